Background: an optimization exercise with open tools, aiming at small area, a short achievable clock period and few clock cycles. Do not read the settings as production practice. At most, simulation tests tie the RTL to the original design; equivalence was not proved. The runs stand in the order in which they began. Some may have run side by side, so a run need not build on the results above it, and the first need not be the original design. Not every run is shown, and edits may drop behaviour that the tests do not exercise. Function not checked in runs 2 to 6, 8 to 13, 16, 17, 20, 21 and 29: the RTL went through the layout flow alone.

==> flow/design.v <==
`timescale          1ns/1ps
`default_nettype    none
module NfiVe_MDU (
	input clk,
	input rst_n,
	input start,
	output done,
	input [2:0] op,
	input mul_div,
	input [31:0] op1, op2,
	output [31:0] result
);
	wire [31:0] result_m, result_d;
	wire done_m, done_d;
	wire start_m, start_d;
	assign result = mul_div ? result_m : result_d;
	assign done = mul_div ? done_m : done_d;
	assign start_m = mul_div & start;
	assign start_d = ~mul_div & start;
	div div_unit (
		.clk(clk),
		.rst(rst_n),
		.dividend_i(op1),      
		.divisor_i(op2),       
		.start_i(start_d),                 
		.op_i(op),                
		.reg_waddr_i(5'd0),
		.result_o(result_d),        
		.ready_o(done_d)             
	);
	mul mul_unit (
    	.clk(clk),
		.rst_n(rst_n),
    	.op1(op1), 
		.op2(op2),
    	.op(op),
    	.result(result_m),
    	.done(done_m),
    	.start(start_m)
	);
endmodule
module mul #(parameter size = 32) (
    input clk, 
    input rst_n,
    input [size-1:0] op1, op2,
    input [2:0] op,
    output wire [size-1:0] result,
    output done,
    input start
);
    reg[2*size-1:0] mul_temp;
    reg[2*size-1:0] mul_temp_invert;
    reg [size-1:0] mul_op1, mul_op2;
    wire [size-1:0] reg1_data_invert = ~op1 + 1;
    wire [size-1:0] reg2_data_invert = ~op2 + 1;
    reg [1:0] cntr;
    always @(posedge clk or negedge rst_n)
        if(~rst_n) cntr <= 2'b00;
        else 
            if(start) 
                cntr <= cntr + 1'b1; 
            else 
                cntr <= 2'b00;
    always @ (posedge clk) if(start) begin
        case (op)
                3'b000, 3'b011: begin
                    mul_op1 <= op1;
                    mul_op2 <= op2;
                end
                3'b010: begin
                    mul_op1 <= (op1[31] == 1'b1)? (reg1_data_invert): op1;
                    mul_op2 <= op2;
                end
                3'b001: begin
                    mul_op1 <= (op1[31] == 1'b1)? (reg1_data_invert): op1;
                    mul_op2 <= (op2[31] == 1'b1)? (reg2_data_invert): op2;
                end
                default: begin
                    mul_op1 <= op1;
                    mul_op2 <= op2;
                end
        endcase
    end
    always @(posedge clk) begin
        mul_temp <= mul_op1 * mul_op2;
        mul_temp_invert <= ~mul_temp + 1;
    end
    reg [31:0] reg_wdata;
    always @* begin
        case (op)
            3'b000: reg_wdata = mul_temp[31:0];
            3'b011: reg_wdata = mul_temp[63:32];
            3'b001: 
                case ({op1[31], op2[31]})
                    2'b00: reg_wdata = mul_temp[63:32];
                    2'b11: reg_wdata = mul_temp[63:32];
                    2'b10: reg_wdata = mul_temp_invert[63:32];
                    default: reg_wdata = mul_temp_invert[63:32];
                endcase
            3'b010: begin
                if (op1[31] == 1'b1) begin
                    reg_wdata = mul_temp_invert[63:32];
                end else begin
                    reg_wdata = mul_temp[63:32];
                end
            end
            default: reg_wdata = mul_temp[31:0];
        endcase
    end
    assign result = reg_wdata;
    assign done = (cntr == 2'b10);
endmodule
module div(
    input wire clk,
    input wire rst,
    input wire[31:0] dividend_i,       
    input wire[31:0] divisor_i,        
    input wire start_i,                   
    input wire[2:0] op_i,                 
    input wire[4:0] reg_waddr_i,  
    output reg[31:0] result_o,         
    output reg ready_o,                   
    output reg busy_o,                   
    output reg[4:0] reg_waddr_o   
    );
    localparam STATE_IDLE  = 4'b0001;
    localparam STATE_START = 4'b0010;
    localparam STATE_CALC  = 4'b0100;
    localparam STATE_END   = 4'b1000;
    reg[31:0] dividend_r;
    reg[31:0] divisor_r;
    reg[2:0] op_r;
    reg[3:0] state;
    reg[31:0] count;
    reg[31:0] div_result;
    reg[31:0] div_remain;
    reg[31:0] minuend;
    reg invert_result;
    wire op_div = (op_r == 3'b100);
    wire op_divu = (op_r == 3'b101);
    wire op_rem = (op_r == 3'b110);
    wire op_remu = (op_r == 3'b111);
    wire[31:0] dividend_invert = (-dividend_r);
    wire[31:0] divisor_invert = (-divisor_r);
    wire minuend_ge_divisor = minuend >= divisor_r;
    wire[31:0] minuend_sub_res = minuend - divisor_r;
    wire[31:0] div_result_tmp = minuend_ge_divisor? ({div_result[30:0], 1'b1}): ({div_result[30:0], 1'b0});
    wire[31:0] minuend_tmp = minuend_ge_divisor? minuend_sub_res[30:0]: minuend[30:0];
    always @ (posedge clk) begin
        if (rst == 1'b0) begin
            state <= STATE_IDLE;
            ready_o <= 1'b0;
            result_o <= 32'h0;
            div_result <= 32'h0;
            div_remain <= 32'h0;
            op_r <= 3'h0;
            reg_waddr_o <= 32'h0;
            dividend_r <= 32'h0;
            divisor_r <= 32'h0;
            minuend <= 32'h0;
            invert_result <= 1'b0;
            busy_o <= 1'b0;
            count <= 32'h0;
        end else begin
            case (state)
                STATE_IDLE: begin
                    if (start_i == 1'b1) begin
                        op_r <= op_i;
                        dividend_r <= dividend_i;
                        divisor_r <= divisor_i;
                        reg_waddr_o <= reg_waddr_i;
                        state <= STATE_START;
                        busy_o <= 1'b1;
                    end else begin
                        op_r <= 3'h0;
                        reg_waddr_o <= 32'h0;
                        dividend_r <= 32'h0;
                        divisor_r <= 32'h0;
                        ready_o <= 1'b0;
                        result_o <= 32'h0;
                        busy_o <= 1'b0;
                    end
                end
                STATE_START: begin
                    if (start_i == 1'b1) begin
                        if (divisor_r == 32'h0) begin
                            if (op_div | op_divu) begin
                                result_o <= 32'hffffffff;
                            end else begin
                                result_o <= dividend_r;
                            end
                            ready_o <= 1'b1;
                            state <= STATE_IDLE;
                            busy_o <= 1'b0;
                        end else begin
                            busy_o <= 1'b1;
                            count <= 32'h40000000;
                            state <= STATE_CALC;
                            div_result <= 32'h0;
                            div_remain <= 32'h0;
                            if (op_div | op_rem) begin
                                if (dividend_r[31] == 1'b1) begin
                                    dividend_r <= dividend_invert;
                                    minuend <= dividend_invert[31];
                                end else begin
                                    minuend <= dividend_r[31];
                                end
                                if (divisor_r[31] == 1'b1) begin
                                    divisor_r <= divisor_invert;
                                end
                            end else begin
                                minuend <= dividend_r[31];
                            end
                            if ((op_div && (dividend_r[31] ^ divisor_r[31] == 1'b1))
                                || (op_rem && (dividend_r[31] == 1'b1))) begin
                                invert_result <= 1'b1;
                            end else begin
                                invert_result <= 1'b0;
                            end
                        end
                    end else begin
                        state <= STATE_IDLE;
                        result_o <= 32'h0;
                        ready_o <= 1'b0;
                        busy_o <= 1'b0;
                    end
                end
                STATE_CALC: begin
                    if (start_i == 1'b1) begin
                        dividend_r <= {dividend_r[30:0], 1'b0};
                        div_result <= div_result_tmp;
                        count <= {1'b0, count[31:1]};
                        if (|count) begin
                            minuend <= {minuend_tmp[30:0], dividend_r[30]};
                        end else begin
                            state <= STATE_END;
                            if (minuend_ge_divisor) begin
                                div_remain <= minuend_sub_res;
                            end else begin
                                div_remain <= minuend;
                            end
                        end
                    end else begin
                        state <= STATE_IDLE;
                        result_o <= 32'h0;
                        ready_o <= 1'b0;
                        busy_o <= 1'b0;
                    end
                end
                STATE_END: begin
                    if (start_i == 1'b1) begin
                        ready_o <= 1'b1;
                        state <= STATE_IDLE;
                        busy_o <= 1'b0;
                        if (op_div | op_divu) begin
                            if (invert_result) begin
                                result_o <= (-div_result);
                            end else begin
                                result_o <= div_result;
                            end
                        end else begin
                            if (invert_result) begin
                                result_o <= (-div_remain);
                            end else begin
                                result_o <= div_remain;
                            end
                        end
                    end else begin
                        state <= STATE_IDLE;
                        result_o <= 32'h0;
                        ready_o <= 1'b0;
                        busy_o <= 1'b0;
                    end
                end
            endcase
        end
    end
endmodule
==> flow/run.sh <==
#!/bin/bash
# synth_recipe.tcl (not shown) runs the flow's synth.tcl, then flattens the netlist and writes it again
# the make line also repeats each setting of config.mk as NAME=value (left out here)
make -C /OpenROAD-flow-scripts/flow DESIGN_CONFIG=/design/flow/config.mk WORK_HOME=/design/flow/orfs CLKGATE_MAP_FILE= SYNTH_SCRIPT=/design/flow/synth_recipe.tcl finish
==> flow/config.mk <==
export PLATFORM = sky130hd
export DESIGN_NAME = NfiVe_MDU
export DESIGN_NICKNAME = NfiVe_MDU
export VERILOG_FILES = /design/flow/design.v
export SDC_FILE = /design/flow/constraint.sdc
export NUM_CORES = 4
export LEC_CHECK = 0
export CAP_MARGIN = 20
export CORE_MARGIN = 2
export CORE_UTILIZATION = 45
export SLEW_MARGIN = 20
==> flow/constraint.sdc <==
create_clock -name core_clock -period 10.0 [get_ports {clk}]
set_input_delay 2.0000 -clock core_clock [delete_from_list [all_inputs] [get_ports {clk}]]
set_output_delay 2.0000 -clock core_clock [all_outputs]
set_load 0.01 [all_outputs]
==> results of run 1 <==
[routing by layer]
layer,vias to the layer above,wire length (µm)
met5,-,13
met4,2,5050
met3,217,10400
met2,1225,78000
met1,21300,68500
li1,19100,-
[final cells by class]
type,instances,area [µm²]
multi-input combinational,4377,39900
fill,11300,60200
timing repair buffer,215,1950
antenna,2,5.00
tap,1536,1920
inverter,924,3470
clock inverter,24,335
sequential,394,8540
clock buffer,67,1410
[flip-flops by register name (all words and copies together) (netlist names)]
register and flops:
mul_unit.mul_temp 64, div_unit.invert_result 1, div_unit.divisor_r 32, mul_unit.mul_temp_invert 32, div_unit.result_o 32, div_unit.dividend_r 32, mul_unit.cntr 2, mul_unit.mul_op1 32
div_unit.ready_o 1, mul_unit.mul_op2 32, div_unit.count 31, div_unit.minuend 32, div_unit.div_remain 32, div_unit.div_result 32, div_unit.op_r 3, div_unit.state 4
[cells in the mapped netlist, drive strengths merged (64+ instances only)]
library cell / n
o21ai: 267
clkbuf: 344
a21oi: 246
xor2: 92
xnor2: 138
a22oi: 67
dfxtp: 328
and2: 633
fa: 897
nor2: 307
nor3: 78
ha: 302
nand3: 69
edfxtp: 64
inv: 924
nand2: 679
[per-stage QoR]
| stage | utilization [%] | hold slack, ns |
|---|---|---|
| 4_1_cts | 48.8 | 0.426 |
| 5_1_grt | 48.9 | 0.443 |
| 6_report | 48.9 | 0.422 |
| 3_3_place_gp | 47.2 | 0.416 |
| 3_5_place_dp | 47.3 | 0.418 |
| 2_1_floorplan | - | 0.403 |
[critical path, delay by kind of cell, from the launching register on]
| family | cells | cell delay [ns] |
|---|---|---|
| buffers and inverters | 6 | 0.83 |
| AOI/OAI and AO/OA | 7 | 1.61 |
| adders and majority gates | 9 | 4.25 |
| xor gates and xnor gates | 1 | 0.20 |
| and+or+nand+nor | 3 | 0.63 |
| DFF | 1 | 1.06 |
[placed cells by master (no fill, tap or decap), types with 11 or more instances in the layout]
cell             netlist  layout
fa_1                 897     897
edfxtp_1              64      64
and3_1                13      13
and2_1               632     632
nand2_1              678     677
a21oi_1              246     245
ha_1                 302     302
clkdlybuf4s50_1        0     102
nand3_1               68      68
xor2_1                92      92
nand2b_1              28      28
buf_4                  3     102
o21a_1                16      16
a222oi_1              42      42
o211ai_1              21      21
o31ai_1               25      25
a32oi_1               12      12
a211oi_1              30      30
nand4_1               32      32
o41ai_1               15      15
inv_1                923     922
o21ai_0              258     257
a31oi_1               39      39
or4_1                 15      15
nor2_1               307     299
nor2b_1               19      18
a22oi_1               67      67
o21bai_1              14      13
mux2i_1               19      19
dfxtp_1              328     328
nor3_1                74      73
clkbuf_16              0      51
or3_1                 36      36
a221oi_1              18      18
nor4_1                49      49
o22ai_1               11      11
a21o_1                46      46
xnor2_1              138     138
[worst paths after layout]
path | from | end
setup / recovery | mul_unit.mul_op1[14]$_DFFE_PP_ | mul_unit.mul_temp[60]$_DFF_P_
hold / removal | mul_unit.cntr[0]$_DFF_PN0_ | mul_unit.cntr[0]$_DFF_PN0_
min in group asynchronous | rst_n | mul_unit.cntr[1]$_DFF_PN0_
max in group asynchronous | rst_n | mul_unit.cntr[0]$_DFF_PN0_
setup reg to reg | mul_unit.mul_op1[14]$_DFFE_PP_ | mul_unit.mul_temp[60]$_DFF_P_
hold reg to reg | mul_unit.cntr[0]$_DFF_PN0_ | mul_unit.cntr[0]$_DFF_PN0_
[logic make-up (layout without fill, tap and decap cells)]
family                   after synthesis  count (layout)
other                                  0               2
flip-flops                           394             394
AO/OA/AOI/OAI                        926             926
XOR/XNOR                             230             230
AND/OR/NAND/NOR                     2000            2000
adder cells (fa/ha/maj)             1199            1199
buffers and inverters               1287            1230
multiplexers                          22              22
==> results.toml, run 1 <==
[status]
status = "timing/DRC/antenna clean"

[synthesis]
synth_top_cell_by_area = "fa_1"
ys.warnings.count = 2
synth_compound_area_share_pct = 11.0
async_flop_share_pct = 0.508
synth-simple-area-share_pct = 18.8
syn-num-nets = 7328
ys_ff_latch = 394
ys_seq_area_share_pct = 16.0
synth_area_per_cell_um2 = 8.79
synth_xor_area_share_pct = 3.78
synth.mux.area_fraction_pct = 0.442
synthAdderAreaFrac_pct = 40.8
synth_cell_types = 84
synth_top_family_by_area = "adder cells"
synth_ff_type = "dfxtp_1"
synth-edff-count = 64
yosys-top-cells-area = "fa_1 (34%), dfxtp_1 (12%), and2_1 (7.4%)"
yosysTopAreaCellShare_pct = 33.7
postSynthCellCount = 6058
synthesis.area_um2 = 53300

[setup_path]
cp.required_ns = 10.51
reg2regPathDepth = 26
cpPeakStageDelay_ns = 1.06
cp-start-kind = "flip-flop"
cp_max_fo = 22
cp_common_cell = "fa_1"
crit_type = "reg2reg"
cp.arrival_ns = 9.23
rrSetupSlack_ns = 1.28
end_kind = "flip-flop"
cpMaxStageDelayCell = "edfxtp_1"

[die]
coreArea_um2 = 118000
die_y_um = 348
rows = 126
die_area_um2 = 121000
dieWidth_um = 348
ios = 104
start_util_pct = 45.2

[drt]
drc = 0
first_iter_violations = 3036
routedWlPerCell_um = 21.5
drtAntennaViolNets = 0
vias = 41900
vias_per_cell = 5.56
firstDrtPassIters = 8
wirelength_um = 162000

[min_path]
whs_path_depth = 1
hold_path.class = "reg2reg"

[clocking]
cts.sinks = 394
cts_tree = "built"
insertion_delay_ns = 0.63
numCtsBuffers = 49
postCtsSetupBuffers = 0
cts-resized-gates = 0
clockRootBuffer = "clkbuf_16"
htreeDepth = 2
cts_buffer_depth = 3
ctsHoldBuffers = 0
clk_pin_slew_ns = 0.06

[placement]
io_buffer_count = 103
place_congestion = 0.955
place_hpwl_um = 131000
placed_area_um2 = 55700
dp_worst_setup_slack_ns = 1.38
dp_cells = 7441

[global_route]
overflow = 0
grt_busiest_layer = "met2"
grt_usage_pct = 27.3
grtUsageMet2_pct = 46.3
grt_first_pass_wirelength_um = 257000
gr-usage-met3_pct = 4.13
grt_use_met1_pct = 36.1
grt_max_degree = 75
grt_pass1_vias = 43700
antenna_found_initial = 4

[timing]
finalMaxSlewViolations = 0
worstMarginPinSlew_ns = 1.11
grt_setup_unrepaired = "false"
clock_skew_ns = 0.0252
finalCritPeriodShare_pct = 87.2
fin_ws_ns = 1.28
max_freq_mhz = 115
finalSetupViolCount = 0
period_minus_slack_ns = 8.72
tns_ns = 0
relSlewSlack_pct = 25.9
hold_violations = 0

[final_layout]
stdcell_count = 7539
area_growth_pct = 8.07
stdcell_area_um2 = 57600
drive_above_1_share_pct = 4.03
fin_nets = 7231

[run]
cap_violations = 0
Testbench counts, summed over its fixed seeds: cycles 51,114.
Power of run 1 is not shown: default switching activity piles up to over one toggle a cycle in this logic, so the estimate is an artifact.
==> inputs of run 2 (changes only) <==
==> flow/design.v (replaced) <==
`timescale          1ns/1ps
`default_nettype    none
module NfiVe_MDU (
	input clk,
	input rst_n,
	input start,
	output done,
	input [2:0] op,
	input mul_div,
	input [31:0] op1, op2,
	output [31:0] result
);
	localparam S_IDLE = 3'd0, S_MUL = 3'd1, S_PRE = 3'd2, S_DIV = 3'd3,
	           S_CORR = 3'd4, S_FIN = 3'd5;
	reg [2:0]  state;
	reg        done_r;
	reg [2:0]  op_r;
	reg [4:0]  cnt;
	reg [32:0] M;       
	reg [31:0] B;       
	reg [33:0] acc;     
	reg        bprev;   
	reg        corr;    
	reg        inv;     
	reg        sa;      
	assign done = done_r;
	assign result = B;
	wire        sgn_div = ~op[0];
	wire        a_neg = sgn_div & op1[31];
	wire        b_neg = sgn_div & op2[31];
	wire [31:0] a_abs = a_neg ? (~op1 + 32'd1) : op1;
	wire [31:0] b_abs = b_neg ? (~op2 + 32'd1) : op2;
	wire       is_mul = (state == S_MUL);
	wire       is_div = (state == S_DIV);
	wire [2:0] bw0 = {B[1:0], bprev};
	wire [2:0] bw1 = B[3:1];
	wire one0 = is_mul ? (bw0[1] ^ bw0[0]) : 1'b1;
	wire two0 = is_mul & ((bw0[2] & ~bw0[1] & ~bw0[0]) | (~bw0[2] & bw0[1] & bw0[0]));
	wire neg0 = is_mul ? bw0[2] : is_div;
	wire one1 = is_mul & (bw1[1] ^ bw1[0]);
	wire two1 = is_mul & ((bw1[2] & ~bw1[1] & ~bw1[0]) | (~bw1[2] & bw1[1] & bw1[0]));
	wire neg1 = is_mul & bw1[2];
	wire [34:0] m35 = {{2{M[32]}}, M};
	wire [34:0] m2  = {M[32], M, 1'b0};
	wire [34:0] pp0 = ({35{one0}} & m35 | {35{two0}} & m2) ^ {35{neg0}};
	wire [34:0] pp1 = ({35{one1}} & m35 | {35{two1}} & m2) ^ {35{neg1}};
	wire [36:0] r0 = {{3{acc[33]}}, acc};
	wire [36:0] r1 = {{2{pp0[34]}}, pp0};
	wire [36:0] r2 = {pp1, neg1, neg1};
	wire [36:0] cs_s = r0 ^ r1 ^ r2;
	wire [36:0] cs_c = (r0 & r1) | (r0 & r2) | (r1 & r2);
	wire [36:0] sum = cs_s + {cs_c[35:0], neg1} + {36'd0, neg0};
	wire [5:0] za, zb;
	lzc32 u_lza (.x(acc[31:0]), .z(za));
	lzc32 u_lzb (.x(M[31:0]), .z(zb));
	wire [6:0] sdiff = {1'b0, zb} - {1'b0, za};
	wire       b_zero = zb[5];
	wire       s_neg = sdiff[6];
	wire [31:0] m_al = M[31:0] << sdiff[4:0];
	wire ge = ~sum[36];
	wire [31:0] r_new = ge ? sum[31:0] : acc[31:0];
	wire        rem = op_r[1];
	always @(posedge clk or negedge rst_n) begin
		if (~rst_n) begin
			state <= S_IDLE;
			done_r <= 1'b0;
		end else begin
			case (state)
			S_IDLE: begin
				done_r <= 1'b0;
				if (start) state <= mul_div ? S_MUL : S_PRE;
			end
			S_MUL: begin
				if (cnt == 5'd0) begin
					state <= corr ? S_CORR : S_IDLE;
					done_r <= corr;
				end else
					done_r <= (cnt == 5'd1) & ~corr;
			end
			S_CORR: begin
				state <= S_IDLE;
				done_r <= 1'b0;
			end
			S_PRE: begin
				if (b_zero | s_neg) begin
					state <= S_FIN;
					done_r <= 1'b1;
				end else begin
					state <= S_DIV;
					done_r <= (sdiff[4:0] == 5'd0) & ~(rem ? sa : (sa ^ inv));
				end
			end
			S_DIV: begin
				if (cnt == 5'd0) begin
					state <= inv ? S_FIN : S_IDLE;
					done_r <= inv;
				end else
					done_r <= (cnt == 5'd1) & ~inv;
			end
			default: begin  
				state <= S_IDLE;
				done_r <= 1'b0;
			end
			endcase
		end
	end
	always @(posedge clk) begin
		case (state)
		S_IDLE: if (start) begin
			op_r <= op;
			bprev <= 1'b0;
			if (mul_div) begin
				M <= {op[1:0] != 2'b11 & op1[31], op1};
				B <= op2;
				acc <= 34'd0;
				cnt <= 5'd7;
				corr <= op[1] & op2[31];
			end else begin
				M <= {1'b0, b_abs};
				acc <= {2'b00, a_abs};
				sa <= a_neg;
				inv <= b_neg;    
			end
		end
		S_MUL: begin
			acc <= {sum[36], sum[36:4]};
			bprev <= B[3];
			if (cnt == 5'd0 && op_r[1:0] != 2'b00 && !corr)
				B <= sum[35:4];
			else
				B <= {sum[3:0], B[31:4]};
			cnt <= cnt - 5'd1;
		end
		S_CORR: B <= sum[31:0];
		S_PRE: begin
			if (b_zero) begin
				B <= rem ? acc[31:0] : 32'hffffffff;
				inv <= rem & sa;
			end else if (s_neg) begin
				B <= rem ? acc[31:0] : 32'd0;
				inv <= rem & sa;
			end else begin
				B <= 32'd0;
				M <= {1'b0, m_al};
				cnt <= sdiff[4:0];
				inv <= rem ? sa : (sa ^ inv);
			end
		end
		S_DIV: begin
			acc <= {2'b00, r_new};
			M <= {1'b0, M[32:1]};
			cnt <= cnt - 5'd1;
			if (cnt == 5'd0 && rem)
				B <= r_new;
			else
				B <= {B[30:0], ge};
		end
		S_FIN: if (inv) B <= ~B + 32'd1;
		default: ;
		endcase
	end
endmodule
module lzc32 (
	input  [31:0] x,
	output [5:0]  z
);
	wire [7:0] v;
	wire [15:0] g;   
	genvar i;
	generate
		for (i = 0; i < 8; i = i + 1) begin : grp
			wire [3:0] n = x[4*i+3:4*i];
			assign v[i] = |n;
			assign g[2*i+1:2*i] = n[3] ? 2'd0 : n[2] ? 2'd1 : n[1] ? 2'd2 : 2'd3;
		end
	endgenerate
	wire [3:0] v8;
	wire [11:0] g8;
	generate
		for (i = 0; i < 4; i = i + 1) begin : p8
			assign v8[i] = v[2*i+1] | v[2*i];
			assign g8[3*i+2:3*i] = v[2*i+1] ? {1'b0, g[4*i+3:4*i+2]} : {1'b1, g[4*i+1:4*i]};
		end
	endgenerate
	wire [1:0] v16;
	wire [7:0] g16;
	generate
		for (i = 0; i < 2; i = i + 1) begin : p16
			assign v16[i] = v8[2*i+1] | v8[2*i];
			assign g16[4*i+3:4*i] = v8[2*i+1] ? {1'b0, g8[6*i+5:6*i+3]} : {1'b1, g8[6*i+2:6*i]};
		end
	endgenerate
	assign z = v16[1] ? {2'b00, g16[7:4]} :
	           v16[0] ? {2'b01, g16[3:0]} : 6'd32;
endmodule
==> run 2 against run 1 <==
  * Register-to-register slack improved by 1.6 ns
  * Maximum frequency increased by 23%
  * Highest routed layer is now met4
  * Synthesized area shrank 70%
  * Hold slack gained 0.31 ns
  * Global-route usage increased by 10 points
  * Count of clock-buffer cells in the layout shrank 48
  * Wire length decreased by 57%
  * Sequential share of layout area is 3.9 points higher
  * Still clean
  * Final area shrank 69%
==> results.toml, run 2 <==
[drt]
drc = 0
vias_per_cell = 6.75
firstDrtPassIters = 6
wirelength_um = 70100
drtAntennaViolNets = 0
routedWlPerCell_um = 27.8
first_iter_violations = 1978
vias = 17000

[synthesis]
synthAdderAreaFrac_pct = 8.63
postSynthCellCount = 2060
yosys-top-cells-area = "edfxtp_1 (20%), xnor2_1 (6.9%), o21ai_0 (5.6%)"
synthTopCellsByCount = "nor2_1 (188), nand2_1 (182), o21ai_0 (181)"
synth_area_per_cell_um2 = 7.80
synth_compound_area_share_pct = 28.7
async_flop_share_pct = 3.54
synth_top_family_by_area = "compound AO/OA/AOI/OAI gates"
yosysTopAreaCellShare_pct = 20.4
ys.warnings.count = 1
synth_top_cell_by_area = "edfxtp_1"
synth_ff_type = "edfxtp_1"
synth.most_common_cell = "nor2_1"
synthesis.area_um2 = 16100
synth-edff-count = 109
synth_cell_types = 83
synth_xor_area_share_pct = 10.5
ys_ff_latch = 113
ys_seq_area_share_pct = 21.0
synth.mux.area_fraction_pct = 6.88
syn-num-nets = 2219
synth-simple-area-share_pct = 18.6

[clocking]
ctsHoldBuffers = 0
numCtsBuffers = 17
cts_buffer_depth = 2
postCtsSetupBuffers = 0
clk_pin_slew_ns = 0.06
cts.sinks = 113
clockRootBuffer = "clkbuf_16"
cts_tree = "built"
htreeDepth = 4
cts-resized-gates = 0
insertion_delay_ns = 0.46

[run]
cap_violations = 0

[final_layout]
fin_nets = 2205
final_common_cell = "nor2_1"
final_cell_mix = "nor2_1 (183), nand2_1 (182), o21ai_0 (181)"
stdcell_count = 2520
reg_top3 = "M: 33 flops, acc: 33 flops, B: 32 flops"
drive_above_1_share_pct = 6.31
diodes = 0
area_growth_pct = 12.0
utilization_pct = 50.9
fillers = 3511

[die]
die_y_um = 193
start_util_pct = 45.4
dieWidth_um = 193
die_area_um2 = 37200
coreArea_um2 = 35400
ios = 104
rows = 69

[placement]
place_hpwl_um = 54400
place_congestion = 0.966
dp_cells = 2486
dp_worst_setup_slack_ns = 2.70
io_buffer_count = 102

[timing]
max_freq_mhz = 141
worstMarginPinSlew_ns = 0.998
grt_setup_unrepaired = "false"
tns_ns = 0
finalCritPeriodShare_pct = 71.1
finalMaxSlewViolations = 0
clock_skew_ns = 0.00935
finalSetupViolCount = 0
period_minus_slack_ns = 7.11
fin_ws_ns = 2.89
relSlewSlack_pct = 33.5
hold_violations = 0

[global_route]
grt_usage_pct = 37.5
antenna_found_initial = 0
grt_max_degree = 64
grt_first_pass_wirelength_um = 102000
overflow = 0
grt_pass1_vias = 15700

[status]
status = "timing/DRC/antenna clean"

[setup_path]
cpPeakStageDelay_ns = 0.86
cp-start-kind = "flip-flop"
end_kind = "flip-flop"
r2r-start = "state[1]$_DFFE_PN0P_"
cp_max_fo = 33
crit_type = "reg2reg"
cp.arrival_ns = 7.32
rrSetupSlack_ns = 2.89
cpMaxStageDelayCell = "and2_2"
timing.rr.end = "B[8]$_DFFE_PP_"
reg2regPathDepth = 20
cp_common_cell = "buf_4"
cp.required_ns = 10.21
crit_chain = "buf_4, nor2_2, buf_4, and2_2, inv_1, xnor2_1, fa_1, inv_1, ha_1, a21o_1, a21oi_1, nand2_1, a21oi_1, o31ai_4, mux2i_4, buf_16, buf_4, mux2i_1, a211oi_1, o22a_1"

[min_path]
min_from = "sa$_DFFE_PP_"
hold_path.class = "reg2reg"
whs_path_depth = 3
holdPathEnd = "done_r$_DFF_PN0_"
-- run 2: cell type report --
class | count | area (µm²) | area share [%]
tap | 461 | 577 | 3.20
multi-input combinational | 1712 | 11900 | 66.2
sequential | 113 | 3370 | 18.7
clock buffer | 19 | 433 | 2.41
inverter | 61 | 229 | 1.27
clock inverter | 13 | 120 | 0.667
timing repair buffer | 141 | 1350 | 7.51
-- run 2: critical path: cells and delay by family (launching register included) --
| family | cells | cell delay [ns] |
|---|---|---|
| simple gates | 3 | 1.13 |
| buf+inv | 6 | 1.60 |
| xor+xnor | 1 | 0.24 |
| mux | 2 | 0.84 |
| fa+ha+maj | 2 | 0.84 |
| flops | 1 | 0.66 |
| compound gates | 6 | 1.50 |
-- run 2: kinds of logic (layout without fill, tap and decap cells) --
kind of cell,count (synthesis),after routing
AO/OA/AOI/OAI,712,712
flip-flops,113,113
AND/OR/NAND/NOR,618,618
multiplexers,102,102
XOR/XNOR,192,192
buffers and inverters,235,234
adder cells (fa/ha/maj),88,88
-- run 2: how the worst max path moves through the flow --
stage | start | endpoint | slack [ns] | cells after the start
3_3_place_gp | state[1]$_DFFE_PN0P_ | B[8]$_DFFE_PP_ | 2.75 | 18
5_1_grt | state[1]$_DFFE_PN0P_ | B[10]$_DFFE_PP_ | 2.61 | 20
6_report | state[1]$_DFFE_PN0P_ | B[8]$_DFFE_PP_ | 2.89 | 20
2_1_floorplan | state[2]$_DFFE_PN0P_ | B[19]$_DFFE_PP_ | 4.72 | 20
4_1_cts | state[1]$_DFFE_PN0P_ | B[8]$_DFFE_PP_ | 2.67 | 18
3_5_place_dp | state[1]$_DFFE_PN0P_ | B[8]$_DFFE_PP_ | 2.70 | 18
-- run 2: per-layer routing --
layer | routed length (µm) | up-vias | GRT usage, %
met3 | 5520 | 168 | 5.67
met4 | 4190 | 0 | 20.7
li1 | - | 7648 | -
met1 | 29700 | 8284 | 51.1
met5 | 0 | - | 0
met2 | 30700 | 898 | 57.1
-- run 2: per-stage QoR --
stage | hold slack, ns | instance area [µm²]
5_1_grt | 0.765 | 18000
3_3_place_gp | 0.707 | 17400
4_1_cts | 0.735 | 17900
3_5_place_dp | 0.724 | 17400
6_report | 0.732 | 18000
2_1_floorplan | 0.614 | 16100
Power of run 2 is left out for the same reason.
==> inputs of run 3 (changes only) <==
--- a/flow/config.mk
+++ b/flow/config.mk
@@ -6,6 +6,8 @@
 export NUM_CORES = 4
 export LEC_CHECK = 0
+export ABC_CLOCK_PERIOD_IN_PS = 3000
 export CAP_MARGIN = 20
 export CORE_MARGIN = 2
 export CORE_UTILIZATION = 45
+export SETUP_SLACK_MARGIN = 5
 export SLEW_MARGIN = 20
==> run 3 against run 2 <==
  * Synthesized area unchanged
  * Worst setup slack improved by 2.1 ns
  * Count of clock-buffer cells in the layout is 1 lower
  * Synthesized cell count unchanged
  * Critical path depth is 2 higher
  * Critical path type unchanged
  * Highest routed layer unchanged
==> results.toml, run 3 <==
[clocking]
cts_buffer_depth = 2
insertion_delay_ns = 0.45
ctsHoldBuffers = 0
cts_tree = "built"
htreeDepth = 4
clockRootBuffer = "clkbuf_16"
cts.sinks = 113
clk_pin_slew_ns = 0.06
numCtsBuffers = 17

[final_layout]
multi_input_area_um2 = 13400
final_cell_mix = "nand2_1 (178), nor2_1 (178), o21ai_0 (169)"
fin_nets = 2362
reg_top3 = "M: 33 flops, acc: 33 flops, B: 32 flops"
fillers = 3262
register_area_um2 = 3370
drive_above_1_share_pct = 21.0
area_growth_pct = 30.9

[timing]
worstMarginPinSlew_ns = 1.06
grt_setup_unrepaired = "true"
hold_violations = 0
clock_skew_ns = 0.0119
finalMaxSlewViolations = 0
finalSetupViolCount = 0
relSlewSlack_pct = 29.2
period_minus_slack_ns = 5.04
tns_ns = 0
finalCritPeriodShare_pct = 50.4
max_freq_mhz = 199

[setup_path]
cp-start-kind = "flip-flop"
cp.required_ns = 10.20
crit_chain = "buf_4, xnor2_2, nand2_8, buf_12, nand2_1, xnor2_2, ha_1, nor3b_2, or2_4, nand2_1, fa_2, nor2b_4, o2111ai_4, nand2_2, a21oi_4, o31ai_4, mux2i_4, buf_12, buf_8, mux2i_4, nor2_1, o32a_1"
cpPeakStageDelay_ns = 0.45
r2r-start = "B[0]$_DFFE_PP_"
rrSetupSlack_ns = 4.96
timing.rr.end = "B[21]$_DFFE_PP_"
crit_type = "reg2reg"
cp_max_fo = 9
cpMaxStageDelayCell = "edfxtp_1"
reg2regPathDepth = 22
end_kind = "flip-flop"
cp.arrival_ns = 5.23

[synthesis]
synth_ff_type = "edfxtp_1"
yosys-top-cells-area = "edfxtp_1 (20%), xnor2_1 (6.9%), o21ai_0 (5.6%)"
synth.most_common_cell = "nor2_1"
ys_ff_latch = 113
synthTopCellsByCount = "nor2_1 (188), nand2_1 (182), o21ai_0 (181)"
ys.warnings.count = 1
synth-edff-count = 109
ys_seq_area_share_pct = 21.0
synth_top_cell_by_area = "edfxtp_1"
async_flop_share_pct = 3.54
syn-num-nets = 2219
postSynthCellCount = 2060
yosysTopAreaCellShare_pct = 20.4
synth_area_per_cell_um2 = 7.80
synthesis.area_um2 = 16100
synth_cell_types = 83

[placement]
io_buffer_count = 102
place_hpwl_um = 55800
place_congestion = 0.993

[min_path]
holdPathEnd = "inv$_DFFE_PP_"
hold_path.class = "reg2reg"
whs_path_depth = 2
min_from = "sa$_DFFE_PP_"

[drt]
firstDrtPassIters = 6
first_iter_violations = 2612
wirelength_um = 79200
vias = 18400
drtAntennaViolNets = 0
drc = 0
routedWlPerCell_um = 29.6
vias_per_cell = 6.88

[global_route]
grt_use_met1_pct = 57.0
grt_busiest_layer = "met2"
grt_usage_pct = 41.0
overflow = 0
grt_max_degree = 77
grt_pass1_vias = 16200
grt_first_pass_wirelength_um = 110000
gr-usage-met3_pct = 7.75
grtUsageMet2_pct = 59.8
antenna_found_initial = 2

[run]
cap_violations = 0

[die]
die_y_um = 193
start_util_pct = 45.4
ios = 104
dieWidth_um = 193
coreArea_um2 = 35400
rows = 69
die_area_um2 = 37200

[status]
status = "timing/DRC/antenna clean"
-- run 3: changes by cell type in the layout (fill, tap and decap cells not counted), sizes merged, moves of 2 or more --
cell,before,now
clkinvlp,4,0
buf,40,182
a21oi,175,177
dlymetal6s2s,0,3
bufbuf,0,6
clkinv,9,13
clkdlybuf4s50,101,98
-- run 3: how the worst max path moves through the flow --
stage,start,endpoint,depth (start not counted)
final,B[0]$_DFFE_PP_,B[21]$_DFFE_PP_,22
after global routing,B[0]$_DFFE_PP_,B[13]$_DFFE_PP_,22
after CTS,state[2]$_DFFE_PN0P_,B[24]$_DFFE_PP_,19
after detailed placement,state[2]$_DFFE_PN0P_,B[15]$_DFFE_PP_,18
after global placement,state[2]$_DFFE_PN0P_,B[15]$_DFFE_PP_,18
after floorplan,state[2]$_DFFE_PN0P_,B[19]$_DFFE_PP_,21
-- run 3: timing repair --
item,in CTS,in global routing
setup buffers,49,91
cloned,13,3
endpoints found under the setup margin,130,129
resized for setup,170,142
pin swaps,32,61
-- run 3: critical path, delay by kind of cell (launching register included) --
kind / cells / cell delay (ns)
buffers and inverters: 4 / 0.67
AO/OA/AOI/OAI: 4 / 0.95
multiplexers: 2 / 0.53
adder cells (fa/ha/maj): 2 / 0.67
XOR/XNOR: 2 / 0.44
AND/OR/NAND/NOR: 8 / 1.05
flip-flops: 1 / 0.45
-- run 3: layout make-up --
class                           count  area share [%]
Antenna cell                        1          0.0119
Clock buffer                       18            2.04
Clock inverter                     14           0.696
Inverter                           61            1.12
Multi-Input combinational cell   1719            63.5
Sequential cell                   113            16.0
Tap cell                          461            2.74
Timing Repair Buffer              291            13.8
-- run 3: stage by stage --
step                      area, µm²  worst slack, ns  hold WS (ns)  instances  utilization (%)
after CTS                     19500             4.93         0.724       2583             55.2
after global placement        17400             2.76         0.706       2489             49.1
final                         21000             4.96         0.734       2678             59.4
after detailed placement      17400             2.78         0.716       2489             49.1
after global routing          21000             4.79         0.770       2678             59.4
after floorplan               16100             5.03         0.614       2060                -
-- run 3: cells by family (layout without fill, tap and decap cells) --
logic type,Yosys count,in the layout,share of synthesized area [%]
XOR/XNOR,192,193,10.5
AND/OR/NAND/NOR,618,620,18.6
buffers and inverters,235,384,5.65
flip-flops,113,113,21.0
AO/OA/AOI/OAI,712,715,28.7
other,0,1,0
adder cells (fa/ha/maj),88,88,8.63
multiplexers,102,103,6.88
-- run 3: metal layers --
metal  part of all wire [%]  vias to the layer above
met5                      0                        -
met4                    6.5                        0
met3                     11                      218
met2                     42                     1256
met1                     41                     8973
li1                       -                     7976
Power of run 3 is left out for the same reason.
==> inputs of run 4 (changes only) <==
--- a/flow/config.mk
+++ b/flow/config.mk
@@ -6,5 +6,4 @@
 export NUM_CORES = 4
 export LEC_CHECK = 0
-export ABC_CLOCK_PERIOD_IN_PS = 3000
 export CAP_MARGIN = 20
 export CORE_MARGIN = 2
==> run 4 against run 3 <==
  * Via count is the same
  * Final cell count unchanged
  * Hold slack did not move
  * Critical path depth is the same
  * Final area unchanged
  * Register-to-register slack is essentially flat
  * Wire length is the same
==> results.toml, run 4 <==
[status]
status = "timing/DRC/antenna clean"

[timing]
clock_skew_ns = 0.0119
finalSetupViolCount = 0
max_freq_mhz = 199
holdWs_ns = 0.734
worstMarginPinSlew_ns = 1.06
relSlewSlack_pct = 29.2
finalCritPeriodShare_pct = 50.4
finalMaxSlewViolations = 0
period_minus_slack_ns = 5.04
fin_ws_ns = 4.96
tns_ns = 0
hold_violations = 0
grt_setup_unrepaired = "true"

[placement]
place_congestion = 0.993
place_hpwl_um = 55800
io_buffer_count = 102
placed_area_um2 = 17400
dp_worst_setup_slack_ns = 2.78

[global_route]
overflow = 0
grt_pass1_vias = 16200
antenna_found_initial = 2
grt_max_degree = 77
grt_usage_pct = 41.0
grt_first_pass_wirelength_um = 110000

[setup_path]
cpPeakStageDelay_ns = 0.45
crit_chain = "buf_4, xnor2_2, nand2_8, buf_12, nand2_1, xnor2_2, ha_1, nor3b_2, or2_4, nand2_1, fa_2, nor2b_4, o2111ai_4, nand2_2, a21oi_4, o31ai_4, mux2i_4, buf_12, buf_8, mux2i_4, nor2_1, o32a_1"
cp.required_ns = 10.20
cp-start-kind = "flip-flop"
reg2regPathDepth = 22
crit_family = "simple AND/OR/NAND/NOR gates"
end_kind = "flip-flop"
crit_type = "reg2reg"
cp.arrival_ns = 5.23
critPathBufInv = 4
cpMaxStageDelayCell = "edfxtp_1"
cp_max_fo = 9
worst-path-stages = 22

[synthesis]
ys.warnings.count = 1
synthTopCellsByCount = "nor2_1 (188), nand2_1 (182), o21ai_0 (181)"
synth_ff_type = "edfxtp_1"
synth_cell_types = 83
ys_seq_area_share_pct = 21.0
syn-num-nets = 2219
synth.most_common_cell = "nor2_1"
yosysTopAreaCellShare_pct = 20.4
synth-edff-count = 109
synth_area_per_cell_um2 = 7.80
postSynthCellCount = 2060
synthesis.area_um2 = 16100
yosys-top-cells-area = "edfxtp_1 (20%), xnor2_1 (6.9%), o21ai_0 (5.6%)"
ys_ff_latch = 113
synth_top_cell_by_area = "edfxtp_1"
async_flop_share_pct = 3.54

[final_layout]
stdcell_area_um2 = 21000
fin_nets = 2362
final_cell_mix = "nand2_1 (178), nor2_1 (178), o21ai_0 (169)"
drive_above_1_share_pct = 21.0
area_growth_pct = 30.9
reg_top3 = "M: 33 flops, acc: 33 flops, B: 32 flops"

[min_path]
whs_path_depth = 2
hold_path.class = "reg2reg"

[clocking]
numCtsBuffers = 17
clk_pin_slew_ns = 0.06
cts_tree = "built"
cts.sinks = 113
insertion_delay_ns = 0.45
htreeDepth = 4
ctsHoldBuffers = 0
clockRootBuffer = "clkbuf_16"
cts_buffer_depth = 2

[drt]
vias_per_cell = 6.88
routedWlPerCell_um = 29.6
drc = 0
first_iter_violations = 2612
wirelength_um = 79200
vias = 18400
drtAntennaViolNets = 0
firstDrtPassIters = 6

[run]
cap_violations = 0

[die]
rows = 69
die_y_um = 193
start_util_pct = 45.4
dieWidth_um = 193
die_area_um2 = 37200
coreArea_um2 = 35400
ios = 104
[run 4: cell counts in the layout (fill, tap and decap cells not counted)]
No cell type changed its count.
[run 4: area by class of cell]
type                            instances  area (µm²)
Fill cell                            3262       14400
Multi-Input combinational cell       1719       13400
Sequential cell                       113        3370
Timing Repair Buffer                  291        2910
Tap cell                              461         577
Clock buffer                           18         429
Inverter                               61         236
Clock inverter                         14         146
Antenna cell                            1        2.50
[run 4: routing by layer]
metal | vias to the layer above | track usage (%) | wire length, µm | part of all wire (%)
li1 | 7976 | - | - | -
met1 | 8973 | 57.0 | 32100 | 41
met2 | 1256 | 59.8 | 33400 | 42
met3 | 218 | 7.75 | 8530 | 11
met4 | 0 | 22.9 | 5140 | 6.5
met5 | - | 0 | 0 | 0
[run 4: logic make-up (layout without fill, tap and decap cells)]
group | count (synthesis) | after routing | share of synthesized area, %
AOI/OAI and AO/OA | 712 | 715 | 28.7
DFF | 113 | 113 | 21.0
other | 0 | 1 | 0
buffers and inverters | 235 | 384 | 5.65
muxes | 102 | 103 | 6.88
and+or+nand+nor | 618 | 620 | 18.6
xor gates and xnor gates | 192 | 193 | 10.5
adders and majority gates | 88 | 88 | 8.63
[run 4: worst register-to-register path, stage by stage, from the launching register on]
cell       delay, ns
edfxtp_1        0.45
buf_4           0.18
xnor2_2         0.30
nand2_8         0.12
buf_12          0.17
nand2_1         0.10
xnor2_2         0.14
ha_1            0.28
nor3b_2         0.23
or2_4           0.16
nand2_1         0.06
fa_2            0.39
nor2b_4         0.17
o2111ai_4       0.15
nand2_2         0.14
a21oi_4         0.10
o31ai_4         0.37
mux2i_4         0.31
buf_12          0.19
buf_8           0.15
mux2i_4         0.23
nor2_1          0.07
o32a_1          0.34
[run 4: through the flow]
step | utilization (%) | std cells
finish | 59.4 | 2678
CTS | 55.2 | 2583
floorplan | - | 2060
global route | 59.4 | 2678
global placement | 49.1 | 2489
detailed placement | 49.1 | 2489
[run 4: path summary, 6_finish.rpt]
kind / from / to / slack [ns]
min in group asynchronous: rst_n / done_r$_DFF_PN0_ / 1.75
setup reg to reg: B[0]$_DFFE_PP_ / B[21]$_DFFE_PP_ / 4.96
hold / removal: sa$_DFFE_PP_ / inv$_DFFE_PP_ / 0.73
max in group asynchronous: rst_n / state[0]$_DFFE_PN0P_ / 8.08
setup / recovery: B[0]$_DFFE_PP_ / B[21]$_DFFE_PP_ / 4.96
hold reg to reg: sa$_DFFE_PP_ / inv$_DFFE_PP_ / 0.73
[run 4: repair_timing]
item / 4_1_cts / 5_1_grt
setup buffers: 49 / 91
pin swaps: 32 / 61
endpoints found under the setup margin: 130 / 129
gates cloned: 13 / 3
hold endpoints to repair: 0 / 0
gates resized for setup: 170 / 142
Power of run 4 is left out for the same reason.
==> inputs of run 5 (changes only) <==
==> flow/design.v (replaced) <==
`timescale          1ns/1ps
`default_nettype    none
module NfiVe_MDU (
	input clk,
	input rst_n,
	input start,
	output done,
	input [2:0] op,
	input mul_div,
	input [31:0] op1, op2,
	output [31:0] result
);
	reg st_mul, st_pre, st_div, st_corr, st_fin;
	wire st_idle = ~(st_mul | st_pre | st_div | st_corr | st_fin);
	reg        done_r;
	reg        rem;     
	reg        mulhi;   
	reg [4:0]  cnt;
	reg [32:0] M;       
	reg [31:0] B;       
	reg [33:0] acc;     
	reg        corr;    
	reg        inv;     
	reg        sa;      
	reg        dv;      
	reg        one0, two0, neg0, one1, two1, neg1;
	assign done = done_r;
	assign result = B;
	wire        sgn_div = ~op[0];
	wire        a_neg = sgn_div & op1[31];
	wire        b_neg = sgn_div & op2[31];
	wire [31:0] a_abs = (op1 ^ {32{a_neg}}) + {31'd0, a_neg};
	wire [31:0] b_abs = (op2 ^ {32{b_neg}}) + {31'd0, b_neg};
	wire [5:0] za_in, zb_raw;
	lzc32 u_lza (.x(a_abs), .z(za_in));
	lzc32 u_lzb (.x(op2 ^ {32{b_neg}}), .z(zb_raw));
	wire [5:0] zb_in = (zb_raw[5] & b_neg) ? 6'd31 : zb_raw;
	wire        msx = M[32] & ~dv;
	wire [34:0] m35 = {msx, msx, M};
	wire [34:0] m2  = {M[32], M, 1'b0};
	wire [34:0] pp0 = ({35{one0}} & m35 | {35{two0}} & m2) ^ {35{neg0}};
	wire [34:0] pp1 = ({35{one1}} & m35 | {35{two1}} & m2) ^ {35{neg1}};
	wire [36:0] r0 = {{3{acc[33]}}, acc};
	wire [36:0] r1 = {{2{pp0[34]}}, pp0};
	wire [36:0] r2 = {pp1, neg1, neg1};
	wire [36:0] cs_s = r0 ^ r1 ^ r2;
	wire [36:0] cs_c = (r0 & r1) | (r0 & r2) | (r1 & r2);
	wire [37:0] sum_x = {cs_s, 1'b1} + {cs_c[35:0], neg1, neg0};
	wire [36:0] sum = sum_x[37:1];
	wire [2:0] nb0 = st_idle ? {op2[1:0], 1'b0} : B[5:3];
	wire [2:0] nb1 = st_idle ? op2[3:1] : B[7:5];
	reg  [5:0] za, zb;
	wire [6:0] sdiff = {1'b0, zb} - {1'b0, za};
	wire       b_zero = zb[5];
	wire       s_neg = sdiff[6];
	wire [32:0] m_al = {1'b0, M[31:0]} << sdiff[4:0];
	wire ge = ~sum[36];
	wire [31:0] r_new = ge ? sum[31:0] : acc[31:0];
	wire mul_last = st_mul & (cnt == 5'd0);
	wire div_last = st_div & (cnt == 5'd0);
	always @(posedge clk or negedge rst_n) begin
		if (~rst_n) begin
			st_mul <= 1'b0; st_pre <= 1'b0; st_div <= 1'b0; st_corr <= 1'b0; st_fin <= 1'b0;
			done_r <= 1'b0;
		end else begin
			st_mul <= st_idle & start & mul_div | st_mul & (cnt != 5'd0);
			st_corr <= mul_last & corr;
			st_pre <= st_idle & start & ~mul_div;
			st_div <= st_pre & ~(b_zero | s_neg) | st_div & (cnt != 5'd0);
			st_fin <= st_pre & (b_zero | s_neg) | div_last & inv;
			done_r <= st_mul & (cnt == 5'd1) & ~corr
			        | mul_last & corr
			        | st_pre & (b_zero | s_neg)
			        | st_pre & ~(b_zero | s_neg) & (sdiff[4:0] == 5'd0) & ~(rem ? sa : (sa ^ inv))
			        | st_div & (cnt == 5'd1) & ~inv
			        | div_last & inv;
		end
	end
	always @(posedge clk) begin
		if (st_idle | st_mul) begin
			one0 <= nb0[1] ^ nb0[0];
			two0 <= (nb0[2] & ~nb0[1] & ~nb0[0]) | (~nb0[2] & nb0[1] & nb0[0]);
			neg0 <= nb0[2];
			one1 <= nb1[1] ^ nb1[0];
			two1 <= (nb1[2] & ~nb1[1] & ~nb1[0]) | (~nb1[2] & nb1[1] & nb1[0]);
			neg1 <= nb1[2];
		end
		if (st_idle & start & ~mul_div) begin
			one0 <= 1'b1; two0 <= 1'b0; neg0 <= 1'b1;
			one1 <= 1'b0; two1 <= 1'b0; neg1 <= 1'b0;
		end
		if (mul_last) begin
			one0 <= 1'b1; two0 <= 1'b0; neg0 <= 1'b0;
			one1 <= 1'b0; two1 <= 1'b0; neg1 <= 1'b0;
		end
		if (st_idle & start) begin
			rem <= op[1];
			dv <= ~mul_div;
			za <= za_in;
			zb <= zb_in;
			mulhi <= op[1:0] != 2'b00;
			if (mul_div) begin
				M <= {op[1:0] != 2'b11 & op1[31], op1};
				B <= op2;
				acc <= 34'd0;
				cnt <= 5'd7;
				corr <= op[1] & op2[31];
			end else begin
				M <= {1'b0, b_abs};
				acc <= {2'b00, a_abs};
				sa <= a_neg;
				inv <= b_neg;    
			end
		end
		if (st_mul) begin
			acc <= {sum[36], sum[36:4]};
			if (cnt == 5'd0 && mulhi && !corr)
				B <= sum[35:4];
			else
				B <= {sum[3:0], B[31:4]};
			cnt <= cnt - 5'd1;
		end
		if (st_corr) B <= sum[31:0];
		if (st_pre) begin
			if (b_zero) begin
				B <= rem ? acc[31:0] : 32'hffffffff;
				inv <= rem & sa;
			end else if (s_neg) begin
				B <= rem ? acc[31:0] : 32'd0;
				inv <= rem & sa;
			end else begin
				B <= 32'd0;
				M <= m_al;
				cnt <= sdiff[4:0];
				inv <= rem ? sa : (sa ^ inv);
			end
		end
		if (st_div) begin
			acc <= {2'b00, r_new};
			M <= {1'b0, M[32:1]};
			cnt <= cnt - 5'd1;
			if (cnt == 5'd0 && rem)
				B <= r_new;
			else
				B <= {B[30:0], ge};
		end
		if (st_fin & inv) B <= ~B + 32'd1;
	end
endmodule
module lzc32 (
	input  [31:0] x,
	output [5:0]  z
);
	wire [7:0] v;
	wire [15:0] g;   
	genvar i;
	generate
		for (i = 0; i < 8; i = i + 1) begin : grp
			wire [3:0] n = x[4*i+3:4*i];
			assign v[i] = |n;
			assign g[2*i+1:2*i] = n[3] ? 2'd0 : n[2] ? 2'd1 : n[1] ? 2'd2 : 2'd3;
		end
	endgenerate
	wire [3:0] v8;
	wire [11:0] g8;
	generate
		for (i = 0; i < 4; i = i + 1) begin : p8
			assign v8[i] = v[2*i+1] | v[2*i];
			assign g8[3*i+2:3*i] = v[2*i+1] ? {1'b0, g[4*i+3:4*i+2]} : {1'b1, g[4*i+1:4*i]};
		end
	endgenerate
	wire [1:0] v16;
	wire [7:0] g16;
	generate
		for (i = 0; i < 2; i = i + 1) begin : p16
			assign v16[i] = v8[2*i+1] | v8[2*i];
			assign g16[4*i+3:4*i] = v8[2*i+1] ? {1'b0, g8[6*i+5:6*i+3]} : {1'b1, g8[6*i+2:6*i]};
		end
	endgenerate
	assign z = v16[1] ? {2'b00, g16[7:4]} :
	           v16[0] ? {2'b01, g16[3:0]} : 6'd32;
endmodule
==> flow/flow/run.sh (new file) <==
#!/bin/bash
set -euo pipefail
cd "$(dirname "$0")/.."
MARGIN=$(cat flow/margin.txt)
bash standard.sh SETUP_SLACK_MARGIN=$MARGIN finish > flow_standard.log 2>&1
==> flow/flow/margin.txt (new file) <==
7
==> flow/standard.sh (new file) <==
#!/bin/bash
# synth_recipe.tcl (not shown) runs the flow's synth.tcl, then flattens the netlist and writes it again
# the make line also repeats each setting of config.mk as NAME=value (left out here)
make -C /OpenROAD-flow-scripts/flow DESIGN_CONFIG=/design/flow/config.mk WORK_HOME=/design/flow/orfs CLKGATE_MAP_FILE= SYNTH_SCRIPT=/design/flow/synth_recipe.tcl "${@:-finish}"
--- a/flow/config.mk
+++ b/flow/config.mk
@@ -9,4 +9,3 @@
 export CORE_MARGIN = 2
 export CORE_UTILIZATION = 45
-export SETUP_SLACK_MARGIN = 5
 export SLEW_MARGIN = 20
removed: flow/run.sh
==> run 5 against run 4 <==
  * Still clean
  * Count of clock-buffer cells in the layout increased by 7
  * Synthesized area up 18%
  * Die area grew 18%
==> results.toml, run 5 <==
[status]
status = "timing/DRC/antenna clean"

[placement]
dp_worst_setup_slack_ns = 3.17
io_buffer_count = 102
place_congestion = 0.998
place_hpwl_um = 66500
dp_cells = 3015
placed_area_um2 = 20700

[min_path]
holdPathEnd = "M[5]$_DFF_P_"
whs_path_depth = 2
min_from = "M[6]$_DFF_P_"
hold_path.class = "reg2reg"

[setup_path]
cp.arrival_ns = 5.04
cp-start-kind = "input port"
rrSetupSlack_ns = 5.50
end_kind = "flip-flop"
crit_type = "in2reg"
timing.rr.end = "B[31]$_DFFE_PP_"
cp_max_fo = 4
setup.worst_path.start = "op1[6]"
r2r-start = "one0$_SDFFE_PP1P_"
reg2regPathDepth = 20
cp.required_ns = 10.23

[synthesis]
synth.most_common_cell = "nand2_1"
synth_top_cell_by_area = "edfxtp_1"
ys_ff_latch = 133
yosys-top-cells-area = "edfxtp_1 (13%), xnor2_1 (8.1%), a21oi_1 (5.7%)"
synth_ff_type = "edfxtp_1"
syn-num-nets = 2733
synthesis.area_um2 = 19000
synth_area_per_cell_um2 = 7.38
ys.warnings.count = 1
ys_seq_area_share_pct = 18.5
synth_cell_types = 96
synth-edff-count = 83
synthTopCellsByCount = "nand2_1 (240), a21oi_1 (217), clkbuf_1 (211)"
yosysTopAreaCellShare_pct = 13.1
async_flop_share_pct = 4.51
postSynthCellCount = 2576

[timing]
finalMaxSlewViolations = 0
fin_ws_ns = 5.19
finalSetupViolCount = 0
period_minus_slack_ns = 4.81
tns_ns = 0
clock_skew_ns = 0.0157
hold_violations = 0
grt_setup_unrepaired = "true"
max_freq_mhz = 208
finalCritPeriodShare_pct = 48.1
worstMarginPinSlew_ns = 1.25
relSlewSlack_pct = 16.7

[final_layout]
reg_top3 = "M: 33 flops, acc: 33 flops, B: 32 flops"
fin_nets = 3030
drive_above_1_share_pct = 38.0
area_growth_pct = 48.2
final_common_cell = "buf_4"
stdcell_count = 3429
stdcell_area_um2 = 28200
final_cell_mix = "buf_4 (272), nand2_1 (219), a21oi_1 (139)"

[die]
die_area_um2 = 43900
coreArea_um2 = 41900
ios = 104
die_y_um = 210
dieWidth_um = 210
rows = 75
start_util_pct = 45.4

[drt]
drtAntennaViolNets = 0
dr_wl_met2_um = 44600
routedWlPerCell_um = 30.1
first_iter_violations = 3389
highest_layer = "met4"
drc = 0
vias_per_cell = 7.02
wirelength_um = 103000
firstDrtPassIters = 8
vias = 24100
met1_length_um = 37500
dr_wl_met3_um = 12200

[clocking]
ctsHoldBuffers = 0
htreeDepth = 4
cts_tree = "built"
clockRootBuffer = "clkbuf_16"
numCtsBuffers = 17
cts_buffer_depth = 2
insertion_delay_ns = 0.49
clk_pin_slew_ns = 0.06
cts.sinks = 133

[run]
cap_violations = 0

[global_route]
grt_pass1_vias = 22200
grt_first_pass_wirelength_um = 146000
overflow = 0
antenna_found_initial = 2
grt_max_degree = 70
grt_usage_pct = 44.8
run 5: cell types whose count changed in the layout (fill, tap and decap cells not counted), moves of 26 or more:
| cell | change |
|---|---|
| o21ai_1 | +43 |
| inv_1 | +77 |
| nand2_1 | +41 |
| o21ai_0 | -68 |
| o211ai_1 | +32 |
| nand3_1 | +38 |
| buf_4 | +121 |
| xnor2_1 | +33 |
| buf_6 | +91 |
| buf_2 | +35 |
| edfxtp_1 | -26 |
| nor2_1 | -40 |
| clkdlybuf4s50_1 | -91 |
| a21oi_2 | +31 |
run 5: final cells by class:
| class | instances | area [µm²] |
|---|---|---|
| Inverter | 154 | 646 |
| Fill cell | 3422 | 13700 |
| Clock buffer | 25 | 528 |
| Timing Repair Buffer | 511 | 5010 |
| Antenna cell | 4 | 10.0 |
| Tap cell | 539 | 674 |
| Multi-Input combinational cell | 2051 | 17600 |
| Clock inverter | 7 | 88.8 |
| Sequential cell | 133 | 3590 |
| Timing Repair inverter | 5 | 51.3 |
run 5: cell families after synthesis:
logic type / count (synthesis) / synth area share [%]
mux: 77 / 5.08
fa+ha+maj: 86 / 7.12
simple gates: 758 / 19.6
flops: 133 / 18.5
buf+inv: 398 / 7.96
compound gates: 910 / 31.8
xor+xnor: 214 / 9.93
run 5: through the flow:
| stage | util, % | hold WS (ns) |
|---|---|---|
| floorplan | - | 0.524 |
| global placement | 49.5 | 0.556 |
| detailed placement | 49.6 | 0.571 |
| CTS | 62.6 | 0.572 |
| global route | 67.3 | 0.605 |
| finish | 67.3 | 0.573 |
run 5: what timing repair did:
action,in CTS,in global routing
gates cloned,21,4
pin swaps,208,204
gates resized for setup,918,245
buffers inserted,245,108
setup endpoints to repair,240,169
run 5: layer usage:
metal	vias up	track usage [%]
met5	-	0
met4	0	30.5
met3	485	12.1
met2	1790	68.0
met1	11600	55.6
li1	10200	-
run 5: worst max path at each step:
stage / to / slack (ns) / depth (start not counted)
floorplan: za[0]$_DFFE_PP_ / 4.98 / 10
global placement: za[0]$_DFFE_PP_ / 3.20 / 11
detailed placement: za[0]$_DFFE_PP_ / 3.17 / 11
CTS: za[0]$_DFFE_PP_ / 5.17 / 11
global route: za[0]$_DFFE_PP_ / 5.15 / 11
finish: za[0]$_DFFE_PP_ / 5.19 / 11
run 5: worst max-delay path, cell delays in order:
cell and delay [ns]:
buf_8 0.09, or4b_4 0.56, nor4b_4 0.32, buf_4 0.17, o211ai_4 0.10, or3_4 0.43, a211oi_4 0.30, xnor2_4 0.11
or4_4 0.59, nor4bb_4 0.30, nor3_1 0.08
Power of run 5 is left out for the same reason.
==> inputs of run 6 (changes only) <==
--- a/flow/design.v
+++ b/flow/design.v
@@ -23,5 +23,4 @@
 	reg        inv;     
 	reg        sa;      
-	reg        dv;      
 	reg        one0, two0, neg0, one1, two1, neg1;
 	assign done = done_r;
@@ -30,12 +29,7 @@
 	wire        a_neg = sgn_div & op1[31];
 	wire        b_neg = sgn_div & op2[31];
-	wire [31:0] a_abs = (op1 ^ {32{a_neg}}) + {31'd0, a_neg};
-	wire [31:0] b_abs = (op2 ^ {32{b_neg}}) + {31'd0, b_neg};
-	wire [5:0] za_in, zb_raw;
-	lzc32 u_lza (.x(a_abs), .z(za_in));
-	lzc32 u_lzb (.x(op2 ^ {32{b_neg}}), .z(zb_raw));
-	wire [5:0] zb_in = (zb_raw[5] & b_neg) ? 6'd31 : zb_raw;
-	wire        msx = M[32] & ~dv;
-	wire [34:0] m35 = {msx, msx, M};
+	wire [31:0] a_abs = a_neg ? (~op1 + 32'd1) : op1;
+	wire [31:0] b_abs = b_neg ? (~op2 + 32'd1) : op2;
+	wire [34:0] m35 = {{2{M[32]}}, M};
 	wire [34:0] m2  = {M[32], M, 1'b0};
 	wire [34:0] pp0 = ({35{one0}} & m35 | {35{two0}} & m2) ^ {35{neg0}};
@@ -50,9 +44,11 @@
 	wire [2:0] nb0 = st_idle ? {op2[1:0], 1'b0} : B[5:3];
 	wire [2:0] nb1 = st_idle ? op2[3:1] : B[7:5];
-	reg  [5:0] za, zb;
+	wire [5:0] za, zb;
+	lzc32 u_lza (.x(acc[31:0]), .z(za));
+	lzc32 u_lzb (.x(M[31:0]), .z(zb));
 	wire [6:0] sdiff = {1'b0, zb} - {1'b0, za};
 	wire       b_zero = zb[5];
 	wire       s_neg = sdiff[6];
-	wire [32:0] m_al = {1'b0, M[31:0]} << sdiff[4:0];
+	wire [31:0] m_al = M[31:0] << sdiff[4:0];
 	wire ge = ~sum[36];
 	wire [31:0] r_new = ge ? sum[31:0] : acc[31:0];
@@ -96,7 +92,4 @@
 		if (st_idle & start) begin
 			rem <= op[1];
-			dv <= ~mul_div;
-			za <= za_in;
-			zb <= zb_in;
 			mulhi <= op[1:0] != 2'b00;
 			if (mul_div) begin
@@ -131,5 +124,5 @@
 			end else begin
 				B <= 32'd0;
-				M <= m_al;
+				M <= {1'b0, m_al};
 				cnt <= sdiff[4:0];
 				inv <= rem ? sa : (sa ^ inv);
==> run 6 against run 5 <==
  * Via count fell by 9.1%
  * Final cell count fell by 11%
  * Die area fell by 11%
  * Critical endpoint is now M[29]$_DFF_P_
  * Final area fell by 10%
  * Count of clock-buffer cells in the layout fell by 8
  * Still clean
  * Global-route usage rose by 0.26 points
  * Synthesized cell count fell by 10%
  * Register-to-register slack got worse by 0.11 ns
  * Sequential share of layout area fell by 0.080 points
  * Non-clock buffer count fell by 70
  * Clock skew rose by 0.0045 ns
==> results.toml, run 6 <==
[die]
coreArea_um2 = 36800
ios = 104
start_util_pct = 45.9
die_y_um = 198
dieWidth_um = 198
die_area_um2 = 39100
rows = 70

[clocking]
clockRootBuffer = "clkbuf_16"
clk_pin_slew_ns = 0.07
insertion_delay_ns = 0.46
numCtsBuffers = 17
cts_tree = "built"
cts.sinks = 120
htreeDepth = 4
cts_buffer_depth = 2

[global_route]
grt_max_degree = 77
antenna_found_initial = 0
grtUsageMet2_pct = 68.6
gr-usage-met3_pct = 12.2
grt_busiest_layer = "met2"
grt_use_met1_pct = 55.3
grt_first_pass_wirelength_um = 130000
grt_usage_pct = 45.1
grt_pass1_vias = 20000
overflow = 0

[synthesis]
synth_ff_type = "edfxtp_1"
yosysTopAreaCellShare_pct = 12.6
synthTopCellsByCount = "a21oi_1 (228), nor2_1 (211), nand2_1 (199)"
synth_top_cell_by_area = "edfxtp_1"
ys_seq_area_share_pct = 18.6
ys.warnings.count = 1
syn-num-nets = 2469
synth-edff-count = 71
synth.most_common_cell = "a21oi_1"
synth_cell_types = 83
postSynthCellCount = 2313
synth_area_per_cell_um2 = 7.30
ys_ff_latch = 120
synthesis.area_um2 = 16900
async_flop_share_pct = 5.00
yosys-top-cells-area = "edfxtp_1 (13%), xnor2_1 (8.1%), a21oi_1 (6.8%)"

[final_layout]
final_common_cell = "buf_4"
drive_above_1_share_pct = 38.2
final_cell_mix = "buf_4 (222), nand2_1 (181), nor2_1 (170)"
diodes = 0
multi_input_area_um2 = 15900
fin_nets = 2744
stdcell_count = 3068
fillers = 2964
area_growth_pct = 50.0
reg_top3 = "M: 33 flops, acc: 33 flops, B: 32 flops"
stdcell_area_um2 = 25300
register_area_um2 = 3210

[placement]
dp_cells = 2719
place_congestion = 0.998
place_hpwl_um = 59100
io_buffer_count = 102
placed_area_um2 = 18400

[timing]
finalCritPeriodShare_pct = 46.1
period_minus_slack_ns = 4.61
finalSetupViolCount = 0
grt_setup_unrepaired = "true"
hold_violations = 0
finalMaxSlewViolations = 0
tns_ns = 0
worstMarginPinSlew_ns = 1.02
max_freq_mhz = 217
relSlewSlack_pct = 31.7
clock_skew_ns = 0.0203

[setup_path]
cp.required_ns = 10.30
setup.worst_path.start = "acc[25]$_DFFE_PP_"
cp-start-kind = "flip-flop"
crit_type = "reg2reg"
cp_max_fo = 4
r2r-start = "acc[25]$_DFFE_PP_"
cp.arrival_ns = 4.90
end_kind = "flip-flop"

[drt]
vias = 21900
firstDrtPassIters = 7
drtAntennaViolNets = 0
routedWlPerCell_um = 30.4
drc = 0
first_iter_violations = 3536
vias_per_cell = 7.13
wirelength_um = 93300

[status]
status = "timing/DRC/antenna clean"

[min_path]
min_from = "cnt[0]$_DFF_P_"
hold_path.class = "reg2reg"

[run]
cap_violations = 0
## run 6: cell count changes in the layout (fill, tap and decap cells not counted), sizes merged, moves of 19 or more
| cell | before | now |
|---|---|---|
| nand3 | 72 | 39 |
| xnor2 | 177 | 158 |
| nand2 | 242 | 201 |
| nor2 | 154 | 211 |
| clkdlybuf4s50 | 7 | 46 |
| o211ai | 56 | 14 |
| buf | 465 | 375 |
## run 6: kinds of logic (layout without fill, tap and decap cells)
kind of cell,Yosys count,in the layout,share of synthesized area [%]
compound gates,804,804,31.1
simple gates,691,699,19.5
buf+inv,343,622,7.78
xor+xnor,197,197,10.3
flops,120,120,18.6
fa+ha+maj,85,85,7.94
mux,73,73,4.75
## run 6: critical path: stages, from the launching register on
cell,delay (ns)
edfxtp_1,0.43
inv_2,0.17
nand4_1,0.22
nor2_2,0.22
and3_2,0.26
o31ai_4,0.13
o31ai_4,0.37
ha_2,0.24
inv_2,0.05
fa_2,0.57
buf_12,0.12
buf_12,0.10
clkinvlp_4,0.14
buf_6,0.16
buf_6,0.12
a211oi_4,0.16
a21oi_2,0.08
mux2i_2,0.24
mux2i_2,0.16
a2111oi_4,0.38
a221oi_1,0.11
## run 6: layout make-up
cell class | count | area share, %
clock buffer | 17 | 1.68
clock inverter | 14 | 0.617
inverter | 148 | 2.38
multi-input combinational | 1858 | 62.7
sequential | 120 | 12.7
tap | 468 | 2.31
timing repair buffer | 441 | 17.6
timing repair inverter | 2 | 0.0593
## run 6: final timing paths
| kind | to | slack, ns | cells past startpoint |
|---|---|---|---|
| max | M[29]$_DFF_P_ | 5.39 | 20 |
| min | cnt[0]$_DFF_P_ | 0.55 | 1 |
| max reg2reg | M[29]$_DFF_P_ | 5.39 | 20 |
| min reg2reg | cnt[0]$_DFF_P_ | 0.55 | 1 |
| max in group asynchronous | st_div$_DFF_PN0_ | 7.72 | 1 |
| min in group asynchronous | done_r$_DFF_PN0_ | 1.88 | 1 |
## run 6: what timing repair did
item | CTS | global route
endpoints found under the setup margin | 219 | 172
pin swaps | 167 | 115
hold buffers | 0 | 0
resized for setup | 754 | 255
buffers inserted | 205 | 80
cloned | 27 | 6
endpoints found under the hold margin | 0 | 0
## run 6: stage by stage
stage	hold WS (ns)	setup WS (ns)	utilization, %
2_1_floorplan	0.471	5.76	-
3_3_place_gp	0.496	3.93	50.0
3_5_place_dp	0.523	3.98	50.0
4_1_cts	0.535	5.61	63.4
5_1_grt	0.579	5.31	68.9
6_report	0.552	5.39	68.9
## run 6: per-layer routing
metal	share of wire, %	up-vias
met4	9.1	0
met1	35	10400
li1	-	9110
met5	0	-
met2	43	1847
met3	13	521
Power of run 6 is left out for the same reason.
==> inputs of run 7 (changes only) <==
--- a/flow/design.v
+++ b/flow/design.v
@@ -16,4 +16,5 @@
 	reg        rem;     
 	reg        mulhi;   
+	reg        dv;      
 	reg [4:0]  cnt;
 	reg [32:0] M;       
@@ -23,5 +24,7 @@
 	reg        inv;     
 	reg        sa;      
-	reg        one0, two0, neg0, one1, two1, neg1;
+	reg        finw;    
+	reg        one0, two0, neg0, one1, two1, neg1;   
+	reg        r0z, r0i;                             
 	assign done = done_r;
 	assign result = B;
@@ -31,15 +34,17 @@
 	wire [31:0] a_abs = a_neg ? (~op1 + 32'd1) : op1;
 	wire [31:0] b_abs = b_neg ? (~op2 + 32'd1) : op2;
-	wire [34:0] m35 = {{2{M[32]}}, M};
-	wire [34:0] m2  = {M[32], M, 1'b0};
+	wire        msx = M[32] & ~dv;
+	wire [34:0] m35 = {msx, msx, M};
+	wire [34:0] m2  = {msx, M, 1'b0};
 	wire [34:0] pp0 = ({35{one0}} & m35 | {35{two0}} & m2) ^ {35{neg0}};
 	wire [34:0] pp1 = ({35{one1}} & m35 | {35{two1}} & m2) ^ {35{neg1}};
-	wire [36:0] r0 = {{3{acc[33]}}, acc};
+	wire [36:0] r0 = ({{3{acc[33]}}, acc} & {37{~r0z}}) ^ {37{r0i}};
 	wire [36:0] r1 = {{2{pp0[34]}}, pp0};
-	wire [36:0] r2 = {pp1, neg1, neg1};
+	wire [36:0] r2 = {pp1, neg1, neg1 | r0i};
 	wire [36:0] cs_s = r0 ^ r1 ^ r2;
 	wire [36:0] cs_c = (r0 & r1) | (r0 & r2) | (r1 & r2);
 	wire [37:0] sum_x = {cs_s, 1'b1} + {cs_c[35:0], neg1, neg0};
 	wire [36:0] sum = sum_x[37:1];
+	wire        sneg = sum[36];
 	wire [2:0] nb0 = st_idle ? {op2[1:0], 1'b0} : B[5:3];
 	wire [2:0] nb1 = st_idle ? op2[3:1] : B[7:5];
@@ -50,9 +55,10 @@
 	wire       b_zero = zb[5];
 	wire       s_neg = sdiff[6];
+	wire       quick = b_zero | s_neg;
 	wire [31:0] m_al = M[31:0] << sdiff[4:0];
-	wire ge = ~sum[36];
-	wire [31:0] r_new = ge ? sum[31:0] : acc[31:0];
+	wire       inv_n = rem ? sa : (sa ^ inv);
 	wire mul_last = st_mul & (cnt == 5'd0);
 	wire div_last = st_div & (cnt == 5'd0);
+	wire [31:0] q_new = {B[30:0], ~sneg};
 	always @(posedge clk or negedge rst_n) begin
 		if (~rst_n) begin
@@ -63,12 +69,12 @@
 			st_corr <= mul_last & corr;
 			st_pre <= st_idle & start & ~mul_div;
-			st_div <= st_pre & ~(b_zero | s_neg) | st_div & (cnt != 5'd0);
-			st_fin <= st_pre & (b_zero | s_neg) | div_last & inv;
+			st_div <= st_pre & ~quick | st_div & (cnt != 5'd0);
+			st_fin <= st_pre & quick | div_last & (rem | inv);
 			done_r <= st_mul & (cnt == 5'd1) & ~corr
 			        | mul_last & corr
-			        | st_pre & (b_zero | s_neg)
-			        | st_pre & ~(b_zero | s_neg) & (sdiff[4:0] == 5'd0) & ~(rem ? sa : (sa ^ inv))
-			        | st_div & (cnt == 5'd1) & ~inv
-			        | div_last & inv;
+			        | st_pre & quick
+			        | st_pre & ~quick & (sdiff[4:0] == 5'd0) & ~rem & ~inv_n
+			        | st_div & (cnt == 5'd1) & ~rem & ~inv
+			        | div_last & (rem | inv);
 		end
 	end
@@ -81,4 +87,6 @@
 			two1 <= (nb1[2] & ~nb1[1] & ~nb1[0]) | (~nb1[2] & nb1[1] & nb1[0]);
 			neg1 <= nb1[2];
+			r0z <= 1'b0;
+			r0i <= 1'b0;
 		end
 		if (st_idle & start & ~mul_div) begin
@@ -90,7 +98,24 @@
 			one1 <= 1'b0; two1 <= 1'b0; neg1 <= 1'b0;
 		end
+		if (st_pre & quick) begin
+			one0 <= 1'b0; neg0 <= 1'b0;
+			r0i <= rem & sa;
+		end
+		if (st_div) begin
+			if (cnt != 5'd0)
+				neg0 <= ~sneg;
+			else if (rem) begin
+				one0 <= sneg;
+				neg0 <= sneg & inv;
+				r0i <= inv;
+			end else begin
+				neg0 <= 1'b1;
+				r0z <= 1'b1;
+			end
+		end
 		if (st_idle & start) begin
 			rem <= op[1];
 			mulhi <= op[1:0] != 2'b00;
+			dv <= ~mul_div;
 			if (mul_div) begin
 				M <= {op[1:0] != 2'b11 & op1[31], op1};
@@ -116,27 +141,29 @@
 		if (st_corr) B <= sum[31:0];
 		if (st_pre) begin
-			if (b_zero) begin
-				B <= rem ? acc[31:0] : 32'hffffffff;
-				inv <= rem & sa;
-			end else if (s_neg) begin
-				B <= rem ? acc[31:0] : 32'd0;
-				inv <= rem & sa;
+			finw <= rem;
+			if (quick) begin
+				B <= b_zero ? 32'hffffffff : 32'd0;
 			end else begin
 				B <= 32'd0;
 				M <= {1'b0, m_al};
 				cnt <= sdiff[4:0];
-				inv <= rem ? sa : (sa ^ inv);
+				inv <= inv_n;
 			end
 		end
 		if (st_div) begin
-			acc <= {2'b00, r_new};
-			M <= {1'b0, M[32:1]};
+			acc <= sum[33:0];
 			cnt <= cnt - 5'd1;
-			if (cnt == 5'd0 && rem)
-				B <= r_new;
-			else
-				B <= {B[30:0], ge};
-		end
-		if (st_fin & inv) B <= ~B + 32'd1;
+			if (cnt != 5'd0) begin
+				M <= {1'b0, M[32:1]};
+				B <= q_new;
+			end else if (!rem) begin
+				if (inv) begin
+					M <= {1'b0, q_new};
+					finw <= 1'b1;
+				end else
+					B <= q_new;
+			end
+		end
+		if (st_fin & finw) B <= sum[31:0];
 	end
 endmodule
==> run 7 against run 6 <==
  * Final cell count down 4.5%
  * Highest routed layer is now met5
  * Largest cell class unchanged
  * Critical endpoint is now M[26]$_DFF_P_
  * Synthesized area decreased by 4.2%
  * Core utilization is 0.099 points lower
==> results.toml, run 7 <==
[status]
status = "timing/DRC/antenna clean"

[die]
rows = 69
die_area_um2 = 37500
ios = 104
coreArea_um2 = 35500
dieWidth_um = 194
die_y_um = 194
start_util_pct = 45.6

[synthesis]
ys_seq_area_share_pct = 18.1
postSynthCellCount = 2213
synthAdderAreaFrac_pct = 8.33
synthesis.area_um2 = 16200
synth_top_cell_by_area = "dfxtp_1"
synth_xor_area_share_pct = 11.2
async_flop_share_pct = 4.80
synthTopCellsByCount = "nand2_1 (242), nor2_1 (195), a21oi_1 (180)"
synth_compound_area_share_pct = 28.7
synth-simple-area-share_pct = 19.8
ys_ff_latch = 125
synth_ff_type = "dfxtp_1"
syn-num-nets = 2369
synth_cell_types = 77
synth.mux.area_fraction_pct = 6.96
synth.most_common_cell = "nand2_1"
yosys-top-cells-area = "dfxtp_1 (9.8%), xnor2_1 (9.3%), edfxtp_1 (7.4%)"
synth_top_family_by_area = "compound AO/OA/AOI/OAI gates"
synth-edff-count = 40
synth_area_per_cell_um2 = 7.31
ys.warnings.count = 1
yosysTopAreaCellShare_pct = 9.77

[global_route]
overflow = 0
grt_usage_pct = 47.5
grt_pass1_vias = 18900
grt_max_degree = 92
antenna_found_initial = 3
grt_first_pass_wirelength_um = 132000

[final_layout]
drive_above_1_share_pct = 38.4
largest_register = "acc"
reg_top3 = "acc: 34 flops, M: 33 flops, B: 32 flops"
largest_register_ffs = 34
multi_input_area_um2 = 15600
fillers = 2832
final_common_cell = "nand2_1"
register_area_um2 = 3150
fin_nets = 2612
area_growth_pct = 50.8
final_cell_mix = "nand2_1 (218), buf_4 (189), nor2_1 (179)"

[setup_path]
cp.arrival_ns = 5.15
cp.required_ns = 10.36
end_kind = "flip-flop"
crit_type = "reg2reg"
cp_max_fo = 10
r2r-start = "acc[28]$_DFFE_PP_"
setup.worst_path.start = "acc[28]$_DFFE_PP_"
cp-start-kind = "flip-flop"
reg2regPathDepth = 17

[clocking]
cts_buffer_depth = 2
numCtsBuffers = 17
clk_pin_slew_ns = 0.06
clockRootBuffer = "clkbuf_16"
insertion_delay_ns = 0.46
cts.sinks = 125
htreeDepth = 4
cts_tree = "built"
ctsHoldBuffers = 0

[drt]
vias = 20600
drtAntennaViolNets = 0
first_iter_violations = 3469
vias_per_cell = 7.02
firstDrtPassIters = 8
wirelength_um = 93600
routedWlPerCell_um = 31.9
drc = 0

[timing]
relSlewSlack_pct = 22.7
grt_setup_unrepaired = "true"
tns_ns = 0
hold_violations = 0
finalMaxSlewViolations = 0
finalCritPeriodShare_pct = 47.9
clock_skew_ns = 0.0282
finalSetupViolCount = 0
max_freq_mhz = 209
period_minus_slack_ns = 4.79
worstMarginPinSlew_ns = 1.16

[min_path]
min_from = "finw$_DFF_P_"
whs_path_depth = 2
hold_path.class = "reg2reg"

[placement]
place_congestion = 1.03
io_buffer_count = 102
place_hpwl_um = 58900

[run]
cap_violations = 0
-- run 7: worst paths after layout --
kind | slack (ns) | end
worst min register to register | 0.50 | finw$_DFF_P_
max in group asynchronous | 7.86 | st_div$_DFF_PN0_
min in group asynchronous | 1.84 | done_r$_DFF_PN0_
worst max register to register | 5.21 | M[26]$_DFF_P_
worst min-delay path | 0.50 | finw$_DFF_P_
worst max-delay path | 5.21 | M[26]$_DFF_P_
-- run 7: logic make-up (layout without fill, tap and decap cells) --
kind of cell / count (synthesis) / count (layout)
AO/OA/AOI/OAI: 711 / 711
AND/OR/NAND/NOR: 699 / 705
buffers and inverters: 293 / 542
XOR/XNOR: 207 / 208
flip-flops: 125 / 125
multiplexers: 93 / 93
adder cells (fa/ha/maj): 85 / 85
other: 0 / 1
-- run 7: critical path: stages, from the launching register on --
cell and delay (ns):
edfxtp_1 0.41, nor4_2 0.35, and3_1 0.27, nand4_1 0.26, a311oi_4 0.42, nor3_4 0.11, ha_2 0.22, inv_2 0.09
fa_4 0.68, buf_8 0.21, mux2i_2 0.17, mux2i_1 0.43, mux2i_2 0.17, mux2i_2 0.38, nor2_1 0.08, a21oi_1 0.17
o21ai_0 0.11, a31oi_1 0.16
-- run 7: layout make-up --
cell class,count,share of cell area (%)
timing repair buffer,408,16.1
multi-input combinational,1802,64.1
inverter,98,1.93
clock inverter,14,0.554
sequential,125,12.9
clock buffer,18,1.80
timing repair inverter,4,0.251
tap,461,2.36
antenna,1,0.0103
-- run 7: layer usage --
metal	vias to the layer above	routed length (µm)	part of all wire [%]	GRT usage, %
met5	-	13	0.014	0
met4	2	7570	8.1	28.0
met3	417	13200	14	12.2
met2	1726	38100	41	68.0
met1	9918	34800	37	64.4
li1	8501	-	-	-
-- run 7: stage by stage --
| step | instances | worst slack [ns] | hold WS [ns] | util, % | area (µm²) |
|---|---|---|---|---|---|
| floorplan | 2213 | 5.29 | 0.457 | - | 17800 |
| global placement | 2610 | 4.31 | 0.449 | 51.5 | 18300 |
| detailed placement | 2610 | 4.32 | 0.459 | 51.5 | 18300 |
| CTS | 2872 | 5.47 | 0.488 | 65.3 | 23200 |
| global route | 2930 | 5.14 | 0.521 | 68.8 | 24400 |
| finish | 2931 | 5.21 | 0.503 | 68.8 | 24400 |
-- run 7: repair_timing --
action                     in CTS  in global routing
gates cloned                   16                  2
setup endpoints to repair     191                117
pin swaps                     165                113
setup buffers                 214                 56
resized for setup             737                170
Testbench counts for the RTL of run 7, summed over its fixed seeds: cycles 22,552.
Power of run 7 is left out for the same reason.
==> inputs of run 8 (changes only) <==
--- a/flow/design.v
+++ b/flow/design.v
@@ -34,4 +34,8 @@
 	wire [31:0] a_abs = a_neg ? (~op1 + 32'd1) : op1;
 	wire [31:0] b_abs = b_neg ? (~op2 + 32'd1) : op2;
+	wire [5:0] za_in, zb_raw;
+	lzc32 u_lza (.x(op1 ^ {32{a_neg}}), .z(za_in));
+	lzc32 u_lzb (.x(op2 ^ {32{b_neg}}), .z(zb_raw));
+	wire [5:0] zb_in = (zb_raw[5] & b_neg) ? 6'd31 : zb_raw;
 	wire        msx = M[32] & ~dv;
 	wire [34:0] m35 = {msx, msx, M};
@@ -49,12 +53,37 @@
 	wire [2:0] nb0 = st_idle ? {op2[1:0], 1'b0} : B[5:3];
 	wire [2:0] nb1 = st_idle ? op2[3:1] : B[7:5];
-	wire [5:0] za, zb;
-	lzc32 u_lza (.x(acc[31:0]), .z(za));
-	lzc32 u_lzb (.x(M[31:0]), .z(zb));
+	reg  [5:0] za, zb;
+	reg        afix;    
+	wire [31:0] pa = acc[31:0];
+	wire [15:0] any1, mul1;
+	wire [7:0]  any2, mul2;
+	wire [3:0]  any3, mul3;
+	wire [1:0]  any4, mul4;
+	genvar k;
+	generate
+		for (k = 0; k < 16; k = k + 1) begin : pw1
+			assign any1[k] = pa[2*k] | pa[2*k+1];
+			assign mul1[k] = pa[2*k] & pa[2*k+1];
+		end
+		for (k = 0; k < 8; k = k + 1) begin : pw2
+			assign any2[k] = any1[2*k] | any1[2*k+1];
+			assign mul2[k] = mul1[2*k] | mul1[2*k+1] | (any1[2*k] & any1[2*k+1]);
+		end
+		for (k = 0; k < 4; k = k + 1) begin : pw3
+			assign any3[k] = any2[2*k] | any2[2*k+1];
+			assign mul3[k] = mul2[2*k] | mul2[2*k+1] | (any2[2*k] & any2[2*k+1]);
+		end
+		for (k = 0; k < 2; k = k + 1) begin : pw4
+			assign any4[k] = any3[2*k] | any3[2*k+1];
+			assign mul4[k] = mul3[2*k] | mul3[2*k+1] | (any3[2*k] & any3[2*k+1]);
+		end
+	endgenerate
+	wire a_pow2 = ~(mul4[0] | mul4[1] | (any4[0] & any4[1]));
+	wire fix_a = sa & a_pow2 & ~afix;
 	wire [6:0] sdiff = {1'b0, zb} - {1'b0, za};
 	wire       b_zero = zb[5];
 	wire       s_neg = sdiff[6];
 	wire       quick = b_zero | s_neg;
-	wire [31:0] m_al = M[31:0] << sdiff[4:0];
+	wire [32:0] m_al = {1'b0, M[31:0]} << sdiff[4:0];
 	wire       inv_n = rem ? sa : (sa ^ inv);
 	wire mul_last = st_mul & (cnt == 5'd0);
@@ -68,11 +97,11 @@
 			st_mul <= st_idle & start & mul_div | st_mul & (cnt != 5'd0);
 			st_corr <= mul_last & corr;
-			st_pre <= st_idle & start & ~mul_div;
-			st_div <= st_pre & ~quick | st_div & (cnt != 5'd0);
-			st_fin <= st_pre & quick | div_last & (rem | inv);
+			st_pre <= st_idle & start & ~mul_div | st_pre & fix_a;
+			st_div <= st_pre & ~fix_a & ~quick | st_div & (cnt != 5'd0);
+			st_fin <= st_pre & ~fix_a & quick | div_last & (rem | inv);
 			done_r <= st_mul & (cnt == 5'd1) & ~corr
 			        | mul_last & corr
-			        | st_pre & quick
-			        | st_pre & ~quick & (sdiff[4:0] == 5'd0) & ~rem & ~inv_n
+			        | st_pre & ~fix_a & quick
+			        | st_pre & ~fix_a & ~quick & (sdiff[4:0] == 5'd0) & ~rem & ~inv_n
 			        | st_div & (cnt == 5'd1) & ~rem & ~inv
 			        | div_last & (rem | inv);
@@ -98,5 +127,5 @@
 			one1 <= 1'b0; two1 <= 1'b0; neg1 <= 1'b0;
 		end
-		if (st_pre & quick) begin
+		if (st_pre & ~fix_a & quick) begin
 			one0 <= 1'b0; neg0 <= 1'b0;
 			r0i <= rem & sa;
@@ -118,4 +147,7 @@
 			mulhi <= op[1:0] != 2'b00;
 			dv <= ~mul_div;
+			za <= za_in;
+			zb <= zb_in;
+			afix <= 1'b0;
 			if (mul_div) begin
 				M <= {op[1:0] != 2'b11 & op1[31], op1};
@@ -140,5 +172,9 @@
 		end
 		if (st_corr) B <= sum[31:0];
-		if (st_pre) begin
+		if (st_pre & fix_a) begin
+			za <= za - 6'd1;
+			afix <= 1'b1;
+		end
+		if (st_pre & ~fix_a) begin
 			finw <= rem;
 			if (quick) begin
@@ -146,5 +182,5 @@
 			end else begin
 				B <= 32'd0;
-				M <= {1'b0, m_al};
+				M <= m_al;
 				cnt <= sdiff[4:0];
 				inv <= inv_n;
==> flow/flow/run.sh (replaced) <==
#!/bin/bash
set -euo pipefail
cd "$(dirname "$0")/.."
bash standard.sh $(cat flow/knobs.txt) finish > flow_standard.log 2>&1
==> flow/flow/knobs.txt (new file) <==
SETUP_SLACK_MARGIN=6.5 TNS_END_PERCENT=0
removed: flow/flow/margin.txt
==> run 8 against run 7 <==
  * First-iteration DRC count decreased by 7.5%
  * Highest routed layer unchanged
  * Clock skew decreased by 0.0095 ns
  * Wire length decreased by 0.61%
  * Core utilization decreased by 14 points
  * Worst setup slack improved by 0.47 ns
  * Still clean on timing, DRC and antenna
  * Global-route usage decreased by 6.2 points
  * Final area decreased by 8.8%
  * Critical path type is now in2reg
  * Via count increased by 3.6%
==> results.toml, run 8 <==
[status]
status = "timing/DRC/antenna clean"

[final_layout]
reg_top3 = "acc: 34 flops, M: 33 flops, B: 32 flops"
fillers = 3879
drive_above_1_share_pct = 16.2
final_common_cell = "nand2_1"
area_growth_pct = 19.5
largest_register_ffs = 34
final_cell_mix = "nand2_1 (286), o21ai_0 (181), a21oi_1 (176)"
largest_register = "acc"
diodes = 0
fin_nets = 2703

[timing]
grt_setup_unrepaired = "true"
holdWs_ns = 0.497
tns_ns = 0
finalCritPeriodShare_pct = 43.2
clock_skew_ns = 0.0187
finalMaxSlewViolations = 0
hold_violations = 0
max_freq_mhz = 231
worstMarginPinSlew_ns = 1.14
relSlewSlack_pct = 24.0
period_minus_slack_ns = 4.32
finalSetupViolCount = 0

[synthesis]
yosys-top-cells-area = "dfxtp_1 (8.6%), xnor2_1 (8.6%), edfxtp_1 (8.4%)"
synth.most_common_cell = "nand2_1"
synth_ff_type = "dfxtp_1"
postSynthCellCount = 2564
synth_area_per_cell_um2 = 7.26
ys.warnings.count = 1
synthesis.area_um2 = 18600
synth_top_cell_by_area = "dfxtp_1"
synth_cell_types = 105
ys_ff_latch = 138
synthTopCellsByCount = "nand2_1 (289), o21ai_0 (194), clkbuf_1 (193)"
syn-num-nets = 2721
yosysTopAreaCellShare_pct = 8.61
ys_seq_area_share_pct = 17.8
async_flop_share_pct = 4.35
synth-edff-count = 52

[clocking]
clk_pin_slew_ns = 0.07
cts_buffer_depth = 2
clockRootBuffer = "clkbuf_16"
cts.sinks = 138
numCtsBuffers = 17
insertion_delay_ns = 0.49
cts_tree = "built"
htreeDepth = 4

[setup_path]
cp.arrival_ns = 4.73
cp-start-kind = "input port"
crit_family = "compound AO/OA/AOI/OAI gates"
cpPeakStageDelay_ns = 0.66
end_kind = "flip-flop"
cpMaxStageDelayCell = "clkdlybuf4s50_1"
critPathBufInv = 1
crit_type = "in2reg"
cp_max_fo = 7
crit_chain = "clkdlybuf4s50_1, or3_1, o41ai_1, xnor2_1, nand2_1, o211ai_1, a311oi_1, a221o_1"
cp.required_ns = 10.41
r2r-start = "neg0$_DFFE_PP_"
setup.worst_path.start = "op2[19]"

[global_route]
grt_first_pass_wirelength_um = 131000
antenna_found_initial = 2
grt_usage_pct = 41.3
overflow = 0
grt_max_degree = 83
grt_pass1_vias = 19200

[drt]
drtAntennaViolNets = 0
drc = 0
first_iter_violations = 3210
vias = 21300
routedWlPerCell_um = 30.1
vias_per_cell = 6.90
firstDrtPassIters = 8
wirelength_um = 93000

[min_path]
hold_path.class = "reg2reg"
min_from = "afix$_SDFFE_PP1P_"

[die]
rows = 74
die_area_um2 = 43000
ios = 104
dieWidth_um = 207
coreArea_um2 = 40800
start_util_pct = 45.6
die_y_um = 207

[placement]
place_congestion = 1.06
io_buffer_count = 102
place_hpwl_um = 66200

[run]
cap_violations = 0
-- run 8: changes by cell type after synthesis, moves of 12 or more --
cell      delta
a222oi_1    -13
a22oi_1     +15
a31oi_1     +18
buf_2       +25
clkbuf_1    +16
edfxtp_1    +12
inv_1       +18
nand2_1     +47
nand3_1     +18
nand4_1     +18
nor2_1      -17
o21ai_0     +46
o22ai_1     +14
-- run 8: final timing paths --
kind | end | slack, ns | cells past startpoint
setup / recovery | M[21]$_DFF_P_ | 5.68 | 8
hold / removal | afix$_SDFFE_PP1P_ | 0.50 | 2
setup reg to reg | acc[19]$_DFFE_PP_ | 5.75 | 17
hold reg to reg | afix$_SDFFE_PP1P_ | 0.50 | 2
max in group asynchronous | st_div$_DFF_PN0_ | 7.75 | 1
min in group asynchronous | done_r$_DFF_PN0_ | 1.87 | 1
-- run 8: repair_timing --
action,in CTS,in global routing
cloned,4,3
gates resized for setup,241,112
endpoints found under the hold margin,0,0
endpoints found under the setup margin,152,153
pin swaps,43,32
hold buffers,0,0
setup buffers,46,14
-- run 8: logic make-up (layout without fill, tap and decap cells) --
group           count (synthesis)  after routing  share of synthesized area, %
compound gates                875            875                          31.2
xor+xnor                      221            221                          10.5
fa+ha+maj                      86             86                          7.31
buf+inv                       374            369                          8.16
flops                         138            138                          17.8
mux                            74             74                          4.65
simple gates                  796            796                          20.4
-- run 8: layout make-up --
type	instances	area, µm²	share of cell area (%)
multi-input cells	2052	15000	67.4
flip-flops and latches	138	3360	15.1
repair buffers	220	2180	9.78
well taps	532	666	2.99
inverters	116	452	2.03
clock buffers	18	439	1.97
clock inverters	14	149	0.669
repair inverters	1	7.51	0.0337
-- run 8: routing by layer --
| layer | GRT usage (%) | up-vias | routed length (µm) |
|---|---|---|---|
| met5 | 0 | - | 9 |
| met4 | 24.3 | 2 | 6460 |
| met3 | 8.80 | 290 | 11400 |
| met2 | 60.4 | 1534 | 38800 |
| met1 | 55.8 | 10200 | 36300 |
| li1 | - | 9295 | - |
-- run 8: worst register-to-register path, stage by stage (launching register included) --
cell	delay (ns)
edfxtp_1	0.49
clkinv_4	0.17
buf_12	0.16
buf_16	0.16
xnor2_1	0.16
fa_1	0.50
inv_1	0.04
ha_2	0.35
o21ai_1	0.10
a21oi_2	0.18
o21ai_4	0.10
o31a_1	0.34
o21bai_2	0.27
a31oi_1	0.14
xnor2_1	0.14
buf_4	0.21
a221oi_2	0.39
a21oi_1	0.07
-- run 8: metrics by stage --
| step | std cells | util, % | instance area, µm² | setup slack [ns] |
|---|---|---|---|---|
| floorplan | 2564 | - | 18700 | 5.89 |
| global placement | 2992 | 48.2 | 19700 | 4.46 |
| detailed placement | 2992 | 48.2 | 19700 | 4.41 |
| CTS | 3074 | 53.1 | 21700 | 5.76 |
| global route | 3091 | 54.5 | 22200 | 5.63 |
| finish | 3091 | 54.5 | 22200 | 5.68 |
Power of run 8 is left out for the same reason.
==> inputs of run 9 (changes only) <==
==> flow/run.sh (new file) <==
#!/bin/bash
# synth_recipe.tcl (not shown) runs the flow's synth.tcl, then flattens the netlist and writes it again
# the make line also repeats each setting of config.mk as NAME=value (left out here)
make -C /OpenROAD-flow-scripts/flow DESIGN_CONFIG=/design/flow/config.mk WORK_HOME=/design/flow/orfs CLKGATE_MAP_FILE= SYNTH_SCRIPT=/design/flow/synth_recipe.tcl finish
--- a/flow/config.mk
+++ b/flow/config.mk
@@ -9,3 +9,4 @@
 export CORE_MARGIN = 2
 export CORE_UTILIZATION = 45
+export SETUP_SLACK_MARGIN = 5
 export SLEW_MARGIN = 20
removed: flow/flow/run.sh
removed: flow/flow/knobs.txt
removed: flow/standard.sh
==> run 9 against run 8 <==
  * Register-to-register slack worse by 0.71 ns
  * Maximum frequency decreased by 13%
  * Via count down 1.4%
  * Wire length decreased by 4.0%
  * Die area is the same
  * Worst setup slack worse by 0.66 ns
  * Clock skew fell by 0.0018 ns
  * Critical path depth increased by 3
  * Hold slack lost 0.015 ns
  * Final cell count is 1.9% lower
  * Synthesized cell count stayed put
  * First-iteration DRC count grew 1.4%
  * Critical endpoint is now M[22]$_DFF_P_
==> results.toml, run 9 <==
[synthesis]
synth_area_per_cell_um2 = 7.26
ys_ff_latch = 138
synthAdderAreaFrac_pct = 7.31
ys.warnings.count = 1
synth.most_common_cell = "nand2_1"
yosysTopAreaCellShare_pct = 8.61
synth_xor_area_share_pct = 10.5
async_flop_share_pct = 4.35
synth_top_family_by_area = "compound AO/OA/AOI/OAI gates"
syn-num-nets = 2721
synthTopCellsByCount = "nand2_1 (289), o21ai_0 (194), clkbuf_1 (193)"
synth_ff_type = "dfxtp_1"
synth_cell_types = 105
synthesis.area_um2 = 18600
synth-simple-area-share_pct = 20.4
synth_top_cell_by_area = "dfxtp_1"
synth.mux.area_fraction_pct = 4.65
yosys-top-cells-area = "dfxtp_1 (8.6%), xnor2_1 (8.6%), edfxtp_1 (8.4%)"
postSynthCellCount = 2564
synth_compound_area_share_pct = 31.2
ys_seq_area_share_pct = 17.8
synth-edff-count = 52

[drt]
first_iter_violations = 3256
drc = 0
vias = 21000
drtAntennaViolNets = 0
vias_per_cell = 6.93
firstDrtPassIters = 9
routedWlPerCell_um = 29.4
wirelength_um = 89300

[die]
rows = 74
start_util_pct = 45.6
dieWidth_um = 207
coreArea_um2 = 40800
die_area_um2 = 43000
die_y_um = 207
ios = 104

[setup_path]
cp_max_fo = 9
rrSetupSlack_ns = 5.04
cp.arrival_ns = 5.33
end_kind = "flip-flop"
cp.required_ns = 10.35
crit_family = "buffers and inverters"
setup.worst_path.start = "op2[0]"
crit_type = "in2reg"
cpMaxStageDelayCell = "clkdlybuf4s50_1"
worst-path-stages = 11
reg2regPathDepth = 14
crit_chain = "clkdlybuf4s50_1, inv_1, ha_1, nor3b_2, and4_2, nand3_1, o31ai_1, xnor2_1, o21ai_0, a311oi_1, a221o_1"
critPathBufInv = 2
r2r-start = "M[14]$_DFF_P_"
cpPeakStageDelay_ns = 0.72
timing.rr.end = "B[29]$_DFF_P_"
crit_end = "M[22]$_DFF_P_"
cp-start-kind = "input port"

[min_path]
hold_path.class = "reg2reg"

[timing]
hold_violations = 0
worstMarginPinSlew_ns = 1.20
finalMaxSlewViolations = 0
max_freq_mhz = 201
clock_skew_ns = 0.0169
grt_setup_unrepaired = "true"
finalSetupViolCount = 0
finalCritPeriodShare_pct = 49.8
relSlewSlack_pct = 19.8
tns_ns = 0
period_minus_slack_ns = 4.98

[final_layout]
largest_register = "acc"
drive_above_1_share_pct = 7.65
reg_top3 = "acc: 34 flops, M: 33 flops, B: 32 flops"
area_growth_pct = 9.94
utilization_pct = 50.1
largest_register_ffs = 34
final_cell_mix = "nand2_1 (288), o21ai_0 (194), a21oi_1 (186)"
fin_nets = 2641
final_common_cell = "nand2_1"

[global_route]
grt_usage_pct = 40.0
grt_pass1_vias = 19200
antenna_found_initial = 6
overflow = 0
grt_first_pass_wirelength_um = 129000
grt_max_degree = 88

[placement]
place_congestion = 1.03
place_hpwl_um = 67000
io_buffer_count = 102

[clocking]
clockRootBuffer = "clkbuf_16"
cts_buffer_depth = 2
ctsHoldBuffers = 0
cts_tree = "built"
insertion_delay_ns = 0.46
cts.sinks = 138
clk_pin_slew_ns = 0.07
numCtsBuffers = 17
htreeDepth = 4

[run]
cap_violations = 0

[status]
status = "timing/DRC/antenna clean"
==> run 9: cell families (layout without fill, tap and decap cells) <==
kind of cell | count (synthesis) | count (layout)
AND/OR/NAND/NOR | 796 | 796
flip-flops | 138 | 138
buffers and inverters | 374 | 307
other | 0 | 3
multiplexers | 74 | 74
XOR/XNOR | 221 | 221
adder cells (fa/ha/maj) | 86 | 86
AO/OA/AOI/OAI | 875 | 875
==> run 9: worst min-delay path by stage <==
| stage | cells past startpoint | endpoint | startpoint | slack (ns) |
|---|---|---|---|---|
| finish | 2 | afix$_SDFFE_PP1P_ | afix$_SDFFE_PP1P_ | 0.48 |
| CTS | 2 | afix$_SDFFE_PP1P_ | afix$_SDFFE_PP1P_ | 0.48 |
| floorplan | 2 | afix$_SDFFE_PP1P_ | afix$_SDFFE_PP1P_ | 0.43 |
| global placement | 2 | afix$_SDFFE_PP1P_ | afix$_SDFFE_PP1P_ | 0.46 |
| detailed placement | 2 | afix$_SDFFE_PP1P_ | afix$_SDFFE_PP1P_ | 0.48 |
| global route | 2 | afix$_SDFFE_PP1P_ | afix$_SDFFE_PP1P_ | 0.50 |
==> run 9: worst register-to-register path, delay by kind of cell (launching register included) <==
family	cells	cell delay (ns)
AO/OA/AOI/OAI	5	1.34
AND/OR/NAND/NOR	4	1.20
adder cells (fa/ha/maj)	2	0.97
flip-flops	1	0.81
XOR/XNOR	2	0.48
buffers and inverters	1	0.04
==> run 9: per-stage QoR <==
stage                     area, µm²  hold WS (ns)  setup WS [ns]  std cells
after floorplan               18600         0.425           5.42       2564
after global placement        19700         0.460           4.48       2991
after detailed placement      19700         0.477           4.46       2991
after CTS                     20300         0.485           4.97       3024
after global routing          20500         0.496           4.88       3029
final                         20500         0.483           5.02       3032
==> run 9: metal layers <==
layer  vias up  global-route usage [%]  part of all wire [%]
met2      1563                    59.3                    42
met5         -                       0                 0.058
met1      9968                    52.6                    39
li1       9178                       -                     -
met4         6                    20.5                   5.7
met3       300                    11.7                    13
==> run 9: final cells by class <==
class | count | area [µm²]
Timing Repair inverter | 1 | 5.00
Sequential cell | 138 | 3320
Tap cell | 532 | 666
Clock inverter | 13 | 134
Timing Repair Buffer | 158 | 1460
Fill cell | 4064 | 20400
Clock buffer | 19 | 447
Multi-Input combinational cell | 2052 | 14000
Inverter | 116 | 439
Antenna cell | 3 | 7.51
==> run 9: timing repair <==
item                                   in CTS  in global routing
endpoints found under the hold margin       0                  0
gates resized for setup                    10                 25
setup buffers                               0                  5
setup endpoints to repair                  15                 39
cloned                                      1                  0
pin swaps                                   0                  2
Power of run 9 is left out for the same reason.
==> inputs of run 10 (changes only) <==
--- a/flow/design.v
+++ b/flow/design.v
@@ -34,8 +34,7 @@
 	wire [31:0] a_abs = a_neg ? (~op1 + 32'd1) : op1;
 	wire [31:0] b_abs = b_neg ? (~op2 + 32'd1) : op2;
-	wire [5:0] za_in, zb_raw;
-	lzc32 u_lza (.x(op1 ^ {32{a_neg}}), .z(za_in));
-	lzc32 u_lzb (.x(op2 ^ {32{b_neg}}), .z(zb_raw));
-	wire [5:0] zb_in = (zb_raw[5] & b_neg) ? 6'd31 : zb_raw;
+	wire [5:0]  za_in, zb_in;
+	lzc32 u_lza (.x(a_abs), .z(za_in));
+	lzc32 u_lzb (.x(b_abs), .z(zb_in));
 	wire        msx = M[32] & ~dv;
 	wire [34:0] m35 = {msx, msx, M};
@@ -54,36 +53,9 @@
 	wire [2:0] nb1 = st_idle ? op2[3:1] : B[7:5];
 	reg  [5:0] za, zb;
-	reg        afix;    
-	wire [31:0] pa = acc[31:0];
-	wire [15:0] any1, mul1;
-	wire [7:0]  any2, mul2;
-	wire [3:0]  any3, mul3;
-	wire [1:0]  any4, mul4;
-	genvar k;
-	generate
-		for (k = 0; k < 16; k = k + 1) begin : pw1
-			assign any1[k] = pa[2*k] | pa[2*k+1];
-			assign mul1[k] = pa[2*k] & pa[2*k+1];
-		end
-		for (k = 0; k < 8; k = k + 1) begin : pw2
-			assign any2[k] = any1[2*k] | any1[2*k+1];
-			assign mul2[k] = mul1[2*k] | mul1[2*k+1] | (any1[2*k] & any1[2*k+1]);
-		end
-		for (k = 0; k < 4; k = k + 1) begin : pw3
-			assign any3[k] = any2[2*k] | any2[2*k+1];
-			assign mul3[k] = mul2[2*k] | mul2[2*k+1] | (any2[2*k] & any2[2*k+1]);
-		end
-		for (k = 0; k < 2; k = k + 1) begin : pw4
-			assign any4[k] = any3[2*k] | any3[2*k+1];
-			assign mul4[k] = mul3[2*k] | mul3[2*k+1] | (any3[2*k] & any3[2*k+1]);
-		end
-	endgenerate
-	wire a_pow2 = ~(mul4[0] | mul4[1] | (any4[0] & any4[1]));
-	wire fix_a = sa & a_pow2 & ~afix;
 	wire [6:0] sdiff = {1'b0, zb} - {1'b0, za};
 	wire       b_zero = zb[5];
 	wire       s_neg = sdiff[6];
 	wire       quick = b_zero | s_neg;
-	wire [32:0] m_al = {1'b0, M[31:0]} << sdiff[4:0];
+	wire [31:0] m_al = M[31:0] << sdiff[4:0];
 	wire       inv_n = rem ? sa : (sa ^ inv);
 	wire mul_last = st_mul & (cnt == 5'd0);
@@ -97,11 +69,11 @@
 			st_mul <= st_idle & start & mul_div | st_mul & (cnt != 5'd0);
 			st_corr <= mul_last & corr;
-			st_pre <= st_idle & start & ~mul_div | st_pre & fix_a;
-			st_div <= st_pre & ~fix_a & ~quick | st_div & (cnt != 5'd0);
-			st_fin <= st_pre & ~fix_a & quick | div_last & (rem | inv);
+			st_pre <= st_idle & start & ~mul_div;
+			st_div <= st_pre & ~quick | st_div & (cnt != 5'd0);
+			st_fin <= st_pre & quick | div_last & (rem | inv);
 			done_r <= st_mul & (cnt == 5'd1) & ~corr
 			        | mul_last & corr
-			        | st_pre & ~fix_a & quick
-			        | st_pre & ~fix_a & ~quick & (sdiff[4:0] == 5'd0) & ~rem & ~inv_n
+			        | st_pre & quick
+			        | st_pre & ~quick & (sdiff[4:0] == 5'd0) & ~rem & ~inv_n
 			        | st_div & (cnt == 5'd1) & ~rem & ~inv
 			        | div_last & (rem | inv);
@@ -127,5 +99,5 @@
 			one1 <= 1'b0; two1 <= 1'b0; neg1 <= 1'b0;
 		end
-		if (st_pre & ~fix_a & quick) begin
+		if (st_pre & quick) begin
 			one0 <= 1'b0; neg0 <= 1'b0;
 			r0i <= rem & sa;
@@ -149,5 +121,4 @@
 			za <= za_in;
 			zb <= zb_in;
-			afix <= 1'b0;
 			if (mul_div) begin
 				M <= {op[1:0] != 2'b11 & op1[31], op1};
@@ -172,9 +143,5 @@
 		end
 		if (st_corr) B <= sum[31:0];
-		if (st_pre & fix_a) begin
-			za <= za - 6'd1;
-			afix <= 1'b1;
-		end
-		if (st_pre & ~fix_a) begin
+		if (st_pre) begin
 			finw <= rem;
 			if (quick) begin
@@ -182,5 +149,5 @@
 			end else begin
 				B <= 32'd0;
-				M <= m_al;
+				M <= {1'b0, m_al};
 				cnt <= sdiff[4:0];
 				inv <= inv_n;
==> flow/flow/run.sh (new file) <==
#!/bin/bash
set -euo pipefail
cd "$(dirname "$0")/.."
bash standard.sh $(cat flow/knobs.txt) finish > flow_standard.log 2>&1
==> flow/flow/knobs.txt (new file) <==
SETUP_SLACK_MARGIN=6.5 TNS_END_PERCENT=0
==> flow/standard.sh (new file) <==
#!/bin/bash
# synth_recipe.tcl (not shown) runs the flow's synth.tcl, then flattens the netlist and writes it again
# the make line also repeats each setting of config.mk as NAME=value (left out here)
make -C /OpenROAD-flow-scripts/flow DESIGN_CONFIG=/design/flow/config.mk WORK_HOME=/design/flow/orfs CLKGATE_MAP_FILE= SYNTH_SCRIPT=/design/flow/synth_recipe.tcl "${@:-finish}"
--- a/flow/config.mk
+++ b/flow/config.mk
@@ -9,4 +9,3 @@
 export CORE_MARGIN = 2
 export CORE_UTILIZATION = 45
-export SETUP_SLACK_MARGIN = 5
 export SLEW_MARGIN = 20
removed: flow/run.sh
==> run 10 against run 9 <==
  * Sequential cell count shrank 1
  * Global-route usage grew 1.4 points
  * Clock skew shrank 0.0075 ns
  * Non-clock buffer count grew 86
  * Maximum frequency grew 14%
  * Still clean
  * Final area grew 5.9%
  * Register-to-register slack gained 0.61 ns
  * Synthesized area shrank 3.9%
  * Worst setup slack gained 0.61 ns
  * Wire length shrank 2.7%
  * Synthesized cell count shrank 5.3%
  * Die area shrank 3.9%
==> results.toml, run 10 <==
[setup_path]
r2r-start = "neg0$_DFFE_PP_"
crit_type = "in2reg"
cp.arrival_ns = 4.58
cp.required_ns = 10.21
rrSetupSlack_ns = 5.65
cp_max_fo = 5
end_kind = "flip-flop"
cp-start-kind = "input port"
reg2regPathDepth = 16
timing.rr.end = "acc[22]$_DFFE_PP_"

[placement]
place_hpwl_um = 63800
place_congestion = 1.03
io_buffer_count = 102

[final_layout]
final_cell_mix = "nand2_1 (247), nor2_1 (197), o21ai_0 (173)"
drive_above_1_share_pct = 17.6
largest_register = "acc"
area_growth_pct = 21.1
fillers = 3797
fin_nets = 2624
reg_top3 = "acc: 34 flops, M: 33 flops, B: 32 flops"
largest_register_ffs = 34
diodes = 0
final_common_cell = "nand2_1"

[clocking]
cts_tree = "built"
htreeDepth = 4
clk_pin_slew_ns = 0.07
ctsHoldBuffers = 0
numCtsBuffers = 17
clockRootBuffer = "clkbuf_16"
cts_buffer_depth = 2
insertion_delay_ns = 0.46
cts.sinks = 137

[global_route]
grt_first_pass_wirelength_um = 126000
grt_usage_pct = 41.4
antenna_found_initial = 5
overflow = 0
grt_max_degree = 63
grt_pass1_vias = 19200

[drt]
drtAntennaViolNets = 0
routedWlPerCell_um = 28.9
drc = 0
vias_per_cell = 6.76
firstDrtPassIters = 6
vias = 20300
wirelength_um = 86900
first_iter_violations = 2695

[status]
status = "timing/DRC/antenna clean"

[timing]
finalCritPeriodShare_pct = 43.7
hold_violations = 0
relSlewSlack_pct = 18.0
max_freq_mhz = 229
clock_skew_ns = 0.00933
grt_setup_unrepaired = "true"
finalMaxSlewViolations = 0
finalSetupViolCount = 0
worstMarginPinSlew_ns = 1.22
tns_ns = 0
period_minus_slack_ns = 4.37

[min_path]
hold_path.class = "reg2reg"
holdPathEnd = "finw$_DFF_P_"
whs_path_depth = 2
min_from = "finw$_DFF_P_"

[synthesis]
synth_ff_type = "dfxtp_1"
synth_top_cell_by_area = "dfxtp_1"
yosys-top-cells-area = "dfxtp_1 (8.8%), edfxtp_1 (8.7%), xnor2_1 (7.9%)"
synthTopCellsByCount = "nand2_1 (253), nor2_1 (204), o21ai_0 (183)"
postSynthCellCount = 2429
async_flop_share_pct = 4.38
ys_seq_area_share_pct = 18.4
ys_ff_latch = 137
synth_area_per_cell_um2 = 7.36
synth-edff-count = 52
ys.warnings.count = 1
yosysTopAreaCellShare_pct = 8.85
syn-num-nets = 2587
synth.most_common_cell = "nand2_1"
synth_cell_types = 91
synthesis.area_um2 = 17900

[die]
dieWidth_um = 203
die_y_um = 203
ios = 104
start_util_pct = 45.3
die_area_um2 = 41300
coreArea_um2 = 39500
rows = 73

[run]
cap_violations = 0
-- run 10: layout make-up --
| class | count | area [µm²] | area share, % |
|---|---|---|---|
| inverters | 98 | 419 | 1.94 |
| clock buffers | 17 | 425 | 1.96 |
| repair inverters | 1 | 7.51 | 0.0347 |
| repair buffers | 244 | 2300 | 10.6 |
| clock inverters | 15 | 168 | 0.774 |
| multi-input cells | 1967 | 14400 | 66.3 |
| well taps | 525 | 657 | 3.03 |
| flip-flops and latches | 137 | 3330 | 15.4 |
-- run 10: worst max-delay path, stage by stage --
cell             delay, ns
clkdlybuf4s15_2       0.25
or4_4                 0.58
nor4_4                0.29
buf_4                 0.18
a21oi_1               0.09
xnor2_2               0.38
o21ai_0               0.15
o21ai_1               0.17
a31o_1                0.15
a21oi_1               0.06
mux2_4                0.29
-- run 10: logic make-up (layout without fill, tap and decap cells) --
| kind of cell | count (synthesis) | count (layout) | synth area share [%] |
|---|---|---|---|
| flip-flops | 137 | 137 | 18.4 |
| AO/OA/AOI/OAI | 814 | 814 | 30.2 |
| multiplexers | 95 | 95 | 5.86 |
| XOR/XNOR | 210 | 210 | 10.4 |
| adder cells (fa/ha/maj) | 87 | 87 | 7.68 |
| AND/OR/NAND/NOR | 761 | 761 | 20.3 |
| buffers and inverters | 325 | 375 | 7.09 |
-- run 10: worst max-delay path by stage --
stage / from / to
finish: op1[11] / za[0]$_DFFE_PP_
global route: op1[11] / za[0]$_DFFE_PP_
CTS: op1[0] / za[0]$_DFFE_PP_
detailed placement: op1[31] / za[1]$_DFFE_PP_
global placement: op1[31] / za[0]$_DFFE_PP_
floorplan: op1[6] / za[0]$_DFFE_PP_
-- run 10: what timing repair did --
item | CTS | global route
setup endpoints to repair | 185 | 183
gates resized for setup | 387 | 42
pin swaps | 58 | 12
cloned | 4 | 1
buffers inserted | 83 | 7
endpoints found under the hold margin | 0 | 0
-- run 10: through the flow --
| stage | instance area (µm²) | util (%) | instances | worst slack (ns) | hold WS, ns |
|---|---|---|---|---|---|
| 6_report | 21700 | 54.9 | 3004 | 5.63 | 0.514 |
| 5_1_grt | 21700 | 54.9 | 3004 | 5.55 | 0.559 |
| 4_1_cts | 21400 | 54.2 | 2996 | 5.75 | 0.508 |
| 3_5_place_dp | 19100 | 48.5 | 2877 | 3.88 | 0.479 |
| 3_3_place_gp | 19100 | 48.5 | 2877 | 3.92 | 0.473 |
| 2_1_floorplan | 18000 | - | 2429 | 5.52 | 0.457 |
-- run 10: layer usage --
metal / routed length (µm) / up-vias / share of wire, % / global-route usage [%]
met5: 62 / - / 0.071 / 0
met4: 6090 / 10 / 7.0 / 25.5
met3: 8930 / 272 / 10 / 8.02
met2: 37600 / 1303 / 43 / 63.3
met1: 34200 / 9801 / 39 / 53.9
li1: - / 8927 / - / -
Power of run 10 is left out for the same reason.
==> inputs of run 11 (changes only) <==
==> flow/design.v (replaced) <==
`timescale          1ns/1ps
`default_nettype    none
module NfiVe_MDU (
	input clk,
	input rst_n,
	input start,
	output done,
	input [2:0] op,
	input mul_div,
	input [31:0] op1, op2,
	output [31:0] result
);
	reg st_mul, st_corr, st_mfin, st_pre, st_div, st_radd, st_fin;
	wire st_idle = ~(st_mul | st_corr | st_mfin | st_pre | st_div | st_radd | st_fin);
	reg        done_r;
	reg        rem;     
	reg        mulhi;   
	reg        dv;      
	reg [4:0]  cnt;
	reg [32:0] M;       
	reg [31:0] B;       
	reg [35:0] acc_s;   
	reg [35:0] acc_c;   
	reg        cb;      
	reg        corr;    
	reg        inv;     
	reg        sa;      
	reg        one0, two0, neg0, one1, two1, neg1;   
	reg        r0z, r0i;                             
	assign done = done_r;
	assign result = B;
	wire        sgn_div = ~op[0];
	wire        a_neg = sgn_div & op1[31];
	wire        b_neg = sgn_div & op2[31];
	wire [31:0] a_abs = a_neg ? (~op1 + 32'd1) : op1;
	wire [31:0] b_abs = b_neg ? (~op2 + 32'd1) : op2;
	wire [5:0] za_in, zb_raw;
	lzc32 u_lza (.x(op1 ^ {32{a_neg}}), .z(za_in));
	lzc32 u_lzb (.x(op2 ^ {32{b_neg}}), .z(zb_raw));
	wire [5:0] zb_in = (zb_raw[5] & b_neg) ? 6'd31 : zb_raw;
	wire        msx = M[32] & ~dv;
	wire [34:0] m35 = {msx, msx, M};
	wire [34:0] m2  = {msx, M, 1'b0};
	wire [34:0] pp0 = ({35{one0}} & m35 | {35{two0}} & m2) ^ {35{neg0}};
	wire [34:0] pp1 = ({35{one1}} & m35 | {35{two1}} & m2) ^ {35{neg1}};
	wire [39:0] r0 = {{4{acc_s[35]}}, acc_s};
	wire [39:0] r3 = {{4{acc_c[35]}}, acc_c};
	wire [39:0] r1 = {{5{pp0[34]}}, pp0};
	wire [39:0] r2 = {{3{pp1[34]}}, pp1, neg1, neg1};
	wire [39:0] s1 = r0 ^ r1 ^ r2;
	wire [39:0] c1 = {(r0[38:0] & r1[38:0]) | (r0[38:0] & r2[38:0]) | (r1[38:0] & r2[38:0]), neg1};
	wire [39:0] s2 = s1 ^ c1 ^ r3;
	wire [39:0] c2 = {(s1[38:0] & c1[38:0]) | (s1[38:0] & r3[38:0]) | (c1[38:0] & r3[38:0]), neg0};
	wire [4:0]  lo = {1'b0, s2[3:0]} + {1'b0, c2[3:0]} + {4'd0, cb};
	wire [35:0] ax = (acc_s & {36{~r0z}}) ^ {36{r0i}};
	wire [35:0] ay = acc_c | {pp0[34], pp0};
	wire        cin = neg0 | cb | r0i;
	wire [36:0] sum_x = {ax, 1'b1} + {ay, cin};
	wire [35:0] sum = sum_x[36:1];
	wire        sneg = sum[35];
	wire [2:0] nb0 = st_idle ? {op2[1:0], 1'b0} : B[5:3];
	wire [2:0] nb1 = st_idle ? op2[3:1] : B[7:5];
	reg  [5:0] za, zb;
	reg        afix;    
	wire [31:0] pa = acc_s[31:0];
	wire [15:0] any1, mul1;
	wire [7:0]  any2, mul2;
	wire [3:0]  any3, mul3;
	wire [1:0]  any4, mul4;
	genvar k;
	generate
		for (k = 0; k < 16; k = k + 1) begin : pw1
			assign any1[k] = pa[2*k] | pa[2*k+1];
			assign mul1[k] = pa[2*k] & pa[2*k+1];
		end
		for (k = 0; k < 8; k = k + 1) begin : pw2
			assign any2[k] = any1[2*k] | any1[2*k+1];
			assign mul2[k] = mul1[2*k] | mul1[2*k+1] | (any1[2*k] & any1[2*k+1]);
		end
		for (k = 0; k < 4; k = k + 1) begin : pw3
			assign any3[k] = any2[2*k] | any2[2*k+1];
			assign mul3[k] = mul2[2*k] | mul2[2*k+1] | (any2[2*k] & any2[2*k+1]);
		end
		for (k = 0; k < 2; k = k + 1) begin : pw4
			assign any4[k] = any3[2*k] | any3[2*k+1];
			assign mul4[k] = mul3[2*k] | mul3[2*k+1] | (any3[2*k] & any3[2*k+1]);
		end
	endgenerate
	wire a_pow2 = ~(mul4[0] | mul4[1] | (any4[0] & any4[1]));
	wire fix_a = sa & a_pow2 & ~afix;
	wire [6:0] sdiff = {1'b0, zb} - {1'b0, za};
	wire       b_zero = zb[5];
	wire       s_neg = sdiff[6];
	wire       quick = b_zero | s_neg;
	wire [32:0] m_al = {1'b0, M[31:0]} << sdiff[4:0];
	wire       inv_n = rem ? sa : (sa ^ inv);
	wire       pre_go = st_pre & ~fix_a;
	wire mul_last = st_mul & (cnt == 5'd0);
	wire div_last = st_div & (cnt == 5'd0);
	wire [31:0] q_new = {B[30:0], ~sneg};
	always @(posedge clk or negedge rst_n) begin
		if (~rst_n) begin
			st_mul <= 1'b0; st_corr <= 1'b0; st_mfin <= 1'b0;
			st_pre <= 1'b0; st_div <= 1'b0; st_radd <= 1'b0; st_fin <= 1'b0;
			done_r <= 1'b0;
		end else begin
			st_mul  <= st_idle & start & mul_div | st_mul & (cnt != 5'd0);
			st_corr <= mul_last & corr;
			st_mfin <= mul_last & mulhi & ~corr | st_corr;
			st_pre  <= st_idle & start & ~mul_div | st_pre & fix_a;
			st_div  <= pre_go & ~quick | st_div & (cnt != 5'd0);
			st_radd <= div_last & rem & sneg;
			st_fin  <= pre_go & quick | div_last & (rem ? ~sneg : inv) | st_radd & inv;
			done_r  <= st_mul & (cnt == 5'd1) & ~mulhi
			         | mul_last & mulhi & ~corr
			         | st_corr
			         | pre_go & quick
			         | pre_go & ~quick & (sdiff[4:0] == 5'd0) & ~rem & ~inv_n
			         | st_div & (cnt == 5'd1) & ~rem & ~inv
			         | div_last & (rem ? ~(sneg & inv) : inv)
			         | st_radd & inv;
		end
	end
	always @(posedge clk) begin
		if (st_idle | st_mul) begin
			one0 <= nb0[1] ^ nb0[0];
			two0 <= (nb0[2] & ~nb0[1] & ~nb0[0]) | (~nb0[2] & nb0[1] & nb0[0]);
			neg0 <= nb0[2];
			one1 <= nb1[1] ^ nb1[0];
			two1 <= (nb1[2] & ~nb1[1] & ~nb1[0]) | (~nb1[2] & nb1[1] & nb1[0]);
			neg1 <= nb1[2];
			r0z <= 1'b0;
			r0i <= 1'b0;
		end
		if (st_idle & start & ~mul_div) begin
			one0 <= 1'b1; two0 <= 1'b0; neg0 <= 1'b1;
			one1 <= 1'b0; two1 <= 1'b0; neg1 <= 1'b0;
		end
		if (mul_last) begin
			one0 <= corr; two0 <= 1'b0; neg0 <= 1'b0;
			one1 <= 1'b0; two1 <= 1'b0; neg1 <= 1'b0;
		end
		if (st_corr) one0 <= 1'b0;
		if (pre_go & quick) begin
			one0 <= 1'b0; neg0 <= 1'b0;
			r0i <= rem & sa;
		end
		if (st_div) begin
			if (cnt != 5'd0)
				neg0 <= ~sneg;
			else if (rem) begin
				one0 <= sneg;
				neg0 <= 1'b0;
				r0i <= ~sneg & inv;
			end else begin
				neg0 <= 1'b1;
				r0z <= 1'b1;
			end
		end
		if (st_radd) begin
			one0 <= 1'b0;
			r0i <= 1'b1;
		end
		if (st_idle & start) begin
			rem <= op[1];
			mulhi <= op[1:0] != 2'b00;
			dv <= ~mul_div;
			za <= za_in;
			zb <= zb_in;
			afix <= 1'b0;
			cb <= 1'b0;
			acc_c <= 36'd0;
			if (mul_div) begin
				M <= {op[1:0] != 2'b11 & op1[31], op1};
				B <= op2;
				acc_s <= 36'd0;
				cnt <= 5'd7;
				corr <= op[1] & op2[31];
			end else begin
				M <= {1'b0, b_abs};
				acc_s <= {4'd0, a_abs};
				sa <= a_neg;
				inv <= b_neg;    
			end
		end
		if (st_mul) begin
			acc_s <= s2[39:4];
			acc_c <= c2[39:4];
			cb <= lo[4];
			B <= {lo[3:0], B[31:4]};
			cnt <= cnt - 5'd1;
		end
		if (st_corr) begin
			acc_s <= s2[35:0];
			acc_c <= c2[35:0];
		end
		if (st_mfin) B <= sum[31:0];
		if (st_pre & fix_a) begin
			za <= za - 6'd1;
			afix <= 1'b1;
		end
		if (pre_go) begin
			if (quick) begin
				B <= b_zero ? 32'hffffffff : 32'd0;
				inv <= rem & sa;
			end else begin
				B <= 32'd0;
				M <= m_al;
				cnt <= sdiff[4:0];
				inv <= inv_n;
			end
		end
		if (st_div) begin
			acc_s <= sum;
			cnt <= cnt - 5'd1;
			if (cnt != 5'd0) begin
				M <= {1'b0, M[32:1]};
				B <= q_new;
			end else if (!rem) begin
				if (inv)
					M <= {1'b0, q_new};
				else
					B <= q_new;
			end
		end
		if (st_radd) begin
			acc_s <= sum;
			B <= sum[31:0];
		end
		if (st_fin & (rem | inv)) B <= sum[31:0];
	end
endmodule
module lzc32 (
	input  [31:0] x,
	output [5:0]  z
);
	wire [7:0] v;
	wire [15:0] g;   
	genvar i;
	generate
		for (i = 0; i < 8; i = i + 1) begin : grp
			wire [3:0] n = x[4*i+3:4*i];
			assign v[i] = |n;
			assign g[2*i+1:2*i] = n[3] ? 2'd0 : n[2] ? 2'd1 : n[1] ? 2'd2 : 2'd3;
		end
	endgenerate
	wire [3:0] v8;
	wire [11:0] g8;
	generate
		for (i = 0; i < 4; i = i + 1) begin : p8
			assign v8[i] = v[2*i+1] | v[2*i];
			assign g8[3*i+2:3*i] = v[2*i+1] ? {1'b0, g[4*i+3:4*i+2]} : {1'b1, g[4*i+1:4*i]};
		end
	endgenerate
	wire [1:0] v16;
	wire [7:0] g16;
	generate
		for (i = 0; i < 2; i = i + 1) begin : p16
			assign v16[i] = v8[2*i+1] | v8[2*i];
			assign g16[4*i+3:4*i] = v8[2*i+1] ? {1'b0, g8[6*i+5:6*i+3]} : {1'b1, g8[6*i+2:6*i]};
		end
	endgenerate
	assign z = v16[1] ? {2'b00, g16[7:4]} :
	           v16[0] ? {2'b01, g16[3:0]} : 6'd32;
endmodule
==> flow/flow/knobs.txt (replaced) <==
SETUP_SLACK_MARGIN=6.8 TNS_END_PERCENT=0
==> run 11 against run 10 <==
  * Critical endpoint is now acc_s[27]$_DFFE_PP_
  * Highest routed layer is now met4
  * Still clean on timing, DRC and antenna
  * Wire length grew 5.0%
  * Register-to-register slack gained 0.46 ns
  * Maximum frequency grew 9.9%
  * Largest cell class unchanged
  * Synthesized cell count grew 7.2%
  * Count of clock-buffer cells in the layout grew 5
  * Final cell count grew 5.7%
  * Die area grew 14%
  * Critical path type unchanged
==> results.toml, run 11 <==
[timing]
period_minus_slack_ns = 3.98
worstMarginPinSlew_ns = 1.11
clock_skew_ns = 0.0151
finalCritPeriodShare_pct = 39.8
relSlewSlack_pct = 26.1
max_freq_mhz = 251
fin_ws_ns = 6.02
finalMaxSlewViolations = 0
hold_violations = 0
finalSetupViolCount = 0
grt_setup_unrepaired = "true"
tns_ns = 0

[clocking]
ctsHoldBuffers = 0
clk_pin_slew_ns = 0.08
cts.sinks = 178
cts_tree = "built"
numCtsBuffers = 17
htreeDepth = 4
cts_buffer_depth = 2
clockRootBuffer = "clkbuf_16"
insertion_delay_ns = 0.51

[drt]
drc = 0
first_iter_violations = 2450
routedWlPerCell_um = 28.7
vias = 21200
firstDrtPassIters = 6
wirelength_um = 91200
vias_per_cell = 6.69
drtAntennaViolNets = 0

[die]
die_y_um = 217
rows = 78
start_util_pct = 45.4
coreArea_um2 = 45200
dieWidth_um = 217
die_area_um2 = 47300
ios = 104

[setup_path]
cp-start-kind = "input port"
cp.required_ns = 10.26
cp_max_fo = 8
cp.arrival_ns = 4.24
rrSetupSlack_ns = 6.11
end_kind = "flip-flop"
crit_type = "in2reg"

[synthesis]
async_flop_share_pct = 4.49
ys_seq_area_share_pct = 22.1
ys.warnings.count = 1
postSynthCellCount = 2603
synth_cell_types = 101
synth_top_cell_by_area = "edfxtp_1"
yosys-top-cells-area = "edfxtp_1 (13%), xnor2_1 (7.6%), dfxtp_1 (7.6%)"
yosysTopAreaCellShare_pct = 13.5
synth-edff-count = 92
synthTopCellsByCount = "nand2_1 (290), a21oi_1 (197), xnor2_1 (179)"
synth.most_common_cell = "nand2_1"
syn-num-nets = 2802
synth_area_per_cell_um2 = 7.87
synthesis.area_um2 = 20500
ys_ff_latch = 178
synth_ff_type = "edfxtp_1"

[final_layout]
fillers = 4354
reg_top3 = "acc_c: 36 flops, acc_s: 36 flops, M: 33 flops"
fin_nets = 2760
drive_above_1_share_pct = 13.1
final_cell_mix = "nand2_1 (287), a21oi_1 (187), xnor2_1 (170)"
final_common_cell = "nand2_1"
area_growth_pct = 13.1

[min_path]
hold_path.class = "reg2reg"

[global_route]
grt_usage_pct = 38.5
overflow = 0
grt_max_degree = 66
grt_first_pass_wirelength_um = 133000
grt_pass1_vias = 20000
antenna_found_initial = 1

[run]
cap_violations = 0

[placement]
io_buffer_count = 102
place_congestion = 1.02
place_hpwl_um = 68500
dp_worst_setup_slack_ns = 4.33

[status]
status = "timing/DRC/antenna clean"
==> run 11: cell types whose count changed after synthesis, moves of 12 or more <==
cell / previous run / this run
buf_4: 0 / 15
edfxtp_1: 52 / 92
nor2_1: 204 / 170
nand2b_1: 26 / 57
inv_1: 92 / 131
nand3_1: 45 / 33
a21oi_1: 175 / 197
nand2_1: 253 / 290
or3_1: 5 / 21
xnor2_1: 162 / 179
buf_2: 10 / 26
nor2b_1: 48 / 21
fa_1: 38 / 78
o22ai_1: 22 / 82
==> run 11: layout make-up <==
cell class	count	area [µm²]	area share, %
multi-input cells	2037	15000	64.6
flip-flops and latches	178	4560	19.7
repair buffers	188	1700	7.35
well taps	600	751	3.24
inverters	137	567	2.45
clock buffers	22	497	2.14
clock inverters	10	95.1	0.410
repair inverters	2	17.5	0.0756
diodes	1	2.50	0.0108
==> run 11: worst max-delay path, cell delays in order <==
cell and delay [ns]:
buf_4 0.17, or4_4 0.56, nor2_4 0.14, nand4_1 0.16, or3_4 0.43, o31ai_4 0.20, xor2_1 0.20, nor2_2 0.10
o31a_1 0.26
==> run 11: metrics by stage <==
stage	std cells	hold slack [ns]	util (%)	instance area, µm²
final	3175	0.466	51.3	23200
after global routing	3174	0.492	51.3	23200
after CTS	3155	0.463	50.7	22900
after detailed placement	3091	0.447	47.7	21600
after global placement	3090	0.448	47.7	21500
after floorplan	2603	0.415	-	20500
==> run 11: cells by family after synthesis <==
kind of cell               count (synthesis)  share of synthesized area (%)
xor gates and xnor gates                 218                           9.32
muxes                                    105                           6.23
adders and majority gates                128                           10.7
and+or+nand+nor                          746                           17.4
buffers and inverters                    389                           7.64
AOI/OAI and AO/OA                        839                           26.7
DFF                                      178                           22.1
==> run 11: layer usage <==
layer,vias to the layer above,global-route usage [%],share of wire [%]
met4,0,22.8,7.4
li1,9325,-,-
met1,10400,49.1,39
met3,254,8.77,9.4
met5,-,0,0
met2,1253,59.8,44
==> run 11: what timing repair did <==
action,4_1_cts,5_1_grt
resized for setup,246,97
endpoints found under the hold margin,0,0
buffers inserted,26,18
pin swaps,20,34
setup endpoints to repair,199,224
gates cloned,6,0
==> run 11: final timing paths <==
kind	from	endpoint	depth (start not counted)
worst max-delay path	op1[2]	acc_s[27]$_DFFE_PP_	9
worst min-delay path	r0z$_DFF_P_	r0z$_DFF_P_	2
worst max register to register	neg0$_DFFE_PP_	acc_s[28]$_DFFE_PP_	14
worst min register to register	r0z$_DFF_P_	r0z$_DFF_P_	2
max in group asynchronous	rst_n	st_pre$_DFF_PN0_	1
min in group asynchronous	rst_n	st_mul$_DFF_PN0_	1
Power of run 11 is left out for the same reason.
==> inputs of run 12 (changes only) <==
--- a/flow/design.v
+++ b/flow/design.v
@@ -16,7 +16,6 @@
 	reg        rem;     
 	reg        mulhi;   
-	reg        dv;      
 	reg [4:0]  cnt;
-	reg [32:0] M;       
+	reg [33:0] M;       
 	reg [31:0] B;       
 	reg [35:0] acc_s;   
@@ -26,4 +25,6 @@
 	reg        inv;     
 	reg        sa;      
+	reg        bn;      
+	reg        apow2;   
 	reg        one0, two0, neg0, one1, two1, neg1;   
 	reg        r0z, r0i;                             
@@ -33,13 +34,11 @@
 	wire        a_neg = sgn_div & op1[31];
 	wire        b_neg = sgn_div & op2[31];
-	wire [31:0] a_abs = a_neg ? (~op1 + 32'd1) : op1;
-	wire [31:0] b_abs = b_neg ? (~op2 + 32'd1) : op2;
+	wire        a_p2 = a_neg & ~|(~op1[31:1] & op1[30:0]);
 	wire [5:0] za_in, zb_raw;
 	lzc32 u_lza (.x(op1 ^ {32{a_neg}}), .z(za_in));
 	lzc32 u_lzb (.x(op2 ^ {32{b_neg}}), .z(zb_raw));
 	wire [5:0] zb_in = (zb_raw[5] & b_neg) ? 6'd31 : zb_raw;
-	wire        msx = M[32] & ~dv;
-	wire [34:0] m35 = {msx, msx, M};
-	wire [34:0] m2  = {msx, M, 1'b0};
+	wire [34:0] m35 = {M[33], M};
+	wire [34:0] m2  = {M, 1'b0};
 	wire [34:0] pp0 = ({35{one0}} & m35 | {35{two0}} & m2) ^ {35{neg0}};
 	wire [34:0] pp1 = ({35{one1}} & m35 | {35{two1}} & m2) ^ {35{neg1}};
@@ -63,36 +62,11 @@
 	reg  [5:0] za, zb;
 	reg        afix;    
-	wire [31:0] pa = acc_s[31:0];
-	wire [15:0] any1, mul1;
-	wire [7:0]  any2, mul2;
-	wire [3:0]  any3, mul3;
-	wire [1:0]  any4, mul4;
-	genvar k;
-	generate
-		for (k = 0; k < 16; k = k + 1) begin : pw1
-			assign any1[k] = pa[2*k] | pa[2*k+1];
-			assign mul1[k] = pa[2*k] & pa[2*k+1];
-		end
-		for (k = 0; k < 8; k = k + 1) begin : pw2
-			assign any2[k] = any1[2*k] | any1[2*k+1];
-			assign mul2[k] = mul1[2*k] | mul1[2*k+1] | (any1[2*k] & any1[2*k+1]);
-		end
-		for (k = 0; k < 4; k = k + 1) begin : pw3
-			assign any3[k] = any2[2*k] | any2[2*k+1];
-			assign mul3[k] = mul2[2*k] | mul2[2*k+1] | (any2[2*k] & any2[2*k+1]);
-		end
-		for (k = 0; k < 2; k = k + 1) begin : pw4
-			assign any4[k] = any3[2*k] | any3[2*k+1];
-			assign mul4[k] = mul3[2*k] | mul3[2*k+1] | (any3[2*k] & any3[2*k+1]);
-		end
-	endgenerate
-	wire a_pow2 = ~(mul4[0] | mul4[1] | (any4[0] & any4[1]));
-	wire fix_a = sa & a_pow2 & ~afix;
+	wire fix_a = apow2 & ~afix;
 	wire [6:0] sdiff = {1'b0, zb} - {1'b0, za};
 	wire       b_zero = zb[5];
 	wire       s_neg = sdiff[6];
 	wire       quick = b_zero | s_neg;
-	wire [32:0] m_al = {1'b0, M[31:0]} << sdiff[4:0];
-	wire       inv_n = rem ? sa : (sa ^ inv);
+	wire [33:0] m_al = M << sdiff[4:0];
+	wire       inv_n = rem ? sa : (sa ^ bn);
 	wire       pre_go = st_pre & ~fix_a;
 	wire mul_last = st_mul & (cnt == 5'd0);
@@ -134,6 +108,12 @@
 		end
 		if (st_idle & start & ~mul_div) begin
-			one0 <= 1'b1; two0 <= 1'b0; neg0 <= 1'b1;
+			one0 <= 1'b0; two0 <= 1'b0; neg0 <= 1'b0;
 			one1 <= 1'b0; two1 <= 1'b0; neg1 <= 1'b0;
+			r0i <= a_neg;
+		end
+		if (st_pre) begin
+			r0i <= 1'b0;
+			one0 <= 1'b1;
+			neg0 <= ~bn;
 		end
 		if (mul_last) begin
@@ -148,8 +128,8 @@
 		if (st_div) begin
 			if (cnt != 5'd0)
-				neg0 <= ~sneg;
+				neg0 <= ~sneg ^ bn;
 			else if (rem) begin
 				one0 <= sneg;
-				neg0 <= 1'b0;
+				neg0 <= sneg & bn;
 				r0i <= ~sneg & inv;
 			end else begin
@@ -160,4 +140,5 @@
 		if (st_radd) begin
 			one0 <= 1'b0;
+			neg0 <= 1'b0;
 			r0i <= 1'b1;
 		end
@@ -165,5 +146,4 @@
 			rem <= op[1];
 			mulhi <= op[1:0] != 2'b00;
-			dv <= ~mul_div;
 			za <= za_in;
 			zb <= zb_in;
@@ -172,5 +152,5 @@
 			acc_c <= 36'd0;
 			if (mul_div) begin
-				M <= {op[1:0] != 2'b11 & op1[31], op1};
+				M <= {{2{op[1:0] != 2'b11 & op1[31]}}, op1};
 				B <= op2;
 				acc_s <= 36'd0;
@@ -178,8 +158,9 @@
 				corr <= op[1] & op2[31];
 			end else begin
-				M <= {1'b0, b_abs};
-				acc_s <= {4'd0, a_abs};
+				M <= {{2{b_neg}}, op2};
+				acc_s <= {{4{a_neg}}, op1};
 				sa <= a_neg;
-				inv <= b_neg;    
+				bn <= b_neg;
+				apow2 <= a_p2;
 			end
 		end
@@ -196,4 +177,5 @@
 		end
 		if (st_mfin) B <= sum[31:0];
+		if (st_pre & ~afix) acc_s <= sum;    
 		if (st_pre & fix_a) begin
 			za <= za - 6'd1;
@@ -215,9 +197,9 @@
 			cnt <= cnt - 5'd1;
 			if (cnt != 5'd0) begin
-				M <= {1'b0, M[32:1]};
+				M <= {M[33], M[33:1]};
 				B <= q_new;
 			end else if (!rem) begin
 				if (inv)
-					M <= {1'b0, q_new};
+					M <= {2'b00, q_new};
 				else
 					B <= q_new;
==> run 12 against run 11 <==
  * Still clean
  * Final area fell by 5.2%
  * Maximum frequency shrank 2.6%
  * Hold slack better by 0.028 ns
  * Register-to-register slack got worse by 0.17 ns
  * Synthesized cell count down 6.6%
  * Die area is 5.8% lower
  * First-iteration DRC count is 0.57% higher
  * Critical path depth is 1 higher
  * Final cell count shrank 7.1%
  * Via count decreased by 7.1%
  * Count of clock-buffer cells in the layout down 4
  * Global-route usage is 2.1 points lower
==> results.toml, run 12 <==
[drt]
wirelength_um = 81000
drtAntennaViolNets = 0
firstDrtPassIters = 8
vias = 19700
first_iter_violations = 2464
routedWlPerCell_um = 27.5
vias_per_cell = 6.69
drc = 0

[setup_path]
crit_type = "in2reg"
timing.rr.end = "neg0$_SDFFE_PP0P_"
critPathBufInv = 2
r2r-start = "one0$_SDFF_PP0_"
cpPeakStageDelay_ns = 0.73
cp.required_ns = 10.35
worst-path-stages = 10
cp_max_fo = 8
crit_chain = "clkdlybuf4s50_1, inv_1, a211oi_2, o22ai_1, a221oi_2, nand2_1, a21bo_2, nand3_1, a31oi_1, a2bb2oi_2"
rrSetupSlack_ns = 5.94
cp-start-kind = "input port"
setup.worst_path.start = "op2[3]"
crit_family = "compound AO/OA/AOI/OAI gates"
end_kind = "flip-flop"
cp.arrival_ns = 4.44
crit_end = "zb[0]$_SDFFCE_PP1P_"
cpMaxStageDelayCell = "clkdlybuf4s50_1"
reg2regPathDepth = 20

[synthesis]
async_flop_share_pct = 4.44
ys_seq_area_share_pct = 23.7
synth-edff-count = 93
synthesis.area_um2 = 19300
yosys-top-cells-area = "edfxtp_1 (14%), dfxtp_1 (8.2%), fa_1 (8.1%)"
synthTopCellsByCount = "nand2_1 (250), nor2_1 (202), a21oi_1 (182)"
synth_ff_type = "edfxtp_1"
synth_area_per_cell_um2 = 7.93
synth.most_common_cell = "nand2_1"
ys_ff_latch = 180
synth_top_cell_by_area = "edfxtp_1"
postSynthCellCount = 2431
synth_cell_types = 80
ys.warnings.count = 1
syn-num-nets = 2629
yosysTopAreaCellShare_pct = 14.5

[final_layout]
area_growth_pct = 13.9
fin_nets = 2593
register_area_um2 = 4620
final_common_cell = "nand2_1"
multi_input_area_um2 = 13700
fillers = 4016
final_cell_mix = "nand2_1 (249), nor2_1 (198), a21oi_1 (179)"
drive_above_1_share_pct = 10.6
reg_top3 = "acc_c: 36 flops, acc_s: 36 flops, M: 34 flops"

[placement]
io_buffer_count = 102
place_congestion = 0.988
place_hpwl_um = 57600

[global_route]
grt_first_pass_wirelength_um = 120000
antenna_found_initial = 2
overflow = 0
grt_pass1_vias = 18600
grt_usage_pct = 36.4
grt_max_degree = 74

[clocking]
cts_buffer_depth = 2
cts_tree = "built"
ctsHoldBuffers = 0
htreeDepth = 4
insertion_delay_ns = 0.51
numCtsBuffers = 17
clockRootBuffer = "clkbuf_16"
cts.sinks = 180
clk_pin_slew_ns = 0.07

[min_path]
hold_path.class = "reg2reg"

[timing]
relSlewSlack_pct = 26.9
period_minus_slack_ns = 4.09
hold_violations = 0
tns_ns = 0
worstMarginPinSlew_ns = 1.10
finalSetupViolCount = 0
max_freq_mhz = 245
finalCritPeriodShare_pct = 40.9
finalMaxSlewViolations = 0
grt_setup_unrepaired = "true"
clock_skew_ns = 0.0118

[die]
die_y_um = 211
ios = 104
start_util_pct = 45.8
rows = 75
dieWidth_um = 211
die_area_um2 = 44500
coreArea_um2 = 42100

[run]
cap_violations = 0

[status]
status = "timing/DRC/antenna clean"
## run 12: metal layers
layer,track usage (%),part of all wire (%)
met5,0,0
met4,20.4,6.2
met3,8.30,11
met2,53.8,42
met1,49.2,40
## run 12: how the worst min path moves through the flow
| stage | startpoint | endpoint | slack, ns | cells after the start |
|---|---|---|---|---|
| 5_1_grt | afix$_SDFFE_PP1P_ | afix$_SDFFE_PP1P_ | 0.51 | 2 |
| 2_1_floorplan | afix$_SDFFE_PP1P_ | afix$_SDFFE_PP1P_ | 0.46 | 2 |
| 3_3_place_gp | afix$_SDFFE_PP1P_ | afix$_SDFFE_PP1P_ | 0.47 | 2 |
| 6_report | afix$_SDFFE_PP1P_ | afix$_SDFFE_PP1P_ | 0.49 | 2 |
| 4_1_cts | afix$_SDFFE_PP1P_ | afix$_SDFFE_PP1P_ | 0.50 | 2 |
| 3_5_place_dp | afix$_SDFFE_PP1P_ | afix$_SDFFE_PP1P_ | 0.48 | 2 |
## run 12: logic make-up after synthesis
kind of cell | synth area share [%]
mux | 7.36
buf+inv | 7.88
fa+ha+maj | 11.3
simple gates | 16.0
flops | 23.7
xor+xnor | 7.40
compound gates | 26.4
## run 12: area by class of cell
class,instances,share of cell area [%]
clock inverters,14,0.849
repair buffers,173,7.61
multi-input cells,1861,62.4
repair inverters,1,0.0399
flip-flops and latches,180,21.1
inverters,161,3.00
well taps,539,3.07
clock buffers,18,1.95
diodes,2,0.0228
## run 12: worst register-to-register path, stage by stage, from the launching register on
cell and delay, ns:
dfxtp_4 0.39, buf_6 0.13, a22oi_2 0.21, xnor2_2 0.11, or2_4 0.25, ha_4 0.26, o21a_1 0.15, o311a_4 0.22
o2111ai_4 0.18, a21o_4 0.29, o311ai_4 0.34, a31oi_4 0.18, o21ai_4 0.21, xor2_2 0.16, buf_6 0.18, inv_6 0.06
ha_4 0.27, nand2_4 0.05, o31ai_4 0.08, a21oi_2 0.09, o21a_1 0.14
## run 12: timing repair
item / CTS / global route
cloned: 3 / 1
buffers inserted: 28 / 9
resized for setup: 97 / 52
endpoints found under the setup margin: 241 / 243
pin swaps: 18 / 22
## run 12: through the flow
step | util (%) | std cells | instance area [µm²] | hold WS, ns | setup WS, ns
after global routing | 52.1 | 2947 | 22000 | 0.511 | 5.87
after global placement | 48.5 | 2874 | 20400 | 0.472 | 4.37
after detailed placement | 48.6 | 2874 | 20500 | 0.482 | 4.38
final | 52.1 | 2949 | 22000 | 0.494 | 5.91
after CTS | 51.4 | 2937 | 21700 | 0.499 | 6.00
after floorplan | - | 2431 | 19400 | 0.456 | 6.39
Power of run 12 is left out for the same reason.
==> inputs of run 13 (changes only) <==
==> flow/flow/knobs.txt (replaced) <==
SETUP_SLACK_MARGIN=7.3 TNS_END_PERCENT=0
==> run 13 against run 12 <==
  * Worst setup slack is the same
  * Maximum frequency stayed put
  * Final cell count is the same
  * Register-to-register slack hardly changed
  * First-iteration DRC count is the same
  * Core utilization did not move
  * Count of clock-buffer cells in the layout stayed put
  * Global-route usage stayed put
  * Sequential cell count unchanged
  * Highest routed layer unchanged
==> results.toml, run 13 <==
[status]
status = "timing/DRC/antenna clean"

[drt]
vias = 19700
first_iter_violations = 2464
wirelength_um = 81000
vias_per_cell = 6.69
drc = 0
firstDrtPassIters = 8
routedWlPerCell_um = 27.5
drtAntennaViolNets = 0

[setup_path]
crit_type = "in2reg"
critPathBufInv = 2
crit_chain = "clkdlybuf4s50_1, inv_1, a211oi_2, o22ai_1, a221oi_2, nand2_1, a21bo_2, nand3_1, a31oi_1, a2bb2oi_2"
timing.rr.end = "neg0$_SDFFE_PP0P_"
r2r-start = "one0$_SDFF_PP0_"
cpMaxStageDelayCell = "clkdlybuf4s50_1"
crit_family = "compound AO/OA/AOI/OAI gates"
cpPeakStageDelay_ns = 0.73
cp_max_fo = 8
reg2regPathDepth = 20
rrSetupSlack_ns = 5.94
cp.required_ns = 10.35
cp.arrival_ns = 4.44
cp-start-kind = "input port"
end_kind = "flip-flop"

[timing]
max_freq_mhz = 245
finalCritPeriodShare_pct = 40.9
relSlewSlack_pct = 26.9
finalSetupViolCount = 0
clock_skew_ns = 0.0118
grt_setup_unrepaired = "true"
hold_violations = 0
worstMarginPinSlew_ns = 1.10
period_minus_slack_ns = 4.09
finalMaxSlewViolations = 0
tns_ns = 0

[clocking]
clockRootBuffer = "clkbuf_16"
cts_tree = "built"
numCtsBuffers = 17
cts_buffer_depth = 2
clk_pin_slew_ns = 0.07
insertion_delay_ns = 0.51
htreeDepth = 4
cts.sinks = 180

[final_layout]
area_growth_pct = 13.9
reg_top3 = "acc_c: 36 flops, acc_s: 36 flops, M: 34 flops"
drive_above_1_share_pct = 10.6
final_common_cell = "nand2_1"
final_cell_mix = "nand2_1 (249), nor2_1 (198), a21oi_1 (179)"
fin_nets = 2593

[synthesis]
synth_top_family_by_area = "compound AO/OA/AOI/OAI gates"
postSynthCellCount = 2431
ys_ff_latch = 180
synth_compound_area_share_pct = 26.4
synth.mux.area_fraction_pct = 7.36
ys.warnings.count = 1
synth-simple-area-share_pct = 16.0
ys_seq_area_share_pct = 23.7
synth_area_per_cell_um2 = 7.93
async_flop_share_pct = 4.44
synthesis.area_um2 = 19300
synth_cell_types = 80
synth-edff-count = 93
yosys-top-cells-area = "edfxtp_1 (14%), dfxtp_1 (8.2%), fa_1 (8.1%)"
synth_top_cell_by_area = "edfxtp_1"
yosysTopAreaCellShare_pct = 14.5
synthAdderAreaFrac_pct = 11.3
synthTopCellsByCount = "nand2_1 (250), nor2_1 (202), a21oi_1 (182)"
synth_ff_type = "edfxtp_1"
synth_xor_area_share_pct = 7.40
syn-num-nets = 2629
synth.most_common_cell = "nand2_1"

[placement]
place_congestion = 0.988
place_hpwl_um = 57600
io_buffer_count = 102

[die]
rows = 75
ios = 104
coreArea_um2 = 42100
die_y_um = 211
start_util_pct = 45.8
dieWidth_um = 211
die_area_um2 = 44500

[global_route]
antenna_found_initial = 2
grt_max_degree = 74
overflow = 0
grt_usage_pct = 36.4
grt_pass1_vias = 18600
grt_first_pass_wirelength_um = 120000

[min_path]
whs_path_depth = 2
holdPathEnd = "afix$_SDFFE_PP1P_"
min_from = "afix$_SDFFE_PP1P_"
hold_path.class = "reg2reg"

[run]
cap_violations = 0
## run 13: worst max path at each step
stage	from	end	slack (ns)	depth (start not counted)
4_1_cts	one0$_SDFF_PP0_	neg0$_SDFFE_PP0P_	6.00	19
2_1_floorplan	op1[23]	za[0]$_DFFE_PP_	6.39	9
3_5_place_dp	op2[31]	zb[0]$_SDFFCE_PP1P_	4.38	12
5_1_grt	one0$_SDFF_PP0_	neg0$_SDFFE_PP0P_	5.87	20
6_report	op2[3]	zb[0]$_SDFFCE_PP1P_	5.91	10
3_3_place_gp	op2[31]	zb[0]$_SDFFCE_PP1P_	4.37	12
## run 13: repair_timing
| item | in CTS | in global routing |
|---|---|---|
| endpoints found under the setup margin | 299 | 291 |
| resized for setup | 97 | 52 |
| hold buffers | 0 | 0 |
| pin swaps | 18 | 22 |
| cloned | 3 | 1 |
| buffers inserted | 28 | 9 |
## run 13: per-stage QoR
step | area [µm²] | utilization, % | hold WS (ns) | setup WS [ns] | std cells
floorplan | 19400 | - | 0.456 | 6.39 | 2431
global route | 22000 | 52.1 | 0.511 | 5.87 | 2947
finish | 22000 | 52.1 | 0.494 | 5.91 | 2949
detailed placement | 20500 | 48.6 | 0.482 | 4.38 | 2874
CTS | 21700 | 51.4 | 0.499 | 6.00 | 2937
global placement | 20400 | 48.5 | 0.472 | 4.37 | 2874
## run 13: logic make-up (layout without fill, tap and decap cells)
| family | Yosys count | in the layout |
|---|---|---|
| and+or+nand+nor | 681 | 684 |
| other | 0 | 2 |
| adders and majority gates | 127 | 127 |
| DFF | 180 | 180 |
| buffers and inverters | 393 | 367 |
| xor gates and xnor gates | 162 | 162 |
| AOI/OAI and AO/OA | 773 | 773 |
| muxes | 115 | 115 |
## run 13: layer usage
layer / vias to the layer above / global-route usage [%] / wire length, µm
li1: 8669 / - / -
met1: 9603 / 49.2 / 32700
met2: 1250 / 53.8 / 34300
met3: 195 / 8.30 / 9020
met4: 0 / 20.4 / 5000
met5: - / 0 / 0
## run 13: final cells by class
type	count	area (µm²)
repair inverters	1	8.76
clock inverters	14	186
multi-input cells	1861	13700
fillers	4016	20200
repair buffers	173	1670
diodes	2	5.00
inverters	161	658
well taps	539	674
flip-flops and latches	180	4620
clock buffers	18	429
## run 13: worst register-to-register path, cell delays in order (launching register included)
cell,delay (ns)
dfxtp_4,0.39
buf_6,0.13
a22oi_2,0.21
xnor2_2,0.11
or2_4,0.25
ha_4,0.26
o21a_1,0.15
o311a_4,0.22
o2111ai_4,0.18
a21o_4,0.29
o311ai_4,0.34
a31oi_4,0.18
o21ai_4,0.21
xor2_2,0.16
buf_6,0.18
inv_6,0.06
ha_4,0.27
nand2_4,0.05
o31ai_4,0.08
a21oi_2,0.09
o21a_1,0.14
Power of run 13 is left out for the same reason.
==> inputs of run 14 (changes only) <==
==> flow/design.v: back to that of run 7 <==
==> flow/flow/knobs.txt (replaced) <==
SETUP_SLACK_MARGIN=6.5 TNS_END_PERCENT=0
==> run 14 against run 13 <==
  * Still clean on timing, DRC and antenna
  * Via count is 5.9% lower
  * Clock skew is 0.0014 ns higher
  * Global-route usage is 3.1 points higher
  * Critical path depth is 6 higher
  * Count of clock-buffer cells in the layout is 4 higher
  * Synthesized cell count is 9.0% lower
  * Die area is 16% lower
  * Largest cell class unchanged
==> results.toml, run 14 <==
[status]
status = "timing/DRC/antenna clean"

[timing]
grt_setup_unrepaired = "true"
finalSetupViolCount = 0
clock_skew_ns = 0.0132
worstMarginPinSlew_ns = 1.20
finalCritPeriodShare_pct = 45.8
max_freq_mhz = 218
relSlewSlack_pct = 19.7
tns_ns = 0
finalMaxSlewViolations = 0
hold_violations = 0
period_minus_slack_ns = 4.58

[die]
coreArea_um2 = 35500
ios = 104
die_y_um = 194
die_area_um2 = 37500
rows = 69
dieWidth_um = 194
start_util_pct = 45.6

[setup_path]
cp-start-kind = "flip-flop"
cp.required_ns = 10.31
crit_type = "reg2reg"
cp_max_fo = 5
cp.arrival_ns = 4.89
end_kind = "flip-flop"

[synthesis]
ys_ff_latch = 125
synth_xor_area_share_pct = 11.2
postSynthCellCount = 2213
synth-edff-count = 40
synthAdderAreaFrac_pct = 8.33
yosys-top-cells-area = "dfxtp_1 (9.8%), xnor2_1 (9.3%), edfxtp_1 (7.4%)"
ys_seq_area_share_pct = 18.1
async_flop_share_pct = 4.80
synth_area_per_cell_um2 = 7.31
yosysTopAreaCellShare_pct = 9.77
synth_top_family_by_area = "compound AO/OA/AOI/OAI gates"
synth.mux.area_fraction_pct = 6.96
synth_compound_area_share_pct = 28.7
synth_cell_types = 77
synthesis.area_um2 = 16200
ys.warnings.count = 1
synth_top_cell_by_area = "dfxtp_1"
synth.most_common_cell = "nand2_1"
synth_ff_type = "dfxtp_1"
syn-num-nets = 2369
synth-simple-area-share_pct = 19.8
synthTopCellsByCount = "nand2_1 (242), nor2_1 (195), a21oi_1 (180)"

[placement]
io_buffer_count = 102
place_congestion = 1.09
place_hpwl_um = 56700

[global_route]
antenna_found_initial = 1
overflow = 0
grt_max_degree = 73
grt_first_pass_wirelength_um = 112000
grt_usage_pct = 39.5
grt_pass1_vias = 17000

[clocking]
cts.sinks = 125
insertion_delay_ns = 0.44
cts_buffer_depth = 2
clockRootBuffer = "clkbuf_16"
numCtsBuffers = 17
clk_pin_slew_ns = 0.06
cts_tree = "built"
htreeDepth = 4

[final_layout]
reg_top3 = "acc: 34 flops, M: 33 flops, B: 32 flops"
register_area_um2 = 2960
largest_register_ffs = 34
diodes = 0
final_cell_mix = "nand2_1 (241), nor2_1 (189), a21oi_1 (174)"
drive_above_1_share_pct = 14.2
fillers = 3415
largest_register = "acc"
final_common_cell = "nand2_1"
area_growth_pct = 19.0
multi_input_area_um2 = 12900
fin_nets = 2391

[drt]
first_iter_violations = 3116
vias_per_cell = 6.85
drtAntennaViolNets = 0
drc = 0
highest_layer = "met4"
routedWlPerCell_um = 28.5
dr_wl_met3_um = 10500
met1_length_um = 30200
wirelength_um = 77300
dr_wl_met2_um = 31400
vias = 18500
firstDrtPassIters = 10

[min_path]
hold_path.class = "reg2reg"

[run]
cap_violations = 0
run 14: changes by cell type after synthesis, moves of 15 or more:
cell      delta
inv_1       -63
edfxtp_1    -53
o22ai_1     -49
a221oi_1    -43
fa_1        -40
xnor2_1     +34
nand2b_1    -32
mux2i_1     -27
buf_1       -24
nor3_1      +24
nor2b_1     +20
a21o_1      -15
run 14: per-stage QoR:
stage | cells | area (µm²) | setup WS [ns] | hold WS (ns) | util, %
2_1_floorplan | 2213 | 16200 | 5.29 | 0.457 | -
3_3_place_gp | 2628 | 17400 | 4.18 | 0.492 | 49.1
3_5_place_dp | 2628 | 17400 | 4.06 | 0.510 | 49.1
4_1_cts | 2698 | 18900 | 5.54 | 0.530 | 53.3
5_1_grt | 2709 | 19300 | 5.32 | 0.559 | 54.3
6_report | 2709 | 19300 | 5.42 | 0.528 | 54.3
run 14: area by class of cell:
cell class	count	share of cell area, %
Clock buffer	22	2.47
Clock inverter	10	0.409
Inverter	98	1.94
Multi-Input combinational cell	1796	67.2
Sequential cell	125	15.4
Tap cell	461	3.00
Timing Repair Buffer	197	9.59
run 14: routing by layer:
| metal | up-vias | GRT usage, % |
|---|---|---|
| li1 | 8044 | - |
| met3 | 326 | 9.69 |
| met4 | 0 | 20.8 |
| met5 | - | 0 |
| met1 | 8721 | 54.0 |
| met2 | 1458 | 57.5 |
run 14: logic make-up (layout without fill, tap and decap cells):
group | after synthesis | in the layout
AO/OA/AOI/OAI | 711 | 711
AND/OR/NAND/NOR | 699 | 700
XOR/XNOR | 207 | 207
flip-flops | 125 | 125
buffers and inverters | 293 | 327
adder cells (fa/ha/maj) | 85 | 85
multiplexers | 93 | 93
run 14: critical path: stages (launching register included):
cell and delay (ns):
edfxtp_1 0.40, nor4_2 0.37, inv_1 0.14, nor3_4 0.19
a311oi_4 0.16, nor3_4 0.29, ha_2 0.25, inv_2 0.05
fa_2 0.71, buf_12 0.17, mux4_2 0.54, and2_1 0.20
a211oi_2 0.18, a211oi_2 0.09, a211oi_2 0.25, a211oi_2 0.10
a221o_1 0.36
run 14: worst paths after layout:
check	slack [ns]	end	cells after the start	start
setup / recovery	5.42	M[25]$_DFF_P_	16	acc[9]$_DFFE_PP_
max in group asynchronous	7.97	st_div$_DFF_PN0_	1	rst_n
hold / removal	0.53	cnt[0]$_DFF_P_	1	cnt[0]$_DFF_P_
hold reg to reg	0.53	cnt[0]$_DFF_P_	1	cnt[0]$_DFF_P_
setup reg to reg	5.42	M[25]$_DFF_P_	16	acc[9]$_DFFE_PP_
min in group asynchronous	1.80	st_corr$_DFF_PN0_	1	rst_n
run 14: timing repair:
action / in CTS / in global routing
cloned: 3 / 1
hold buffers: 0 / 0
gates resized for setup: 169 / 62
setup endpoints to repair: 150 / 151
pin swaps: 38 / 21
setup buffers: 35 / 10
Testbench counts for the RTL of run 14, summed over its fixed seeds: cycles 22,552.
Power of run 14 is left out for the same reason.
==> inputs of run 15 (changes only) <==
==> flow/flow/knobs.txt (replaced) <==
SETUP_SLACK_MARGIN=7 TNS_END_PERCENT=0
--- a/flow/config.mk
+++ b/flow/config.mk
@@ -8,4 +8,4 @@
 export CAP_MARGIN = 20
 export CORE_MARGIN = 2
-export CORE_UTILIZATION = 45
+export CORE_UTILIZATION = 52
 export SLEW_MARGIN = 20
==> run 15 against run 14 <==
  * Non-clock buffer count is 7 higher
  * Synthesized cell count stayed put
  * Register-to-register slack gained 0.13 ns
  * Sequential share of layout area is essentially flat
  * Final area rose by 0.99%
  * Worst setup slack improved by 0.13 ns
  * Hold slack lost 0.034 ns
  * Still clean
  * Via count is 1.4% higher
  * Critical endpoint is now M[27]$_DFF_P_
  * Global-route usage is 6.1 points higher
==> results.toml, run 15 <==
[synthesis]
synth_xor_area_share_pct = 11.2
synth-simple-area-share_pct = 19.8
synth_top_family_by_area = "compound AO/OA/AOI/OAI gates"
ys.warnings.count = 1
synth.most_common_cell = "nand2_1"
synth_compound_area_share_pct = 28.7
synth_top_cell_by_area = "dfxtp_1"
ys_seq_area_share_pct = 18.1
yosysTopAreaCellShare_pct = 9.77
synth-edff-count = 40
synthesis.area_um2 = 16200
postSynthCellCount = 2213
yosys-top-cells-area = "dfxtp_1 (9.8%), xnor2_1 (9.3%), edfxtp_1 (7.4%)"
synth_area_per_cell_um2 = 7.31
synth.mux.area_fraction_pct = 6.96
async_flop_share_pct = 4.80
synthTopCellsByCount = "nand2_1 (242), nor2_1 (195), a21oi_1 (180)"
synth_cell_types = 77
ys_ff_latch = 125
syn-num-nets = 2369
synth_ff_type = "dfxtp_1"
synthAdderAreaFrac_pct = 8.33

[timing]
fin_ws_ns = 5.55
tns_ns = 0
finalSetupViolCount = 0
clock_skew_ns = 0.0197
grt_setup_unrepaired = "true"
hold_violations = 0
finalCritPeriodShare_pct = 44.5
finalMaxSlewViolations = 0
worstMarginPinSlew_ns = 1.06
relSlewSlack_pct = 29.5
max_freq_mhz = 225
period_minus_slack_ns = 4.45

[final_layout]
fin_nets = 2399
largest_register = "acc"
drive_above_1_share_pct = 15.6
final_cell_mix = "nand2_1 (239), nor2_1 (189), a21oi_1 (170)"
final_common_cell = "nand2_1"
reg_top3 = "acc: 34 flops, M: 33 flops, B: 32 flops"
area_growth_pct = 20.1
largest_register_ffs = 34

[status]
status = "timing/DRC/antenna clean"

[placement]
io_buffer_count = 102
place_hpwl_um = 55500
dp_worst_setup_slack_ns = 3.84
place_congestion = 1.09

[die]
ios = 104
start_util_pct = 52.9
coreArea_um2 = 30600
dieWidth_um = 180
die_y_um = 180
die_area_um2 = 32600
rows = 64

[drt]
first_iter_violations = 3191
vias_per_cell = 7.09
firstDrtPassIters = 7
drc = 0
drtAntennaViolNets = 0
wirelength_um = 77600
vias = 18800
routedWlPerCell_um = 29.3

[min_path]
whs_path_depth = 2
min_from = "r0i$_DFF_P_"
holdPathEnd = "r0i$_DFF_P_"
hold_path.class = "reg2reg"

[setup_path]
rrSetupSlack_ns = 5.55
cp.arrival_ns = 4.83
r2r-start = "M[13]$_DFF_P_"
reg2regPathDepth = 19
crit_type = "reg2reg"
end_kind = "flip-flop"
timing.rr.end = "M[27]$_DFF_P_"
cp-start-kind = "flip-flop"
cp_max_fo = 18
cpMaxStageDelayCell = "or4_4"
cp.required_ns = 10.38
cp_common_cell = "mux2i_1"
crit_chain = "or4_4, nor2_1, nand2_1, nor2_2, nand3_1, a31oi_1, o21ai_1, ha_2, inv_2, fa_2, bufbuf_16, mux2i_1, mux2i_1, mux2i_1, mux2i_2, nor2_1, o21ai_1, nand3_1, nand2_1"
cpPeakStageDelay_ns = 0.51

[global_route]
grt_max_degree = 92
overflow = 0
antenna_found_initial = 2
grt_pass1_vias = 17000
grt_usage_pct = 45.6
grt_first_pass_wirelength_um = 112000

[clocking]
cts_tree = "built"
numCtsBuffers = 17
cts.sinks = 125
htreeDepth = 4
clockRootBuffer = "clkbuf_16"
clk_pin_slew_ns = 0.07
cts_buffer_depth = 2
insertion_delay_ns = 0.45

[run]
cap_violations = 0
-- run 15: cell counts after synthesis --
No cell type changed its count.
-- run 15: area by class of cell --
cell class,instances,area (µm²)
multi-input cells,1797,13000
fillers,2737,11100
flip-flops and latches,125,2980
repair buffers,204,1980
clock buffers,21,504
well taps,396,495
inverters,98,379
clock inverters,11,113
diodes,2,5.00
-- run 15: worst max-delay path by stage --
stage                           start                end  slack [ns]  depth (start not counted)
finish                  M[13]$_DFF_P_      M[27]$_DFF_P_        5.55                         19
global route        acc[17]$_DFFE_PP_      M[24]$_DFF_P_        5.50                         19
CTS                 acc[30]$_DFFE_PP_      M[25]$_DFF_P_        5.58                         17
detailed placement     neg0$_DFFE_PP_     neg0$_DFFE_PP_        3.84                         15
global placement       neg0$_DFFE_PP_     neg0$_DFFE_PP_        3.88                         15
floorplan                      op1[7]  acc[30]$_DFFE_PP_        5.29                         10
-- run 15: cells by family after synthesis --
kind of cell	count (synthesis)
fa+ha+maj	85
simple gates	699
mux	93
compound gates	711
flops	125
xor+xnor	207
buf+inv	293
-- run 15: metal layers --
layer | part of all wire, % | track usage [%] | vias up
met5 | 0.019 | 0 | -
met3 | 14 | 13.0 | 300
li1 | - | - | 8061
met1 | 38 | 62.0 | 8911
met2 | 41 | 67.1 | 1533
met4 | 5.9 | 20.4 | 2
-- run 15: through the flow --
| step | std cells | hold WS (ns) | utilization [%] | cell area [µm²] |
|---|---|---|---|---|
| final | 2654 | 0.495 | 63.6 | 19400 |
| after global routing | 2652 | 0.503 | 63.6 | 19400 |
| after CTS | 2619 | 0.472 | 60.9 | 18600 |
| after detailed placement | 2553 | 0.454 | 56.5 | 17300 |
| after global placement | 2553 | 0.446 | 56.5 | 17300 |
| after floorplan | 2213 | 0.457 | - | 16200 |
-- run 15: timing repair --
| item | 4_1_cts | 5_1_grt |
|---|---|---|
| resized for setup | 137 | 148 |
| buffers inserted | 30 | 31 |
| setup endpoints to repair | 191 | 191 |
| pin swaps | 25 | 34 |
| cloned | 4 | 2 |
| hold buffers | 0 | 0 |
-- run 15: worst max-delay path: cells and delay by family, from the launching register on --
kind / cells / cell delay [ns]
AOI/OAI and AO/OA: 3 / 0.60
adders and majority gates: 2 / 0.69
buffers and inverters: 2 / 0.42
DFF: 1 / 0.41
muxes: 4 / 0.96
and+or+nand+nor: 8 / 1.30
Power of run 15 is left out for the same reason.
==> inputs of run 16 (changes only) <==
==> flow/design.v (replaced) <==
`timescale          1ns/1ps
`default_nettype    none
module NfiVe_MDU (
	input clk,
	input rst_n,
	input start,
	output done,
	input [2:0] op,
	input mul_div,
	input [31:0] op1, op2,
	output [31:0] result
);
	reg st_mul, st_corr, st_mfin, st_pre, st_div, st_radd, st_fin;
	wire st_idle = ~(st_mul | st_corr | st_mfin | st_pre | st_div | st_radd | st_fin);
	reg        done_r;
	reg        rem;     
	reg        mulhi;   
	reg [4:0]  cnt;
	reg [33:0] M;       
	reg [31:0] B;       
	reg [35:0] acc_s;   
	reg [35:0] acc_c;   
	reg        cb;      
	reg        corr;    
	reg        inv;     
	reg        sa;      
	reg        bn;      
	reg        apow2;   
	reg        one0, two0, neg0, one1, two1, neg1;   
	reg        r0i;                                  
	reg        yz;                                   
	assign done = done_r;
	assign result = B;
	wire        sgn_div = ~op[0];
	wire        a_neg = sgn_div & op1[31];
	wire        b_neg = sgn_div & op2[31];
	wire        a_p2 = a_neg & ~|(~op1[31:1] & op1[30:0]);
	wire [5:0] za_in, zb_raw;
	lzc32 u_lza (.x(op1 ^ {32{a_neg}}), .z(za_in));
	lzc32 u_lzb (.x(op2 ^ {32{b_neg}}), .z(zb_raw));
	wire [5:0] zb_in = (zb_raw[5] & b_neg) ? 6'd31 : zb_raw;
	wire [34:0] m35 = {M[33], M};
	wire [34:0] m2  = {M, 1'b0};
	wire [34:0] pp0 = ({35{one0}} & m35 | {35{two0}} & m2) ^ {35{neg0}};
	wire [34:0] pp1 = ({35{one1}} & m35 | {35{two1}} & m2) ^ {35{neg1}};
	wire [39:0] r0 = {{4{acc_s[35]}}, acc_s};
	wire [39:0] r3 = {{4{acc_c[35]}}, acc_c};
	wire [39:0] r1 = {{5{pp0[34]}}, pp0};
	wire [39:0] r2 = {{3{pp1[34]}}, pp1, neg1, neg1};
	wire [39:0] s1 = r0 ^ r1 ^ r2;
	wire [39:0] c1 = {(r0[38:0] & r1[38:0]) | (r0[38:0] & r2[38:0]) | (r1[38:0] & r2[38:0]), neg1};
	wire [39:0] s2 = s1 ^ c1 ^ r3;
	wire [39:0] c2 = {(s1[38:0] & c1[38:0]) | (s1[38:0] & r3[38:0]) | (c1[38:0] & r3[38:0]), neg0};
	wire [4:0]  lo = {1'b0, s2[3:0]} + {1'b0, c2[3:0]} + {4'd0, cb};
	wire [35:0] ax = acc_s ^ {36{r0i}};
	wire        cin = cb | r0i;
	wire [36:0] sum_x = {ax, 1'b1} + {acc_c & {36{~yz}}, cin};
	wire [35:0] sum = sum_x[36:1];
	wire [36:0] dif_x = {acc_s, 1'b1} + {~acc_c, 1'b1};
	wire [35:0] dif = dif_x[36:1];
	wire        dsub = ~acc_s[35] ^ bn;
	wire [35:0] rnew = dsub ? dif : sum;
	wire        sneg = rnew[35];
	wire [2:0] nb0 = st_idle ? {op2[1:0], 1'b0} : B[5:3];
	wire [2:0] nb1 = st_idle ? op2[3:1] : B[7:5];
	reg  [5:0] za, zb;
	reg        afix;    
	wire fix_a = apow2 & ~afix;
	wire [6:0] sdiff = {1'b0, zb} - {1'b0, za};
	wire       b_zero = zb[5];
	wire       s_neg = sdiff[6];
	wire       quick = b_zero | s_neg;
	wire [33:0] m_al = M << sdiff[4:0];
	wire       inv_n = rem ? sa : (sa ^ bn);
	wire       pre_go = st_pre & ~fix_a;
	wire mul_last = st_mul & (cnt == 5'd0);
	wire div_last = st_div & (cnt == 5'd0);
	wire [31:0] q_new = {B[30:0], ~sneg};
	always @(posedge clk or negedge rst_n) begin
		if (~rst_n) begin
			st_mul <= 1'b0; st_corr <= 1'b0; st_mfin <= 1'b0;
			st_pre <= 1'b0; st_div <= 1'b0; st_radd <= 1'b0; st_fin <= 1'b0;
			done_r <= 1'b0;
		end else begin
			st_mul  <= st_idle & start & mul_div | st_mul & (cnt != 5'd0);
			st_corr <= mul_last & corr;
			st_mfin <= mul_last & mulhi & ~corr | st_corr;
			st_pre  <= st_idle & start & ~mul_div | st_pre & fix_a;
			st_div  <= pre_go & ~quick | st_div & (cnt != 5'd0);
			st_radd <= div_last & rem & sneg;
			st_fin  <= pre_go & quick | div_last & (rem ? ~sneg : inv) | st_radd & inv;
			done_r  <= st_mul & (cnt == 5'd1) & ~mulhi
			         | mul_last & mulhi & ~corr
			         | st_corr
			         | pre_go & quick
			         | pre_go & ~quick & (sdiff[4:0] == 5'd0) & ~rem & ~inv_n
			         | st_div & (cnt == 5'd1) & ~rem & ~inv
			         | div_last & (rem ? ~(sneg & inv) : inv)
			         | st_radd & inv;
		end
	end
	always @(posedge clk) begin
		if (st_idle | st_mul) begin
			one0 <= nb0[1] ^ nb0[0];
			two0 <= (nb0[2] & ~nb0[1] & ~nb0[0]) | (~nb0[2] & nb0[1] & nb0[0]);
			neg0 <= nb0[2];
			one1 <= nb1[1] ^ nb1[0];
			two1 <= (nb1[2] & ~nb1[1] & ~nb1[0]) | (~nb1[2] & nb1[1] & nb1[0]);
			neg1 <= nb1[2];
			r0i <= 1'b0;
			yz <= 1'b0;
		end
		if (st_idle & start & ~mul_div) begin
			r0i <= a_neg;
		end
		if (st_pre) r0i <= 1'b0;
		if (mul_last) begin
			one0 <= corr; two0 <= 1'b0; neg0 <= 1'b0;
			one1 <= 1'b0; two1 <= 1'b0; neg1 <= 1'b0;
		end
		if (st_corr) one0 <= 1'b0;
		if (pre_go & quick) begin
			r0i <= rem & sa;
		end
		if (div_last) begin
			r0i <= rem ? ~sneg & inv : 1'b1;
			yz <= ~sneg;
		end
		if (st_radd) begin
			r0i <= 1'b1;
			yz <= 1'b1;
		end
		if (st_idle & start) begin
			rem <= op[1];
			mulhi <= op[1:0] != 2'b00;
			za <= za_in;
			zb <= zb_in;
			afix <= 1'b0;
			cb <= 1'b0;
			acc_c <= 36'd0;
			if (mul_div) begin
				M <= {{2{op[1:0] != 2'b11 & op1[31]}}, op1};
				B <= op2;
				acc_s <= 36'd0;
				cnt <= 5'd7;
				corr <= op[1] & op2[31];
			end else begin
				M <= {{2{b_neg}}, op2};
				acc_s <= {{4{a_neg}}, op1};
				sa <= a_neg;
				bn <= b_neg;
				apow2 <= a_p2;
			end
		end
		if (st_mul) begin
			acc_s <= s2[39:4];
			acc_c <= c2[39:4];
			cb <= lo[4];
			B <= {lo[3:0], B[31:4]};
			cnt <= cnt - 5'd1;
		end
		if (st_corr) begin
			acc_s <= s2[35:0];
			acc_c <= c2[35:0];
		end
		if (st_mfin) B <= sum[31:0];
		if (st_pre & ~afix) acc_s <= sum;    
		if (st_pre & fix_a) begin
			za <= za - 6'd1;
			afix <= 1'b1;
		end
		if (pre_go) begin
			if (quick) begin
				B <= b_zero ? 32'hffffffff : 32'd0;
				inv <= rem & sa;
			end else begin
				B <= 32'd0;
				acc_c <= {{2{m_al[33]}}, m_al};
				cnt <= sdiff[4:0];
				inv <= inv_n;
			end
		end
		if (st_div) begin
			acc_s <= rnew;
			cnt <= cnt - 5'd1;
			if (cnt != 5'd0) begin
				acc_c <= {acc_c[35], acc_c[35:1]};
				B <= q_new;
			end else if (!rem) begin
				acc_s <= {4'd0, q_new};
				acc_c <= 36'd0;
				B <= q_new;
			end
		end
		if (st_radd) begin
			acc_s <= rnew;
			B <= rnew[31:0];
		end
		if (st_fin & (rem | inv)) B <= sum[31:0];
	end
endmodule
module lzc32 (
	input  [31:0] x,
	output [5:0]  z
);
	wire [7:0] v;
	wire [15:0] g;   
	genvar i;
	generate
		for (i = 0; i < 8; i = i + 1) begin : grp
			wire [3:0] n = x[4*i+3:4*i];
			assign v[i] = |n;
			assign g[2*i+1:2*i] = n[3] ? 2'd0 : n[2] ? 2'd1 : n[1] ? 2'd2 : 2'd3;
		end
	endgenerate
	wire [3:0] v8;
	wire [11:0] g8;
	generate
		for (i = 0; i < 4; i = i + 1) begin : p8
			assign v8[i] = v[2*i+1] | v[2*i];
			assign g8[3*i+2:3*i] = v[2*i+1] ? {1'b0, g[4*i+3:4*i+2]} : {1'b1, g[4*i+1:4*i]};
		end
	endgenerate
	wire [1:0] v16;
	wire [7:0] g16;
	generate
		for (i = 0; i < 2; i = i + 1) begin : p16
			assign v16[i] = v8[2*i+1] | v8[2*i];
			assign g16[4*i+3:4*i] = v8[2*i+1] ? {1'b0, g8[6*i+5:6*i+3]} : {1'b1, g8[6*i+2:6*i]};
		end
	endgenerate
	assign z = v16[1] ? {2'b00, g16[7:4]} :
	           v16[0] ? {2'b01, g16[3:0]} : 6'd32;
endmodule
--- a/flow/config.mk
+++ b/flow/config.mk
@@ -8,4 +8,4 @@
 export CAP_MARGIN = 20
 export CORE_MARGIN = 2
-export CORE_UTILIZATION = 52
+export CORE_UTILIZATION = 45
 export SLEW_MARGIN = 20
==> run 16 against run 15 <==
  * Critical endpoint is now zb[0]$_SDFFCE_PP1P_
  * First-iteration DRC count up 20%
  * Die area up 56%
  * Final area increased by 29%
  * Final cell count grew 34%
  * Global-route usage fell by 4.6 points
  * Critical path depth is 11 lower
  * Critical path type is now in2reg
  * Largest cell class unchanged
  * Core utilization decreased by 12 points
  * Worst setup slack improved by 0.61 ns
  * Count of clock-buffer cells in the layout is 3 lower
  * Sequential cell count grew 54
  * Clock skew up 0.014 ns
  * Maximum frequency grew 16%
==> results.toml, run 16 <==
[placement]
place_hpwl_um = 78200
io_buffer_count = 102
place_congestion = 1.04

[drt]
met1_length_um = 41900
highest_layer = "met5"
drc = 0
firstDrtPassIters = 8
wirelength_um = 106000
vias = 24300
drtAntennaViolNets = 0
routedWlPerCell_um = 29.8
dr_wl_met2_um = 43500
dr_wl_met3_um = 12900
vias_per_cell = 6.86
first_iter_violations = 3835

[timing]
period_minus_slack_ns = 3.84
finalMaxSlewViolations = 0
max_freq_mhz = 261
worstMarginPinSlew_ns = 1.09
relSlewSlack_pct = 27.1
hold_violations = 0
tns_ns = 0
finalCritPeriodShare_pct = 38.4
grt_setup_unrepaired = "true"
finalSetupViolCount = 0
clock_skew_ns = 0.0341

[final_layout]
area_growth_pct = 13.3
fin_nets = 3143
reg_top3 = "acc_c: 36 flops, acc_s: 36 flops, M: 33 flops"
final_cell_mix = "nand2_1 (316), a21oi_1 (289), nor2_1 (279)"
final_common_cell = "nand2_1"
drive_above_1_share_pct = 11.1

[die]
die_area_um2 = 50800
ios = 104
dieWidth_um = 225
start_util_pct = 45.3
rows = 81
die_y_um = 225
coreArea_um2 = 48600

[setup_path]
end_kind = "flip-flop"
crit_type = "in2reg"
timing.rr.end = "acc_s[34]$_DFFE_PP_"
cpMaxStageDelayCell = "clkdlybuf4s50_1"
r2r-start = "r0i$_SDFFE_PP1P_"
crit_chain = "clkdlybuf4s50_1, o21ai_0, o22ai_2, a21oi_1, o21bai_1, a21oi_1, o32ai_1, a22o_1"
cp.required_ns = 10.27
cp.arrival_ns = 4.10
rrSetupSlack_ns = 6.20
cp-start-kind = "input port"
reg2regPathDepth = 14
cp_max_fo = 6
cp_common_cell = "a21oi_1"
cpPeakStageDelay_ns = 0.74

[synthesis]
yosysTopAreaCellShare_pct = 12.3
async_flop_share_pct = 4.47
postSynthCellCount = 2931
synth.mux.area_fraction_pct = 6.32
yosys-top-cells-area = "edfxtp_1 (12%), dfxtp_1 (7.4%), fa_1 (7.0%)"
ys_ff_latch = 179
synth_cell_types = 91
synth-edff-count = 90
synthTopCellsByCount = "nand2_1 (318), a21oi_1 (297), nor2_1 (286)"
synthesis.area_um2 = 22100
synth_top_family_by_area = "compound AO/OA/AOI/OAI gates"
ys.warnings.count = 1
synth_compound_area_share_pct = 30.8
ys_seq_area_share_pct = 20.5
synthAdderAreaFrac_pct = 11.7
syn-num-nets = 3162
synth.most_common_cell = "nand2_1"
synth_top_cell_by_area = "edfxtp_1"
synth_area_per_cell_um2 = 7.52
synth_xor_area_share_pct = 7.38
synth_ff_type = "edfxtp_1"
synth-simple-area-share_pct = 16.5

[min_path]
whs_path_depth = 1
holdPathEnd = "acc_c[25]$_DFF_P_"
min_from = "acc_c[26]$_DFF_P_"
hold_path.class = "reg2reg"

[global_route]
grt_first_pass_wirelength_um = 151000
grt_usage_pct = 41.0
antenna_found_initial = 2
grt_max_degree = 88
overflow = 0
grt_pass1_vias = 22300

[clocking]
clk_pin_slew_ns = 0.08
cts_buffer_depth = 2
htreeDepth = 4
cts.sinks = 179
insertion_delay_ns = 0.52
cts_tree = "built"
numCtsBuffers = 17
clockRootBuffer = "clkbuf_16"

[run]
cap_violations = 0

[status]
status = "timing/DRC/antenna clean"
[run 16: cell count changes after synthesis, moves of 29 or more]
| cell | change |
|---|---|
| a21oi_1 | +117 |
| nor2_1 | +91 |
| inv_1 | +83 |
| o22ai_1 | +38 |
| fa_1 | +39 |
| xor2_1 | +29 |
| ha_1 | +36 |
| nand2_1 | +76 |
| a211oi_1 | +33 |
| o21ai_0 | +90 |
| xnor2_1 | -52 |
| edfxtp_1 | +50 |
[run 16: final cells by class]
| type | count | area, µm² |
|---|---|---|
| clock buffers | 18 | 450 |
| multi-input cells | 2358 | 16700 |
| fillers | 4733 | 23700 |
| repair buffers | 175 | 1650 |
| clock inverters | 14 | 150 |
| inverters | 179 | 704 |
| well taps | 622 | 778 |
| flip-flops and latches | 179 | 4540 |
| repair inverters | 2 | 17.5 |
| diodes | 2 | 5.00 |
[run 16: worst max path at each step]
stage	startpoint	end	slack, ns
2_1_floorplan	op1[18]	za[0]$_DFFE_PP_	6.17
3_3_place_gp	op[0]	zb[1]$_SDFFCE_PP1P_	4.62
3_5_place_dp	op[0]	zb[1]$_SDFFCE_PP1P_	4.61
4_1_cts	op[0]	za[0]$_DFFE_PP_	6.27
5_1_grt	op[0]	za[0]$_DFFE_PP_	6.16
6_report	op2[17]	zb[0]$_SDFFCE_PP1P_	6.16
[run 16: per-stage QoR]
stage          instance area [µm²]  hold WS [ns]  instances  worst slack [ns]  util (%)
3_3_place_gp                 23500         0.488       3484              4.62      48.3
4_1_cts                      24600         0.513       3533              6.27      50.6
6_report                     25000         0.516       3549              6.16      51.4
3_5_place_dp                 23500         0.497       3484              4.61      48.3
2_1_floorplan                22100         0.461       2931              6.17         -
5_1_grt                      25000         0.545       3547              6.16      51.4
[run 16: kinds of logic (layout without fill, tap and decap cells)]
logic type | count (synthesis) | after routing
AO/OA/AOI/OAI | 1063 | 1063
AND/OR/NAND/NOR | 834 | 835
buffers and inverters | 395 | 388
XOR/XNOR | 185 | 185
flip-flops | 179 | 179
adder cells (fa/ha/maj) | 160 | 160
multiplexers | 115 | 115
other | 0 | 2
[run 16: critical path, delay by kind of cell]
family | cells | cell delay (ns)
compound gates | 7 | 1.35
buf+inv | 1 | 0.74
[run 16: layer usage]
layer / vias to the layer above / global-route usage, %
met4: 2 / 25.2
met3: 345 / 9.17
met1: 11600 / 55.5
li1: 10600 / -
met2: 1754 / 59.1
met5: - / 0
[run 16: timing repair]
action | 4_1_cts | 5_1_grt
hold buffers | 0 | 0
buffers inserted | 14 | 11
endpoints found under the setup margin | 275 | 202
pin swaps | 16 | 17
resized for setup | 216 | 109
gates cloned | 3 | 3
Power of run 16 is left out for the same reason.
==> inputs of run 17 (changes only) <==
--- a/flow/config.mk
+++ b/flow/config.mk
@@ -6,4 +6,5 @@
 export NUM_CORES = 4
 export LEC_CHECK = 0
+export ABC_AREA = 1
 export CAP_MARGIN = 20
 export CORE_MARGIN = 2
==> run 17 against run 16 <==
  * Still clean
  * Count of clock-buffer cells in the layout up 3
  * Non-clock buffer count up 20
  * Critical path depth up 5
  * Synthesized area increased by 8.6%
==> results.toml, run 17 <==
[setup_path]
critPathBufInv = 4
crit_family = "adder cells"
timing.rr.end = "acc_s[21]$_DFFE_PP_"
end_kind = "flip-flop"
crit_type = "reg2reg"
r2r-start = "two0$_SDFFE_PP0P_"
cp.arrival_ns = 3.78
cp_max_fo = 13
cpPeakStageDelay_ns = 0.64
cpMaxStageDelayCell = "fa_1"
crit_chain = "clkinvlp_4, buf_12, buf_12, o22ai_1, xor2_1, fa_1, inv_1, fa_1, o22ai_1, nand2_1, o211ai_1, nand3_1, nand3_1"
cp-start-kind = "flip-flop"
rrSetupSlack_ns = 6.48
reg2regPathDepth = 13
cp.required_ns = 10.26

[global_route]
grt_max_degree = 111
overflow = 0
grt_pass1_vias = 25000
antenna_found_initial = 4
grt_first_pass_wirelength_um = 169000
grt_usage_pct = 41.6

[clocking]
cts_tree = "built"
htreeDepth = 4
clk_pin_slew_ns = 0.08
cts.sinks = 179
ctsHoldBuffers = 0
numCtsBuffers = 17
insertion_delay_ns = 0.52
cts_buffer_depth = 2
clockRootBuffer = "clkbuf_16"

[timing]
period_minus_slack_ns = 3.52
tns_ns = 0
worstMarginPinSlew_ns = 1.19
hold_violations = 0
finalSetupViolCount = 0
relSlewSlack_pct = 19.8
max_freq_mhz = 284
finalCritPeriodShare_pct = 35.2
grt_setup_unrepaired = "true"
finalMaxSlewViolations = 0
clock_skew_ns = 0.0167

[synthesis]
synth.most_common_cell = "nand2_1"
synth_cell_types = 62
synthTopCellsByCount = "nand2_1 (1027), inv_1 (562), o21ai_0 (325)"
syn-num-nets = 4092
synth_top_cell_by_area = "nand2_1"
postSynthCellCount = 3861
yosysTopAreaCellShare_pct = 16.1
ys_ff_latch = 179
synth-edff-count = 90
synth_ff_type = "edfxtp_1"
synthesis.area_um2 = 23900
synth_area_per_cell_um2 = 6.20
ys.warnings.count = 1
ys_seq_area_share_pct = 18.9
yosys-top-cells-area = "nand2_1 (16%), edfxtp_1 (11%), inv_1 (8.8%)"
async_flop_share_pct = 4.47

[die]
ios = 104
coreArea_um2 = 52600
die_y_um = 235
start_util_pct = 45.6
rows = 84
die_area_um2 = 55100
dieWidth_um = 235

[min_path]
hold_path.class = "reg2reg"
holdPathEnd = "acc_c[6]$_DFF_P_"
min_from = "acc_c[7]$_DFF_P_"
whs_path_depth = 2

[placement]
io_buffer_count = 102
place_hpwl_um = 90500
place_congestion = 1.03

[run]
cap_violations = 0

[drt]
vias = 27900
wirelength_um = 119000
drc = 0
first_iter_violations = 4061
routedWlPerCell_um = 25.8
drtAntennaViolNets = 0
firstDrtPassIters = 7
vias_per_cell = 6.06

[final_layout]
reg_top3 = "acc_c: 36 flops, acc_s: 36 flops, M: 33 flops"
drive_above_1_share_pct = 8.31
area_growth_pct = 12.7
fillers = 5645
final_cell_mix = "nand2_1 (1020), inv_1 (535), o21ai_0 (316)"
final_common_cell = "nand2_1"
utilization_pct = 51.4
multi_input_area_um2 = 16800
register_area_um2 = 4600
fin_nets = 4131

[status]
status = "timing/DRC/antenna clean"
-- run 17: final cells by class --
cell class                      count  share of cell area (%)
Sequential cell                   179                    17.1
Clock inverter                     11                   0.297
Timing Repair Buffer              195                    7.16
Inverter                          581                    8.36
Multi-Input combinational cell   2923                    62.1
Tap cell                          688                    3.19
Timing Repair inverter              3                  0.0880
Antenna cell                        5                  0.0463
Clock buffer                       21                    1.67
-- run 17: how the worst max path moves through the flow --
| stage | end | from | slack [ns] | cells past startpoint |
|---|---|---|---|---|
| floorplan | acc_s[0]$_DFFE_PP_ | start | 6.23 | 2 |
| global placement | za[2]$_DFFE_PP_ | op[0] | 4.76 | 12 |
| detailed placement | za[2]$_DFFE_PP_ | op[0] | 4.78 | 13 |
| CTS | B[30]$_DFF_P_ | M[0]$_DFFE_PP_ | 6.66 | 19 |
| global route | B[30]$_DFF_P_ | M[0]$_DFFE_PP_ | 6.43 | 19 |
| finish | acc_s[21]$_DFFE_PP_ | two0$_SDFFE_PP0P_ | 6.48 | 13 |
-- run 17: stage by stage --
| stage | instance area (µm²) | hold WS [ns] | worst slack (ns) | instances |
|---|---|---|---|---|
| finish | 27000 | 0.483 | 6.48 | 4606 |
| CTS | 26700 | 0.480 | 6.66 | 4590 |
| global route | 27000 | 0.511 | 6.43 | 4601 |
| detailed placement | 25200 | 0.468 | 4.78 | 4499 |
| global placement | 25200 | 0.471 | 4.76 | 4499 |
| floorplan | 24000 | 0.448 | 6.23 | 3861 |
-- run 17: worst reg2reg max path, cell delays in order, from the launching register on --
cell and delay, ns:
dfxtp_4 0.39, clkinvlp_4 0.12, buf_12 0.15, buf_12 0.15, o22ai_1 0.20, xor2_1 0.10, fa_1 0.49, inv_1 0.05
fa_1 0.64, o22ai_1 0.14, nand2_1 0.09, o211ai_1 0.43, nand3_1 0.23, nand3_1 0.09
-- run 17: cell families (layout without fill, tap and decap cells) --
| group | count (synthesis) | count (layout) | share of synthesized area [%] |
|---|---|---|---|
| mux | 20 | 20 | 0.836 |
| other cells | 0 | 5 | 0 |
| compound gates | 906 | 906 | 21.7 |
| fa+ha+maj | 160 | 160 | 10.8 |
| flops | 179 | 179 | 18.9 |
| simple gates | 1659 | 1665 | 28.7 |
| buf+inv | 765 | 811 | 12.7 |
| xor+xnor | 172 | 172 | 6.42 |
-- run 17: per-layer routing --
layer	track usage (%)	share of wire, %
met5	0	0
met4	27.0	7.5
met3	12.0	13
met2	57.0	39
met1	56.6	40
-- run 17: timing repair --
item                       4_1_cts  5_1_grt
setup buffers                   48        8
setup endpoints to repair      249      203
pin swaps                       42       27
gates cloned                    11        3
resized for setup              251       26
Power of run 17 is left out for the same reason.
==> inputs of run 18 (changes only) <==
==> flow/design.v: back to that of run 7 <==
==> flow/flow/knobs.txt (replaced) <==
SETUP_SLACK_MARGIN=7.5 TNS_END_PERCENT=0
==> run 18 against run 17 <==
  * Sequential share of layout area decreased by 2.9 points
  * Highest routed layer unchanged
  * Synthesized cell count decreased by 28%
  * Via count decreased by 25%
  * Still clean on timing, DRC and antenna
==> results.toml, run 18 <==
[status]
status = "timing/DRC/antenna clean"

[drt]
vias = 21100
wirelength_um = 87600
vias_per_cell = 6.16
drc = 0
first_iter_violations = 2943
drtAntennaViolNets = 0
routedWlPerCell_um = 25.6
firstDrtPassIters = 9

[timing]
max_freq_mhz = 249
worstMarginPinSlew_ns = 1.13
hold_violations = 0
tns_ns = 0
finalSetupViolCount = 0
period_minus_slack_ns = 4.02
clock_skew_ns = 0.0191
finalMaxSlewViolations = 0
grt_setup_unrepaired = "true"
finalCritPeriodShare_pct = 40.2
relSlewSlack_pct = 24.4

[synthesis]
yosysTopAreaCellShare_pct = 15.7
synthTopCellsByCount = "nand2_1 (711), inv_1 (360), a21oi_1 (202)"
ys_ff_latch = 125
ys.warnings.count = 1
postSynthCellCount = 2789
synth_ff_type = "dfxtp_1"
yosys-top-cells-area = "nand2_1 (16%), dfxtp_1 (9.3%), inv_1 (8.0%)"
synth_top_cell_by_area = "nand2_1"
synthesis.area_um2 = 16900
ys_seq_area_share_pct = 17.3
async_flop_share_pct = 4.80
syn-num-nets = 2945
synth_cell_types = 63
synth-edff-count = 40
synth.most_common_cell = "nand2_1"
synth_area_per_cell_um2 = 6.08

[global_route]
grt_pass1_vias = 19100
overflow = 0
grt_first_pass_wirelength_um = 125000
grt_usage_pct = 43.9
grt_max_degree = 74
antenna_found_initial = 1

[final_layout]
reg_top3 = "acc: 34 flops, M: 33 flops, B: 32 flops"
final_common_cell = "nand2_1"
fillers = 3792
final_cell_mix = "nand2_1 (676), inv_1 (331), nor2_1 (180)"
drive_above_1_share_pct = 15.3
fin_nets = 3052
diodes = 0
area_growth_pct = 23.5
largest_register = "acc"
largest_register_ffs = 34

[setup_path]
cp_max_fo = 13
crit_type = "in2reg"
r2r-start = "neg1$_SDFFE_PP0N_"
cp.arrival_ns = 4.18
cp.required_ns = 10.15
cp-start-kind = "input port"
end_kind = "flip-flop"
setup.worst_path.start = "op1[31]"

[clocking]
insertion_delay_ns = 0.46
numCtsBuffers = 17
cts_buffer_depth = 2
clockRootBuffer = "clkbuf_16"
htreeDepth = 4
cts_tree = "built"
cts.sinks = 125
clk_pin_slew_ns = 0.06

[die]
die_y_um = 198
die_area_um2 = 39200
coreArea_um2 = 37400
dieWidth_um = 198
start_util_pct = 45.3
ios = 104
rows = 71

[placement]
io_buffer_count = 102
place_hpwl_um = 66100
place_congestion = 1.06

[run]
cap_violations = 0

[min_path]
min_from = "cnt[0]$_DFF_P_"
hold_path.class = "reg2reg"
==> run 18: cell types whose count changed after synthesis, sizes merged, moves of 36 or more <==
cell	previous run	this run
inv	573	379
ha	83	47
nand2	1041	720
edfxtp	90	40
nor2	295	211
a21oi	247	202
fa	77	38
nand3	245	160
clkbuf	106	68
o21ai	368	234
==> run 18: layout make-up <==
type                       count  area, µm²  share of cell area, %
sequential                   125       2960                   14.1
multi-input combinational   2138      12900                   61.6
timing repair inverter         4       38.8                  0.185
timing repair buffer         223       2210                   10.6
inverter                     387       1570                   7.52
clock buffer                  17        425                   2.03
tap                          511        639                   3.06
clock inverter                15        184                  0.879
==> run 18: kinds of logic after synthesis <==
kind of cell | Yosys count | share of synthesized area [%]
AOI/OAI and AO/OA | 718 | 24.7
xor gates and xnor gates | 150 | 7.91
adders and majority gates | 85 | 7.96
buffers and inverters | 528 | 12.3
DFF | 125 | 17.3
muxes | 12 | 0.709
and+or+nand+nor | 1171 | 29.1
==> run 18: final timing paths <==
check                                    end  slack, ns  depth (start not counted)
hold / removal                cnt[0]$_DFF_P_       0.50                          1
hold reg to reg               cnt[0]$_DFF_P_       0.50                          1
setup reg to reg              neg0$_DFFE_PP_       5.98                         20
min in group asynchronous   done_r$_DFF_PN0_       1.84                          1
setup / recovery           acc[29]$_DFFE_PP_       5.98                         13
max in group asynchronous   st_mul$_DFF_PN0_       7.84                          1
==> run 18: worst max-delay path: stages <==
cell,delay (ns)
clkdlybuf4s50_1,0.55
inv_1,0.18
nor2_4,0.19
buf_6,0.22
clkinvlp_4,0.16
a21oi_2,0.17
nor2_2,0.08
o21ai_0,0.11
a21oi_1,0.09
o21ai_0,0.09
o21ai_0,0.10
nand2_1,0.09
o21ai_0,0.12
==> run 18: what timing repair did <==
action / in CTS / in global routing
setup endpoints to repair: 194 / 195
gates resized for setup: 219 / 129
gates cloned: 9 / 1
pin swaps: 29 / 28
hold buffers: 0 / 0
setup buffers: 59 / 26
==> run 18: per-layer routing <==
metal	vias to the layer above	track usage [%]	part of all wire, %
li1	9510	-	-
met1	9794	55.3	37
met2	1413	65.0	42
met3	342	9.85	12
met4	0	34.0	9.3
met5	-	0	0
==> run 18: stage by stage <==
| stage | worst slack (ns) | cells | hold slack [ns] | instance area (µm²) | utilization, % |
|---|---|---|---|---|---|
| 2_1_floorplan | 6.48 | 2789 | 0.454 | 17000 | - |
| 3_3_place_gp | 4.72 | 3293 | 0.474 | 18300 | 48.9 |
| 3_5_place_dp | 4.68 | 3293 | 0.482 | 18300 | 48.9 |
| 4_1_cts | 6.05 | 3393 | 0.502 | 20200 | 54.1 |
| 5_1_grt | 5.87 | 3420 | 0.506 | 20900 | 55.9 |
| 6_report | 5.98 | 3420 | 0.498 | 20900 | 55.9 |
Testbench counts for the RTL of run 18, summed over its fixed seeds: cycles 22,552.
Power of run 18 is left out for the same reason.
==> inputs of run 19 (changes only) <==
==> flow/flow/run.sh (replaced) <==
#!/bin/bash
set -euo pipefail
cd "$(dirname "$0")/.."
knobs=()
while IFS= read -r line; do
  [[ -n "$line" ]] && knobs+=("$line")
done < flow/knobs.txt
bash standard.sh "${knobs[@]}" finish > flow_standard.log 2>&1
==> flow/flow/knobs.txt (replaced) <==
SETUP_SLACK_MARGIN=6.5
TNS_END_PERCENT=0
BUFFER_PORTS_ARGS=-buffer_cell sky130_fd_sc_hd__buf_4
==> run 19 against run 18 <==
  * Count of clock-buffer cells in the layout is 3 higher
  * Core utilization barely moved
  * Non-clock buffer count decreased by 9
  * Still clean on timing, DRC and antenna
  * Synthesized area unchanged
  * Final area barely moved
  * Die area unchanged
  * Maximum frequency increased by 0.30%
  * Hold slack worse by 0.0059 ns
  * Critical path type is now reg2reg
  * Highest routed layer is now met5
  * First-iteration DRC count fell by 12%
==> results.toml, run 19 <==
[setup_path]
worst-path-stages = 19
crit_family = "simple AND/OR/NAND/NOR gates"
setup.worst_path.start = "acc[2]$_DFFE_PP_"
cp.required_ns = 10.34
cp-start-kind = "flip-flop"
reg2regPathDepth = 19
cp.arrival_ns = 4.35
cp_max_fo = 6
crit_chain = "nor4_2, nand3_1, nand3_2, o211ai_1, o2111ai_1, inv_2, ha_4, inv_4, fa_2, buf_12, buf_12, o21ai_4, nor2_1, a31oi_2, nor2_2, o211ai_1, nand2_1, o21ai_1, nand2_1"
cpPeakStageDelay_ns = 0.50
critPathBufInv = 4
end_kind = "flip-flop"
cpMaxStageDelayCell = "nor4_2"
crit_type = "reg2reg"
r2r-start = "acc[2]$_DFFE_PP_"

[synthesis]
async_flop_share_pct = 4.80
synth_cell_types = 63
yosysTopAreaCellShare_pct = 15.7
synth.mux.area_fraction_pct = 0.709
ys_seq_area_share_pct = 17.3
synth_xor_area_share_pct = 7.91
synthAdderAreaFrac_pct = 7.96
synth_ff_type = "dfxtp_1"
synthTopCellsByCount = "nand2_1 (711), inv_1 (360), a21oi_1 (202)"
synth_compound_area_share_pct = 24.7
synth-simple-area-share_pct = 29.1
synth_area_per_cell_um2 = 6.08
syn-num-nets = 2945
postSynthCellCount = 2789
ys.warnings.count = 1
synth-edff-count = 40
yosys-top-cells-area = "nand2_1 (16%), dfxtp_1 (9.3%), inv_1 (8.0%)"
synth_top_family_by_area = "simple AND/OR/NAND/NOR gates"
synthesis.area_um2 = 16900
synth.most_common_cell = "nand2_1"
synth_top_cell_by_area = "nand2_1"
ys_ff_latch = 125

[drt]
highest_layer = "met5"
drc = 0
firstDrtPassIters = 7
dr_wl_met3_um = 10300
drtAntennaViolNets = 0
vias = 21100
dr_wl_met2_um = 36500
routedWlPerCell_um = 26.0
vias_per_cell = 6.17
met1_length_um = 32900
first_iter_violations = 2589
wirelength_um = 88700

[global_route]
grt_usage_pct = 44.1
overflow = 0
grt_first_pass_wirelength_um = 125000
grt_pass1_vias = 19200
grt_max_degree = 74
antenna_found_initial = 1

[timing]
relSlewSlack_pct = 31.3
finalMaxSlewViolations = 0
worstMarginPinSlew_ns = 1.03
clock_skew_ns = 0.0159
period_minus_slack_ns = 4.01
tns_ns = 0
hold_violations = 0
finalCritPeriodShare_pct = 40.1
grt_setup_unrepaired = "true"
max_freq_mhz = 249
finalSetupViolCount = 0

[clocking]
htreeDepth = 4
ctsHoldBuffers = 0
numCtsBuffers = 17
cts_buffer_depth = 2
cts.sinks = 125
clk_pin_slew_ns = 0.07
clockRootBuffer = "clkbuf_16"
insertion_delay_ns = 0.46
cts_tree = "built"

[die]
coreArea_um2 = 37400
ios = 104
die_area_um2 = 39200
dieWidth_um = 198
start_util_pct = 45.3
die_y_um = 198
rows = 71

[placement]
place_congestion = 1.06
place_hpwl_um = 66900
io_buffer_count = 102

[min_path]
whs_path_depth = 2
hold_path.class = "reg2reg"
min_from = "two1$_SDFFE_PP0N_"

[final_layout]
largest_register_ffs = 34
fillers = 3778
area_growth_pct = 23.4
register_area_um2 = 2960
largest_register = "acc"
diodes = 0
reg_top3 = "acc: 34 flops, M: 33 flops, B: 32 flops"
final_cell_mix = "nand2_1 (664), inv_1 (332), buf_4 (185)"
final_common_cell = "nand2_1"
multi_input_area_um2 = 13100
fin_nets = 3043
drive_above_1_share_pct = 19.8

[run]
cap_violations = 0

[status]
status = "timing/DRC/antenna clean"
==> run 19: cell counts after synthesis <==
Identical to the previous run, type by type.
==> run 19: worst paths after layout <==
check	slack, ns	endpoint
min in group asynchronous	1.34	done_r$_DFF_PN0_
setup / recovery	5.99	M[21]$_DFF_P_
max in group asynchronous	8.53	st_mul$_DFF_PN0_
hold / removal	0.49	two1$_SDFFE_PP0N_
setup reg to reg	5.99	M[21]$_DFF_P_
hold reg to reg	0.49	two1$_SDFFE_PP0N_
==> run 19: per-stage QoR <==
| step | cells | worst slack, ns | cell area (µm²) | utilization, % | hold WS, ns |
|---|---|---|---|---|---|
| floorplan | 2789 | 6.40 | 17000 | - | 0.454 |
| global placement | 3289 | 4.98 | 17900 | 48.0 | 0.474 |
| detailed placement | 3289 | 4.95 | 17900 | 48.0 | 0.474 |
| CTS | 3361 | 6.00 | 19400 | 51.8 | 0.492 |
| global route | 3411 | 5.96 | 20900 | 55.9 | 0.525 |
| finish | 3411 | 5.99 | 20900 | 55.9 | 0.492 |
==> run 19: what timing repair did <==
item,CTS,global route
resized for setup,122,277
setup buffers,32,49
pin swaps,17,52
cloned,8,1
setup endpoints to repair,153,151
==> run 19: cell families after synthesis <==
group	after synthesis
and+or+nand+nor	1171
DFF	125
AOI/OAI and AO/OA	718
muxes	12
adders and majority gates	85
buffers and inverters	528
xor gates and xnor gates	150
==> run 19: per-layer routing <==
layer | GRT usage [%] | vias up
met3 | 11.1 | 378
met5 | 0 | -
met4 | 37.8 | 2
met2 | 64.2 | 1469
li1 | - | 9494
met1 | 54.3 | 9718
==> run 19: worst register-to-register path: stages (launching register included) <==
cell and delay, ns:
edfxtp_1 0.47, nor4_2 0.50, nand3_1 0.26, nand3_2 0.15, o211ai_1 0.15, o2111ai_1 0.12
inv_2 0.10, ha_4 0.17, inv_4 0.05, fa_2 0.47, buf_12 0.19, buf_12 0.14
o21ai_4 0.14, nor2_1 0.06, a31oi_2 0.22, nor2_2 0.10, o211ai_1 0.29, nand2_1 0.14
o21ai_1 0.10, nand2_1 0.06
==> run 19: area by class of cell <==
cell class | instances | share of cell area (%)
clock buffers | 20 | 2.24
clock inverters | 12 | 0.646
inverters | 387 | 7.64
multi-input cells | 2138 | 62.9
flip-flops and latches | 125 | 14.2
well taps | 511 | 3.06
repair buffers | 214 | 9.24
repair inverters | 4 | 0.156
Power of run 19 is left out for the same reason.
==> inputs of run 20 (changes only) <==
--- a/flow/design.v
+++ b/flow/design.v
@@ -34,4 +34,7 @@
 	wire [31:0] a_abs = a_neg ? (~op1 + 32'd1) : op1;
 	wire [31:0] b_abs = b_neg ? (~op2 + 32'd1) : op2;
+	wire [5:0]  za_in, zb_in;
+	lzc32 u_lza (.x(a_abs), .z(za_in));
+	lzc32 u_lzb (.x(b_abs), .z(zb_in));
 	wire        msx = M[32] & ~dv;
 	wire [34:0] m35 = {msx, msx, M};
@@ -49,7 +52,5 @@
 	wire [2:0] nb0 = st_idle ? {op2[1:0], 1'b0} : B[5:3];
 	wire [2:0] nb1 = st_idle ? op2[3:1] : B[7:5];
-	wire [5:0] za, zb;
-	lzc32 u_lza (.x(acc[31:0]), .z(za));
-	lzc32 u_lzb (.x(M[31:0]), .z(zb));
+	reg  [5:0] za, zb;
 	wire [6:0] sdiff = {1'b0, zb} - {1'b0, za};
 	wire       b_zero = zb[5];
@@ -118,4 +119,6 @@
 			mulhi <= op[1:0] != 2'b00;
 			dv <= ~mul_div;
+			za <= za_in;
+			zb <= zb_in;
 			if (mul_div) begin
 				M <= {op[1:0] != 2'b11 & op1[31], op1};
==> flow/flow/knobs.txt (replaced) <==
SETUP_SLACK_MARGIN=6.5
TNS_END_PERCENT=0
==> run 20 against run 19 <==
  * Count of clock-buffer cells in the layout increased by 2
  * Maximum frequency increased by 6.5%
  * Critical path depth increased by 1
  * Largest cell class unchanged
  * Still clean on timing, DRC and antenna
  * Final cell count increased by 13%
  * Highest routed layer unchanged
==> results.toml, run 20 <==
[status]
status = "timing/DRC/antenna clean"

[timing]
tns_ns = 0
max_freq_mhz = 266
grt_setup_unrepaired = "true"
relSlewSlack_pct = 26.6
worstMarginPinSlew_ns = 1.09
finalMaxSlewViolations = 0
finalCritPeriodShare_pct = 37.6
clock_skew_ns = 0.0119
period_minus_slack_ns = 3.76
hold_violations = 0
finalSetupViolCount = 0

[global_route]
grtUsageMet2_pct = 64.7
grt_usage_pct = 44.0
grt_pass1_vias = 21000
grt_busiest_layer = "met2"
gr-usage-met3_pct = 12.3
grt_max_degree = 64
overflow = 0
antenna_found_initial = 8
grt_first_pass_wirelength_um = 136000
grt_use_met1_pct = 57.9

[setup_path]
r2r-start = "two0$_SDFFE_PP0N_"
cp-start-kind = "flip-flop"
cp_max_fo = 15
cp.required_ns = 10.35
crit_type = "reg2reg"
end_kind = "flip-flop"
cp.arrival_ns = 4.11
setup.worst_path.start = "two0$_SDFFE_PP0N_"

[clocking]
cts_tree = "built"
cts.sinks = 137
htreeDepth = 4
clk_pin_slew_ns = 0.07
cts_buffer_depth = 2
clockRootBuffer = "clkbuf_16"
numCtsBuffers = 17
insertion_delay_ns = 0.45

[drt]
wirelength_um = 97900
drc = 0
vias_per_cell = 6.09
drtAntennaViolNets = 0
routedWlPerCell_um = 25.4
vias = 23500
first_iter_violations = 3138
firstDrtPassIters = 7

[die]
coreArea_um2 = 40700
start_util_pct = 45.5
dieWidth_um = 207
ios = 104
die_y_um = 207
die_area_um2 = 42800
rows = 74

[synthesis]
yosys-top-cells-area = "nand2_1 (20%), inv_1 (8.9%), dfxtp_1 (8.5%)"
synth_area_per_cell_um2 = 5.83
synth_cell_types = 58
synth_top_cell_by_area = "nand2_1"
ys_seq_area_share_pct = 17.8
syn-num-nets = 3338
synthTopCellsByCount = "nand2_1 (979), inv_1 (438), nor2_1 (261)"
ys_ff_latch = 137
synth_ff_type = "dfxtp_1"
synth-edff-count = 52
ys.warnings.count = 1
postSynthCellCount = 3180
yosysTopAreaCellShare_pct = 19.8
async_flop_share_pct = 4.38
synthesis.area_um2 = 18500
synth.most_common_cell = "nand2_1"

[placement]
io_buffer_count = 102
place_congestion = 1.03
place_hpwl_um = 71500

[final_layout]
final_cell_mix = "nand2_1 (870), inv_1 (394), a21oi_1 (208)"
fin_nets = 3467
largest_register_ffs = 34
area_growth_pct = 28.9
final_common_cell = "nand2_1"
reg_top3 = "acc: 34 flops, M: 33 flops, B: 32 flops"
utilization_pct = 58.6
largest_register = "acc"
register_area_um2 = 3320
multi_input_area_um2 = 15200
fillers = 4036
drive_above_1_share_pct = 21.9

[min_path]
hold_path.class = "reg2reg"
min_from = "M[29]$_DFF_P_"

[run]
cap_violations = 0
-- run 20: changes by cell type after synthesis, sizes merged, moves of 24 or more --
cell | previous run | this run
a21oi | 202 | 239
a31oi | 48 | 23
clkbuf | 68 | 92
inv | 379 | 451
nand2 | 720 | 997
nor2 | 211 | 295
o211ai | 60 | 36
-- run 20: kinds of logic (layout without fill, tap and decap cells) --
kind of cell / count (synthesis) / count (layout) / synth area share, %
AND/OR/NAND/NOR: 1528 / 1530 / 34.2
AO/OA/AOI/OAI: 650 / 650 / 19.7
buffers and inverters: 605 / 745 / 12.6
XOR/XNOR: 161 / 161 / 7.65
flip-flops: 137 / 137 / 17.8
adder cells (fa/ha/maj): 87 / 87 / 7.41
multiplexers: 12 / 12 / 0.655
other: 0 / 3 / 0
-- run 20: final cells by class --
class | count | area share (%)
Sequential cell | 137 | 13.9
Timing Repair Buffer | 244 | 9.25
Multi-Input combinational cell | 2440 | 63.6
Antenna cell | 3 | 0.0314
Timing Repair inverter | 7 | 0.298
Inverter | 462 | 7.71
Clock buffer | 22 | 2.03
Clock inverter | 10 | 0.377
Tap cell | 532 | 2.79
-- run 20: timing repair --
action                                  CTS  global route
endpoints found under the setup margin  177           148
gates resized for setup                 380           411
hold buffers                              0             0
gates cloned                             10             5
pin swaps                                59           144
setup buffers                            64            45
-- run 20: critical path: stages, from the launching register on --
cell and delay [ns]:
dfxtp_4 0.40, clkinvlp_4 0.15, buf_12 0.18, o22ai_2 0.20, xor2_1 0.12, fa_1 0.52, inv_1 0.07, ha_4 0.32
nand2_2 0.11, nor2_4 0.16, nand4_1 0.22, nor2_2 0.23, nand4_1 0.23, nand4_1 0.21, nand3_2 0.15, nand2_1 0.12
nand2_1 0.05, nand2_1 0.05, nand2_1 0.04, nand2_1 0.06, nand2_1 0.05
-- run 20: path summary, 6_finish.rpt --
check	slack, ns	end	cells past startpoint
max in group asynchronous	7.90	st_mul$_DFF_PN0_	1
setup / recovery	6.24	B[31]$_DFF_P_	20
hold reg to reg	0.48	M[28]$_DFF_P_	2
min in group asynchronous	1.82	st_div$_DFF_PN0_	1
hold / removal	0.48	M[28]$_DFF_P_	2
setup reg to reg	6.24	B[31]$_DFF_P_	20
-- run 20: per-layer routing --
metal | part of all wire (%) | up-vias | wire length (µm)
met5 | 0.068 | - | 67
met4 | 7.3 | 10 | 7130
met3 | 13 | 384 | 12800
met2 | 42 | 1636 | 40700
met1 | 38 | 10900 | 37100
li1 | - | 10500 | -
-- run 20: per-stage QoR --
step           area [µm²]  setup slack (ns)  instances  hold slack (ns)
5_1_grt             23900              6.18       3854            0.509
4_1_cts             22100              6.26       3804            0.484
3_5_place_dp        19900              4.59       3698            0.467
2_1_floorplan       18600              6.29       3180            0.442
3_3_place_gp        19900              4.61       3698            0.452
6_report            23900              6.24       3857            0.483
Power of run 20 is left out for the same reason.
==> inputs of run 21 (changes only) <==
--- a/flow/design.v
+++ b/flow/design.v
@@ -21,4 +21,5 @@
 	reg [31:0] B;       
 	reg [33:0] acc;     
+	reg        short;   
 	reg        corr;    
 	reg        inv;     
@@ -34,7 +35,13 @@
 	wire [31:0] a_abs = a_neg ? (~op1 + 32'd1) : op1;
 	wire [31:0] b_abs = b_neg ? (~op2 + 32'd1) : op2;
-	wire [5:0]  za_in, zb_in;
-	lzc32 u_lza (.x(a_abs), .z(za_in));
-	lzc32 u_lzb (.x(b_abs), .z(zb_in));
+	wire        sh1 = &op1[31:7] | ~|op1[31:7];
+	wire        sh2 = &op2[31:7] | ~|op2[31:7];
+	wire        swap = sh1 & ~sh2;
+	wire [31:0] mc = swap ? op2 : op1;
+	wire [31:0] mp = swap ? op1 : op2;
+	wire        s1 = op[1:0] != 2'b11;    
+	wire        s2 = ~op[1];              
+	wire        mc_s = swap ? s2 : s1;
+	wire        mp_u = swap ? ~s1 : ~s2;
 	wire        msx = M[32] & ~dv;
 	wire [34:0] m35 = {msx, msx, M};
@@ -50,7 +57,9 @@
 	wire [36:0] sum = sum_x[37:1];
 	wire        sneg = sum[36];
-	wire [2:0] nb0 = st_idle ? {op2[1:0], 1'b0} : B[5:3];
-	wire [2:0] nb1 = st_idle ? op2[3:1] : B[7:5];
-	reg  [5:0] za, zb;
+	wire [2:0] nb0 = st_idle ? {mp[1:0], 1'b0} : B[5:3];
+	wire [2:0] nb1 = st_idle ? mp[3:1] : B[7:5];
+	wire [5:0] za, zb;
+	lzc32 u_lza (.x(acc[31:0]), .z(za));
+	lzc32 u_lzb (.x(M[31:0]), .z(zb));
 	wire [6:0] sdiff = {1'b0, zb} - {1'b0, za};
 	wire       b_zero = zb[5];
@@ -59,5 +68,7 @@
 	wire [31:0] m_al = M[31:0] << sdiff[4:0];
 	wire       inv_n = rem ? sa : (sa ^ inv);
-	wire mul_last = st_mul & (cnt == 5'd0);
+	wire early = st_mul & short & (cnt == 5'd6);
+	wire mul_last = st_mul & (cnt == 5'd0) | early;
+	wire [33:0] hi8 = {{25{sum[36]}}, sum[36:28]};
 	wire div_last = st_div & (cnt == 5'd0);
 	wire [31:0] q_new = {B[30:0], ~sneg};
@@ -67,10 +78,10 @@
 			done_r <= 1'b0;
 		end else begin
-			st_mul <= st_idle & start & mul_div | st_mul & (cnt != 5'd0);
+			st_mul <= st_idle & start & mul_div | st_mul & ~mul_last;
 			st_corr <= mul_last & corr;
 			st_pre <= st_idle & start & ~mul_div;
 			st_div <= st_pre & ~quick | st_div & (cnt != 5'd0);
 			st_fin <= st_pre & quick | div_last & (rem | inv);
-			done_r <= st_mul & (cnt == 5'd1) & ~corr
+			done_r <= st_mul & ((cnt == 5'd1) | short & (cnt == 5'd7)) & ~corr
 			        | mul_last & corr
 			        | st_pre & quick
@@ -119,12 +130,11 @@
 			mulhi <= op[1:0] != 2'b00;
 			dv <= ~mul_div;
-			za <= za_in;
-			zb <= zb_in;
 			if (mul_div) begin
-				M <= {op[1:0] != 2'b11 & op1[31], op1};
-				B <= op2;
+				M <= {mc_s & mc[31], mc};
+				B <= mp;
 				acc <= 34'd0;
 				cnt <= 5'd7;
-				corr <= op[1] & op2[31];
+				corr <= mp_u & mp[31];
+				short <= sh1 | sh2;
 			end else begin
 				M <= {1'b0, b_abs};
@@ -135,9 +145,17 @@
 		end
 		if (st_mul) begin
-			acc <= {sum[36], sum[36:4]};
-			if (cnt == 5'd0 && mulhi && !corr)
-				B <= sum[35:4];
-			else
-				B <= {sum[3:0], B[31:4]};
+			if (early) begin
+				acc <= hi8;
+				if (mulhi && !corr)
+					B <= hi8[31:0];
+				else
+					B <= {sum[27:0], B[31:28]};
+			end else begin
+				acc <= {sum[36], sum[36:4]};
+				if (cnt == 5'd0 && mulhi && !corr)
+					B <= sum[35:4];
+				else
+					B <= {sum[3:0], B[31:4]};
+			end
 			cnt <= cnt - 5'd1;
 		end
==> run 21 against run 20 <==
  * Highest routed layer is now met4
  * Critical path type unchanged
  * Final area grew 9.7%
  * Via count is 7.7% higher
  * Critical path depth up 1
  * Die area increased by 0.66%
  * Final cell count increased by 3.2%
  * Largest cell class unchanged
  * First-iteration DRC count is 24% higher
  * Core utilization up 5.4 points
==> results.toml, run 21 <==
[setup_path]
timing.rr.end = "acc[0]$_DFFE_PP_"
r2r-start = "M[16]$_DFF_P_"
cp-start-kind = "flip-flop"
cp.required_ns = 10.24
reg2regPathDepth = 21
crit_type = "reg2reg"
end_kind = "flip-flop"
cp.arrival_ns = 4.28
rrSetupSlack_ns = 5.96
cp_max_fo = 5

[timing]
relSlewSlack_pct = 25.5
finalSetupViolCount = 0
grt_setup_unrepaired = "true"
finalCritPeriodShare_pct = 40.4
tns_ns = 0
hold_violations = 0
finalMaxSlewViolations = 0
max_freq_mhz = 247
worstMarginPinSlew_ns = 1.11
clock_skew_ns = 0.0134
fin_ws_ns = 5.96
period_minus_slack_ns = 4.04

[status]
status = "timing/DRC/antenna clean"

[synthesis]
ys.warnings.count = 1
postSynthCellCount = 3208
ys_ff_latch = 126
synth_area_per_cell_um2 = 5.82
synth-edff-count = 41
async_flop_share_pct = 4.76
syn-num-nets = 3366
synth_top_cell_by_area = "nand2_1"
ys_seq_area_share_pct = 15.9
yosys-top-cells-area = "nand2_1 (17%), inv_1 (9.3%), o21ai_0 (8.5%)"
synthTopCellsByCount = "nand2_1 (848), inv_1 (464), o21ai_0 (318)"
yosysTopAreaCellShare_pct = 17.1
synth.most_common_cell = "nand2_1"
synthesis.area_um2 = 18700
synth_ff_type = "dfxtp_1"
synth_cell_types = 63

[final_layout]
drive_above_1_share_pct = 28.1
stdcell_count = 3981
fin_nets = 3592
reg_top3 = "acc: 34 flops, M: 33 flops, B: 32 flops"
final_cell_mix = "nand2_1 (750), inv_1 (392), o21ai_0 (223)"
utilization_pct = 64.1
area_growth_pct = 40.4
largest_register = "acc"
final_common_cell = "nand2_1"
largest_register_ffs = 34

[die]
start_util_pct = 45.6
die_y_um = 208
rows = 74
ios = 104
coreArea_um2 = 40900
die_area_um2 = 43100
dieWidth_um = 208

[placement]
dp_cells = 3713
io_buffer_count = 102
dp_worst_setup_slack_ns = 3.66
place_hpwl_um = 73000
place_congestion = 1.08

[drt]
first_iter_violations = 3887
routedWlPerCell_um = 26.3
vias = 25300
drc = 0
wirelength_um = 105000
drtAntennaViolNets = 0
vias_per_cell = 6.36
firstDrtPassIters = 7

[global_route]
grt_usage_pct = 44.5
grt_max_degree = 66
grt_pass1_vias = 22400
grt_first_pass_wirelength_um = 144000
overflow = 0
antenna_found_initial = 1

[clocking]
clockRootBuffer = "clkbuf_16"
cts_buffer_depth = 2
insertion_delay_ns = 0.45
cts.sinks = 126
clk_pin_slew_ns = 0.06
numCtsBuffers = 17
htreeDepth = 4
cts_tree = "built"
ctsHoldBuffers = 0

[min_path]
hold_path.class = "reg2reg"
holdPathEnd = "M[32]$_DFF_P_"
whs_path_depth = 2
min_from = "M[32]$_DFF_P_"

[run]
cap_violations = 0
## run 21: cell types whose count changed after synthesis, moves of 23 or more
cell,previous run,this run
nand3_1,173,128
o21ai_1,7,39
o21ai_0,202,318
nand2_1,979,848
xor2_1,151,128
inv_1,438,464
## run 21: cells by family after synthesis
kind of cell | Yosys count | share of synthesized area, %
AND/OR/NAND/NOR | 1318 | 28.6
AO/OA/AOI/OAI | 863 | 26.6
buffers and inverters | 650 | 13.6
XOR/XNOR | 140 | 6.61
flip-flops | 126 | 15.9
adder cells (fa/ha/maj) | 87 | 7.36
multiplexers | 24 | 1.29
## run 21: through the flow
stage	cell area, µm²	hold WS (ns)
finish	26200	0.522
CTS	23500	0.496
detailed placement	20000	0.481
floorplan	18700	0.454
global placement	20000	0.472
global route	26200	0.545
## run 21: worst max-delay path: stages, from the launching register on
cell and delay [ns]:
dfxtp_4 0.40, clkinvlp_4 0.25, buf_6 0.21, o22ai_2 0.13, xor2_1 0.24, fa_1 0.43, inv_1 0.11, ha_4 0.23
nand2_4 0.08, inv_1 0.05, nand2_1 0.09, nand2_2 0.09, a21oi_4 0.15, nand3_4 0.12, buf_4 0.15, nand2_1 0.08
nand3_1 0.07, nand2_1 0.14, nand2_1 0.10, inv_1 0.19, nand2_1 0.17, a32oi_1 0.35
## run 21: worst max-delay path by stage
| stage | startpoint | endpoint |
|---|---|---|
| after detailed placement | acc[30]$_DFFE_PP_ | M[23]$_DFF_P_ |
| after global placement | acc[30]$_DFFE_PP_ | M[23]$_DFF_P_ |
| after floorplan | op1[1] | acc[30]$_DFFE_PP_ |
| after CTS | acc[3]$_DFFE_PP_ | M[10]$_DFF_P_ |
| final | M[16]$_DFF_P_ | acc[0]$_DFFE_PP_ |
| after global routing | two1$_SDFFE_PP0N_ | B[11]$_DFF_P_ |
## run 21: area by class of cell
type	count	area, µm²
antenna	2	5.00
clock buffer	17	425
clock inverter	15	185
fill	3793	14700
inverter	490	2090
multi-input combinational	2433	16400
sequential	126	3040
tap	532	666
timing repair buffer	352	3260
timing repair inverter	14	155
## run 21: what timing repair did
item / in CTS / in global routing
pin swaps: 68 / 141
gates resized for setup: 642 / 537
setup endpoints to repair: 147 / 140
gates cloned: 15 / 13
buffers inserted: 132 / 74
## run 21: per-layer routing
metal / part of all wire [%] / GRT usage [%] / vias up / wire, µm
li1: - / - / 11000 / -
met3: 13 / 10.9 / 403 / 14100
met5: 0 / 0 / - / 0
met1: 37 / 57.8 / 11900 / 38400
met4: 8.4 / 26.2 / 0 / 8800
met2: 42 / 66.9 / 2006 / 43500
Power of run 21 is left out for the same reason.
==> inputs of run 22 (changes only) <==
==> flow/design.v: back to that of run 7 <==
==> flow/flow/run.sh (replaced) <==
#!/bin/bash
set -euo pipefail
cd "$(dirname "$0")/.."
bash standard.sh $(cat flow/knobs.txt) finish > flow_standard.log 2>&1
==> flow/flow/knobs.txt (replaced) <==
SETUP_SLACK_MARGIN=6.5 TNS_END_PERCENT=0
==> run 22 against run 21 <==
  * Via count shrank 17%
  * Largest cell class unchanged
  * Die area shrank 9.0%
  * Global-route usage grew 0.12 points
  * First-iteration DRC count shrank 33%
  * Core utilization shrank 8.1 points
  * Sequential cell count shrank 1
  * Highest routed layer is now met5
  * Synthesized cell count shrank 13%
  * Worst setup slack gained 0.071 ns
  * Count of clock-buffer cells in the layout grew 1
  * Critical path depth shrank 7
  * Wire length shrank 15%
  * Critical path type is now in2reg
==> results.toml, run 22 <==
[status]
status = "timing/DRC/antenna clean"

[placement]
place_congestion = 1.05
place_hpwl_um = 66800
placed_area_um2 = 18300
io_buffer_count = 102

[clocking]
insertion_delay_ns = 0.47
cts_tree = "built"
cts.sinks = 125
htreeDepth = 4
numCtsBuffers = 17
clk_pin_slew_ns = 0.06
cts_buffer_depth = 2
ctsHoldBuffers = 0
clockRootBuffer = "clkbuf_16"

[synthesis]
yosys-top-cells-area = "nand2_1 (16%), dfxtp_1 (9.3%), inv_1 (8.0%)"
synth_ff_type = "dfxtp_1"
synth_cell_types = 63
ys_ff_latch = 125
synth_area_per_cell_um2 = 6.08
synth-edff-count = 40
ys.warnings.count = 1
synth.most_common_cell = "nand2_1"
async_flop_share_pct = 4.80
postSynthCellCount = 2789
syn-num-nets = 2945
yosysTopAreaCellShare_pct = 15.7
synthTopCellsByCount = "nand2_1 (711), inv_1 (360), a21oi_1 (202)"
synth_top_cell_by_area = "nand2_1"
ys_seq_area_share_pct = 17.3
synthesis.area_um2 = 16900

[die]
start_util_pct = 45.3
die_area_um2 = 39200
dieWidth_um = 198
ios = 104
rows = 71
coreArea_um2 = 37400
die_y_um = 198

[drt]
vias = 21000
wirelength_um = 88700
firstDrtPassIters = 6
first_iter_violations = 2589
vias_per_cell = 6.14
drtAntennaViolNets = 0
drc = 0
routedWlPerCell_um = 25.9

[timing]
worstMarginPinSlew_ns = 1.05
grt_setup_unrepaired = "true"
finalCritPeriodShare_pct = 39.7
hold_violations = 0
clock_skew_ns = 0.0157
max_freq_mhz = 252
holdWs_ns = 0.490
period_minus_slack_ns = 3.97
finalMaxSlewViolations = 0
tns_ns = 0
relSlewSlack_pct = 29.5
finalSetupViolCount = 0

[setup_path]
cp.arrival_ns = 4.16
cpMaxStageDelayCell = "clkdlybuf4s50_1"
end_kind = "flip-flop"
cp.required_ns = 10.19
cpPeakStageDelay_ns = 0.47
cp_max_fo = 3
crit_type = "in2reg"
cp-start-kind = "input port"
crit_chain = "clkdlybuf4s50_1, inv_2, ha_4, nand3_4, nor2_4, nand2_2, inv_2, nand4_1, buf_4, buf_4, nand2_1, nand2_1, a31oi_1, a21oi_1"

[global_route]
antenna_found_initial = 2
overflow = 0
grt_usage_pct = 44.6
grt_pass1_vias = 19200
grt_first_pass_wirelength_um = 127000
grt_max_degree = 74

[final_layout]
fillers = 3828
final_common_cell = "nand2_1"
reg_top3 = "acc: 34 flops, M: 33 flops, B: 32 flops"
largest_register_ffs = 34
area_growth_pct = 23.6
largest_register = "acc"
stdcell_area_um2 = 20900
fin_nets = 3053
final_cell_mix = "nand2_1 (679), inv_1 (329), nor2_1 (179)"
drive_above_1_share_pct = 15.4

[min_path]
hold_path.class = "reg2reg"

[run]
cap_violations = 0
==> run 22: cell count changes after synthesis, moves of 28 or more <==
cell      change
nand2_1     -137
a21oi_1      -28
a31oi_1      +29
o21ai_0     -117
nor2_1       -43
nand3_1      +28
inv_1       -104
clkbuf_1     -36
==> run 22: cell type report <==
type,count,area [µm²],share of cell area (%)
Multi-Input combinational cell,2138,12900,61.6
Sequential cell,125,2960,14.1
Timing Repair Buffer,225,2220,10.6
Inverter,387,1570,7.51
Tap cell,511,639,3.05
Clock buffer,18,450,2.15
Clock inverter,14,155,0.741
Timing Repair inverter,3,32.5,0.155
Antenna cell,3,7.51,0.0358
==> run 22: path summary, 6_finish.rpt <==
kind                                    from                end  slack (ns)  depth (start not counted)
min                           cnt[0]$_DFF_P_     cnt[0]$_DFF_P_        0.49                          1
min reg2reg                   cnt[0]$_DFF_P_     cnt[0]$_DFF_P_        0.49                          1
min in group asynchronous              rst_n   st_fin$_DFF_PN0_        1.80                          1
max in group asynchronous              rst_n   st_mul$_DFF_PN0_        7.92                          1
max reg2reg                acc[14]$_DFFE_PP_      M[21]$_DFF_P_        6.06                         21
max                                   op1[0]  acc[18]$_DFFE_PP_        6.03                         14
==> run 22: routing by layer <==
| metal | part of all wire [%] | vias up | track usage, % | routed length, µm |
|---|---|---|---|---|
| li1 | - | 9503 | - | - |
| met1 | 37 | 9726 | 55.4 | 32700 |
| met2 | 42 | 1434 | 67.8 | 37500 |
| met3 | 12 | 372 | 10.0 | 10300 |
| met4 | 9.2 | 4 | 32.9 | 8160 |
| met5 | 0.044 | - | 0 | 39 |
==> run 22: critical path, delay by kind of cell <==
family,cells,cell delay (ns)
buf+inv,5,1.04
compound gates,2,0.37
simple gates,6,0.57
fa+ha+maj,1,0.17
==> run 22: stage by stage <==
step	setup slack, ns	std cells	utilization (%)
floorplan	6.40	2789	-
global placement	4.83	3296	48.8
detailed placement	4.82	3296	48.8
CTS	6.08	3383	53.3
global route	5.93	3421	56.0
finish	6.03	3424	56.0
==> run 22: logic make-up (layout without fill, tap and decap cells) <==
kind of cell    count (synthesis)  in the layout  share of synthesized area [%]
fa+ha+maj                      85             85                           7.96
xor+xnor                      150            151                           7.91
other cells                     0              3                              0
buf+inv                       528            647                           12.3
mux                            12             12                          0.709
flops                         125            125                           17.3
simple gates                 1171           1172                           29.1
compound gates                718            718                           24.7
==> run 22: timing repair <==
| item | CTS | global route |
|---|---|---|
| buffers inserted | 48 | 35 |
| cloned | 7 | 3 |
| endpoints found under the setup margin | 171 | 167 |
| gates resized for setup | 170 | 195 |
| hold endpoints to repair | 0 | 0 |
| pin swaps | 20 | 49 |
Testbench counts for the RTL of run 22, summed over its fixed seeds: cycles 22,552.
Power of run 22 is left out for the same reason.
==> inputs of run 23 (changes only) <==
==> flow/flow/run.sh (replaced) <==
#!/bin/bash
set -euo pipefail
cd "$(dirname "$0")/.."
knobs=()
while IFS= read -r line; do
  [[ -n "$line" ]] && knobs+=("$line")
done < flow/knobs.txt
bash standard.sh "${knobs[@]}" finish > flow_standard.log 2>&1
==> flow/flow/knobs.txt (replaced) <==
SETUP_SLACK_MARGIN=6.5
TNS_END_PERCENT=0
--- a/flow/config.mk
+++ b/flow/config.mk
@@ -10,3 +10,4 @@
 export CORE_MARGIN = 2
 export CORE_UTILIZATION = 45
+export PLACE_DENSITY = 0.75
 export SLEW_MARGIN = 20
==> run 23 against run 22 <==
  * Via count increased by 2.3%
  * Worst setup slack got worse by 0.0050 ns
  * Synthesized cell count unchanged
  * Clock skew decreased by 0.00053 ns
  * Non-clock buffer count increased by 14
  * Critical path depth increased by 3
  * Largest cell class unchanged
  * First-iteration DRC count increased by 28%
  * Critical path type is now reg2reg
==> results.toml, run 23 <==
[status]
status = "timing/DRC/antenna clean"

[synthesis]
async_flop_share_pct = 4.80
synth_top_cell_by_area = "nand2_1"
synth_cell_types = 63
yosysTopAreaCellShare_pct = 15.7
syn-num-nets = 2945
ys_seq_area_share_pct = 17.3
yosys-top-cells-area = "nand2_1 (16%), dfxtp_1 (9.3%), inv_1 (8.0%)"
ys_ff_latch = 125
postSynthCellCount = 2789
synth_ff_type = "dfxtp_1"
synth.most_common_cell = "nand2_1"
synth-edff-count = 40
synthTopCellsByCount = "nand2_1 (711), inv_1 (360), a21oi_1 (202)"
ys.warnings.count = 1
synth_area_per_cell_um2 = 6.08
synthesis.area_um2 = 16900

[placement]
io_buffer_count = 102
place_hpwl_um = 63900
place_congestion = 1.08
dp_cells = 3286

[setup_path]
timing.rr.end = "M[23]$_DFF_P_"
cp.required_ns = 10.33
cpMaxStageDelayCell = "fa_2"
r2r-start = "acc[8]$_DFFE_PP_"
end_kind = "flip-flop"
cp_common_cell = "o21ai_1"
rrSetupSlack_ns = 6.02
cp-start-kind = "flip-flop"
cpPeakStageDelay_ns = 0.46
cp.arrival_ns = 4.31
crit_chain = "nor4_4, nand3_2, o211ai_1, o2111ai_2, inv_1, ha_2, inv_2, fa_2, a31oi_4, nor2_1, o21ai_1, nand2_2, nand3_4, buf_4, o221ai_1, o21ai_1, nand2_1"
crit_type = "reg2reg"
cp_max_fo = 5
reg2regPathDepth = 17

[drt]
routedWlPerCell_um = 25.3
dr_wl_met3_um = 12100
highest_layer = "met5"
drtAntennaViolNets = 0
met1_length_um = 32300
firstDrtPassIters = 9
drc = 0
dr_wl_met2_um = 35200
first_iter_violations = 3312
vias = 21500
wirelength_um = 87000
vias_per_cell = 6.26

[timing]
period_minus_slack_ns = 3.98
clock_skew_ns = 0.0151
tns_ns = 0
grt_setup_unrepaired = "true"
max_freq_mhz = 251
hold_violations = 0
finalMaxSlewViolations = 0
worstMarginPinSlew_ns = 0.851
finalSetupViolCount = 0
finalCritPeriodShare_pct = 39.8
relSlewSlack_pct = 43.2

[final_layout]
area_growth_pct = 24.4
stdcell_count = 3440
largest_register = "acc"
final_common_cell = "nand2_1"
drive_above_1_share_pct = 16.2
reg_top3 = "acc: 34 flops, M: 33 flops, B: 32 flops"
final_cell_mix = "nand2_1 (671), inv_1 (323), nor2_1 (181)"
fin_nets = 3070
largest_register_ffs = 34

[clocking]
clockRootBuffer = "clkbuf_16"
cts.sinks = 125
numCtsBuffers = 17
cts_buffer_depth = 2
ctsHoldBuffers = 0
clk_pin_slew_ns = 0.06
cts_tree = "built"
insertion_delay_ns = 0.45
htreeDepth = 4

[die]
dieWidth_um = 198
coreArea_um2 = 37400
rows = 71
die_y_um = 198
start_util_pct = 45.3
ios = 104
die_area_um2 = 39200

[global_route]
grt_first_pass_wirelength_um = 123000
overflow = 0
antenna_found_initial = 4
grt_usage_pct = 43.1
grt_pass1_vias = 19300
grt_max_degree = 74

[min_path]
holdPathEnd = "finw$_DFF_P_"
whs_path_depth = 2
min_from = "finw$_DFF_P_"
hold_path.class = "reg2reg"

[run]
cap_violations = 0
## run 23: cell count changes in the layout (fill, tap and decap cells not counted), sizes merged, moves of 2 or more
cell / change
buf: +14
inv: -12
clkinvlp: +8
dlygate4sd2: +4
clkdlybuf4s50: -3
clkinv: +3
clkbuf: +2
## run 23: how the worst max path moves through the flow
stage,from,end,slack (ns),cells after the start
detailed placement,op[0],M[28]$_DFF_P_,4.90,13
global route,M[16]$_DFF_P_,B[23]$_DFF_P_,5.91,19
global placement,op[0],M[28]$_DFF_P_,4.90,13
CTS,acc[31]$_DFFE_PP_,M[26]$_DFF_P_,6.15,24
finish,acc[8]$_DFFE_PP_,M[23]$_DFF_P_,6.02,17
floorplan,acc[31]$_DFFE_PP_,M[31]$_DFF_P_,6.40,23
## run 23: layout make-up
cell class	count	area, µm²
antenna	2	5.00
clock buffer	21	454
clock inverter	11	119
fill	3624	16300
inverter	387	1610
multi-input combinational	2138	12900
sequential	125	2980
tap	511	639
timing repair buffer	239	2330
timing repair inverter	6	68.8
## run 23: cell families (layout without fill, tap and decap cells)
logic type               Yosys count  after routing  share of synthesized area (%)
AND/OR/NAND/NOR                 1171           1172                           29.1
AO/OA/AOI/OAI                    718            718                           24.7
buffers and inverters            528            664                           12.3
XOR/XNOR                         150            151                           7.91
flip-flops                       125            125                           17.3
adder cells (fa/ha/maj)           85             85                           7.96
multiplexers                      12             12                          0.709
other                              0              2                              0
## run 23: worst max-delay path: cells and delay by family, from the launching register on
family	cells	cell delay, ns
buffers and inverters	3	0.36
adders and majority gates	2	0.63
AOI/OAI and AO/OA	6	1.38
DFF	1	0.44
and+or+nand+nor	6	1.06
## run 23: what timing repair did
item                                    CTS  global route
endpoints found under the hold margin     0             0
endpoints found under the setup margin  174           171
cloned                                   12             2
gates resized for setup                 241           144
pin swaps                                32            46
buffers inserted                         87            19
## run 23: layer usage
layer	GRT usage [%]	up-vias
met5	0	-
met1	55.3	9982
met3	13.0	348
li1	-	9552
met2	61.4	1641
met4	30.4	2
## run 23: metrics by stage
step           instance area, µm²  util, %  hold slack, ns  setup slack (ns)
6_report                    21100     56.4           0.495              6.02
5_1_grt                     21100     56.3           0.545              5.91
4_1_cts                     20400     54.5           0.496              6.15
3_5_place_dp                18200     48.6           0.479              4.90
3_3_place_gp                18200     48.6           0.474              4.90
2_1_floorplan               17000        -           0.454              6.40
Power of run 23 is left out for the same reason.
==> inputs of run 24 (changes only) <==
--- a/flow/config.mk
+++ b/flow/config.mk
@@ -9,5 +9,4 @@
 export CAP_MARGIN = 20
 export CORE_MARGIN = 2
-export CORE_UTILIZATION = 45
-export PLACE_DENSITY = 0.75
+export CORE_UTILIZATION = 55
 export SLEW_MARGIN = 20
==> run 24 against run 23 <==
  * Largest cell class unchanged
  * Worst setup slack worse by 0.23 ns
  * Sequential share of layout area is 0.33 points higher
  * Wire length grew 0.78%
  * Die area is 18% lower
  * Sequential cell count stayed put
  * Via count up 3.8%
==> results.toml, run 24 <==
[status]
status = "timing/DRC/antenna clean"

[drt]
drc = 0
routedWlPerCell_um = 26.4
vias = 22300
wirelength_um = 87600
drtAntennaViolNets = 0
firstDrtPassIters = 8
vias_per_cell = 6.74
first_iter_violations = 3858

[min_path]
hold_path.class = "reg2reg"
min_from = "r0z$_DFF_P_"
whs_path_depth = 2
holdPathEnd = "r0z$_DFF_P_"

[setup_path]
end_kind = "flip-flop"
cp-start-kind = "flip-flop"
rrSetupSlack_ns = 5.80
cp.required_ns = 10.40
timing.rr.end = "M[26]$_DFF_P_"
cp.arrival_ns = 4.60
cp_max_fo = 7
r2r-start = "acc[15]$_DFFE_PP_"
reg2regPathDepth = 18
crit_type = "reg2reg"

[synthesis]
synth-edff-count = 40
ys.warnings.count = 1
async_flop_share_pct = 4.80
synthesis.area_um2 = 16900
ys_ff_latch = 125
yosys-top-cells-area = "nand2_1 (16%), dfxtp_1 (9.3%), inv_1 (8.0%)"
synth_top_cell_by_area = "nand2_1"
synth_compound_area_share_pct = 24.7
synth_ff_type = "dfxtp_1"
ys_seq_area_share_pct = 17.3
synthTopCellsByCount = "nand2_1 (711), inv_1 (360), a21oi_1 (202)"
synthAdderAreaFrac_pct = 7.96
synth_top_family_by_area = "simple AND/OR/NAND/NOR gates"
synth_xor_area_share_pct = 7.91
postSynthCellCount = 2789
synth_cell_types = 63
yosysTopAreaCellShare_pct = 15.7
synth_area_per_cell_um2 = 6.08
synth.mux.area_fraction_pct = 0.709
syn-num-nets = 2945
synth.most_common_cell = "nand2_1"
synth-simple-area-share_pct = 29.1

[timing]
hold_violations = 0
holdWs_ns = 0.476
relSlewSlack_pct = 41.6
tns_ns = 0
max_freq_mhz = 238
finalSetupViolCount = 0
clock_skew_ns = 0.0217
finalMaxSlewViolations = 0
worstMarginPinSlew_ns = 0.873
finalCritPeriodShare_pct = 42.0
period_minus_slack_ns = 4.20
grt_setup_unrepaired = "true"
fin_ws_ns = 5.80

[final_layout]
area_growth_pct = 21.0
final_common_cell = "nand2_1"
drive_above_1_share_pct = 13.8
largest_register = "acc"
largest_register_ffs = 34
fin_nets = 3062
stdcell_count = 3317
reg_top3 = "acc: 34 flops, M: 33 flops, B: 32 flops"
final_cell_mix = "nand2_1 (681), inv_1 (331), a21oi_1 (190)"

[clocking]
numCtsBuffers = 17
ctsHoldBuffers = 0
cts_tree = "built"
htreeDepth = 4
cts_buffer_depth = 2
clk_pin_slew_ns = 0.07
clockRootBuffer = "clkbuf_16"
cts.sinks = 125
insertion_delay_ns = 0.46

[global_route]
overflow = 0
grt_pass1_vias = 19900
grt_usage_pct = 51.4
antenna_found_initial = 2
grt_max_degree = 74
grt_first_pass_wirelength_um = 124000

[placement]
dp_cells = 3180
dp_worst_setup_slack_ns = 5.22
io_buffer_count = 102
place_congestion = 1.10
place_hpwl_um = 62400

[die]
start_util_pct = 55.7
die_y_um = 180
die_area_um2 = 32200
coreArea_um2 = 30400
ios = 104
rows = 64
dieWidth_um = 180

[run]
cap_violations = 0
[run 24: cell counts after synthesis]
Identical to the previous run, type by type.
[run 24: critical path, cell delays in order, from the launching register on]
cell and delay [ns]:
edfxtp_1 0.43, nor2_2 0.18, buf_4 0.13, buf_4 0.10
buf_4 0.09, buf_4 0.10, nand2_1 0.06, o31ai_2 0.35
o2111ai_2 0.28, fa_2 0.81, buf_12 0.22, inv_6 0.07
o21ai_1 0.35, o21ai_1 0.20, o21ai_1 0.22, o211ai_1 0.25
nand2_1 0.18, nand2_1 0.06, nand2_1 0.06
[run 24: logic make-up (layout without fill, tap and decap cells)]
group	Yosys count	after routing
XOR/XNOR	150	150
multiplexers	12	12
buffers and inverters	528	657
other	0	2
AND/OR/NAND/NOR	1171	1172
flip-flops	125	125
AO/OA/AOI/OAI	718	718
adder cells (fa/ha/maj)	85	85
[run 24: how the worst max path moves through the flow]
stage,start,to,slack (ns)
CTS,acc[30]$_DFFE_PP_,M[26]$_DFF_P_,6.08
detailed placement,acc[31]$_DFFE_PP_,M[26]$_DFF_P_,5.22
global route,acc[31]$_DFFE_PP_,M[26]$_DFF_P_,5.75
global placement,op2[31],M[26]$_DFF_P_,5.22
floorplan,acc[31]$_DFFE_PP_,M[31]$_DFF_P_,6.40
finish,acc[15]$_DFFE_PP_,M[26]$_DFF_P_,5.80
[run 24: routing by layer]
layer	GRT usage [%]	wire [µm]	vias up
met4	41.5	9260	0
met2	71.9	34500	2103
met3	18.4	14400	594
met5	0	0	-
met1	63.3	29500	10100
li1	-	-	9541
[run 24: repair_timing]
action / in CTS / in global routing
endpoints found under the setup margin: 174 / 173
pin swaps: 38 / 31
gates resized for setup: 179 / 93
setup buffers: 68 / 25
cloned: 8 / 2
hold endpoints to repair: 0 / 0
[run 24: stage by stage]
step | util [%] | area (µm²)
floorplan | - | 17000
global placement | 59.5 | 18100
detailed placement | 59.5 | 18100
CTS | 65.5 | 19900
global route | 67.4 | 20500
finish | 67.4 | 20500
[run 24: cell type report]
cell class / count / area [µm²]
multi-input cells: 2137 / 12500
fillers: 2692 / 9920
flip-flops and latches: 125 / 2960
repair buffers: 234 / 2260
inverters: 387 / 1560
clock buffers: 22 / 508
well taps: 396 / 495
clock inverters: 10 / 126
repair inverters: 4 / 35.0
diodes: 2 / 5.00
Power of run 24 is left out for the same reason.
==> inputs of run 25 (changes only) <==
==> flow/flow/knobs.txt (replaced) <==
SETUP_SLACK_MARGIN=6.5
TNS_END_PERCENT=100
--- a/flow/config.mk
+++ b/flow/config.mk
@@ -9,4 +9,4 @@
 export CAP_MARGIN = 20
 export CORE_MARGIN = 2
-export CORE_UTILIZATION = 55
+export CORE_UTILIZATION = 45
 export SLEW_MARGIN = 20
==> run 25 against run 24 <==
  * Wire length increased by 31%
  * Clock skew decreased by 0.0027 ns
  * Worst setup slack got worse by 0.21 ns
  * Final cell count increased by 9.8%
  * Non-clock buffer count increased by 206
  * Hold slack got worse by 0.0016 ns
  * Highest routed layer is now met5
  * Register-to-register slack got worse by 0.21 ns
  * Largest cell class unchanged
  * Final area increased by 30%
  * Critical path type unchanged
  * Die area increased by 22%
  * Still clean on timing, DRC and antenna
==> results.toml, run 25 <==
[setup_path]
cp-start-kind = "flip-flop"
cp.arrival_ns = 4.58
rrSetupSlack_ns = 5.58
cp.required_ns = 10.16
end_kind = "flip-flop"
crit_type = "reg2reg"
cp_max_fo = 5

[synthesis]
postSynthCellCount = 2789
synth_area_per_cell_um2 = 6.08
ys.warnings.count = 1
synth_top_cell_by_area = "nand2_1"
synth.most_common_cell = "nand2_1"
async_flop_share_pct = 4.80
ys_ff_latch = 125
yosysTopAreaCellShare_pct = 15.7
synthTopCellsByCount = "nand2_1 (711), inv_1 (360), a21oi_1 (202)"
synth_cell_types = 63
ys_seq_area_share_pct = 17.3
synthesis.area_um2 = 16900
syn-num-nets = 2945
synth_ff_type = "dfxtp_1"
yosys-top-cells-area = "nand2_1 (16%), dfxtp_1 (9.3%), inv_1 (8.0%)"
synth-edff-count = 40

[timing]
worstMarginPinSlew_ns = 1.00
fin_ws_ns = 5.58
finalCritPeriodShare_pct = 44.2
hold_violations = 0
max_freq_mhz = 226
grt_setup_unrepaired = "true"
tns_ns = 0
period_minus_slack_ns = 4.42
finalMaxSlewViolations = 0
relSlewSlack_pct = 33.2
finalSetupViolCount = 0
clock_skew_ns = 0.0190

[drt]
routedWlPerCell_um = 31.5
first_iter_violations = 3955
firstDrtPassIters = 11
vias = 24500
drc = 0
wirelength_um = 115000
vias_per_cell = 6.73
drtAntennaViolNets = 0

[global_route]
overflow = 0
grt_first_pass_wirelength_um = 141000
antenna_found_initial = 4
grt_max_degree = 66
grt_pass1_vias = 20900
grt_usage_pct = 50.3

[run]
cap_violations = 0

[final_layout]
largest_register_ffs = 34
largest_register = "acc"
fin_nets = 3271
final_common_cell = "nand2_1"
reg_top3 = "acc: 34 flops, M: 33 flops, B: 32 flops"
final_cell_mix = "nand2_1 (568), inv_1 (285), buf_4 (221)"
drive_above_1_share_pct = 36.7
area_growth_pct = 57.9
fillers = 2798

[placement]
place_congestion = 1.05
place_hpwl_um = 67000
dp_worst_setup_slack_ns = 4.46
io_buffer_count = 102

[die]
dieWidth_um = 198
coreArea_um2 = 37400
start_util_pct = 45.3
die_area_um2 = 39200
die_y_um = 198
ios = 104
rows = 71

[clocking]
insertion_delay_ns = 0.47
cts_buffer_depth = 2
cts.sinks = 125
numCtsBuffers = 17
clk_pin_slew_ns = 0.06
htreeDepth = 4
clockRootBuffer = "clkbuf_16"
cts_tree = "built"

[min_path]
hold_path.class = "reg2reg"

[status]
status = "timing/DRC/antenna clean"
run 25: cells by family (layout without fill, tap and decap cells):
family / Yosys count / after routing / synth area share (%)
simple gates: 1171 / 1172 / 29.1
buf+inv: 528 / 865 / 12.3
fa+ha+maj: 85 / 85 / 7.96
compound gates: 718 / 718 / 24.7
other cells: 0 / 4 / 0
xor+xnor: 150 / 151 / 7.91
mux: 12 / 12 / 0.709
flops: 125 / 125 / 17.3
run 25: area by class of cell:
type,instances,area [µm²],share of cell area [%]
Sequential cell,125,3030,11.3
Tap cell,511,639,2.39
Multi-Input combinational cell,2138,16000,59.7
Antenna cell,4,10.0,0.0374
Timing Repair Buffer,440,4770,17.8
Timing Repair inverter,6,62.6,0.234
Inverter,387,1660,6.22
Clock buffer,19,475,1.78
Clock inverter,13,135,0.505
run 25: routing by layer:
metal  up-vias  share of wire, %  track usage, %
met3       859                17            18.1
li1       9958                 -               -
met5         -              0.31               0
met4        12                11            42.9
met2      2331                39            71.9
met1     11400                32            59.8
run 25: worst paths after layout:
| check | cells after the start | from | endpoint |
|---|---|---|---|
| max in group asynchronous | 1 | rst_n | st_mul$_DFF_PN0_ |
| worst max register to register | 19 | M[8]$_DFF_P_ | acc[31]$_DFFE_PP_ |
| worst min-delay path | 1 | cnt[0]$_DFF_P_ | cnt[0]$_DFF_P_ |
| min in group asynchronous | 1 | rst_n | st_pre$_DFF_PN0_ |
| worst min register to register | 1 | cnt[0]$_DFF_P_ | cnt[0]$_DFF_P_ |
| worst max-delay path | 19 | M[8]$_DFF_P_ | acc[31]$_DFFE_PP_ |
run 25: stage by stage:
stage	util, %	hold slack (ns)	instance area, µm²	std cells
floorplan	-	0.454	17000	2789
global placement	48.9	0.458	18300	3297
detailed placement	48.9	0.469	18300	3297
CTS	62.0	0.476	23200	3495
global route	71.5	0.506	26700	3639
finish	71.5	0.475	26800	3643
run 25: what timing repair did:
item | in CTS | in global routing
pin swaps | 156 | 234
endpoints found under the setup margin | 173 | 113
buffers inserted | 139 | 141
gates cloned | 27 | 3
hold buffers | 0 | 0
gates resized for setup | 706 | 543
run 25: critical path: stages (launching register included):
cell and delay (ns):
dfxtp_4 0.37, clkinvlp_4 0.24, buf_6 0.21, o22ai_4 0.20, xor2_2 0.21, fa_1 0.40, inv_1 0.45, ha_4 0.35
a21oi_4 0.24, o21ai_2 0.10, inv_1 0.15, nand2_1 0.10, nand2_1 0.13, nand3_2 0.10, nand2_1 0.12, nand2_1 0.08
nand2_1 0.12, nand2_1 0.06, nand2_1 0.28, a31oi_2 0.17
Power of run 25 is left out for the same reason.
==> inputs of run 26 (changes only) <==
==> flow/flow/knobs.txt (replaced) <==
SETUP_SLACK_MARGIN=5.5
TNS_END_PERCENT=0
==> run 26 against run 25 <==
  * Still clean on timing, DRC and antenna
  * First-iteration DRC count decreased by 34%
  * Die area unchanged
  * Global-route usage decreased by 6.3 points
  * Worst setup slack got worse by 0.067 ns
  * Sequential cell count unchanged
  * Register-to-register slack got worse by 0.07 ns
  * Core utilization decreased by 20 points
  * Hold slack improved by 0.027 ns
  * Critical endpoint is now B[24]$_DFF_P_
  * Highest routed layer unchanged
==> results.toml, run 26 <==
[status]
status = "timing/DRC/antenna clean"

[placement]
placed_area_um2 = 18300
place_hpwl_um = 68200
place_congestion = 1.05
io_buffer_count = 102
dp_worst_setup_slack_ns = 4.56

[setup_path]
cp_common_cell = "nand2_1"
cp.required_ns = 10.37
cpMaxStageDelayCell = "dfxtp_2"
cp_max_fo = 17
end_kind = "flip-flop"
cp-start-kind = "flip-flop"
cpPeakStageDelay_ns = 0.53
cp.arrival_ns = 4.85
crit_type = "reg2reg"
crit_chain = "clkinvlp_4, buf_4, o22ai_1, xor2_1, fa_1, inv_1, ha_1, nand2_1, inv_1, nand3_1, nor3_1, nand2_1, nand2_1, nand2_1, nand3_1, nand2_1, o21ai_0, nand2_1, nand3_1, nand2_1, nand2_1, nand2_1"

[drt]
routedWlPerCell_um = 26.0
wirelength_um = 87200
drtAntennaViolNets = 0
vias = 20600
firstDrtPassIters = 9
first_iter_violations = 2621
drc = 0
vias_per_cell = 6.15

[clocking]
cts_tree = "built"
cts_buffer_depth = 2
insertion_delay_ns = 0.48
htreeDepth = 4
clk_pin_slew_ns = 0.07
clockRootBuffer = "clkbuf_16"
cts.sinks = 125
numCtsBuffers = 17

[global_route]
grt_first_pass_wirelength_um = 124000
antenna_found_initial = 4
overflow = 0
grt_pass1_vias = 18600
grt_max_degree = 66
grt_usage_pct = 44.1

[synthesis]
synthTopCellsByCount = "nand2_1 (711), inv_1 (360), a21oi_1 (202)"
synth.most_common_cell = "nand2_1"
async_flop_share_pct = 4.80
synth_xor_area_share_pct = 7.91
ys.warnings.count = 1
synth-edff-count = 40
synthesis.area_um2 = 16900
synth-simple-area-share_pct = 29.1
synth_cell_types = 63
yosys-top-cells-area = "nand2_1 (16%), dfxtp_1 (9.3%), inv_1 (8.0%)"
synth_area_per_cell_um2 = 6.08
ys_seq_area_share_pct = 17.3
postSynthCellCount = 2789
ys_ff_latch = 125
yosysTopAreaCellShare_pct = 15.7
synth.mux.area_fraction_pct = 0.709
synth_ff_type = "dfxtp_1"
synthAdderAreaFrac_pct = 7.96
syn-num-nets = 2945
synth_top_cell_by_area = "nand2_1"
synth_compound_area_share_pct = 24.7
synth_top_family_by_area = "simple AND/OR/NAND/NOR gates"

[final_layout]
reg_top3 = "acc: 34 flops, M: 33 flops, B: 32 flops"
fillers = 3971
final_cell_mix = "nand2_1 (707), inv_1 (355), a21oi_1 (200)"
final_common_cell = "nand2_1"
stdcell_area_um2 = 19200
drive_above_1_share_pct = 6.86
fin_nets = 2985
largest_register_ffs = 34
largest_register = "acc"
area_growth_pct = 13.4
utilization_pct = 51.4

[die]
start_util_pct = 45.3
die_y_um = 198
coreArea_um2 = 37400
rows = 71
dieWidth_um = 198
die_area_um2 = 39200
ios = 104

[timing]
finalMaxSlewViolations = 0
period_minus_slack_ns = 4.48
hold_violations = 0
clock_skew_ns = 0.0210
worstMarginPinSlew_ns = 1.13
tns_ns = 0
finalSetupViolCount = 0
relSlewSlack_pct = 24.4
grt_setup_unrepaired = "true"
finalCritPeriodShare_pct = 44.8
max_freq_mhz = 223
fin_ws_ns = 5.52

[min_path]
hold_path.class = "reg2reg"

[run]
cap_violations = 0
run 26: cell counts after synthesis:
No cell type changed its count.
run 26: kinds of logic after synthesis:
logic type,Yosys count
buf+inv,528
flops,125
fa+ha+maj,85
simple gates,1171
compound gates,718
xor+xnor,150
mux,12
run 26: path summary, 6_finish.rpt:
| path | start | end | slack [ns] | cells past startpoint |
|---|---|---|---|---|
| max in group asynchronous | rst_n | st_mul$_DFF_PN0_ | 8.02 | 1 |
| min | M[29]$_DFF_P_ | M[28]$_DFF_P_ | 0.50 | 2 |
| min in group asynchronous | rst_n | st_fin$_DFF_PN0_ | 1.75 | 1 |
| max | two0$_SDFFE_PP0N_ | B[24]$_DFF_P_ | 5.52 | 22 |
| min reg2reg | M[29]$_DFF_P_ | M[28]$_DFF_P_ | 0.50 | 2 |
| max reg2reg | two0$_SDFFE_PP0N_ | B[24]$_DFF_P_ | 5.52 | 22 |
run 26: final cells by class:
cell class	count	area, µm²	share of cell area [%]
Tap cell	511	639	3.33
Sequential cell	125	2950	15.3
Inverter	387	1500	7.82
Antenna cell	1	2.50	0.0130
Timing Repair inverter	4	30.0	0.156
Timing Repair Buffer	156	1480	7.72
Multi-Input combinational cell	2138	12100	62.8
Clock buffer	18	429	2.23
Clock inverter	14	125	0.651
run 26: what timing repair did:
action | in CTS | in global routing
pin swaps | 1 | 2
hold buffers | 0 | 0
setup endpoints to repair | 90 | 80
gates cloned | 5 | 1
endpoints found under the hold margin | 0 | 0
setup buffers | 10 | 8
gates resized for setup | 21 | 36
run 26: per-stage QoR:
| step | std cells | hold WS, ns |
|---|---|---|
| finish | 3354 | 0.502 |
| global route | 3354 | 0.524 |
| CTS | 3344 | 0.502 |
| detailed placement | 3297 | 0.480 |
| global placement | 3296 | 0.475 |
| floorplan | 2789 | 0.454 |
run 26: worst max-delay path, delay by kind of cell (launching register included):
| family | cells | cell delay [ns] |
|---|---|---|
| simple gates | 13 | 1.75 |
| xor+xnor | 1 | 0.12 |
| fa+ha+maj | 2 | 0.91 |
| buf+inv | 4 | 0.51 |
| compound gates | 2 | 0.55 |
| flops | 1 | 0.53 |
run 26: layer usage:
| metal | up-vias | track usage [%] | wire length [µm] |
|---|---|---|---|
| li1 | 9379 | - | - |
| met1 | 9669 | 54.8 | 33000 |
| met2 | 1261 | 64.7 | 36100 |
| met3 | 307 | 10.7 | 9620 |
| met4 | 4 | 35.7 | 8480 |
| met5 | - | 0 | 28 |
Power of run 26 is left out for the same reason.
==> inputs of run 27 (changes only) <==
==> flow/flow/knobs.txt (replaced) <==
SETUP_SLACK_MARGIN=6.5
TNS_END_PERCENT=0
BUFFER_PORTS_ARGS=-buffer_cell sky130_fd_sc_hd__buf_2
==> run 27 against run 26 <==
  * Still clean on timing, DRC and antenna
  * Core utilization increased by 2.4 points
  * Final cell count increased by 1.3%
  * Final area increased by 4.7%
  * Critical path type unchanged
  * Critical endpoint is now M[22]$_DFF_P_
==> results.toml, run 27 <==
[clocking]
cts.sinks = 125
ctsHoldBuffers = 0
clk_pin_slew_ns = 0.07
numCtsBuffers = 17
cts_tree = "built"
htreeDepth = 4
clockRootBuffer = "clkbuf_16"
insertion_delay_ns = 0.47
cts_buffer_depth = 2

[final_layout]
final_common_cell = "nand2_1"
largest_register = "acc"
reg_top3 = "acc: 34 flops, M: 33 flops, B: 32 flops"
fin_nets = 3030
largest_register_ffs = 34
area_growth_pct = 18.7
stdcell_area_um2 = 20100
utilization_pct = 53.8
drive_above_1_share_pct = 17.0
fillers = 3951
final_cell_mix = "nand2_1 (683), inv_1 (338), nor2_1 (189)"

[timing]
finalMaxSlewViolations = 0
clock_skew_ns = 0.0149
worstMarginPinSlew_ns = 0.990
period_minus_slack_ns = 4.02
tns_ns = 0
finalSetupViolCount = 0
max_freq_mhz = 249
relSlewSlack_pct = 33.5
grt_setup_unrepaired = "true"
hold_violations = 0
finalCritPeriodShare_pct = 40.2
fin_ws_ns = 5.98

[die]
coreArea_um2 = 37400
start_util_pct = 45.3
die_y_um = 198
dieWidth_um = 198
rows = 71
ios = 104
die_area_um2 = 39200

[synthesis]
synth_top_cell_by_area = "nand2_1"
synth_area_per_cell_um2 = 6.08
syn-num-nets = 2945
synth_ff_type = "dfxtp_1"
yosys-top-cells-area = "nand2_1 (16%), dfxtp_1 (9.3%), inv_1 (8.0%)"
ys_ff_latch = 125
synth.most_common_cell = "nand2_1"
ys_seq_area_share_pct = 17.3
postSynthCellCount = 2789
synthTopCellsByCount = "nand2_1 (711), inv_1 (360), a21oi_1 (202)"
synth_cell_types = 63
synthesis.area_um2 = 16900
async_flop_share_pct = 4.80
yosysTopAreaCellShare_pct = 15.7
ys.warnings.count = 1
synth-edff-count = 40

[placement]
place_hpwl_um = 66800
place_congestion = 1.07
dp_worst_setup_slack_ns = 4.99
placed_area_um2 = 17700
io_buffer_count = 102

[setup_path]
cp-start-kind = "flip-flop"
cp.arrival_ns = 4.38
crit_type = "reg2reg"
cp.required_ns = 10.36
end_kind = "flip-flop"
rrSetupSlack_ns = 5.98
cp_max_fo = 14

[global_route]
grt_pass1_vias = 19000
overflow = 0
grt_usage_pct = 44.4
grt_first_pass_wirelength_um = 125000
grt_max_degree = 66
antenna_found_initial = 0

[drt]
first_iter_violations = 2877
drtAntennaViolNets = 0
vias_per_cell = 6.12
routedWlPerCell_um = 25.9
wirelength_um = 88100
firstDrtPassIters = 9
vias = 20800
drc = 0

[run]
cap_violations = 0

[min_path]
hold_path.class = "reg2reg"

[status]
status = "timing/DRC/antenna clean"
run 27: repair_timing:
| item | in CTS | in global routing |
|---|---|---|
| buffers inserted | 34 | 28 |
| cloned | 9 | 1 |
| setup endpoints to repair | 149 | 150 |
| pin swaps | 19 | 32 |
| resized for setup | 142 | 161 |
run 27: final timing paths:
path                                    from                to  cells after the start
setup / recovery           acc[14]$_DFFE_PP_     M[22]$_DFF_P_                     21
hold / removal                cnt[0]$_DFF_P_    cnt[0]$_DFF_P_                      1
setup reg to reg           acc[14]$_DFFE_PP_     M[22]$_DFF_P_                     21
hold reg to reg               cnt[0]$_DFF_P_    cnt[0]$_DFF_P_                      1
max in group asynchronous              rst_n  st_mul$_DFF_PN0_                      1
min in group asynchronous              rst_n  st_fin$_DFF_PN0_                      1
run 27: critical path: stages, from the launching register on:
cell	delay, ns
edfxtp_1	0.42
nor2_2	0.15
inv_1	0.09
nor3_4	0.23
nand3_2	0.10
o211ai_1	0.33
o2111ai_1	0.17
inv_1	0.10
ha_2	0.17
inv_2	0.05
fa_2	0.73
buf_12	0.20
buf_6	0.12
inv_6	0.06
nand2_1	0.07
o21ai_1	0.08
o21ai_1	0.23
o21ai_1	0.09
o22ai_1	0.21
nand2_1	0.15
nand3_2	0.09
nand2_1	0.05
run 27: routing by layer:
layer  up-vias  routed length, µm  GRT usage [%]
met5         -                  0              0
met4         0               7810           33.4
met3       314              10000           10.5
met2      1313              36900           66.1
met1      9721              33300           55.6
li1       9465                  -              -
run 27: through the flow:
stage | cells | hold slack [ns]
global placement | 3294 | 0.472
global route | 3398 | 0.517
floorplan | 2789 | 0.454
CTS | 3369 | 0.495
detailed placement | 3294 | 0.483
finish | 3399 | 0.501
run 27: logic make-up (layout without fill, tap and decap cells):
logic type               count (synthesis)  in the layout  share of synthesized area (%)
AO/OA/AOI/OAI                          718            718                           24.7
XOR/XNOR                               150            151                           7.91
adder cells (fa/ha/maj)                 85             85                           7.96
buffers and inverters                  528            624                           12.3
flip-flops                             125            125                           17.3
multiplexers                            12             12                          0.709
other                                    0              1                              0
AND/OR/NAND/NOR                       1171           1172                           29.1
run 27: layout make-up:
cell class	count	area [µm²]	share of cell area, %
antenna	1	2.50	0.0124
clock buffer	19	475	2.36
clock inverter	13	138	0.684
inverter	387	1570	7.79
multi-input combinational	2138	12800	63.5
sequential	125	2960	14.7
tap	511	639	3.18
timing repair buffer	201	1520	7.53
timing repair inverter	4	33.8	0.168
Power of run 27 is left out for the same reason.
==> inputs of run 28 (changes only) <==
==> flow/flow/knobs.txt (replaced) <==
SETUP_SLACK_MARGIN=6.5
TNS_END_PERCENT=0
BUFFER_PORTS_ARGS=-buffer_cell sky130_fd_sc_hd__buf_1
==> run 28 against run 27 <==
  * Worst setup slack improved by 0.058 ns
  * Die area unchanged
  * Core utilization down 0.36 points
  * Still clean on timing, DRC and antenna
==> results.toml, run 28 <==
[status]
status = "timing/DRC/antenna clean"

[clocking]
ctsHoldBuffers = 0
cts_tree = "built"
numCtsBuffers = 17
cts_buffer_depth = 2
clockRootBuffer = "clkbuf_16"
cts.sinks = 125
htreeDepth = 4
insertion_delay_ns = 0.47
clk_pin_slew_ns = 0.07

[die]
rows = 71
start_util_pct = 45.3
dieWidth_um = 198
coreArea_um2 = 37400
ios = 104
die_y_um = 198
die_area_um2 = 39200

[final_layout]
area_growth_pct = 18.0
largest_register_ffs = 34
largest_register = "acc"
utilization_pct = 53.4
stdcell_count = 3395
final_common_cell = "nand2_1"
drive_above_1_share_pct = 13.6
fin_nets = 3025
reg_top3 = "acc: 34 flops, M: 33 flops, B: 32 flops"
stdcell_area_um2 = 20000
final_cell_mix = "nand2_1 (680), inv_1 (344), nor2_1 (180)"

[synthesis]
synthesis.area_um2 = 16900
synth-edff-count = 40
synth_cell_types = 63
synth_ff_type = "dfxtp_1"
yosys-top-cells-area = "nand2_1 (16%), dfxtp_1 (9.3%), inv_1 (8.0%)"
ys.warnings.count = 1
ys_ff_latch = 125
postSynthCellCount = 2789
ys_seq_area_share_pct = 17.3
yosysTopAreaCellShare_pct = 15.7
synth_top_cell_by_area = "nand2_1"
synthTopCellsByCount = "nand2_1 (711), inv_1 (360), a21oi_1 (202)"
synth_area_per_cell_um2 = 6.08
async_flop_share_pct = 4.80
synth.most_common_cell = "nand2_1"
syn-num-nets = 2945

[timing]
grt_setup_unrepaired = "true"
finalMaxSlewViolations = 0
max_freq_mhz = 253
worstMarginPinSlew_ns = 1.03
finalCritPeriodShare_pct = 39.6
tns_ns = 0
period_minus_slack_ns = 3.96
clock_skew_ns = 0.0136
finalSetupViolCount = 0
relSlewSlack_pct = 30.6
hold_violations = 0

[setup_path]
crit_type = "reg2reg"
cp.arrival_ns = 4.18
cp-start-kind = "flip-flop"
end_kind = "flip-flop"
cp.required_ns = 10.22
cp_max_fo = 17

[min_path]
hold_path.class = "reg2reg"

[placement]
place_congestion = 1.06
dp_cells = 3290
placed_area_um2 = 17600
place_hpwl_um = 66800
io_buffer_count = 102

[drt]
drtAntennaViolNets = 0
first_iter_violations = 2466
vias_per_cell = 6.11
drc = 0
vias = 20700
firstDrtPassIters = 8
routedWlPerCell_um = 25.8
wirelength_um = 87500

[run]
cap_violations = 0

[global_route]
grt_usage_pct = 44.3
grt_max_degree = 74
grt_first_pass_wirelength_um = 125000
grt_pass1_vias = 19300
antenna_found_initial = 1
overflow = 0
-- run 28: cell counts after synthesis --
Identical to the previous run, type by type.
-- run 28: final timing paths --
| path | startpoint | end | slack (ns) | cells past startpoint |
|---|---|---|---|---|
| max in group asynchronous | rst_n | st_mul$_DFF_PN0_ | 8.29 | 1 |
| setup reg to reg | two0$_SDFFE_PP0N_ | neg0$_DFFE_PP_ | 6.04 | 20 |
| hold reg to reg | cnt[0]$_DFF_P_ | cnt[0]$_DFF_P_ | 0.49 | 1 |
| hold / removal | cnt[0]$_DFF_P_ | cnt[0]$_DFF_P_ | 0.49 | 1 |
| min in group asynchronous | rst_n | done_r$_DFF_PN0_ | 1.42 | 1 |
| setup / recovery | two0$_SDFFE_PP0N_ | neg0$_DFFE_PP_ | 6.04 | 20 |
-- run 28: worst max-delay path: stages, from the launching register on --
cell and delay [ns]:
dfxtp_4 0.44, clkinvlp_4 0.11, buf_4 0.22, o22ai_1 0.26, xor2_1 0.13, fa_2 0.63
inv_1 0.09, ha_4 0.32, nand2_1 0.13, nor2_4 0.17, inv_1 0.08, nor3_2 0.21
nand2_2 0.10, nand2_1 0.12, nand2_1 0.12, nand2_1 0.09, nand2_2 0.09, nand2_2 0.13
o21ai_1 0.08, nand3_1 0.07, nand2_1 0.07
-- run 28: area by class of cell --
type                       instances  area [µm²]
timing repair buffer             197        1250
tap                              511         639
antenna                            2        5.00
clock buffer                      19         464
clock inverter                    13         136
inverter                         387        1560
sequential                       125        2960
timing repair inverter             3        22.5
fill                            3891       17400
multi-input combinational       2138       13000
-- run 28: cells by family (layout without fill, tap and decap cells) --
group	Yosys count	in the layout	synth area share, %
mux	12	12	0.709
flops	125	125	17.3
other cells	0	2	0
xor+xnor	150	151	7.91
buf+inv	528	619	12.3
simple gates	1171	1172	29.1
fa+ha+maj	85	85	7.96
compound gates	718	718	24.7
-- run 28: per-stage QoR --
| stage | hold slack, ns | setup WS (ns) |
|---|---|---|
| floorplan | 0.454 | 6.40 |
| global placement | 0.473 | 4.98 |
| detailed placement | 0.479 | 4.98 |
| CTS | 0.489 | 6.09 |
| global route | 0.512 | 5.90 |
| finish | 0.488 | 6.04 |
-- run 28: per-layer routing --
| layer | wire length, µm | GRT usage, % |
|---|---|---|
| met2 | 36900 | 67.3 |
| met1 | 32500 | 52.7 |
| met3 | 9620 | 12.9 |
| met4 | 8390 | 34.2 |
| met5 | 0 | 0 |
-- run 28: repair_timing --
action                     CTS  global route
resized for setup          161           160
gates cloned                 7             0
pin swaps                   15            27
buffers inserted            39            25
setup endpoints to repair  152           150
Power of run 28 is left out for the same reason.
==> inputs of run 29 (changes only) <==
--- a/flow/design.v
+++ b/flow/design.v
@@ -42,5 +42,7 @@
 	wire [36:0] r1 = {{2{pp0[34]}}, pp0};
 	wire [36:0] r2 = {pp1, neg1, neg1 | r0i};
-	wire [36:0] cs_s = r0 ^ r1 ^ r2;
+	wire [36:0] x01;
+	xor2v #(.W(37)) u_x01 (.a(r0), .b(r1), .y(x01));
+	wire [36:0] cs_s = x01 ^ r2;
 	wire [36:0] cs_c = (r0 & r1) | (r0 & r2) | (r1 & r2);
 	wire [37:0] sum_x = {cs_s, 1'b1} + {cs_c[35:0], neg1, neg0};
@@ -201,2 +203,9 @@
 	           v16[0] ? {2'b01, g16[3:0]} : 6'd32;
 endmodule
+module xor2v #(parameter W = 1) (
+	input  [W-1:0] a,
+	input  [W-1:0] b,
+	output [W-1:0] y
+);
+	assign y = a ^ b;
+endmodule
--- a/flow/config.mk
+++ b/flow/config.mk
@@ -11,2 +11,4 @@
 export CORE_UTILIZATION = 45
 export SLEW_MARGIN = 20
+export SYNTH_HIERARCHICAL = 1
+export SYNTH_MINIMUM_KEEP_SIZE = 0
==> run 29 against run 28 <==
  * Count of clock-buffer cells in the layout up 4
  * Register-to-register slack improved by 0.19 ns
  * Highest routed layer unchanged
  * Die area is 5.8% higher
  * First-iteration DRC count is 9.8% higher
  * Critical endpoint is now M[25]$_DFF_P_
  * Non-clock buffer count up 61
  * Synthesized area grew 5.9%
  * Critical path depth shrank 1
==> results.toml, run 29 <==
[status]
status = "timing/DRC/antenna clean"

[drt]
vias = 22500
highest_layer = "met4"
dr_wl_met2_um = 39300
routedWlPerCell_um = 23.7
drtAntennaViolNets = 0
met1_length_um = 33900
vias_per_cell = 5.95
first_iter_violations = 2707
drc = 0
wirelength_um = 89700
dr_wl_met3_um = 8960
firstDrtPassIters = 7

[timing]
grt_setup_unrepaired = "true"
finalMaxSlewViolations = 0
finalCritPeriodShare_pct = 37.7
worstMarginPinSlew_ns = 1.08
finalSetupViolCount = 0
hold_violations = 0
period_minus_slack_ns = 3.77
relSlewSlack_pct = 27.2
max_freq_mhz = 266
tns_ns = 0
clock_skew_ns = 0.0117

[synthesis]
yosys-top-cells-area = "nand2_1 (18%), dfxtp_1 (8.8%), inv_1 (8.4%)"
yosysTopAreaCellShare_pct = 18.5
synthesis.area_um2 = 17900
synthTopCellsByCount = "nand2_1 (883), inv_1 (401), nor2_1 (236)"
async_flop_share_pct = 4.80
syn-num-nets = 3219
synth_top_cell_by_area = "nand2_1"
ys_ff_latch = 125
synth-edff-count = 40
postSynthCellCount = 3101
ys.warnings.count = 7
synth.most_common_cell = "nand2_1"
ys_seq_area_share_pct = 16.3
synth_ff_type = "dfxtp_1"
synth_area_per_cell_um2 = 5.79
synth_cell_types = 58

[final_layout]
final_common_cell = "nand2_1"
reg_top3 = "acc: 34 flops, M: 33 flops, B: 32 flops"
area_growth_pct = 23.7
final_cell_mix = "nand2_1 (829), inv_1 (361), nor2_1 (202)"
fin_nets = 3362
largest_register_ffs = 34
drive_above_1_share_pct = 19.6
largest_register = "acc"
stdcell_count = 3783

[setup_path]
end_kind = "flip-flop"
reg2regPathDepth = 19
cpPeakStageDelay_ns = 0.60
rrSetupSlack_ns = 6.23
crit_type = "reg2reg"
worst-path-stages = 19
crit_chain = "nor2_2, nand2_2, nor2_4, buf_6, nand3_4, a21oi_4, inv_2, fa_2, buf_12, clkinvlp_4, buf_6, nand2_1, nand2_1, nand2_1, o21ai_1, mux2i_2, nand2_1, a41oi_1, nand2_1"
timing.rr.end = "M[25]$_DFF_P_"
critPathBufInv = 5
cpMaxStageDelayCell = "fa_2"
cp.arrival_ns = 4.08
r2r-start = "acc[15]$_DFFE_PP_"
cp-start-kind = "flip-flop"
cp_max_fo = 7
setup.worst_path.start = "acc[15]$_DFFE_PP_"
cp.required_ns = 10.31
crit_end = "M[25]$_DFF_P_"
crit_family = "simple AND/OR/NAND/NOR gates"
cp_common_cell = "nand2_1"

[clocking]
htreeDepth = 4
cts_buffer_depth = 2
numCtsBuffers = 17
clockRootBuffer = "clkbuf_16"
clk_pin_slew_ns = 0.06
cts.sinks = 125
insertion_delay_ns = 0.44
ctsHoldBuffers = 0
cts_tree = "built"

[global_route]
grt_max_degree = 65
grt_first_pass_wirelength_um = 127000
antenna_found_initial = 1
grt_pass1_vias = 20500
grt_usage_pct = 41.4
overflow = 0

[die]
die_area_um2 = 41500
coreArea_um2 = 39500
rows = 73
dieWidth_um = 204
ios = 104
die_y_um = 204
start_util_pct = 45.4

[run]
cap_violations = 0

[min_path]
hold_path.class = "reg2reg"
whs_path_depth = 2

[placement]
place_congestion = 1.06
dp_cells = 3614
io_buffer_count = 102
place_hpwl_um = 66000
==> run 29: cell types whose count changed in the layout (fill, tap and decap cells not counted), moves of 25 or more <==
cell / delta
buf_4: +40
fa_1: -35
inv_2: +28
nand2_1: +149
nand2_2: +37
nand3_1: -25
xnor2_1: +25
==> run 29: per-layer routing <==
metal,vias up,global-route usage (%)
met2,1356,65.0
met4,0,29.5
met5,-,0
met3,339,8.41
li1,10400,-
met1,10400,50.5
==> run 29: cell families after synthesis <==
| group | count (synthesis) | synth area share [%] |
|---|---|---|
| multiplexers | 18 | 1.00 |
| XOR/XNOR | 183 | 9.33 |
| buffers and inverters | 584 | 12.9 |
| AO/OA/AOI/OAI | 712 | 22.5 |
| AND/OR/NAND/NOR | 1400 | 32.8 |
| flip-flops | 125 | 16.3 |
| adder cells (fa/ha/maj) | 79 | 5.10 |
==> run 29: through the flow <==
| step | utilization [%] | hold slack (ns) | instance area [µm²] | setup WS (ns) |
|---|---|---|---|---|
| final | 56.1 | 0.501 | 22200 | 6.23 |
| after global routing | 56.1 | 0.559 | 22200 | 6.11 |
| after CTS | 53.3 | 0.496 | 21100 | 6.41 |
| after detailed placement | 47.0 | 0.479 | 18600 | 4.84 |
| after global placement | 47.0 | 0.481 | 18600 | 4.92 |
| after floorplan | - | 0.459 | 18000 | 6.49 |
==> run 29: cell type report <==
cell class | instances | area [µm²]
Antenna cell | 1 | 2.50
Clock buffer | 23 | 503
Clock inverter | 9 | 131
Fill cell | 4020 | 17400
Inverter | 444 | 1790
Multi-Input combinational cell | 2396 | 14200
Sequential cell | 125 | 2970
Tap cell | 525 | 657
Timing Repair Buffer | 258 | 1950
Timing Repair inverter | 2 | 12.5
==> run 29: timing repair <==
action / 4_1_cts / 5_1_grt
pin swaps: 55 / 50
resized for setup: 306 / 171
buffers inserted: 78 / 44
cloned: 11 / 3
endpoints found under the setup margin: 120 / 111
==> run 29: per-module statistics from Yosys (local to each module, per instance), excerpt <==
module / cell area, µm² / times used
NfiVe_MDU: 16400 / 1
lzc32: 428 / 2
==> run 29: worst register-to-register path, delay by kind of cell (launching register included) <==
family          cells  cell delay [ns]
compound gates      3             0.58
fa+ha+maj           1             0.61
buf+inv             5             0.70
flops               1             0.45
mux                 1             0.33
simple gates        9             0.98
==> run 29: worst min-delay path by stage <==
| stage | from | to | slack, ns |
|---|---|---|---|
| finish | finw$_DFF_P_ | finw$_DFF_P_ | 0.50 |
| global route | M[6]$_DFF_P_ | M[5]$_DFF_P_ | 0.56 |
| CTS | finw$_DFF_P_ | finw$_DFF_P_ | 0.50 |
| detailed placement | finw$_DFF_P_ | finw$_DFF_P_ | 0.48 |
| global placement | finw$_DFF_P_ | finw$_DFF_P_ | 0.48 |
| floorplan | finw$_DFF_P_ | finw$_DFF_P_ | 0.46 |
Power of run 29 is left out for the same reason.
==> inputs of run 30 (changes only) <==
--- a/flow/design.v
+++ b/flow/design.v
@@ -42,7 +42,5 @@
 	wire [36:0] r1 = {{2{pp0[34]}}, pp0};
 	wire [36:0] r2 = {pp1, neg1, neg1 | r0i};
-	wire [36:0] x01;
-	xor2v #(.W(37)) u_x01 (.a(r0), .b(r1), .y(x01));
-	wire [36:0] cs_s = x01 ^ r2;
+	wire [36:0] cs_s = r0 ^ r1 ^ r2;
 	wire [36:0] cs_c = (r0 & r1) | (r0 & r2) | (r1 & r2);
 	wire [37:0] sum_x = {cs_s, 1'b1} + {cs_c[35:0], neg1, neg0};
@@ -203,9 +201,2 @@
 	           v16[0] ? {2'b01, g16[3:0]} : 6'd32;
 endmodule
-module xor2v #(parameter W = 1) (
-	input  [W-1:0] a,
-	input  [W-1:0] b,
-	output [W-1:0] y
-);
-	assign y = a ^ b;
-endmodule
--- a/flow/config.mk
+++ b/flow/config.mk
@@ -7,8 +7,7 @@
 export LEC_CHECK = 0
 export ABC_AREA = 1
-export CAP_MARGIN = 20
+export CAP_MARGIN = 10
 export CORE_MARGIN = 2
 export CORE_UTILIZATION = 45
-export SLEW_MARGIN = 20
-export SYNTH_HIERARCHICAL = 1
-export SYNTH_MINIMUM_KEEP_SIZE = 0
+export CTS_BUF_LIST = sky130_fd_sc_hd__clkbuf_8
+export SLEW_MARGIN = 10
==> run 30 against run 29 <==
  * Still clean on timing, DRC and antenna
  * Sequential share of layout area is 1.1 points higher
  * Die area is 5.5% lower
  * Synthesized area is 5.6% lower
  * Wire length is 2.0% lower
  * Clock skew is 0.013 ns higher
  * Register-to-register slack worse by 0.22 ns
  * Hold slack worse by 0.0094 ns
  * Largest cell class unchanged
  * Highest routed layer is now met5
==> results.toml, run 30 <==
[status]
status = "timing/DRC/antenna clean"

[drt]
routedWlPerCell_um = 25.7
vias_per_cell = 6.11
first_iter_violations = 2536
vias = 20900
firstDrtPassIters = 6
drc = 0
wirelength_um = 87800
drtAntennaViolNets = 0

[timing]
clock_skew_ns = 0.0245
max_freq_mhz = 251
hold_violations = 0
finalMaxSlewViolations = 0
finalSetupViolCount = 0
tns_ns = 0
finalCritPeriodShare_pct = 39.9
relSlewSlack_pct = 30.4
period_minus_slack_ns = 3.99
worstMarginPinSlew_ns = 1.04
grt_setup_unrepaired = "true"

[synthesis]
synth_area_per_cell_um2 = 6.08
ys_seq_area_share_pct = 17.3
synth-edff-count = 40
synth_compound_area_share_pct = 24.7
yosysTopAreaCellShare_pct = 15.7
synthTopCellsByCount = "nand2_1 (711), inv_1 (360), a21oi_1 (202)"
synth_top_cell_by_area = "nand2_1"
synth_xor_area_share_pct = 7.91
synth_ff_type = "dfxtp_1"
synthAdderAreaFrac_pct = 7.96
synth_cell_types = 63
ys_ff_latch = 125
synth_top_family_by_area = "simple AND/OR/NAND/NOR gates"
synth.most_common_cell = "nand2_1"
synth.mux.area_fraction_pct = 0.709
synth-simple-area-share_pct = 29.1
ys.warnings.count = 1
synthesis.area_um2 = 16900
syn-num-nets = 2945
postSynthCellCount = 2789
yosys-top-cells-area = "nand2_1 (16%), dfxtp_1 (9.3%), inv_1 (8.0%)"
async_flop_share_pct = 4.80

[clocking]
clockRootBuffer = "clkbuf_8"
insertion_delay_ns = 0.53
cts_buffer_depth = 2
clk_pin_slew_ns = 0.08
numCtsBuffers = 17
htreeDepth = 4
cts.sinks = 125
cts_tree = "built"

[setup_path]
end_kind = "flip-flop"
cpPeakStageDelay_ns = 0.42
cp.required_ns = 10.40
cpMaxStageDelayCell = "edfxtp_1"
cp_max_fo = 19
crit_family = "simple AND/OR/NAND/NOR gates"
crit_type = "reg2reg"
critPathBufInv = 6
cp-start-kind = "flip-flop"
cp.arrival_ns = 4.38
crit_chain = "nor2_1, inv_1, nor3_2, nand2_2, inv_2, nand2_4, nor4_4, o211ai_1, o2111ai_1, inv_1, ha_2, inv_2, fa_2, a31oi_4, nor2_1, o21ai_1, nand2_1, nand3_4, inv_8, nand2_4, inv_4, a31oi_1, o21ai_1"

[final_layout]
final_cell_mix = "nand2_1 (671), inv_1 (336), nor2_1 (177)"
stdcell_area_um2 = 20400
largest_register = "acc"
drive_above_1_share_pct = 16.1
largest_register_ffs = 34
utilization_pct = 54.6
area_growth_pct = 20.5
fin_nets = 3042
reg_top3 = "acc: 34 flops, M: 33 flops, B: 32 flops"
final_common_cell = "nand2_1"

[global_route]
antenna_found_initial = 1
grtUsageMet2_pct = 67.5
gr-usage-met3_pct = 12.9
overflow = 0
grt_use_met1_pct = 52.6
grt_pass1_vias = 19200
grt_busiest_layer = "met2"
grt_usage_pct = 44.3
grt_first_pass_wirelength_um = 125000
grt_max_degree = 74

[die]
ios = 104
dieWidth_um = 198
start_util_pct = 45.3
die_y_um = 198
die_area_um2 = 39200
coreArea_um2 = 37400
rows = 71

[placement]
place_congestion = 1.06
place_hpwl_um = 66800
placed_area_um2 = 17600
io_buffer_count = 102

[min_path]
hold_path.class = "reg2reg"

[run]
cap_violations = 0
[run 30: changes by cell type after synthesis, sizes merged, moves of 11 or more]
cell,delta
a22oi,+15
nand2,-191
inv,-58
fa,+37
a31oi,+19
xor2,-11
maj3,-32
o211ai,+25
o21ai,-16
xnor2,-22
nor2,-56
a21oi,-28
[run 30: worst paths after layout]
path | startpoint | to | slack, ns | cells past startpoint
setup reg to reg | acc[27]$_DFFE_PP_ | M[12]$_DFF_P_ | 6.01 | 23
setup / recovery | acc[27]$_DFFE_PP_ | M[12]$_DFF_P_ | 6.01 | 23
hold reg to reg | cnt[0]$_DFF_P_ | cnt[0]$_DFF_P_ | 0.49 | 1
max in group asynchronous | rst_n | st_mul$_DFF_PN0_ | 8.36 | 1
min in group asynchronous | rst_n | st_div$_DFF_PN0_ | 1.36 | 1
hold / removal | cnt[0]$_DFF_P_ | cnt[0]$_DFF_P_ | 0.49 | 1
[run 30: worst register-to-register path, delay by kind of cell (launching register included)]
kind	cells	cell delay, ns
adder cells (fa/ha/maj)	2	0.49
buffers and inverters	6	0.77
AND/OR/NAND/NOR	9	1.36
flip-flops	1	0.42
AO/OA/AOI/OAI	6	0.82
[run 30: kinds of logic (layout without fill, tap and decap cells)]
family | after synthesis | after routing
DFF | 125 | 125
AOI/OAI and AO/OA | 718 | 718
muxes | 12 | 12
adders and majority gates | 85 | 85
other | 0 | 2
buffers and inverters | 528 | 636
xor gates and xnor gates | 150 | 151
and+or+nand+nor | 1171 | 1172
[run 30: cell type report]
class / count / area, µm²
diodes: 2 / 5.00
clock buffers: 18 / 248
clock inverters: 14 / 166
fillers: 3816 / 17000
inverters: 387 / 1610
multi-input cells: 2138 / 13300
flip-flops and latches: 125 / 2960
well taps: 511 / 639
repair buffers: 213 / 1460
repair inverters: 4 / 38.8
[run 30: metrics by stage]
stage | hold WS [ns] | std cells | worst slack, ns
2_1_floorplan | 0.454 | 2789 | 6.40
3_3_place_gp | 0.473 | 3290 | 4.98
3_5_place_dp | 0.479 | 3290 | 4.98
4_1_cts | 0.493 | 3368 | 6.12
5_1_grt | 0.515 | 3410 | 5.91
6_report | 0.491 | 3412 | 6.01
[run 30: routing by layer]
metal,part of all wire [%],vias to the layer above
met5,0.085,-
met4,9.2,4
met3,11,347
met2,43,1275
met1,37,9740
li1,-,9491
[run 30: repair_timing]
| item | in CTS | in global routing |
|---|---|---|
| hold buffers | 0 | 0 |
| setup endpoints to repair | 152 | 147 |
| gates resized for setup | 176 | 246 |
| buffers inserted | 38 | 40 |
| cloned | 8 | 2 |
| pin swaps | 17 | 45 |
Testbench counts for the RTL of run 30, summed over its fixed seeds: cycles 22,552.
Power of run 30 is left out for the same reason.

## re-timing with driven ports
The results above use ideal ports. As a check the final layouts listed here were re-extracted and re-timed, cells and wires unchanged. Step 1 sets driving cells, clkbuf_16 on the clock port and buf_2 on the other inputs (assumed; they add their load-dependent delay and slew). Step 2 adds t to the input delays and takes it off the output delays; t is the mean of the earliest and latest rising clock arrival at the registers after step 1. Input paths then give back, and output paths get back, about the clock's delay inside the block. Three values: ideal, step 1, step 2; two values: the first two.
run | shift t [ns] | slack for setup (ns) | clock arrival spread, ns
run 1 | 0.681 | 1.281 / 1.281 / 1.281 | 0.026 / 0.027
run 2 | 0.510 | 2.889 / 2.889 / 2.889 | 0.009 / 0.009
run 3 | 0.504 | 4.964 / 4.964 / 4.598 | 0.012 / 0.012
run 4 | 0.504 | 4.964 / 4.964 / 4.598 | 0.012 / 0.012
run 5 | 0.542 | 5.190 / 5.207 / 4.665 | 0.016 / 0.016
run 6 | 0.510 | 5.392 / 5.392 / 5.071 | 0.020 / 0.020
run 7 | 0.498 | 5.212 / 5.212 / 4.893 | 0.028 / 0.028
run 8 | 0.530 | 5.677 / 5.709 / 5.180 | 0.019 / 0.019
run 9 | 0.510 | 5.020 / 5.037 / 4.539 | 0.017 / 0.017
run 10 | 0.511 | 5.630 / 5.647 / 5.150 | 0.009 / 0.010
run 11 | 0.554 | 6.022 / 6.051 / 5.496 | 0.015 / 0.015
run 12 | 0.556 | 5.914 / 5.912 / 5.356 | 0.013 / 0.013
run 13 | 0.556 | 5.914 / 5.912 / 5.356 | 0.013 / 0.013
run 14 | 0.483 | 5.417 / 5.417 / 4.963 | 0.013 / 0.013
run 15 | 0.490 | 5.549 / 5.549 / 5.105 | 0.019 / 0.020
run 16 | 0.559 | 6.164 / 6.184 / 5.641 | 0.034 / 0.034
run 17 | 0.571 | 6.485 / 6.485 / 6.026 | 0.017 / 0.016
run 18 | 0.506 | 5.979 / 5.983 / 5.505 | 0.019 / 0.019
run 19 | 0.509 | 5.991 / 5.991 / 5.650 | 0.016 / 0.016
run 20 | 0.502 | 6.237 / 6.237 / 5.799 | 0.011 / 0.012
run 21 | 0.493 | 5.957 / 5.957 / 5.515 | 0.014 / 0.013
run 22 | 0.515 | 6.028 / 6.050 / 5.535 | 0.016 / 0.016
run 23 | 0.497 | 6.023 / 6.023 / 5.616 | 0.015 / 0.015
run 24 | 0.502 | 5.795 / 5.795 / 5.405 | 0.022 / 0.022
run 25 | 0.520 | 5.584 / 5.584 / 5.450 | 0.019 / 0.019
run 26 | 0.530 | 5.517 / 5.517 / 5.047 | 0.021 / 0.021
run 27 | 0.522 | 5.982 / 5.982 / 5.525 | 0.015 / 0.015
run 28 | 0.517 | 6.040 / 6.040 / 5.653 | 0.013 / 0.014
run 29 | 0.490 | 6.235 / 6.235 / 5.839 | 0.012 / 0.012
run 30 | 0.569 | 6.014 / 6.014 / 5.683 | 0.024 / 0.025
After both steps every run listed still meets setup and hold.
